Source: an optimization exercise on an open RTL-to-GDS flow (aim: small area, a short achievable clock period and few clock cycles). Production flows keep margins and buffers that such runs may drop.
At most, simulation tests tie the RTL to the original design; equivalence was not proved.
The runs stand in the order in which they began. Some may have run side by side, so a run need not build on the results above it, and the first need not be the original design.
The series may have gaps, and a smaller design here may also do less where the tests do not look.
Only the layout flow was run in runs 4 to 6 and 9; the RTL was not checked for function there.
No activity file was given, so power comes from the tool's default toggle rates.

==> flow/design.v <==
module projectCPU2022(
  clk,
  rst,
  wrEn,
  data_fromRAM,
  addr_toRAM,
  data_toRAM,
  PC,
  W
);
input clk, rst;
input wire [15:0] data_fromRAM;
output reg [15:0] data_toRAM;
output reg wrEn;
output reg [12:0] addr_toRAM;
output reg [12:0] PC;  
output reg [15:0] W;  
reg [12:0] PCNext;
reg [2:0] opcode, opcodeNext;
reg [12:0] operand, operandNext;
reg [15:0] num, numNext;
reg [2:0] state, stateNext;
reg [15:0] WNext;
always @(posedge clk)begin
	state    <= stateNext;
	PC       <= PCNext;
	opcode   <= opcodeNext;
	operand  <= operandNext;
	W        <= WNext;
	num      <= numNext;
end
always @*begin
	stateNext    = state;
	PCNext       = PC;
	opcodeNext   = opcode;
	operandNext  = operand;
	numNext      = num;
	WNext        = W;
	addr_toRAM   = 0;
	wrEn         = 0;
	data_toRAM   = 0;
if(rst)
	begin
	stateNext    = 0;
	PCNext       = 0;
	opcodeNext   = 0;
	operandNext  = 0;
	WNext        = 0;
	numNext      = 0;
	addr_toRAM   = 0;
	wrEn         = 0;
	data_toRAM   = 0;
	end
else 
	case(state)
		0: begin
			PCNext      = PC;
			opcodeNext  = opcode;
			operandNext = 0;
			addr_toRAM  = PC;
			numNext     = 0;
			WNext       = W;
			wrEn        = 0;
			data_toRAM  = 0;
			stateNext   = 1;
		end
		1: begin
			PCNext      = PC;
			opcodeNext  = data_fromRAM[15:13];
			operandNext = data_fromRAM[12:0];
			numNext     = num;
			WNext       = W;
			wrEn        = 0;
			addr_toRAM  = data_fromRAM[12:0];
			stateNext   = 3;
			if(operandNext == 0) begin
				addr_toRAM  = 4;
				stateNext   = 2;
			end
		end
		2: begin
			PCNext      = PC;
			opcodeNext  = opcode;
			operandNext = data_fromRAM;
			WNext       = W;
			addr_toRAM  = data_fromRAM;
			numNext     = 0;
			wrEn        = 0;
			data_toRAM  = 0;
			stateNext   = 3;
		end 
		3: begin
			PCNext      = PC;
			opcodeNext  = opcode;
			operandNext = operand;
			addr_toRAM  = operand;
			numNext     = 0;
			WNext       = W;
			wrEn        = 0;
			data_toRAM  = 0;
			if(opcodeNext == 3'b000) begin
				stateNext = 4;
			end
			if(opcodeNext == 3'b001) begin
				stateNext = 4;
			end
			if(opcodeNext == 3'b010) begin
				stateNext = 4;
			end
			if(opcodeNext == 3'b011) begin
				stateNext = 4;
			end
			if(opcodeNext == 3'b100) begin
				stateNext = 4;
			end
			if(opcodeNext == 3'b101) begin
				stateNext = 4;
			end
			if(opcodeNext == 3'b110) begin
				stateNext = 4;
			end
			if(opcodeNext == 3'b111) begin
				stateNext = 4;
			end	
		end
		4: begin
			PCNext       = PC + 1;
			opcodeNext   = opcode;
			operandNext  = operand;
			addr_toRAM   = operand;
			numNext      = data_fromRAM;
			wrEn         = 1;
			WNext        = W;
			if(opcode == 3'b000) begin
				wrEn      = 0;
				WNext     = W + data_fromRAM;
				stateNext = 0;
			end
			if(opcode == 3'b001) begin
				wrEn      = 0;
				WNext     = ~(W | data_fromRAM);
				stateNext = 0;
			end
			if(opcode == 3'b010) begin
				wrEn      = 0;
				stateNext = 0;
				if(data_fromRAM < 16) begin
					WNext = W >> data_fromRAM;
				end
				else begin
					WNext = W << data_fromRAM[3:0];
				end
			end 
			if(opcode == 3'b011) begin
				wrEn        = 0;
				stateNext   = 0;
				if(data_fromRAM < 16) begin
					WNext = (W >> data_fromRAM) | (W << (16-data_fromRAM));
				end
				else begin
					WNext = (W << data_fromRAM[3:0]) | (W >> (16-data_fromRAM[3:0]));
				end
			end
			if(opcode == 3'b100) begin
				wrEn      = 0;
				stateNext = 0;
				if(W < data_fromRAM) begin
					WNext  = 16'hFFFF; 
				end
				else if (W == data_fromRAM) begin
					WNext  = 16'h0000;
				end
				else begin
					WNext  = 16'h0001;
				end
			end
			if(opcode == 3'b101) begin
				stateNext = 0;
				if(data_fromRAM == 0) begin
					wrEn   = 0;
					PCNext = W;
				end
				else begin
					wrEn   = 0;
					PCNext = PC + 1;
				end
			end
			if(opcode == 3'b110) begin
				wrEn      = 0;
				stateNext = 0;
				WNext     = data_fromRAM;
			end
			if(opcode == 3'b111) begin
				data_toRAM = W;
				stateNext  = 0;
			end
		end
		default: begin
			stateNext    = 0;
			PCNext       = 0;
			opcodeNext   = 0;
			operandNext  = 0;
			WNext        = 0;
			numNext      = 0;
			addr_toRAM   = 0;
			wrEn         = 0; 
			data_toRAM   = 0;
		end
	endcase
end
endmodule
==> flow/run.sh <==
#!/bin/bash
# synth_recipe.tcl (not shown) runs the flow's synth.tcl, then flattens the netlist and writes it again
# the make line also repeats each setting of config.mk as NAME=value (left out here)
make -C /OpenROAD-flow-scripts/flow DESIGN_CONFIG=/design/flow/config.mk WORK_HOME=/design/flow/orfs CLKGATE_MAP_FILE= SYNTH_SCRIPT=/design/flow/synth_recipe.tcl finish
==> flow/config.mk <==
export PLATFORM = sky130hd
export DESIGN_NAME = projectCPU2022
export DESIGN_NICKNAME = projectCPU2022
export VERILOG_FILES = /design/flow/design.v
export SDC_FILE = /design/flow/constraint.sdc
export NUM_CORES = 4
export LEC_CHECK = 0
export CAP_MARGIN = 20
export CORE_MARGIN = 2
export CORE_UTILIZATION = 40
export SLEW_MARGIN = 20
==> flow/constraint.sdc <==
create_clock -name core_clock -period 5.0 [get_ports {clk}]
set_input_delay 1.0000 -clock core_clock [delete_from_list [all_inputs] [get_ports {clk}]]
set_output_delay 1.0000 -clock core_clock [all_outputs]
set_load 0.01 [all_outputs]
==> flow_results.org, run 1 <==
** Run status
- The run finished with no timing, DRC or antenna violations.

** Clock network
- In this run the deepest clock path goes through 2 buffers.
- TritonCTS built the clock tree.
- Worst-skew pair later-pin latency :: 0.30 ns
- Clock tree synthesis found a total of 48 sinks.
- After clock tree synthesis, the clock-pin slew on the worst setup and hold paths is 0.07 ns.
- The H-tree generated during clock tree synthesis spans 2 levels.
- TritonCTS created 5 clock buffers.
- The root buffer cell chosen for the clock tree is sky130_fd_sc_hd__clkbuf_16.
- Once the clock tree was built, the setup fixing pass inserted 0 buffers.

** STA
- Share of the clock period used by the worst path :: a little over nine tenths
- Final Setup Violations :: 0
- Setup repair after global routing left no endpoint under its margin.
- Clock period minus worst slack :: ~4.7 ns
- Across the routed clock network, the largest skew measured is roughly 0.0053 ns.
- Final-report max-slew violation count :: 0
- Max frequency :: around 0.21 GHz
- Setup TNS :: 0 ns
- Transition time at the pin with the least slew margin :: between 0.8 and 0.9 ns
- Hold violation total from the final report :: 0
- Relative slew margins :: around two fifths

** Pwr
- Power per cell area :: 160 mW/mm^2
- Portion of total power attributed to sequential cells :: 30.4%
- Summed over all cells, the static leakage comes to 3.21 nW.
- Clk pwr share :: 30.7%
- Net switching is around 39% of the power.
- Internal power consumption :: around 0.84 mW
- Max IR drop VDD :: approximately 140 uV
- The completed layout was analyzed and its total power is 1.36 mW.
- For this design the total switching power over the nets is between 0.5 and 0.6 mW.
- Combinational fraction of design power :: between 30% and 40%

** Global route
- Wire length of the first global-routing pass :: 48,200 um
- The number of antenna violations at the first check in global routing came to 0.
- Met1 capacity usage during global routing :: ~42%
- Number of global-route vias before repair :: 7,817
- Met2 global-route usage :: roughly half
- Entering global routing, the biggest net connects 47 pins.
- Busiest metal layer after global routing :: met2
- Summed over all layers, the global routing overflow is 0.
- Met3 capacity usage during global routing :: 6.09%
- All-Layer GR Usage :: around a third

** Drt
- Vias per Instance :: ~6.4
- Final ANT Viol Nets :: 0
- Wires add up to roughly 32,000 um.
- The first routing iteration left 851 violations.
- Total number of vias :: 8,530
- In the routed design, unresolved DRC markers number 0.
- Average wire per standard cell :: approximately 24 um
- First-pass DRT Iterations :: 9

** Setup path
- The setup check on the worst reg-to-reg path leaves a slack of about 1.5 ns.
- Data on the critical path arrives at its endpoint at approximately 3.7 ns.
- Family of cells with the greatest summed delay on the critical path :: buffers and inverters
- Ordered cell list for the critical path :: clkdlybuf4s50_1 -> inv_2 -> ha_1 -> nand4_1 -> a21oi_1 -> nor2_1 -> a22oi_1 -> a21oi_1 -> nor2_1 -> nor2_1 -> clkdlybuf4s50_1
- Depth of the critical timing path with buffers and inverters included :: 11
- On the worst path, the slowest cell contributes a delay of 0.59 ns.
- Slowest CP cell :: sky130_fd_sc_hd__nor2_1
- Crit Reg-Reg Endpoint :: W[14]
- The critical path starts at data_fromRAM[1].
- Counting cells, the worst reg-to-reg path comes to 11.
- The critical path ends at addr_toRAM[6].
- The worst setup path is of the in -> out kind.
- For the worst setup path, the data required time is 4.00 ns.
- Most used cell, CP :: sky130_fd_sc_hd__nor2_1
- Crit end category :: output pin
- STA classifies the critical path startpoint as an input pin.
- Biggest fanout along the worst timing path :: 11
- Buf/Inv on CP :: 3
- Critical register-to-register path startpoint :: W[1]

** Die
- The die covers around 0.020 mm^2.
- Number of rows in the core area :: 49
- Boundary Pins :: between 70 and 80
- Area of the placeable core :: roughly 0.018 mm^2
- The die is 140 um tall.
- For this configuration, the core starts out at a cell density of about two fifths.
- The die is ~140 um wide.

** Yosys
- By area the synthesized netlist is led by sky130_fd_sc_hd__dfxtp_1, sky130_fd_sc_hd__ha_1, sky130_fd_sc_hd__nor2_1.
- Counting every net in the synthesized netlist gives 1,127.
- The mapped netlist covers around 0.0074 mm^2.
- Number of storage elements in the synthesis netlist :: between 40 and 50
- Yosys top cell area share :: 13.0%
- For this run, asynchronously set or reset flops after synthesis account for 0%.
- In this run the mean area of a mapped cell was approximately 7 um^2.
- Counting distinct cell types in the post-synthesis netlist gives 76.
- Number of synthesized flops with an enable pin :: 0
- sky130_fd_sc_hd__dfxtp_1 takes more of the synthesized area than any other cell.
- Register area share after synthesis :: between 10 and 15%
- Counting every instance in the synthesized netlist gives around 1.1k.
- Most common flop cell mapped by yosys :: sky130_fd_sc_hd__dfxtp_1
- Number of warnings issued by yosys :: 1

** Layout
- Final design area excluding fillers :: ~0.0085 mm^2
- The filler cells instantiated in the layout total between 1.5k and 2k.
- Share of layout cells above drive strength 1 :: 10.1%
- 0 antenna diodes ended up in the layout.
- The area growth from synthesis to layout is 15.3%.
- In the layout the commonest cells are sky130_fd_sc_hd__nor2_1, sky130_fd_sc_hd__nand2_1, sky130_fd_sc_hd__a21oi_1, sky130_fd_sc_hd__clkdlybuf4s50_1, sky130_fd_sc_hd__ha_1.
- The finished layout holds between 1k and 1.5k standard cells, fillers aside.
- For this run, the post-layout net count is between 1k and 1.5k.
- Most common cell after layout, fill and taps aside :: sky130_fd_sc_hd__nor2_1
- Cells fill between 40% and 50% of the core in the end.

** Flow run
- Max-cap violations in this run came to 0.

** Placement
- The number of placed instances, taps included, is approximately 1.3k.
- Final weighted congestion of routability-driven global placement :: 1.01
- After legalization and detailed placement, the total HPWL measured between 20,000 and 25,000 um.
- Input and output buffers added on the ports amount to 76.
- Summing all placed instances gives a cell area of about 0.0083 mm^2.

** Worst hold path
- Worst min-delay path class :: reg -> reg
-- sequential cells by signal (all words and copies together), names as in the netlist --
register  cells
opcode        3
PC           13
W            16
operand      13
state         3
-- worst min-delay path by stage --
stage	endpoint	slack [ns]	cells past startpoint	start
after floorplan	operand[12]	0.48	2	operand[12]
after global placement	operand[12]	0.50	2	operand[12]
after detailed placement	operand[0]	0.51	2	operand[0]
after CTS	operand[2]	0.53	2	operand[2]
after global routing	operand[11]	0.56	2	operand[11]
final	operand[2]	0.52	2	operand[2]
-- power groups by stage --
stage	Clock, mW	Combinational (mW)	Sequential (mW)
global placement	0	0.517	0.423
floorplan	0	0.353	0.411
detailed placement	0	0.515	0.423
CTS	0.422	0.518	0.414
finish	0.418	0.529	0.414
global route	0.437	0.572	0.415
-- cells in the mapped netlist, types with 8 or more instances --
master / n
sky130_fd_sc_hd__o21ai_1: 19
sky130_fd_sc_hd__clkbuf_1: 50
sky130_fd_sc_hd__o31ai_1: 9
sky130_fd_sc_hd__nor2_1: 142
sky130_fd_sc_hd__dfxtp_1: 48
sky130_fd_sc_hd__a31oi_1: 15
sky130_fd_sc_hd__a211oi_1: 14
sky130_fd_sc_hd__buf_1: 11
sky130_fd_sc_hd__a21oi_1: 90
sky130_fd_sc_hd__nand3_1: 26
sky130_fd_sc_hd__mux2i_1: 41
sky130_fd_sc_hd__mux4_2: 18
sky130_fd_sc_hd__nand2_1: 115
sky130_fd_sc_hd__nand2b_1: 8
sky130_fd_sc_hd__and2_1: 26
sky130_fd_sc_hd__o211ai_1: 19
sky130_fd_sc_hd__ha_1: 50
sky130_fd_sc_hd__nor3_1: 26
sky130_fd_sc_hd__mux2_2: 21
sky130_fd_sc_hd__a22oi_1: 28
sky130_fd_sc_hd__nor4_1: 10
sky130_fd_sc_hd__o21ai_0: 48
sky130_fd_sc_hd__inv_1: 44
sky130_fd_sc_hd__xor2_1: 8
sky130_fd_sc_hd__buf_2: 18
-- final cells by class --
| class | count | area, um^2 | share of cell area [%] |
|---|---|---|---|
| Multi-Input combinational cell | 873 | 5880 | 68.9 |
| Clock buffer | 6 | 139 | 1.63 |
| Inverter | 50 | 188 | 2.20 |
| Timing Repair Buffer | 115 | 1040 | 12.2 |
| Clock inverter | 2 | 38.8 | 0.455 |
| Tap cell | 229 | 287 | 3.36 |
| Sequential cell | 48 | 961 | 11.3 |
-- timing repair --
action,CTS,global route
resized for setup,0,1
endpoints found under the hold margin,0,0
hold buffers,0,0
setup endpoints to repair,0,4
-- logic make-up after synthesis --
logic type               Yosys count  synth area share, %
adder cells (fa/ha/maj)           51                 8.73
AO/OA/AOI/OAI                    327                 28.8
AND/OR/NAND/NOR                  396                 24.5
XOR/XNOR                          14                 2.01
flip-flops                        48                 13.0
buffers and inverters            137                 7.81
multiplexers                      85                 15.1
-- tightest hold or removal path, delay by kind of cell (launching register included) --
family / cells / cell delay [ns]
AOI/OAI and AO/OA: 1 / 0.08
DFF: 1 / 0.33
and+or+nand+nor: 1 / 0.08
-- stage by stage --
stage	hold slack (ns)	setup slack, ns
after floorplan	0.478	0.736
after global placement	0.497	0.232
after detailed placement	0.513	0.212
after CTS	0.525	0.197
after global routing	0.556	0.0997
final	0.519	0.275
-- metal layers --
metal,part of all wire (%),vias to the layer above,routed length [um]
met5,0,-,0
met1,42,4108,13300
li1,-,3925,-
met4,3.8,0,1200
met2,46,413,14500
met3,8.5,84,2700
Testbench counts, summed over its fixed seeds: cycles 95,127.
==> run 2: changes to the inputs <==
==> flow/design.v (replaced) <==
module projectCPU2022(
  clk,
  rst,
  wrEn,
  data_fromRAM,
  addr_toRAM,
  data_toRAM,
  PC,
  W
);
input clk, rst;
input wire [15:0] data_fromRAM;
output reg [15:0] data_toRAM;
output reg wrEn;
output reg [12:0] addr_toRAM;
output reg [12:0] PC;
output reg [15:0] W;
localparam [1:0] S_FETCH = 2'd0,   
                 S_DEC   = 2'd1,   
                 S_IND   = 2'd2,   
                 S_EXE   = 2'd3;   
reg [1:0]  state, stateNext;
reg [2:0]  opcode, opcodeNext;
reg [12:0] PCNext;
reg [15:0] WNext;
wire [15:0] D      = data_fromRAM;
wire [12:0] PCinc  = PC + 13'd1;
wire        opd0   = (D[12:0] == 13'd0);
wire        isST   = (opcode == 3'd7);
wire        left   = |D[15:4];
wire [3:0]  k      = D[3:0];
wire [3:0]  r      = left ? (4'd0 - k) : k;
wire [31:0] WW     = {W, W};
wire [15:0] rot    = WW >> r;
wire [15:0] mask   = left ? (16'hFFFF << k) : (16'hFFFF >> k);
reg [15:0] alu;
always @* begin
  case (opcode)
    3'd0: alu = W + D;
    3'd1: alu = ~(W | D);
    3'd2: alu = rot & mask;
    3'd3: alu = rot;
    3'd4: alu = (W < D) ? 16'hFFFF : ((W == D) ? 16'h0000 : 16'h0001);
    3'd6: alu = D;
    default: alu = W;
  endcase
end
always @(posedge clk) begin
  state  <= stateNext;
  opcode <= opcodeNext;
  PC     <= PCNext;
  W      <= WNext;
end
always @* begin
  stateNext  = state;
  opcodeNext = opcode;
  PCNext     = PC;
  WNext      = W;
  addr_toRAM = PC;
  wrEn       = 1'b0;
  data_toRAM = W;
  if (rst) begin
    stateNext  = S_FETCH;
    opcodeNext = 3'd0;
    PCNext     = 13'd0;
    WNext      = 16'd0;
  end else begin
    case (state)
      S_FETCH: begin
        addr_toRAM = PC;
        stateNext  = S_DEC;
      end
      S_DEC: begin
        opcodeNext = D[15:13];
        if (opd0) begin
          addr_toRAM = 13'd4;
          stateNext  = S_IND;
        end else begin
          addr_toRAM = D[12:0];
          if (D[15:13] == 3'd7) begin
            wrEn      = 1'b1;
            PCNext    = PCinc;
            stateNext = S_FETCH;
          end else begin
            stateNext = S_EXE;
          end
        end
      end
      S_IND: begin
        addr_toRAM = D[12:0];
        if (isST) begin
          wrEn      = 1'b1;
          PCNext    = PCinc;
          stateNext = S_FETCH;
        end else begin
          stateNext = S_EXE;
        end
      end
      S_EXE: begin
        WNext = alu;
        if (opcode == 3'd5 && D == 16'd0)
          PCNext = W[12:0];
        else
          PCNext = PCinc;
        addr_toRAM = PCNext;
        stateNext  = S_DEC;
      end
    endcase
  end
end
endmodule
==> flow_results.org, run 2 <==
** Run status
- The run finished with no timing, DRC or antenna violations.

** Setup path
- Crit Reg-Reg Endpoint :: W[0]
- Crit end category :: output pin
- The number of cells on the worst reg-to-reg path was 11 (unchanged).
- STA classifies the critical path startpoint as an input pin.
- Worst setup path class :: in -> out
- The required time reported for the critical path endpoint came to 4.00 ns (about the same).
- The data arrival time of the worst path was 3.85 ns (+0.13 ns).
- Worst setup path startpoint :: data_fromRAM[6]
- Capture point of the critical path :: addr_toRAM[0]
- Biggest fanout along the worst timing path :: 6 (-5)
- The reg2reg setup slack was 1.66 ns (+0.16 ns).
- Critical register-to-register path startpoint :: W[3]

** Die
- Die extent in x :: 120 um (-14%)
- Starting Density :: 40.9% (about the same)
- Number of rows in the core area :: 42 (-14%)
- Boundary Pins :: 77 (unchanged)
- Area of the placeable core :: 0.0132 mm^2 (-27%)
- The height of the die was 120 um (-14%).
- Die Area :: 0.0144 mm^2 (-26%)

** Layout
- The fill cell instance count of the final layout came to 1,333 (-28%).
- The post-route core utilization was 48.8% (+1.6 points).
- Largest Register :: W
- The top cell types in the final layout, fill and taps aside, are sky130_fd_sc_hd__nor2_1, sky130_fd_sc_hd__clkdlybuf4s50_1, sky130_fd_sc_hd__a21oi_1, sky130_fd_sc_hd__nand2_1, sky130_fd_sc_hd__ha_1.
- Post-route non-filler standard cell count :: 983 (-26%)
- Leaving out fill and tap cells, the most frequent cell in the layout is sky130_fd_sc_hd__nor2_1.
- Largest regs :: W x16, PC x13, opcode x3
- Flip-flop count of the largest register, all copies and words added :: 16 (unchanged)
- From synthesis to final layout, the design area changed by 19.3%.
- Final design area excluding fillers :: 0.00644 mm^2 (-25%)
- The number of diodes came to 0 (unchanged).
- The final layout net count came to 884 (-24%).
- Share of layout cells above drive strength 1 :: 7.68% (-2.5 points)

** Yosys
- Most frequent cells after synthesis :: sky130_fd_sc_hd__nor2_1, sky130_fd_sc_hd__a21oi_1, sky130_fd_sc_hd__nand2_1
- The number of register bits inferred by synthesis came to 34 (-29%).
- The share of synthesized registers carrying an async set or reset is 0% (unchanged).
- sky130_fd_sc_hd__nor2_1 is the most common cell in the netlist.
- The number of instances in the synthesized netlist was 757 (-28%).
- Most common flop cell mapped by yosys :: sky130_fd_sc_hd__dfxtp_1
- Ranking of synthesized cells by area :: sky130_fd_sc_hd__ha_1, sky130_fd_sc_hd__dfxtp_1, sky130_fd_sc_hd__mux2i_1
- Register area share after synthesis :: 12.6% (-0.37 points)
- The number of synthesized flops with an enable pin is 0 (unchanged).
- The synthesized net count was 834 (-26%).
- The synthesized area divided by synthesized cell count came to 7.13 um^2 (+1.9%).
- The cell area after synthesis is 0.00539 mm^2 (-27%).
- Cell accounting for the most synthesized area :: sky130_fd_sc_hd__ha_1
- Distinct cell type count of the synthesized netlist :: 67 (-12%)
- The Yosys warning count came to 1 (unchanged).
- The portion of synthesized cell area occupied by the leading cell type is 13.5% (+0.47 points).

** STA
- Max frequency :: 0.206 GHz (-2.5%)
- Final-report max-slew violation count :: 0 (unchanged)
- Hold violation total from the final report :: 0 (unchanged)
- Setup repair after global routing left no endpoint under its margin.
- The worst slew slack as a fraction of its limit was 38.3% (-3.4 points).
- Clock period minus worst slack :: 4.85 ns (+0.121 ns)
- The count of endpoints failing setup in the final report came to 0 (unchanged).
- The setup TNS was 0 ns (unchanged).
- Transition time at the pin with the least slew margin :: 0.925 ns (+0.0522 ns)
- The post-route fraction of the period consumed by the critical path is 96.9% (+2.4 points).
- The clock skew came to 0.00611 ns (+0.000826 ns).

** Pwr
- The power density over the cells was 250 mW/mm^2 (+57%).
- Total Power Consumption :: 1.61 mW (+18%)
- The worst supply voltage drop on vdd came to 114 uV (-19%).
- Static Leak :: 2.53 nW (-21%)

** Placement
- The weighted congestion reported at the end of routability-driven placement came to 0.943 (-6.7%).
- Count of port buffers added during placement :: 76 (unchanged)
- Placed wire-length estimate after detailed placement :: 15,000 um (-35%)
- The number of instances in the placed design came to 976 (-26%).
- The post-place instance area was 0.00630 mm^2 (-24%).

** Clock network
- Cts bufs inserted :: 5 (unchanged)
- TritonCTS built the clock tree.
- The maximum clock insertion buffer count is 2 (unchanged).
- Sink count of the clock tree :: 34 (-29%)
- Clock transition time at the flip-flop clock pins of the worst setup and hold paths :: 0.06 ns (about the same)
- Setup Buffers After CTS :: 0 (unchanged)
- The tree is rooted in a sky130_fd_sc_hd__clkbuf_16.
- Number of hold buffers added after cts :: 0 (unchanged)
- The number of H-tree branching levels came to 2 (unchanged).
- The clock insertion delay at the later pin of the skew report was 0.30 ns (about the same).

** Drt
- The number of iterations in the first detailed-routing pass is 6 (-3).
- Final ANT Viol Nets :: 0 (unchanged)
- Total number of vias :: 5,974 (-30%)
- The number of vias per cell was 6.08 (-5.7%).
- The detailed-route wire length came to 20,400 um (-36%).
- Average wire per standard cell :: 20.7 um (-13%)
- The first-iteration detailed-routing DRC count was 496 (-42%).
- The DRC violation count after routing was 0 (unchanged).

** Worst hold path
- Worst min-delay path class :: reg -> reg

** Global route
- The overall fraction of global-route tracks in use was 28.0% (-3.5 points).
- Largest net degree at the start of global routing :: 37 (-21%)
- The number of antenna violations at the first check in global routing was 0 (unchanged).
- The number of global-route vias before repair was 5,763 (-26%).
- The remaining global-route overflow was 0 (unchanged).
- The wire length of the first global-routing pass was 31,500 um (-35%).

** Flow run
- The max-cap violation count was 0 (unchanged).
## run 2: cell count changes in the layout (fill, tap and decap cells not counted), moves of 10 or more
cell,change
sky130_fd_sc_hd__a21oi_1,-20
sky130_fd_sc_hd__a221oi_1,+10
sky130_fd_sc_hd__a22oi_1,-19
sky130_fd_sc_hd__and2_1,-21
sky130_fd_sc_hd__dfxtp_1,-14
sky130_fd_sc_hd__mux2_2,-18
sky130_fd_sc_hd__mux4_2,-14
sky130_fd_sc_hd__nand2_1,-56
sky130_fd_sc_hd__nor2_1,-54
sky130_fd_sc_hd__o211ai_1,-12
sky130_fd_sc_hd__o21ai_1,-18
sky130_fd_sc_hd__xnor2_1,+11
## run 2: cells by family after synthesis
group	count (synthesis)	share of synthesized area, %
AO/OA/AOI/OAI	237	28.8
XOR/XNOR	18	2.92
adder cells (fa/ha/maj)	59	13.8
buffers and inverters	119	10.2
flip-flops	34	12.6
multiplexers	52	10.9
AND/OR/NAND/NOR	238	20.8
## run 2: metal layers
metal  up-vias  share of wire, %  global-route usage (%)
met5         -                 0                       0
met4         0               3.1                    10.6
met3        44               7.0                    5.04
met2       269                48                    48.0
met1      2843                42                    34.9
li1       2818                 -                       -
## run 2: area by class of cell
class	instances	area, um^2	share of cell area (%)
Timing Repair Buffer	113	1050	16.3
Inverter	49	184	2.86
Sequential cell	34	681	10.6
Multi-Input combinational cell	604	4170	64.8
Tap cell	176	220	3.42
Clock buffer	7	133	2.06
## run 2: repair_timing
| item | in CTS | in global routing |
|---|---|---|
| resized for setup | 0 | 1 |
| hold endpoints to repair | 0 | 0 |
| setup endpoints to repair | 0 | 1 |
## run 2: where the power goes
group          leakage, nW  switching (mW)  internal [mW]
clock               0.0640           0.133          0.183
sequential           0.276          0.0819          0.300
combinational         2.19           0.514          0.398
total                 2.53           0.730          0.881
## run 2: metrics by stage
stage,worst slack [ns],hold WS [ns]
finish,0.154,0.574
global route,0.0360,0.603
CTS,0.101,0.573
detailed placement,0.129,0.563
global placement,0.230,0.549
floorplan,1.05,0.559
## run 2: worst max-delay path, stage by stage
cell and delay (ns):
sky130_fd_sc_hd__clkdlybuf4s50_1 0.46, sky130_fd_sc_hd__nor4_4 0.38, sky130_fd_sc_hd__nand4_1 0.17, sky130_fd_sc_hd__or4_1 0.61, sky130_fd_sc_hd__buf_4 0.20, sky130_fd_sc_hd__nor2_4 0.09
sky130_fd_sc_hd__nand2_1 0.08, sky130_fd_sc_hd__nand2_1 0.10, sky130_fd_sc_hd__nand2_1 0.05, sky130_fd_sc_hd__o31ai_1 0.10, sky130_fd_sc_hd__clkdlybuf4s50_1 0.60
## run 2: worst min-delay path by stage
| stage | start | end | cells after the start |
|---|---|---|---|
| detailed placement | PC[1] | PC[1] | 2 |
| floorplan | PC[11] | PC[11] | 2 |
| CTS | PC[1] | PC[1] | 2 |
| global route | PC[11] | PC[11] | 2 |
| global placement | PC[11] | PC[11] | 2 |
| finish | PC[11] | PC[11] | 2 |
Testbench counts for the RTL of run 2, summed over its fixed seeds: cycles 48,579.
==> run 3: changes to the inputs <==
--- a/flow/config.mk
+++ b/flow/config.mk
@@ -8,4 +8,5 @@
 export CAP_MARGIN = 20
 export CORE_MARGIN = 2
 export CORE_UTILIZATION = 40
+export SETUP_SLACK_MARGIN = 2.3
 export SLEW_MARGIN = 20
==> flow_results.org, run 3 <==
** Run status
- Result of the run :: timing/DRC/antenna clean

** Pwr
- Static Leak :: 3.07 nW (+21%)
- The power density over the cells was 245 mW/mm^2 (-1.9%).
- The total design power came to 1.93 mW (+20%).
- The worst supply voltage drop on vdd is 122 uV (+7.8%).

** Layout
- The post-route core utilization is 59.6% (+11 points).
- In the final layout, the registers with the most flip-flops are W x16, PC x13, opcode x3.
- The number of diodes came to 0 (unchanged).
- The top cell types in the final layout, fill and taps aside, are sky130_fd_sc_hd__nor2_1, sky130_fd_sc_hd__buf_4, sky130_fd_sc_hd__nand2_1, sky130_fd_sc_hd__ha_1, sky130_fd_sc_hd__a21oi_1.
- Share of layout cells above drive strength 1 :: 30.6% (+23 points)
- Flip-flop count of the largest register, all copies and words added :: 16 (unchanged)
- From synthesis to final layout, the design area changed by 45.8%.
- Number of nets in the finished design :: 940 (+6.3%)
- Ranked by flip-flop count, first place goes to W.
- The library cell used most frequently in the layout, excluding fill and tap cells, is sky130_fd_sc_hd__nor2_1.

** Yosys
- Cell with the most instances after synthesis :: sky130_fd_sc_hd__nor2_1
- The synthesized net count came to 834 (unchanged).
- Ranking of synthesized cells by area :: sky130_fd_sc_hd__ha_1, sky130_fd_sc_hd__dfxtp_1, sky130_fd_sc_hd__mux2i_1
- Register area share after synthesis :: 12.6% (unchanged)
- After synthesis, the most frequently instantiated cells are sky130_fd_sc_hd__nor2_1, sky130_fd_sc_hd__a21oi_1, sky130_fd_sc_hd__nand2_1.
- The portion of synthesized cell area occupied by the leading cell type was 13.5% (unchanged).
- The synthesized design spends more area on one cell type than any other, namely sky130_fd_sc_hd__ha_1.
- The number of instances in the synthesized netlist is 757 (unchanged).
- The number of distinct library cells after synthesis was 67 (unchanged).
- The number of synthesized flops with an enable pin is 0 (unchanged).
- Number of storage elements in the synthesis netlist :: 34 (unchanged)
- The synthesized area divided by synthesized cell count is 7.13 um^2 (unchanged).
- The share of synthesized registers carrying an async set or reset was 0% (unchanged).
- Number of warnings issued by yosys :: 1 (unchanged)
- Post-synthesis instance area :: 0.00539 mm^2 (unchanged)
- For this run, the leading register cell type out of synthesis is sky130_fd_sc_hd__dfxtp_1.

** Drt
- Total Routed Length :: 22,600 um (+11%)
- First-pass DRT Iterations :: 5 (-1)
- The number of vias per cell was 6.14 (+1.0%).
- DRT iter0 DRCs :: 623 (+26%)
- The count of vias placed by the detailed router was 6,385 (+6.9%).
- Average wire per standard cell :: 21.7 um (+4.8%)
- Final ANT Viol Nets :: 0 (unchanged)
- DRC viols :: 0 (unchanged)

** STA
- The pin slew with the least headroom to its limit came to 1.15 ns (+0.225 ns).
- Setup repair after global routing could not meet its margin everywhere.
- Setup TNS :: 0 ns (unchanged)
- The final number of hold-violating endpoints is 0 (unchanged).
- Relative slew margins :: 22.5% (-16 points)
- The post-route fraction of the period consumed by the critical path was 79.7% (-17 points).
- The number of max-slew violations in the final report was 0 (unchanged).
- The clock period minus final worst setup slack came to 3.98 ns (-0.862 ns).
- Final Setup Violations :: 0 (unchanged)
- The maximum clock frequency is 0.251 GHz (+22%).
- Post-route setup slack :: 1.02 ns (+0.862 ns)
- The clock skew is 0.00343 ns (-0.00268 ns).

** Placement
- Final weighted congestion of routability-driven global placement :: 0.948 (+0.49%)
- The half-perimeter wire length after detailed placement was 15,100 um (+0.66%).
- The quantity of I/O buffers inserted on ports is 76 (unchanged).
- The setup slack at placement was 0.175 ns (+0.0458 ns).

** Clock network
- The number of H-tree branching levels was 2 (unchanged).
- The clock insertion delay at the later pin of the skew report was 0.30 ns (about the same).
- Clock tree from TritonCTS :: done
- The number of buffers inserted during clock tree synthesis is 5 (unchanged).
- The clock sink total was 34 (unchanged).
- Number of hold buffers added after cts :: 0 (unchanged)
- The maximum clock insertion buffer count was 2 (unchanged).
- Clock transition time at the flip-flop clock pins of the worst setup and hold paths :: 0.06 ns (about the same)
- Buffer type at the clock tree root :: sky130_fd_sc_hd__clkbuf_16

** Die
- The width of the die came to 120 um (unchanged).
- The number of I/O pins is 77 (unchanged).
- The area of the die came to 0.0144 mm^2 (unchanged).
- The total core area was 0.0132 mm^2 (unchanged).
- Die Height :: 120 um (unchanged)
- The initial cell density of the core came to 40.9% (unchanged).
- Number of rows in the core area :: 42 (unchanged)

** Global route
- The number of global-route vias before repair is 5,898 (+2.3%).
- The met1 demand-to-capacity share in global routing came to 44.2% (+9.4 points).
- Largest net degree at the start of global routing :: 37 (unchanged)
- The routing usage on met3 is 4.13% (-0.90 points).
- The wire length of the first global-routing pass was 34,500 um (+9.7%).
- The number of antenna violations at the first check in global routing came to 0 (unchanged).
- The global routing met2 resource utilization is 47.5% (-0.46 points).
- The remaining global-route overflow came to 0 (unchanged).
- All-Layer GR Usage :: 30.7% (+2.7 points)
- Busiest metal layer after global routing :: met2

** Setup path
- The required time reported for the critical path endpoint was 4.00 ns (about the same).
- Ordered cell list for the critical path :: buf_8 -> nor4_4 -> nand4_1 -> or4_4 -> buf_4 -> buf_16 -> nand3_2 -> o211ai_1 -> a31oi_1 -> buf_2
- The peak fanout along the critical path was 7 (+1).
- Worst setup path class :: in -> out
- The slowest stage of the critical path is the sky130_fd_sc_hd__or4_4 cell.
- Largest stage delay, worst path :: 0.52 ns (-0.09 ns)
- CP startpoint kind :: input pin
- The worst setup path is captured at an output pin.
- The data arrival time of the worst path came to 2.98 ns (-0.87 ns).

** Flow run
- The max-cap violation count came to 0 (unchanged).

** Worst hold path
- The tightest min-delay check is of the reg -> reg type.
[run 3: cell types whose count changed in the layout (fill, tap and decap cells not counted), sizes merged]
cell	previous run	this run
clkbuf	7	8
inv	49	48
clkdlybuf4s15	0	4
bufbuf	0	2
clkdlybuf4s50	76	46
clkinvlp	0	1
dlygate4sd2	0	3
buf	37	112
bufinv	0	2
[run 3: power breakdown]
part / internal [mW] / switching, mW / total [mW]
logic: 0.479 / 0.620 / 1.10
clock network: 0.300 / 0.148 / 0.448
registers: 0.300 / 0.0819 / 0.382
[run 3: layout make-up]
cell class	instances	area, um^2
flip-flops and latches	34	682
inverters	49	208
clock buffers	6	139
well taps	176	220
repair buffers	169	1670
fillers	1179	5330
multi-input cells	604	4880
clock inverters	2	60.1
[run 3: metrics by stage]
step,std cells,hold slack [ns],instance area (um^2)
2_1_floorplan,757,0.559,5710
3_3_place_gp,971,0.550,6460
6_report,1040,0.574,7860
5_1_grt,1040,0.617,7860
4_1_cts,1027,0.573,7480
3_5_place_dp,971,0.564,6460
[run 3: cells by family after synthesis]
family | after synthesis | share of synthesized area [%]
adder cells (fa/ha/maj) | 59 | 13.8
XOR/XNOR | 18 | 2.92
AND/OR/NAND/NOR | 238 | 20.8
AO/OA/AOI/OAI | 237 | 28.8
flip-flops | 34 | 12.6
buffers and inverters | 119 | 10.2
multiplexers | 52 | 10.9
[run 3: worst max-delay path: cells and delay by family]
family,cells,cell delay (ns)
AO/OA/AOI/OAI,2,0.32
buffers and inverters,4,0.60
AND/OR/NAND/NOR,4,1.07
[run 3: metal layers]
metal,wire [um],part of all wire [%]
met1,9940,44
met5,0,0
met2,10400,46
met3,1730,7.6
met4,541,2.4
[run 3: final timing paths]
check,startpoint,depth (start not counted),endpoint,slack (ns)
worst max-delay path,data_fromRAM[6],10,addr_toRAM[2],1.02
worst min-delay path,PC[11],2,PC[11],0.57
worst max register to register,W[9],11,W[12],1.94
worst min register to register,PC[11],2,PC[11],0.57
[run 3: what timing repair did]
action,4_1_cts,5_1_grt
setup endpoints to repair,43,45
gates cloned,7,1
pin swaps,29,27
resized for setup,193,68
buffers inserted,41,12
==> run 4: changes to the inputs <==
==> flow/design.v (replaced) <==
module projectCPU2022(
  clk,
  rst,
  wrEn,
  data_fromRAM,
  addr_toRAM,
  data_toRAM,
  PC,
  W
);
input clk, rst;
input wire [15:0] data_fromRAM;
output reg [15:0] data_toRAM;
output reg wrEn;
output reg [12:0] addr_toRAM;
output reg [12:0] PC;
output reg [15:0] W;
localparam [2:0] S_FET = 3'd0,   
                 S_DEC = 3'd1,   
                 S_PTR = 3'd2,   
                 S_IND = 3'd3,   
                 S_EXE = 3'd4,   
                 S_WR  = 3'd5;   
reg [2:0]  state;
reg [2:0]  opcode;
reg [15:0] M;         
reg        exe;       
wire [15:0] D     = data_fromRAM;
wire [12:0] PCinc = PC + 13'd1;
wire        opd0  = (D[12:0] == 13'd0);
wire        left  = |M[15:4];
wire [3:0]  k     = M[3:0];
wire [3:0]  r     = left ? (4'd0 - k) : k;
wire [31:0] WW    = {W, W};
wire [15:0] rot   = WW >> r;
wire [15:0] mask  = left ? (16'hFFFF << k) : (16'hFFFF >> k);
reg [15:0] alu;
always @* begin
  case (opcode)
    3'd0: alu = W + M;
    3'd1: alu = ~(W | M);
    3'd2: alu = rot & mask;
    3'd3: alu = rot;
    3'd4: alu = (W < M) ? 16'hFFFF : ((W == M) ? 16'h0000 : 16'h0001);
    default: alu = M;
  endcase
end
always @* begin
  case (state)
    S_DEC, S_IND: addr_toRAM = D[12:0];
    S_PTR:        addr_toRAM = 13'd4;
    S_EXE:        addr_toRAM = PCinc;
    S_WR:         addr_toRAM = M[12:0];
    default:      addr_toRAM = PC;
  endcase
  wrEn       = (state == S_WR);
  data_toRAM = W;
end
always @(posedge clk)
  M <= D;
always @(posedge clk) begin
  if (rst) begin
    state <= S_FET;
    PC    <= 13'd0;
    W     <= 16'd0;
    exe   <= 1'b0;
  end else begin
    exe <= 1'b0;
    if (exe)
      W <= alu;
    case (state)
      S_FET: state <= S_DEC;
      S_DEC: begin
        opcode <= D[15:13];
        if (opd0)
          state <= S_PTR;
        else if (D[15:13] == 3'd7)
          state <= S_WR;
        else
          state <= S_EXE;
      end
      S_PTR: state <= S_IND;
      S_IND: begin
        if (opcode == 3'd7)
          state <= S_WR;
        else
          state <= S_EXE;
      end
      S_EXE: begin
        exe <= (opcode != 3'd5);
        if (opcode == 3'd5 && D == 16'd0) begin
          PC    <= W[12:0];
          state <= S_FET;
        end else begin
          PC    <= PCinc;
          state <= S_DEC;
        end
      end
      S_WR: begin
        PC    <= PCinc;
        state <= S_FET;
      end
      default: state <= S_FET;
    endcase
  end
end
endmodule
--- a/flow/config.mk
+++ b/flow/config.mk
@@ -8,5 +8,4 @@
 export CAP_MARGIN = 20
 export CORE_MARGIN = 2
 export CORE_UTILIZATION = 40
-export SETUP_SLACK_MARGIN = 2.3
 export SLEW_MARGIN = 20
==> flow_results.org, run 4 <==
** Clock network
- The clock edge transition at the registers on the reported setup and hold paths came to 0.07 ns (about the same).
- Setup Buffers After CTS :: 0 (-100%)
- The number of H-tree branching levels is 2 (unchanged).
- The number of buffers inserted during clock tree synthesis is 5 (unchanged).
- The clock sink total came to 52 (+53%).
- Clock tree from TritonCTS :: done
- The post-cts sizing count was 0 (-100%).
- Worst-skew pair later-pin latency :: 0.32 ns (+0.02 ns)
- Buffer depth of the longest clock path :: 2 (unchanged)
- Number of hold buffers added after cts :: 0 (unchanged)
- Buffer type at the clock tree root :: sky130_fd_sc_hd__clkbuf_16

** Die
- Number of rows in the core area :: 44 (+4.8%)
- The total core area came to 0.0144 mm^2 (+8.9%).
- Die Area :: 0.0155 mm^2 (+7.5%)
- Boundary Pins :: 77 (unchanged)
- The width of the die came to 125 um (+3.7%).
- Die Height :: 125 um (+3.7%)
- The initial cell density of the core is 40.5% (-0.44 points).

** Yosys
- The synthesized net count was 862 (+3.4%).
- The most common cell in the synthesized netlist is sky130_fd_sc_hd__nor2_1.
- The cell area after synthesis was 0.00581 mm^2 (+7.8%).
- Most common flop cell mapped by yosys :: sky130_fd_sc_hd__dfxtp_1
- The synthesized area divided by synthesized cell count was 7.35 um^2 (+3.1%).
- The commonest cells after synthesis are sky130_fd_sc_hd__nor2_1, sky130_fd_sc_hd__nand2_1, sky130_fd_sc_hd__a21oi_1.
- The number of instances in the synthesized netlist was 791 (+4.5%).
- The sequential-to-total area share from yosys stat is 18.4% (+5.8 points).
- The share of synthesized registers carrying an async set or reset was 0% (unchanged).
- The Yosys warning count was 1 (unchanged).
- The number of synthesized flops with an enable pin came to 3 (+3).
- Yosys attributes the largest share of cell area to sky130_fd_sc_hd__dfxtp_1, sky130_fd_sc_hd__ha_1, sky130_fd_sc_hd__mux2i_1.
- Number of storage elements in the synthesis netlist :: 52 (+53%)
- Cell accounting for the most synthesized area :: sky130_fd_sc_hd__dfxtp_1
- The number of distinct library cells after synthesis is 61 (-9.0%).
- Yosys top cell area share :: 16.9% (+3.4 points)

** STA
- Relative slew margins :: 30.3% (+7.7 points)
- Tightest hold margin :: 0.525 ns (-0.0487 ns)
- Clock skew :: 0.0123 ns (+0.00884 ns)
- Final Setup Violations :: 0 (unchanged)
- The setup TNS is 0 ns (unchanged).
- The post-route fraction of the period consumed by the critical path is 80.8% (+1.1 points).
- Final-report max-slew violation count :: 0 (unchanged)
- Post-route setup slack :: 0.962 ns (-0.0540 ns)
- The maximum clock frequency was 0.248 GHz (-1.3%).
- Unrepaired setup endpoints after global routing :: no
- The pin slew with the least headroom to its limit came to 1.04 ns (-0.109 ns).
- The final number of hold-violating endpoints was 0 (unchanged).
- The clock period minus final worst setup slack was 4.04 ns (+0.0540 ns).

** Global route
- The largest net degree at the start of global routing is 38 (+2.7%).
- The number of global-route vias before repair came to 5,848 (-0.85%).
- The remaining global-route overflow was 0 (unchanged).
- The overall fraction of global-route tracks in use was 25.9% (-4.8 points).
- The wire length of the first global-routing pass came to 32,300 um (-6.4%).
- Initial antenna violation count :: 0 (unchanged)

** Setup path
- Worst EP required :: 4.00 ns (about the same)
- Crit end category :: output pin
- The data arrival time of the worst path is 3.04 ns (+0.06 ns).
- Biggest fanout along the worst timing path :: 9 (+2)
- The critical path is of the reg -> out type.
- The worst setup path is launched from a flop.

** Layout
- Largest regs :: M x16, W x16, PC x13
- Synthesis-to-layout area growth :: 16.5%
- The library cells used most frequently in the layout, excluding fill and tap cells, are sky130_fd_sc_hd__nor2_1, sky130_fd_sc_hd__clkdlybuf4s50_1, sky130_fd_sc_hd__nand2_1, sky130_fd_sc_hd__a21oi_1, sky130_fd_sc_hd__o21ai_0.
- Filler cells :: 1,435 (+22%)
- Post-route non-filler standard cell count :: 1,007 (-3.2%)
- The share of layout cells above drive strength 1 was 5.71% (-25 points).
- Leaving out fill and tap cells, the most frequent cell in the layout is sky130_fd_sc_hd__nor2_1.
- Multi-input combinational cell area :: 0.00425 mm^2 (-13%)
- Final antenna diode count :: 0 (unchanged)
- Sequential cell area :: 0.00107 mm^2 (+57%)
- The final layout net count was 893 (-5.0%).

** Placement
- Count of port buffers added during placement :: 76 (unchanged)
- Placed instance count :: 999 (+2.9%)
- Final weighted congestion of routability-driven global placement :: 0.957 (+1.0%)
- The half-perimeter wire length after detailed placement is 15,700 um (+3.9%).
- The setup slack at placement was 1.20 ns (+1.03 ns).

** Drt
- The first-iteration detailed-routing DRC count was 482 (-23%).
- The number of vias per cell came to 6.04 (-1.6%).
- The detailed-route wire length came to 20,600 um (-9.1%).
- The count of vias placed by the detailed router is 6,084 (-4.7%).
- The number of iterations in the first detailed-routing pass is 7 (+2).
- DRC viols :: 0 (unchanged)
- The remaining antenna violation count after routing came to 0 (unchanged).
- Average wire per standard cell :: 20.4 um (-6.1%)

** Flow run
- The max-cap violation count came to 0 (unchanged).

** Pwr
- The worst supply voltage drop on vdd came to 191 uV (+56%).
- Static Leak :: 2.62 nW (-15%)
- The power density over the cells is 187 mW/mm^2 (-24%).

** Run status
- Result of the run :: timing/DRC/antenna clean

** Worst hold path
- The tightest min-delay check is of the reg -> reg type.
## run 4: cell types whose count changed in the layout (fill, tap and decap cells not counted), sizes merged, moves of 8 or more
cell / change
mux2: +9
nand2b: -10
o22ai: +8
dfxtp: +15
o21ai: +15
a211oi: +9
nand2: +12
clkdlybuf4s50: +30
buf: -97
## run 4: power breakdown
group	total, mW	internal, mW	switching (mW)
Sequential	0.469	0.433	0.0357
Clock	0.416	0.236	0.180
Combinational	0.380	0.165	0.215
## run 4: through the flow
stage	cell area [um^2]	total power [mW]	util (%)
after floorplan	5810	0.712	-
after global placement	6610	0.853	46.0
after detailed placement	6610	0.852	46.0
after CTS	6770	1.27	47.1
after global routing	6770	1.32	47.1
final	6770	1.26	47.1
## run 4: kinds of logic (layout without fill, tap and decap cells)
group	Yosys count	in the layout	share of synthesized area, %
simple gates	227	227	17.7
mux	66	66	12.8
compound gates	262	262	28.4
fa+ha+maj	53	53	11.5
xor+xnor	16	16	2.54
buf+inv	115	147	8.57
flops	52	52	18.4
## run 4: cell type report
cell class / count / area share, %
multi-input cells: 624 / 62.8
inverters: 48 / 2.66
repair buffers: 91 / 12.9
clock inverters: 3 / 0.628
well taps: 184 / 3.40
flip-flops and latches: 52 / 15.8
clock buffers: 5 / 1.85
## run 4: worst paths after layout
path	start	to	slack, ns	cells past startpoint
max	PC[0]	addr_toRAM[10]	0.96	9
max reg2reg	M[3]	W[14]	1.38	9
min	PC[12]	PC[12]	0.53	2
min reg2reg	PC[12]	PC[12]	0.53	2
## run 4: per-layer routing
| layer | wire length [um] | part of all wire [%] | GRT usage, % |
|---|---|---|---|
| met1 | 8830 | 43 | 33.3 |
| met2 | 9510 | 46 | 42.7 |
| met3 | 1500 | 7.3 | 4.85 |
| met4 | 719 | 3.5 | 10.4 |
| met5 | 0 | 0 | 0 |
## run 4: critical path, stage by stage (launching register included)
cell	delay (ns)
sky130_fd_sc_hd__dfxtp_1	0.48
sky130_fd_sc_hd__ha_1	0.29
sky130_fd_sc_hd__and3_1	0.22
sky130_fd_sc_hd__nand3_1	0.25
sky130_fd_sc_hd__nor2_1	0.34
sky130_fd_sc_hd__nand3_1	0.17
sky130_fd_sc_hd__mux2i_1	0.20
sky130_fd_sc_hd__a21oi_1	0.08
sky130_fd_sc_hd__nor2_1	0.15
sky130_fd_sc_hd__clkdlybuf4s50_1	0.54
==> run 5: changes to the inputs <==
--- a/flow/design.v
+++ b/flow/design.v
@@ -28,28 +28,55 @@
 wire [15:0] D     = data_fromRAM;
 wire [12:0] PCinc = PC + 13'd1;
 wire        opd0  = (D[12:0] == 13'd0);
+wire        sub   = (opcode == 3'd4);
+wire        isADD = (opcode == 3'd0);
+wire        isNOR = (opcode == 3'd1);
+wire        isSRL = (opcode == 3'd2);
+wire        isRRL = (opcode == 3'd3);
+wire        isLD  = (opcode == 3'd6);
+wire [15:0] p = W ^ M;
+wire [15:0] g = W & M;
+reg  [15:0] G, P;
+integer j, s;
+always @* begin
+  G = g; P = p;
+  G[0] = g[0] | (p[0] & sub);
+  for (s = 1; s < 16; s = s * 2)
+    for (j = 2 * s - 1; j < 16; j = j + 2 * s) begin
+      G[j] = G[j] | (P[j] & G[j - s]);
+      P[j] = P[j] & P[j - s];
+    end
+  for (s = 4; s >= 1; s = s / 2)
+    for (j = 3 * s - 1; j < 16; j = j + 2 * s) begin
+      G[j] = G[j] | (P[j] & G[j - s]);
+      P[j] = P[j] & P[j - s];
+    end
+end
+wire [15:0] sum = p ^ {G[14:0], sub};
+wire        lt  = ~G[15];        
+wire        eq  = &p;            
 wire        left  = |M[15:4];
 wire [3:0]  k     = M[3:0];
-wire [3:0]  r     = left ? (4'd0 - k) : k;
-wire [31:0] WW    = {W, W};
-wire [15:0] rot   = WW >> r;
-wire [15:0] mask  = left ? (16'hFFFF << k) : (16'hFFFF >> k);
-reg [15:0] alu;
-always @* begin
-  case (opcode)
-    3'd0: alu = W + M;
-    3'd1: alu = ~(W | M);
-    3'd2: alu = rot & mask;
-    3'd3: alu = rot;
-    3'd4: alu = (W < M) ? 16'hFFFF : ((W == M) ? 16'h0000 : 16'h0001);
-    default: alu = M;
-  endcase
-end
+wire        fill  = isRRL;
+reg  [15:0] Wrev, frev;
+integer q;
+always @* for (q = 0; q < 16; q = q + 1) Wrev[q] = W[15 - q];
+wire [15:0] x0 = left ? Wrev : W;
+wire [15:0] x1 = k[0] ? {x0[0]   & fill,       x0[15:1]} : x0;
+wire [15:0] x2 = k[1] ? {x1[1:0] & {2{fill}},  x1[15:2]} : x1;
+wire [15:0] x3 = k[2] ? {x2[3:0] & {4{fill}},  x2[15:4]} : x2;
+wire [15:0] x4 = k[3] ? {x3[7:0] & {8{fill}},  x3[15:8]} : x3;
+always @* for (q = 0; q < 16; q = q + 1) frev[q] = x4[15 - q];
+wire [15:0] shres = left ? frev : x4;
+wire        isSH  = isSRL | isRRL;
+wire [15:0] cmpres = {{15{lt}}, ~eq};
+wire [15:0] alu = ({16{isADD}} & sum) | ({16{sub}} & cmpres) | ({16{isNOR}} & ~(W | M)) |
+                  ({16{isSH}} & shres) | ({16{isLD}} & M);
 always @* begin
   case (state)
     S_DEC, S_IND: addr_toRAM = D[12:0];
+    S_EXE, S_FET: addr_toRAM = PC;
     S_PTR:        addr_toRAM = 13'd4;
-    S_EXE:        addr_toRAM = PCinc;
     S_WR:         addr_toRAM = M[12:0];
     default:      addr_toRAM = PC;
   endcase
@@ -57,7 +84,7 @@
   data_toRAM = W;
 end
 always @(posedge clk)
-  M <= D;
+  M <= D ^ {16{state == S_EXE && opcode == 3'd4}};
 always @(posedge clk) begin
   if (rst) begin
     state <= S_FET;
@@ -72,6 +99,8 @@
       S_FET: state <= S_DEC;
       S_DEC: begin
         opcode <= D[15:13];
+        if (D[15:13] != 3'd7)
+          PC <= PCinc;
         if (opd0)
           state <= S_PTR;
         else if (D[15:13] == 3'd7)
@@ -80,19 +109,13 @@
           state <= S_EXE;
       end
       S_PTR: state <= S_IND;
-      S_IND: begin
-        if (opcode == 3'd7)
-          state <= S_WR;
-        else
-          state <= S_EXE;
-      end
+      S_IND: state <= (opcode == 3'd7) ? S_WR : S_EXE;
       S_EXE: begin
         exe <= (opcode != 3'd5);
         if (opcode == 3'd5 && D == 16'd0) begin
           PC    <= W[12:0];
           state <= S_FET;
         end else begin
-          PC    <= PCinc;
           state <= S_DEC;
         end
       end
--- a/flow/config.mk
+++ b/flow/config.mk
@@ -5,7 +5,9 @@
 export SDC_FILE = /design/flow/constraint.sdc
 export NUM_CORES = 4
 export LEC_CHECK = 0
+export ABC_AREA = 1
 export CAP_MARGIN = 20
 export CORE_MARGIN = 2
 export CORE_UTILIZATION = 40
+export SETUP_SLACK_MARGIN = 2.0
 export SLEW_MARGIN = 20
==> flow_results.org, run 5 <==
** Yosys
- Number of warnings issued by yosys :: 1 (unchanged)
- The most common cell in the synthesized netlist is sky130_fd_sc_hd__nand3_1.
- By count the netlist is led by sky130_fd_sc_hd__nand3_1, sky130_fd_sc_hd__nand2_1, sky130_fd_sc_hd__inv_1.
- Summed over all instances, the cell type with the most area after synthesis is sky130_fd_sc_hd__nand3_1.
- The number of register bits inferred by synthesis came to 52 (unchanged).
- Number of synthesized flops with an enable pin :: 3 (unchanged)
- Distinct cell type count of the synthesized netlist :: 44 (-28%)
- Average instance area after synthesis :: 6.51 um^2 (-11%)
- Post-synthesis instance area :: 0.00508 mm^2 (-13%)
- The sequential-to-total area share from yosys stat is 21.1% (+2.7 points).
- The share of synthesized registers carrying an async set or reset was 0% (unchanged).
- Most common flop cell mapped by yosys :: sky130_fd_sc_hd__dfxtp_1
- Ranked by total cell area, the synthesized netlist is headed by sky130_fd_sc_hd__nand3_1, sky130_fd_sc_hd__dfxtp_1, sky130_fd_sc_hd__nand2_1.
- Yosys top cell area share :: 21.2% (+4.3 points)
- Cells after Synth :: 781 (-1.3%)
- The synthesized net count came to 839 (-2.7%).

** Die
- The placement row count came to 41 (-6.8%).
- Starting Density :: 40.6% (+0.14 points)
- Die extent in x :: 117 um (-6.3%)
- Die Height :: 117 um (-6.3%)
- Die Area :: 0.0136 mm^2 (-12%)
- Boundary Pins :: 77 (unchanged)
- Area of the placeable core :: 0.0125 mm^2 (-13%)

** Layout
- The fill cell instance count of the final layout was 1,351 (-5.9%).
- Post-route non-filler standard cell count :: 1,002 (-0.50%)
- The number of diodes is 0 (unchanged).
- Compared with the post-synthesis result, the final layout area differs by 21.4%.
- The area taken by flip-flops and latches came to 0.00108 mm^2 (+0.58%).
- Largest regs :: M x16, W x16, PC x13
- Multi-input combinational cell area :: 0.00362 mm^2 (-15%)
- Leaving out fill and tap cells, the most frequent cell in the layout is sky130_fd_sc_hd__nand3_1.
- Highest-count cells in the layout ignoring fill and taps :: sky130_fd_sc_hd__nand3_1, sky130_fd_sc_hd__nand2_1, sky130_fd_sc_hd__inv_1, sky130_fd_sc_hd__clkdlybuf4s50_1, sky130_fd_sc_hd__dfxtp_1
- Share of layout cells above drive strength 1 :: 9.16% (+3.4 points)
- Number of nets in the finished design :: 887 (-0.67%)

** Worst hold path
- The number of cells on the worst hold path came to 2 (unchanged).
- The worst hold path belongs to the class reg -> reg.

** STA
- The count of endpoints failing setup in the final report came to 0 (unchanged).
- The setup TNS was 0 ns (unchanged).
- Clock skew :: 0.0103 ns (-0.00198 ns)
- The pin slew with the least headroom to its limit is 0.915 ns (-0.126 ns).
- Final-report max-slew violation count :: 0 (unchanged)
- The worst slack on hold paths came to 0.516 ns (-0.00953 ns).
- Setup repair after global routing could not meet its margin everywhere.
- The final number of hold-violating endpoints came to 0 (unchanged).
- The maximum clock frequency is 0.330 GHz (+33%).
- Clock period minus worst slack :: 3.03 ns (-1.01 ns)
- Share of the clock period used by the worst path :: 60.6% (-20 points)
- Relative slew margins :: 38.7% (+8.4 points)

** Drt
- Total Routed Length :: 20,300 um (-1.3%)
- The detail-routed net length per standard cell is 20.2 um (-0.81%).
- First-pass DRT Iterations :: 5 (-2)
- The remaining antenna violation count after routing is 0 (unchanged).
- The first-iteration detailed-routing DRC count is 594 (+23%).
- The number of vias per cell is 5.89 (-2.6%).
- The count of vias placed by the detailed router was 5,897 (-3.1%).
- The DRC violation count after routing was 0 (unchanged).

** Global route
- Number of global-route vias before repair :: 5,412 (-7.5%)
- Largest net degree at the start of global routing :: 39 (+2.6%)
- The wire length of the first global-routing pass was 30,900 um (-4.4%).
- The number of antenna violations at the first check in global routing was 0 (unchanged).
- All-Layer GR Usage :: 30.0% (+4.1 points)
- Global-route congestion overflow total :: 0 (unchanged)

** Setup path
- Biggest fanout along the worst timing path :: 3 (-6)
- The cell family contributing the most delay on the critical path is adder cells.
- The highest cell delay on the worst timing path is 0.49 ns (-0.05 ns).
- Number of cell instances on the worst register-to-register path :: 14 (+5)
- Worst setup path class :: reg -> reg
- CP startpoint kind :: flop
- The slowest stage of the critical path belongs to the cell sky130_fd_sc_hd__fa_1.
- The number of buffer and inverter instances along the worst setup path came to 1 (unchanged).
- Depth of the critical timing path with buffers and inverters included :: 14 (+5)
- Worst EP required :: 5.20 ns (+1.20 ns)
- STA classifies the critical path endpoint as a flop.
- Traced cell by cell, the critical path runs through nor3_4 -> fa_2 -> inv_2 -> fa_2 -> nand3b_1 -> nand2_1 -> nand2_1 -> o211ai_1 -> a31oi_1 -> fa_1 -> nor4_1 -> a221o_1 -> nor2_1 -> a21oi_1.
- The data arrival time of the worst path came to 3.23 ns (+0.19 ns).

** Pwr
- Power per cell area :: 202 mW/mm^2 (+8.3%)
- Static Leak :: 2.66 nW (+1.7%)
- The worst supply voltage drop on vdd was 144 uV (-25%).

** Placement
- Count of port buffers added during placement :: 76 (unchanged)
- The half-perimeter wire length after detailed placement is 15,100 um (-3.9%).
- The number of instances in the placed design is 983 (-1.6%).
- Final weighted congestion of routability-driven global placement :: 0.961 (+0.36%)

** Clock network
- Buffer depth of the longest clock path :: 2 (unchanged)
- The clock edge transition at the registers on the reported setup and hold paths came to 0.08 ns (about the same).
- The number of buffers inserted during clock tree synthesis was 5 (unchanged).
- The clock sink total was 52 (unchanged).
- Count of H-tree levels built during CTS :: 2 (unchanged)
- In this run the clock root is driven by a sky130_fd_sc_hd__clkbuf_16.
- Worst-skew pair later-pin latency :: 0.32 ns (about the same)
- Clock tree from TritonCTS :: done

** Flow run
- Max cap viols :: 0 (unchanged)

** Run status
- Result of the run :: timing/DRC/antenna clean
==> run 5: cell count changes after synthesis, moves of 16 or more <==
cell                       change
sky130_fd_sc_hd__a21oi_1      -30
sky130_fd_sc_hd__clkbuf_1     -28
sky130_fd_sc_hd__nand3_1     +202
sky130_fd_sc_hd__nand2_1      +64
sky130_fd_sc_hd__nor2_1       -37
sky130_fd_sc_hd__xor2_1       +18
sky130_fd_sc_hd__a211oi_1     -17
sky130_fd_sc_hd__ha_1         -21
sky130_fd_sc_hd__o21ai_0      -30
sky130_fd_sc_hd__inv_1        +16
sky130_fd_sc_hd__mux2i_1      -49
==> run 5: timing repair <==
item,CTS,global route
setup endpoints to repair,42,27
hold buffers,0,0
gates resized for setup,54,19
pin swaps,3,2
setup buffers,6,2
cloned,0,3
==> run 5: metal layers <==
layer	vias up	GRT usage (%)	routed length, um
met5	-	0	0
met1	2790	40.8	8880
li1	2770	-	-
met4	0	11.0	818
met3	58	4.36	1330
met2	279	48.4	9260
==> run 5: final timing paths <==
kind                 to  slack (ns)  startpoint
setup reg to reg  W[10]        1.97   opcode[1]
hold reg to reg   PC[1]        0.52       PC[1]
setup / recovery  W[10]        1.97   opcode[1]
hold / removal    PC[1]        0.52       PC[1]
==> run 5: area by class of cell <==
type / count / area share [%]
multi-input cells: 607 / 58.7
flip-flops and latches: 52 / 17.5
repair buffers: 94 / 13.8
inverters: 69 / 4.24
well taps: 172 / 3.49
clock buffers: 5 / 2.03
clock inverters: 3 / 0.284
==> run 5: cells by family after synthesis <==
group           after synthesis  synth area share (%)
simple gates                426                  38.6
buf+inv                     125                  11.4
compound gates              113                  13.4
flops                        52                  21.1
fa+ha+maj                    40                  11.2
xor+xnor                     25                  4.31
==> run 5: per-stage QoR <==
step / area (um^2) / setup slack (ns) / power [mW] / util [%]
3_5_place_dp: 5820 / 1.30 / 0.868 / 46.5
5_1_grt: 6170 / 1.75 / 1.30 / 49.3
6_report: 6170 / 1.97 / 1.25 / 49.3
2_1_floorplan: 5080 / 2.05 / 0.710 / -
4_1_cts: 6090 / 1.89 / 1.23 / 48.7
3_3_place_gp: 5820 / 1.35 / 0.866 / 46.5
==> run 5: where the power goes <==
group / total (mW) / internal [mW] / leakage [nW] / switching, mW
Clock: 0.369 / 0.186 / 0.0716 / 0.183
Sequential: 0.479 / 0.441 / 0.433 / 0.0380
Combinational: 0.399 / 0.153 / 2.16 / 0.247
Total: 1.25 / 0.780 / 2.66 / 0.467
==> run 5: worst reg2reg max path, cell delays in order, from the launching register on <==
cell,delay [ns]
sky130_fd_sc_hd__edfxtp_1,0.44
sky130_fd_sc_hd__nor3_4,0.24
sky130_fd_sc_hd__fa_2,0.22
sky130_fd_sc_hd__inv_2,0.04
sky130_fd_sc_hd__fa_2,0.32
sky130_fd_sc_hd__nand3b_1,0.16
sky130_fd_sc_hd__nand2_1,0.09
sky130_fd_sc_hd__nand2_1,0.05
sky130_fd_sc_hd__o211ai_1,0.20
sky130_fd_sc_hd__a31oi_1,0.17
sky130_fd_sc_hd__fa_1,0.49
sky130_fd_sc_hd__nor4_1,0.04
sky130_fd_sc_hd__a221o_1,0.27
sky130_fd_sc_hd__nor2_1,0.11
sky130_fd_sc_hd__a21oi_1,0.08
==> run 6: changes to the inputs <==
--- a/flow/config.mk
+++ b/flow/config.mk
@@ -9,5 +9,5 @@
 export CAP_MARGIN = 20
 export CORE_MARGIN = 2
 export CORE_UTILIZATION = 40
-export SETUP_SLACK_MARGIN = 2.0
+export SETUP_SLACK_MARGIN = 2.4
 export SLEW_MARGIN = 20
==> flow_results.org, run 6 <==
** Die
- Starting Density :: 40.6% (unchanged)
- The total core area was 0.0125 mm^2 (unchanged).
- Die extent in x :: 117 um (unchanged)
- Number of rows in the core area :: 41 (unchanged)
- Boundary Pins :: 77 (unchanged)
- The height of the die was 117 um (unchanged).
- The area of the die came to 0.0136 mm^2 (unchanged).

** STA
- The pin slew with the least headroom to its limit came to 0.936 ns (+0.0214 ns).
- Hold violation total from the final report :: 0 (unchanged)
- The post-route fraction of the period consumed by the critical path is 60.1% (-0.56 points).
- Setup TNS :: 0 ns (unchanged)
- Final Setup Violations :: 0 (unchanged)
- Unrepaired setup endpoints after global routing :: yes
- The clock period minus final worst setup slack came to 3.00 ns (-0.0279 ns).
- The maximum clock frequency is 0.333 GHz (+0.93%).
- Clock skew :: 0.0118 ns (+0.00156 ns)
- Relative slew margins :: 37.1% (-1.6 points)
- Final-report max-slew violation count :: 0 (unchanged)

** Setup path
- The worst setup path is captured at a flop.
- Worst EP required :: 5.19 ns (about the same)
- CP startpoint kind :: flop
- The peak fanout along the critical path came to 2 (-1).
- Crit path DAT :: 3.19 ns (-0.04 ns)
- The setup path with the least slack is of type reg -> reg.

** Pwr
- Static Leak :: 2.77 nW (+4.1%)
- The switching fraction of total power came to 37.0% (-0.47 points).
- The fraction of power consumed by sequential logic is 38.5% (about the same).
- The clock network power share was 27.9% (-1.7 points).
- Combinational fraction of design power :: 33.7% (+1.7 points)
- Power per cell area :: 192 mW/mm^2 (-4.9%)
- The internal portion of total power was 0.792 mW (+1.5%).
- The worst supply voltage drop on vdd came to 130 uV (-9.4%).
- The switching component of the power is 0.465 mW (-0.51%).

** Placement
- Final weighted congestion of routability-driven global placement :: 0.921 (-4.1%)
- The half-perimeter wire length after detailed placement is 14,400 um (-4.7%).
- The quantity of I/O buffers inserted on ports was 76 (unchanged).

** Worst hold path
- The worst hold path belongs to the class reg -> reg.

** Yosys
- Average instance area after synthesis :: 6.51 um^2 (unchanged)
- The number of synthesized flops with an enable pin was 3 (unchanged).
- Number of storage elements in the synthesis netlist :: 52 (unchanged)
- Cells after Synth :: 781 (unchanged)
- Distinct cell type count of the synthesized netlist :: 44 (unchanged)
- By count the netlist is led by sky130_fd_sc_hd__nand3_1, sky130_fd_sc_hd__nand2_1, sky130_fd_sc_hd__inv_1.
- The Yosys warning count is 1 (unchanged).
- Ranking of synthesized cells by area :: sky130_fd_sc_hd__nand3_1, sky130_fd_sc_hd__dfxtp_1, sky130_fd_sc_hd__nand2_1
- Cell with the most instances after synthesis :: sky130_fd_sc_hd__nand3_1
- The biggest area contributor in the post-synthesis netlist is sky130_fd_sc_hd__nand3_1.
- Most common flop cell mapped by yosys :: sky130_fd_sc_hd__dfxtp_1
- Fraction of registers with async set or reset after synthesis :: 0% (unchanged)
- Net count of the mapped netlist :: 839 (unchanged)
- The sequential-to-total area share from yosys stat came to 21.1% (unchanged).
- The portion of synthesized cell area occupied by the leading cell type was 21.2% (unchanged).
- The cell area after synthesis is 0.00508 mm^2 (unchanged).

** Layout
- The library cells used most frequently in the layout, excluding fill and tap cells, are sky130_fd_sc_hd__nand3_1, sky130_fd_sc_hd__nand2_1, sky130_fd_sc_hd__inv_1, sky130_fd_sc_hd__clkdlybuf4s50_1, sky130_fd_sc_hd__dfxtp_1.
- Filler cells :: 1,291 (-4.4%)
- Final design utilization :: 52.2% (+2.9 points)
- Leaving out fill and tap cells, the most frequent cell in the layout is sky130_fd_sc_hd__nand3_1.
- The number of diodes is 0 (unchanged).
- Largest regs :: M x16, W x16, PC x13
- The area of combinational cells with multiple inputs was 0.00385 mm^2 (+6.4%).
- Number of nets in the finished design :: 910 (+2.6%)
- From synthesis to final layout, the design area changed by 28.6%.
- The share of layout cells above drive strength 1 was 18.8% (+9.6 points).
- The area taken by flip-flops and latches was 0.00109 mm^2 (+0.93%).

** Drt
- DRT iter0 DRCs :: 538 (-9.4%)
- Average wire per standard cell :: 19.9 um (-1.5%)
- The detailed-route wire length is 20,400 um (+0.80%).
- Vias per Instance :: 5.91 (+0.41%)
- DRC viols :: 0 (unchanged)
- Final ANT Viol Nets :: 0 (unchanged)
- The count of vias placed by the detailed router is 6,057 (+2.7%).
- The number of iterations in the first detailed-routing pass was 5 (unchanged).

** Global route
- The number of global-route vias before repair was 5,630 (+4.0%).
- Met2 global-route usage :: 50.5% (+2.1 points)
- Met1 capacity usage during global routing :: 39.5% (-1.3 points)
- Wire length of the first global-routing pass :: 31,300 um (+1.4%)
- Initial antenna violation count :: 0 (unchanged)
- All-Layer GR Usage :: 30.2% (+0.24 points)
- The routing usage on met3 is 3.22% (-1.1 points).
- Global-route congestion overflow total :: 0 (unchanged)
- Largest net degree at the start of global routing :: 39 (unchanged)
- The global routing stage identified its most utilized layer as met2.

** Run status
- The flow ran to the end and the layout has no timing, DRC or antenna violations.

** Clock network
- Count of H-tree levels built during CTS :: 2 (unchanged)
- The maximum clock insertion buffer count is 2 (unchanged).
- The clock insertion delay at the later pin of the skew report was 0.30 ns (-0.02 ns).
- Sink count of the clock tree :: 52 (unchanged)
- The total of hold buffers inserted after clock tree synthesis is 0 (unchanged).
- Buffer type at the clock tree root :: sky130_fd_sc_hd__clkbuf_16
- TritonCTS built the clock tree.
- The number of buffers inserted during clock tree synthesis came to 5 (unchanged).
- Clock transition time at the flip-flop clock pins of the worst setup and hold paths :: 0.07 ns (about the same)

** Flow run
- Max cap viols :: 0 (unchanged)
-- run 6: cell counts after synthesis --
Identical to the previous run, type by type.
-- run 6: worst paths after layout --
check / from / to / slack (ns) / cells past startpoint
min: PC[10] / PC[10] / 0.55 / 2
max reg2reg: opcode[1] / W[14] / 2.00 / 18
max: opcode[1] / W[14] / 2.00 / 18
min reg2reg: PC[10] / PC[10] / 0.55 / 2
-- run 6: power groups by stage --
| stage | sequential [mW] | clock (mW) | combinational [mW] |
|---|---|---|---|
| global route | 0.488 | 0.373 | 0.462 |
| CTS | 0.481 | 0.359 | 0.391 |
| detailed placement | 0.495 | 0 | 0.368 |
| global placement | 0.494 | 0 | 0.368 |
| floorplan | 0.480 | 0 | 0.232 |
| finish | 0.483 | 0.350 | 0.423 |
-- run 6: worst max-delay path, cell delays in order, from the launching register on --
cell	delay [ns]
sky130_fd_sc_hd__edfxtp_1	0.44
sky130_fd_sc_hd__nor3_4	0.25
sky130_fd_sc_hd__fa_2	0.23
sky130_fd_sc_hd__inv_2	0.04
sky130_fd_sc_hd__fa_2	0.33
sky130_fd_sc_hd__nand3b_1	0.16
sky130_fd_sc_hd__nand2_1	0.09
sky130_fd_sc_hd__nand2_1	0.06
sky130_fd_sc_hd__o211ai_1	0.11
sky130_fd_sc_hd__buf_4	0.17
sky130_fd_sc_hd__nand2_2	0.05
sky130_fd_sc_hd__nand2_2	0.09
sky130_fd_sc_hd__nand3_2	0.08
sky130_fd_sc_hd__nand2_2	0.07
sky130_fd_sc_hd__fa_2	0.42
sky130_fd_sc_hd__nand2_1	0.08
sky130_fd_sc_hd__nand3_1	0.07
sky130_fd_sc_hd__nor2_1	0.08
sky130_fd_sc_hd__a21oi_1	0.07
-- run 6: through the flow --
| step | power [mW] | worst slack [ns] | hold WS [ns] | instance area, um^2 | std cells |
|---|---|---|---|---|---|
| 6_report | 1.26 | 2.00 | 0.551 | 6540 | 1025 |
| 2_1_floorplan | 0.712 | 2.15 | 0.496 | 5110 | 781 |
| 4_1_cts | 1.23 | 2.00 | 0.525 | 6200 | 1007 |
| 5_1_grt | 1.32 | 1.79 | 0.581 | 6540 | 1025 |
| 3_3_place_gp | 0.862 | 1.31 | 0.537 | 5830 | 981 |
| 3_5_place_dp | 0.862 | 1.26 | 0.543 | 5830 | 981 |
-- run 6: layout make-up --
class,instances,area share (%)
well taps,172,3.29
clock inverters,1,0.134
clock buffers,7,2.03
inverters,69,4.40
multi-input cells,611,59.0
flip-flops and latches,52,16.6
repair inverters,1,0.115
repair buffers,112,14.4
-- run 6: timing repair --
action	CTS	global route
endpoints found under the setup margin	43	44
pin swaps	27	29
buffers inserted	13	15
cloned	5	3
gates resized for setup	147	72
-- run 6: layer usage --
| layer | routed length (um) | share of wire, % |
|---|---|---|
| met1 | 8450 | 41 |
| met2 | 9900 | 48 |
| met3 | 1110 | 5.4 |
| met4 | 983 | 4.8 |
| met5 | 0 | 0 |
-- run 6: cell families (layout without fill, tap and decap cells) --
| group | after synthesis | count (layout) | share of synthesized area [%] |
|---|---|---|---|
| XOR/XNOR | 25 | 25 | 4.31 |
| AND/OR/NAND/NOR | 426 | 432 | 38.6 |
| AO/OA/AOI/OAI | 113 | 114 | 13.4 |
| adder cells (fa/ha/maj) | 40 | 40 | 11.2 |
| flip-flops | 52 | 52 | 21.1 |
| buffers and inverters | 125 | 190 | 11.4 |
==> run 7: changes to the inputs <==
--- a/flow/design.v
+++ b/flow/design.v
@@ -24,17 +24,19 @@
 reg [2:0]  state;
 reg [2:0]  opcode;
 reg [15:0] M;         
+reg [15:0] Px;        
 reg        exe;       
+reg        sub;       
 wire [15:0] D     = data_fromRAM;
 wire [12:0] PCinc = PC + 13'd1;
 wire        opd0  = (D[12:0] == 13'd0);
-wire        sub   = (opcode == 3'd4);
 wire        isADD = (opcode == 3'd0);
+wire        isCMP = (opcode == 3'd4);
 wire        isNOR = (opcode == 3'd1);
 wire        isSRL = (opcode == 3'd2);
 wire        isRRL = (opcode == 3'd3);
 wire        isLD  = (opcode == 3'd6);
-wire [15:0] p = W ^ M;
+wire [15:0] p = Px;
 wire [15:0] g = W & M;
 reg  [15:0] G, P;
 integer j, s;
@@ -42,15 +44,11 @@
   G = g; P = p;
   G[0] = g[0] | (p[0] & sub);
   for (s = 1; s < 16; s = s * 2)
-    for (j = 2 * s - 1; j < 16; j = j + 2 * s) begin
-      G[j] = G[j] | (P[j] & G[j - s]);
-      P[j] = P[j] & P[j - s];
-    end
-  for (s = 4; s >= 1; s = s / 2)
-    for (j = 3 * s - 1; j < 16; j = j + 2 * s) begin
-      G[j] = G[j] | (P[j] & G[j - s]);
-      P[j] = P[j] & P[j - s];
-    end
+    for (j = 0; j < 16; j = j + 1)
+      if (j & s) begin
+        G[j] = G[j] | (P[j] & G[(j & ~(s - 1)) - 1]);
+        P[j] = P[j] & P[(j & ~(s - 1)) - 1];
+      end
 end
 wire [15:0] sum = p ^ {G[14:0], sub};
 wire        lt  = ~G[15];        
@@ -70,7 +68,7 @@
 wire [15:0] shres = left ? frev : x4;
 wire        isSH  = isSRL | isRRL;
 wire [15:0] cmpres = {{15{lt}}, ~eq};
-wire [15:0] alu = ({16{isADD}} & sum) | ({16{sub}} & cmpres) | ({16{isNOR}} & ~(W | M)) |
+wire [15:0] alu = ({16{isADD}} & sum) | ({16{isCMP}} & cmpres) | ({16{isNOR}} & ~(W | M)) |
                   ({16{isSH}} & shres) | ({16{isLD}} & M);
 always @* begin
   case (state)
@@ -83,8 +81,12 @@
   wrEn       = (state == S_WR);
   data_toRAM = W;
 end
-always @(posedge clk)
-  M <= D ^ {16{state == S_EXE && opcode == 3'd4}};
+wire        cmpx  = (state == S_EXE) && (opcode == 3'd4);
+always @(posedge clk) begin
+  M   <= D ^ {16{cmpx}};
+  Px  <= D ^ {16{cmpx}} ^ W;
+  sub <= cmpx;
+end
 always @(posedge clk) begin
   if (rst) begin
     state <= S_FET;
--- a/flow/config.mk
+++ b/flow/config.mk
@@ -9,5 +9,5 @@
 export CAP_MARGIN = 20
 export CORE_MARGIN = 2
 export CORE_UTILIZATION = 40
-export SETUP_SLACK_MARGIN = 2.4
+export SETUP_SLACK_MARGIN = 2.5
 export SLEW_MARGIN = 20
==> flow_results.org, run 7 <==
** Die
- The height of the die was 120 um (+3.1%).
- Die Area :: 0.0145 mm^2 (+6.3%)
- The number of I/O pins came to 77 (unchanged).
- The total core area was 0.0132 mm^2 (+5.8%).
- Die extent in x :: 120 um (+3.1%)
- The placement row count was 42 (+2.4%).
- The initial cell density of the core came to 40.9% (+0.26 points).

** Clock network
- The maximum clock insertion buffer count came to 2 (unchanged).
- Clock tree from TritonCTS :: done
- Cts bufs inserted :: 9 (+4)
- Worst-skew pair later-pin latency :: 0.34 ns (+0.04 ns)
- Buffer type at the clock tree root :: sky130_fd_sc_hd__clkbuf_16
- The total of hold buffers inserted after clock tree synthesis was 0 (unchanged).
- Clock transition time at the flip-flop clock pins of the worst setup and hold paths :: 0.06 ns (about the same)
- The number of H-tree branching levels came to 3 (+1).
- The clock sink total is 69 (+33%).

** Layout
- Most common cell after layout, fill and taps aside :: sky130_fd_sc_hd__nand3_1
- Synthesis-to-layout area growth :: 27.7%
- Final design area excluding fillers :: 0.00691 mm^2 (+5.7%)
- The final instance count without filler cells was 1,093 (+6.6%).
- The number of diodes came to 0 (unchanged).
- In the layout the commonest cells are sky130_fd_sc_hd__nand3_1, sky130_fd_sc_hd__nand2_1, sky130_fd_sc_hd__inv_1, sky130_fd_sc_hd__clkdlybuf4s50_1.
- The post-route core utilization is 52.2% (about the same).
- The largest registers in the layout are M x16, Px x16, W x16.
- Number of nets in the finished design :: 936 (+2.9%)
- The share of layout cells above drive strength 1 came to 18.8% (about the same).

** Setup path
- On the critical path, the stage with the largest delay is an instance of sky130_fd_sc_hd__dfxtp_4.
- CP startpoint kind :: flop
- Crit path DAT :: 1.70 ns (-1.49 ns)
- By instance count, the cell type seen most on the critical path is sky130_fd_sc_hd__buf_6.
- The signal on the critical path passes through inv_2 -> nand2_2 -> nor2_2 -> buf_6 -> clkinvlp_4 -> buf_6 -> o221ai_2 -> buf_2.
- The highest cell delay on the worst timing path came to 0.35 ns (-0.09 ns).
- The required time reported for the critical path endpoint is 4.00 ns (-1.19 ns).
- Worst setup path class :: reg -> out
- Biggest fanout along the worst timing path :: 7 (+5)
- STA classifies the critical path endpoint as an output pin.

** STA
- The final number of hold-violating endpoints came to 0 (unchanged).
- The clock period minus final worst setup slack came to 2.70 ns (-0.307 ns).
- The setup TNS was 0 ns (unchanged).
- Share of the clock period used by the worst path :: 53.9% (-6.1 points)
- Setup repair after global routing could not meet its margin everywhere.
- The worst slew slack as a fraction of its limit was 38.5% (+1.4 points).
- Max frequency :: 0.371 GHz (+11%)
- Final-report max-slew violation count :: 0 (unchanged)
- Clock skew :: 0.00510 ns (-0.00674 ns)
- Final Setup Violations :: 0 (unchanged)
- Transition time at the pin with the least slew margin :: 0.921 ns (-0.0154 ns)
- The final worst setup slack came to 2.30 ns (+0.307 ns).

** Yosys
- The cell area after synthesis came to 0.00541 mm^2 (+6.5%).
- The number of synthesized flops with an enable pin was 3 (unchanged).
- The number of register bits inferred by synthesis came to 69 (+33%).
- The number of instances in the synthesized netlist was 843 (+7.9%).
- Number of warnings issued by yosys :: 1 (unchanged)
- After synthesis, the cell types taking the most area are sky130_fd_sc_hd__dfxtp_1, sky130_fd_sc_hd__nand3_1, sky130_fd_sc_hd__nand2_1.
- Distinct cell type count of the synthesized netlist :: 47 (+6.8%)
- Sorting the synthesized cells by how often they occur yields sky130_fd_sc_hd__nand3_1, sky130_fd_sc_hd__nand2_1, sky130_fd_sc_hd__inv_1.
- Most common flop cell mapped by yosys :: sky130_fd_sc_hd__dfxtp_1
- Yosys top cell area share :: 24.4% (+3.2 points)
- Register area share after synthesis :: 26.1% (+5.0 points)
- By instance count, the leading cell after synthesis is sky130_fd_sc_hd__nand3_1.
- Fraction of registers with async set or reset after synthesis :: 0% (unchanged)
- The synthesized area divided by synthesized cell count is 6.42 um^2 (-1.4%).
- The synthesized design spends more area on one cell type than any other, namely sky130_fd_sc_hd__dfxtp_1.
- Net count of the mapped netlist :: 867 (+3.3%)

** Placement
- The half-perimeter wire length after detailed placement came to 14,500 um (+0.42%).
- Placed instance count :: 1,036 (+5.6%)
- Count of port buffers added during placement :: 76 (unchanged)
- The post-place instance area was 0.00602 mm^2 (+3.4%).
- The weighted congestion reported at the end of routability-driven placement was 0.937 (+1.7%).
- Worst slack at placement :: 1.37 ns (+0.117 ns)

** Flow run
- The max-cap violation count was 0 (unchanged).

** Worst hold path
- Worst min-delay path class :: reg -> reg

** Drt
- Final ANT Viol Nets :: 0 (unchanged)
- The number of vias per cell came to 5.92 (+0.20%).
- Total number of vias :: 6,472 (+6.9%)
- Total Routed Length :: 21,200 um (+3.5%)
- The detail-routed net length per standard cell is 19.4 um (-3.0%).
- DRT iter0 DRCs :: 724 (+35%)
- First-pass DRT Iterations :: 5 (unchanged)
- The DRC violation count after routing is 0 (unchanged).

** Pwr
- The power density over the cells is 266 mW/mm^2 (+38%).
- The worst supply voltage drop on vdd is 131 uV (+0.32%).
- The static leakage was 2.99 nW (+7.8%).

** Global route
- The remaining global-route overflow came to 0 (unchanged).
- The number of global-route vias before repair was 5,935 (+5.4%).
- The largest net degree at the start of global routing came to 38 (-2.6%).
- Initial antenna violation count :: 0 (unchanged)
- The overall fraction of global-route tracks in use was 28.3% (-1.9 points).
- Wire length of the first global-routing pass :: 31,900 um (+1.8%)

** Run status
- The run finished with no timing, DRC or antenna violations.
-- run 7: cell count changes after synthesis, moves of 6 or more --
cell / previous run / this run
sky130_fd_sc_hd__fa_1: 9 / 0
sky130_fd_sc_hd__a21oi_1: 39 / 50
sky130_fd_sc_hd__xor2_1: 22 / 35
sky130_fd_sc_hd__nor3_1: 7 / 25
sky130_fd_sc_hd__ha_1: 31 / 6
sky130_fd_sc_hd__nand2_1: 136 / 151
sky130_fd_sc_hd__dfxtp_1: 49 / 66
sky130_fd_sc_hd__a221oi_1: 10 / 4
sky130_fd_sc_hd__inv_1: 64 / 74
-- run 7: cells by family after synthesis --
| kind of cell | after synthesis | share of synthesized area [%] |
|---|---|---|
| AOI/OAI and AO/OA | 130 | 14.2 |
| DFF | 69 | 26.1 |
| adders and majority gates | 6 | 1.39 |
| and+or+nand+nor | 465 | 40.2 |
| buffers and inverters | 138 | 12.5 |
| xor gates and xnor gates | 35 | 5.67 |
-- run 7: cell type report --
cell class	instances	area [um^2]
clock buffers	11	243
clock inverters	5	50.0
fillers	1354	6330
inverters	78	335
multi-input cells	639	3590
flip-flops and latches	69	1450
well taps	176	220
repair buffers	111	992
repair inverters	4	26.3
-- run 7: per-layer routing --
| metal | share of wire, % | wire [um] | vias to the layer above | global-route usage [%] |
|---|---|---|---|---|
| met2 | 46 | 9820 | 370 | 44.9 |
| met1 | 40 | 8560 | 3019 | 37.1 |
| li1 | - | - | 3016 | - |
| met3 | 8.7 | 1840 | 67 | 4.86 |
| met5 | 0 | 0 | - | 0 |
| met4 | 4.5 | 943 | 0 | 14.1 |
-- run 7: power by group --
part           switching [mW]  internal, mW  total [mW]
registers              0.0803         0.602       0.682
clock network           0.238         0.396       0.634
logic                   0.305         0.218       0.523
-- run 7: critical path: cells and delay by family, from the launching register on --
kind	cells	cell delay, ns
flip-flops	1	0.35
buffers and inverters	5	0.73
AND/OR/NAND/NOR	2	0.14
AO/OA/AOI/OAI	1	0.13
-- run 7: path summary, 6_finish.rpt --
| check | start | to | slack, ns | cells after the start |
|---|---|---|---|---|
| worst max-delay path | state[1] | addr_toRAM[8] | 2.30 | 8 |
| worst min-delay path | PC[1] | PC[1] | 0.52 | 2 |
| worst max register to register | Px[0] | W[9] | 2.58 | 15 |
| worst min register to register | PC[1] | PC[1] | 0.52 | 2 |
-- run 7: timing repair --
item                                    in CTS  in global routing
resized for setup                          147                 47
pin swaps                                   10                 12
cloned                                       4                  3
endpoints found under the hold margin        0                  0
endpoints found under the setup margin      66                 42
buffers inserted                            21                 13
-- run 7: stage by stage --
step,hold WS (ns),total power [mW]
2_1_floorplan,0.498,0.945
3_3_place_gp,0.495,1.12
6_report,0.515,1.84
4_1_cts,0.524,1.79
3_5_place_dp,0.514,1.13
5_1_grt,0.539,1.93
Testbench counts for the RTL of run 7, summed over its fixed seeds: cycles 57,384.
==> run 8: changes to the inputs <==
--- a/flow/config.mk
+++ b/flow/config.mk
@@ -9,5 +9,5 @@
 export CAP_MARGIN = 20
 export CORE_MARGIN = 2
 export CORE_UTILIZATION = 40
-export SETUP_SLACK_MARGIN = 2.5
+export SETUP_SLACK_MARGIN = 2.4
 export SLEW_MARGIN = 20
==> flow_results.org, run 8 <==
** STA
- The worst slack on hold paths came to 0.520 ns (+0.00477 ns).
- The number of max-slew violations in the final report came to 0 (unchanged).
- Max frequency :: 0.371 GHz (about the same)
- Setup repair after global routing could not meet its margin everywhere.
- Clock skew :: 0.00478 ns (-0.000320 ns)
- Final Setup Violations :: 0 (unchanged)
- The final number of hold-violating endpoints was 0 (unchanged).
- Setup TNS :: 0 ns (unchanged)
- The clock period minus final worst setup slack was 2.70 ns (-0.0000100 ns).
- Share of the clock period used by the worst path :: 53.9% (about the same)
- Transition time at the pin with the least slew margin :: 0.872 ns (-0.0492 ns)
- Relative slew margins :: 41.8% (+3.3 points)

** Global route
- Number of global-route vias before repair :: 5,933 (-0.034%)
- Initial antenna violation count :: 0 (unchanged)
- The wire length of the first global-routing pass was 31,800 um (-0.22%).
- The routing usage on met3 came to 4.76% (-0.094 points).
- Met1 capacity usage during global routing :: 37.2% (+0.058 points)
- Largest net degree at the start of global routing :: 38 (unchanged)
- The remaining global-route overflow was 0 (unchanged).
- Met2 global-route usage :: 44.4% (-0.50 points)
- Busiest metal layer after global routing :: met2
- The overall fraction of global-route tracks in use was 28.2% (-0.090 points).

** Setup path
- STA classifies the critical path endpoint as an output pin.
- The reg2reg setup slack came to 2.56 ns (-0.02 ns).
- Biggest fanout along the worst timing path :: 7 (unchanged)
- By startpoint and endpoint, the worst setup path is classified as reg -> out.
- CP startpoint kind :: flop
- The required time reported for the critical path endpoint was 4.00 ns (about the same).
- Number of cell instances on the worst register-to-register path :: 15 (unchanged)
- Crit path DAT :: 1.70 ns (about the same)
- The startpoint identified for the worst register-to-register timing path is Px[0].
- The endpoint identified for the worst register-to-register timing path is W[9].

** Worst hold path
- The number of cells on the worst hold path came to 2 (unchanged).
- Worst min-delay path class :: reg -> reg
- The worst hold path terminates at PC[1].
- Start point of the worst hold path :: PC[1]

** Die
- Die extent in x :: 120 um (unchanged)
- Die Height :: 120 um (unchanged)
- The total core area was 0.0132 mm^2 (unchanged).
- The initial cell density of the core is 40.9% (unchanged).
- Die Area :: 0.0145 mm^2 (unchanged)
- The placement row count is 42 (unchanged).
- Boundary Pins :: 77 (unchanged)

** Placement
- The quantity of I/O buffers inserted on ports is 76 (unchanged).
- The half-perimeter wire length after detailed placement came to 14,500 um (unchanged).
- The weighted congestion reported at the end of routability-driven placement is 0.937 (unchanged).
- The number of instances in the placed design came to 1,036 (unchanged).

** Layout
- The final layout net count is 928 (-0.85%).
- Leaving out fill and tap cells, the most frequent cell in the layout is sky130_fd_sc_hd__nand3_1.
- Synthesis-to-layout area growth :: 23.4%
- The number of diodes is 0 (unchanged).
- The largest registers in the layout are M x16, Px x16, W x16.
- Sequential cell area :: 0.00145 mm^2 (about the same)
- Share of layout cells above drive strength 1 :: 16.0% (-2.8 points)
- The fill cell instance count of the final layout was 1,390 (+2.7%).
- Multi-input combinational cell area :: 0.00347 mm^2 (-3.4%)
- The top cell types in the final layout, fill and taps aside, are sky130_fd_sc_hd__nand3_1, sky130_fd_sc_hd__nand2_1, sky130_fd_sc_hd__inv_1, sky130_fd_sc_hd__clkdlybuf4s50_1.
- The final instance count without filler cells is 1,085 (-0.73%).

** Drt
- Vias per Instance :: 5.92 (about the same)
- The remaining antenna violation count after routing came to 0 (unchanged).
- The detailed-route wire length came to 20,500 um (-3.2%).
- The detail-routed net length per standard cell was 18.9 um (-2.5%).
- DRT iter0 DRCs :: 808 (+12%)
- First-pass DRT Iterations :: 6 (+1)
- DRC viols :: 0 (unchanged)
- Total number of vias :: 6,428 (-0.68%)

** Yosys
- The number of distinct library cells after synthesis was 47 (unchanged).
- The area fraction in compound gates after synthesis came to 14.2% (unchanged).
- Cell accounting for the most synthesized area :: sky130_fd_sc_hd__dfxtp_1
- The synthesized-area fraction occupied by adder cells is 1.39% (unchanged).
- Number of storage elements in the synthesis netlist :: 69 (unchanged)
- Cell with the most instances after synthesis :: sky130_fd_sc_hd__nand3_1
- Most frequent cells after synthesis :: sky130_fd_sc_hd__nand3_1, sky130_fd_sc_hd__nand2_1, sky130_fd_sc_hd__inv_1
- The share of synthesized registers carrying an async set or reset was 0% (unchanged).
- The number of synthesized flops with an enable pin is 3 (unchanged).
- Register area share after synthesis :: 26.1% (unchanged)
- Number of warnings issued by yosys :: 1 (unchanged)
- By area, the combinational part of the netlist is dominated by simple AND/OR/NAND/NOR gates.
- Among all flip-flop cells after synthesis, the most frequent one is sky130_fd_sc_hd__dfxtp_1.
- Net count of the mapped netlist :: 867 (unchanged)
- Yosys attributes the largest share of cell area to sky130_fd_sc_hd__dfxtp_1, sky130_fd_sc_hd__nand3_1, sky130_fd_sc_hd__nand2_1.
- The mux cell area share after synthesis was 0% (unchanged).
- The parity-gate share of the synthesized area counting xor and xnor cells is 5.67% (unchanged).
- Post-synthesis instance area :: 0.00541 mm^2 (unchanged)
- Cells after Synth :: 843 (unchanged)
- Average instance area after synthesis :: 6.42 um^2 (unchanged)
- Yosys top cell area share :: 24.4% (unchanged)
- Simple-gate share of the synthesized area :: 40.2% (unchanged)

** Clock network
- TritonCTS built the clock tree.
- Cts bufs inserted :: 9 (unchanged)
- Number of hold buffers added after cts :: 0 (unchanged)
- The clock edge transition at the registers on the reported setup and hold paths came to 0.06 ns (about the same).
- Worst-skew pair later-pin latency :: 0.34 ns (about the same)
- The clock sink total is 69 (unchanged).
- Buffer depth of the longest clock path :: 2 (unchanged)
- Count of H-tree levels built during CTS :: 3 (unchanged)
- The tree is rooted in a sky130_fd_sc_hd__clkbuf_16.

** Pwr
- The worst supply voltage drop on vdd came to 135 uV (+3.0%).
- Total Power Consumption :: 1.81 mW (-1.3%)
- Static Leak :: 2.90 nW (-2.8%)
- Power per cell area :: 272 mW/mm^2 (+2.1%)

** Run status
- The flow ran to the end and the layout has no timing, DRC or antenna violations.

** Flow run
- Max cap viols :: 0 (unchanged)
## run 8: cell counts after synthesis
No cell type changed its count.
## run 8: metrics by stage
step,worst slack (ns),area (um^2),util (%)
2_1_floorplan,2.64,5410,-
3_3_place_gp,1.48,6020,45.5
3_5_place_dp,1.37,6020,45.5
4_1_cts,2.28,6530,49.3
5_1_grt,2.23,6680,50.4
6_report,2.30,6680,50.4
## run 8: how the worst max path moves through the flow
stage | start | endpoint
after floorplan | data_fromRAM[0] | addr_toRAM[0]
after global placement | data_fromRAM[7] | PC[7]
after detailed placement | data_fromRAM[7] | PC[7]
after CTS | state[1] | addr_toRAM[8]
after global routing | state[1] | addr_toRAM[8]
final | state[1] | addr_toRAM[8]
## run 8: cell type report
| class | count | share of cell area [%] |
|---|---|---|
| flip-flops and latches | 69 | 21.7 |
| clock inverters | 5 | 0.750 |
| clock buffers | 11 | 3.64 |
| well taps | 176 | 3.30 |
| multi-input cells | 638 | 52.0 |
| repair inverters | 3 | 0.244 |
| repair buffers | 105 | 13.5 |
| inverters | 78 | 4.95 |
## run 8: worst max-delay path, cell delays in order, from the launching register on
cell	delay, ns
sky130_fd_sc_hd__dfxtp_4	0.35
sky130_fd_sc_hd__inv_2	0.06
sky130_fd_sc_hd__nand2_2	0.05
sky130_fd_sc_hd__nor2_2	0.09
sky130_fd_sc_hd__buf_6	0.14
sky130_fd_sc_hd__clkinvlp_4	0.19
sky130_fd_sc_hd__buf_6	0.18
sky130_fd_sc_hd__o221ai_2	0.13
sky130_fd_sc_hd__buf_2	0.16
## run 8: power breakdown
part / leakage (nW) / switching [mW] / internal, mW
sequential: 0.583 / 0.0783 / 0.601
clock: 0.149 / 0.242 / 0.396
combinational: 2.17 / 0.294 / 0.202
total: 2.90 / 0.614 / 1.20
## run 8: what timing repair did
item                                    4_1_cts  5_1_grt
pin swaps                                     9        5
gates resized for setup                     132       29
cloned                                        4        1
buffers inserted                             17       11
endpoints found under the setup margin       51       50
endpoints found under the hold margin         0        0
## run 8: cells by family (layout without fill, tap and decap cells)
kind of cell / count (synthesis) / after routing
simple gates: 465 / 467
buf+inv: 138 / 202
xor+xnor: 35 / 35
fa+ha+maj: 6 / 6
flops: 69 / 69
compound gates: 130 / 130
## run 8: per-layer routing
metal / part of all wire (%) / wire length (um) / vias up
met1: 41 / 8470 / 3009
met2: 46 / 9440 / 363
met4: 4.3 / 876 / 0
met5: 0 / 0 / -
met3: 8.2 / 1680 / 57
li1: - / - / 2999
==> run 9: changes to the inputs <==
--- a/flow/design.v
+++ b/flow/design.v
@@ -15,13 +15,7 @@
 output reg [12:0] addr_toRAM;
 output reg [12:0] PC;
 output reg [15:0] W;
-localparam [2:0] S_FET = 3'd0,   
-                 S_DEC = 3'd1,   
-                 S_PTR = 3'd2,   
-                 S_IND = 3'd3,   
-                 S_EXE = 3'd4,   
-                 S_WR  = 3'd5;   
-reg [2:0]  state;
+reg        stPC, stBus, stPtr, stWr, st2;
 reg [2:0]  opcode;
 reg [15:0] M;         
 reg [15:0] Px;        
@@ -70,18 +64,17 @@
 wire [15:0] cmpres = {{15{lt}}, ~eq};
 wire [15:0] alu = ({16{isADD}} & sum) | ({16{isCMP}} & cmpres) | ({16{isNOR}} & ~(W | M)) |
                   ({16{isSH}} & shres) | ({16{isLD}} & M);
+wire sFET = stPC & ~st2;
+wire sDEC = stBus & ~st2;
+wire sIND = stBus & st2;
+wire sEXE = stPC & st2;
 always @* begin
-  case (state)
-    S_DEC, S_IND: addr_toRAM = D[12:0];
-    S_EXE, S_FET: addr_toRAM = PC;
-    S_PTR:        addr_toRAM = 13'd4;
-    S_WR:         addr_toRAM = M[12:0];
-    default:      addr_toRAM = PC;
-  endcase
-  wrEn       = (state == S_WR);
+  addr_toRAM = ({13{stBus}} & D[12:0]) | ({13{stPC}} & PC) | ({13{stWr}} & M[12:0]) |
+               {10'd0, stPtr, 2'd0};
+  wrEn       = stWr;
   data_toRAM = W;
 end
-wire        cmpx  = (state == S_EXE) && (opcode == 3'd4);
+wire        cmpx  = sEXE && (opcode == 3'd4);
 always @(posedge clk) begin
   M   <= D ^ {16{cmpx}};
   Px  <= D ^ {16{cmpx}} ^ W;
@@ -89,7 +82,11 @@
 end
 always @(posedge clk) begin
   if (rst) begin
-    state <= S_FET;
+    stPC  <= 1'b1;
+    stBus <= 1'b0;
+    stPtr <= 1'b0;
+    stWr  <= 1'b0;
+    st2   <= 1'b0;
     PC    <= 13'd0;
     W     <= 16'd0;
     exe   <= 1'b0;
@@ -97,36 +94,50 @@
     exe <= 1'b0;
     if (exe)
       W <= alu;
-    case (state)
-      S_FET: state <= S_DEC;
-      S_DEC: begin
-        opcode <= D[15:13];
-        if (D[15:13] != 3'd7)
-          PC <= PCinc;
-        if (opd0)
-          state <= S_PTR;
-        else if (D[15:13] == 3'd7)
-          state <= S_WR;
-        else
-          state <= S_EXE;
+    stPC  <= 1'b0;
+    stBus <= 1'b0;
+    stPtr <= 1'b0;
+    stWr  <= 1'b0;
+    st2   <= 1'b0;
+    if (sFET)
+      stBus <= 1'b1;                     
+    if (sDEC) begin
+      opcode <= D[15:13];
+      if (D[15:13] != 3'd7)
+        PC <= PCinc;
+      if (opd0)
+        stPtr <= 1'b1;                   
+      else if (D[15:13] == 3'd7)
+        stWr <= 1'b1;                    
+      else begin
+        stPC <= 1'b1;                    
+        st2  <= 1'b1;
       end
-      S_PTR: state <= S_IND;
-      S_IND: state <= (opcode == 3'd7) ? S_WR : S_EXE;
-      S_EXE: begin
-        exe <= (opcode != 3'd5);
-        if (opcode == 3'd5 && D == 16'd0) begin
-          PC    <= W[12:0];
-          state <= S_FET;
-        end else begin
-          state <= S_DEC;
-        end
+    end
+    if (stPtr) begin
+      stBus <= 1'b1;                     
+      st2   <= 1'b1;
+    end
+    if (sIND) begin
+      if (opcode == 3'd7)
+        stWr <= 1'b1;                    
+      else begin
+        stPC <= 1'b1;                    
+        st2  <= 1'b1;
       end
-      S_WR: begin
-        PC    <= PCinc;
-        state <= S_FET;
-      end
-      default: state <= S_FET;
-    endcase
+    end
+    if (sEXE) begin
+      exe <= (opcode != 3'd5);
+      if (opcode == 3'd5 && D == 16'd0) begin
+        PC   <= W[12:0];
+        stPC <= 1'b1;                    
+      end else
+        stBus <= 1'b1;                   
+    end
+    if (stWr) begin
+      PC   <= PCinc;
+      stPC <= 1'b1;                      
+    end
   end
 end
 endmodule
--- a/flow/config.mk
+++ b/flow/config.mk
@@ -9,5 +9,5 @@
 export CAP_MARGIN = 20
 export CORE_MARGIN = 2
 export CORE_UTILIZATION = 40
-export SETUP_SLACK_MARGIN = 2.4
+export SETUP_SLACK_MARGIN = 2.5
 export SLEW_MARGIN = 20
==> flow_results.org, run 9 <==
** Yosys
- In the synthesized netlist the dominant register cell turns out to be sky130_fd_sc_hd__dfxtp_1.
- By instance count, the leading cell after synthesis is sky130_fd_sc_hd__nand3_1.
- The share of synthesized registers carrying an async set or reset came to 0% (unchanged).
- The cell area after synthesis is 0.00550 mm^2 (+1.6%).
- In the post-synthesis netlist, the biggest area contributors are sky130_fd_sc_hd__dfxtp_1, sky130_fd_sc_hd__nand3_1, sky130_fd_sc_hd__nand2_1.
- Distinct cell type count of the synthesized netlist :: 41 (-13%)
- Net count of the mapped netlist :: 885 (+2.1%)
- Number of synthesized flops with an enable pin :: 3 (unchanged)
- Register area share after synthesis :: 26.4% (+0.32 points)
- The number of instances in the synthesized netlist came to 861 (+2.1%).
- Yosys top cell area share :: 24.8% (+0.34 points)
- The biggest area contributor in the post-synthesis netlist is sky130_fd_sc_hd__dfxtp_1.
- Most frequent cells after synthesis :: sky130_fd_sc_hd__nand3_1, sky130_fd_sc_hd__nand2_1, sky130_fd_sc_hd__inv_1
- The Yosys warning count came to 1 (unchanged).
- The synthesized area divided by synthesized cell count came to 6.38 um^2 (-0.53%).
- The number of register bits inferred by synthesis came to 71 (+2.9%).

** Layout
- The final instance count without filler cells came to 1,086 (+0.092%).
- The fill cell instance count of the final layout came to 1,391 (+0.072%).
- Highest-count cells in the layout ignoring fill and taps :: sky130_fd_sc_hd__nand3_1, sky130_fd_sc_hd__nand2_1, sky130_fd_sc_hd__inv_1, sky130_fd_sc_hd__dfxtp_1, sky130_fd_sc_hd__clkdlybuf4s50_1
- Number of nets in the finished design :: 931 (+0.32%)
- Final antenna diode count :: 0 (unchanged)
- The area growth from synthesis to layout is 22.5%.
- Share of layout cells above drive strength 1 :: 15.6% (-0.35 points)
- Largest regs :: M x16, Px x16, W x16
- Leaving out fill and tap cells, the most frequent cell in the layout is sky130_fd_sc_hd__nand3_1.

** STA
- Share of the clock period used by the worst path :: 49.9% (-4.0 points)
- Clock skew :: 0.00702 ns (+0.00224 ns)
- Setup TNS :: 0 ns (unchanged)
- The count of endpoints failing setup in the final report is 0 (unchanged).
- Hold violation total from the final report :: 0 (unchanged)
- The pin slew with the least headroom to its limit is 1.09 ns (+0.216 ns).
- The worst slew slack as a fraction of its limit came to 27.4% (-14 points).
- The number of max-slew violations in the final report came to 0 (unchanged).
- The maximum clock frequency was 0.401 GHz (+8.1%).
- Clock period minus worst slack :: 2.49 ns (-0.202 ns)
- Unrepaired setup endpoints after global routing :: yes

** Setup path
- Walking the worst path, the cells encountered are buf_2 -> nand2_1 -> o211ai_1 -> buf_2.
- Crit path DAT :: 1.49 ns (-0.21 ns)
- Largest stage delay, worst path :: 0.17 ns (-0.18 ns)
- STA classifies the critical path startpoint as an input pin.
- The required time reported for the critical path endpoint came to 4.00 ns (about the same).
- Slowest CP cell :: sky130_fd_sc_hd__buf_2
- The worst setup path is of the in -> out kind.
- On the critical path the largest part of the delay comes from buffers and inverters.
- Crit end category :: output pin
- Biggest fanout along the worst timing path :: 3 (-4)
- The number of buffer and inverter instances along the worst setup path was 2 (-3).
- Most used cell, CP :: sky130_fd_sc_hd__buf_2

** Placement
- Placed instance count :: 1,051 (+1.4%)
- Final weighted congestion of routability-driven global placement :: 0.971 (+3.7%)
- Count of port buffers added during placement :: 76 (unchanged)
- The half-perimeter wire length after detailed placement was 15,100 um (+4.7%).

** Flow run
- The max-cap violation count came to 0 (unchanged).

** Global route
- The number of global-route vias before repair is 5,928 (-0.084%).
- The largest net degree at the start of global routing was 39 (+2.6%).
- All-Layer GR Usage :: 28.4% (+0.19 points)
- The remaining global-route overflow was 0 (unchanged).
- Wire length of the first global-routing pass :: 32,200 um (+1.1%)
- The number of antenna violations at the first check in global routing is 0 (unchanged).

** Pwr
- The combinational share of power was 21.1% (-6.3 points).
- The internal portion of total power is 1.09 mW (-9.4%).
- Power per cell area :: 237 mW/mm^2 (-13%)
- Portion of total power attributed to sequential cells :: 41.4% (+3.9 points)
- The clock network power share is 37.5% (+2.3 points).
- Max IR drop VDD :: 166 uV (+23%)
- Power spent charging and discharging nets :: 0.510 mW (-17%)
- The static leakage was 2.91 nW (+0.39%).
- The switching fraction of total power came to 31.9% (-1.9 points).

** Drt
- DRT iter0 DRCs :: 649 (-20%)
- The count of vias placed by the detailed router is 6,445 (+0.26%).
- Vias per Instance :: 5.93 (+0.17%)
- Average wire per standard cell :: 19.4 um (+2.9%)
- First-pass DRT Iterations :: 5 (-1)
- The DRC violation count after routing was 0 (unchanged).
- Total Routed Length :: 21,100 um (+3.0%)
- Final ANT Viol Nets :: 0 (unchanged)

** Clock network
- Clock transition time at the flip-flop clock pins of the worst setup and hold paths :: 0.05 ns (about the same)
- Buffer depth of the longest clock path :: 2 (unchanged)
- Sink count of the clock tree :: 71 (+2.9%)
- Count of H-tree levels built during CTS :: 3 (unchanged)
- Clock tree from TritonCTS :: done
- Buffer type at the clock tree root :: sky130_fd_sc_hd__clkbuf_16
- Worst-skew pair later-pin latency :: 0.34 ns (about the same)
- The number of buffers inserted during clock tree synthesis was 9 (unchanged).

** Die
- Die Height :: 121 um (+0.77%)
- Area of the placeable core :: 0.0133 mm^2 (+0.79%)
- Number of rows in the core area :: 42 (unchanged)
- The width of the die came to 121 um (+0.77%).
- The area of the die is 0.0147 mm^2 (+1.5%).
- Boundary Pins :: 77 (unchanged)
- The initial cell density of the core was 41.2% (+0.33 points).

** Worst hold path
- The worst hold path belongs to the class reg -> reg.

** Run status
- Result of the run :: timing/DRC/antenna clean
-- run 9: repair_timing --
action / CTS / global route
gates cloned: 4 / 1
hold buffers: 0 / 0
buffers inserted: 9 / 7
endpoints found under the setup margin: 70 / 37
pin swaps: 9 / 6
gates resized for setup: 164 / 30
-- run 9: power groups by stage --
| stage | clock [mW] | sequential (mW) | combinational, mW |
|---|---|---|---|
| 2_1_floorplan | 0 | 0.645 | 0.212 |
| 3_3_place_gp | 0 | 0.674 | 0.301 |
| 3_5_place_dp | 0 | 0.674 | 0.304 |
| 4_1_cts | 0.604 | 0.662 | 0.318 |
| 5_1_grt | 0.631 | 0.666 | 0.366 |
| 6_report | 0.598 | 0.661 | 0.337 |
-- run 9: area by class of cell --
cell class / instances / area (um^2) / share of cell area, %
inverter: 84 / 339 / 5.03
timing repair inverter: 2 / 10.0 / 0.149
tap: 176 / 220 / 3.27
clock inverter: 1 / 5.00 / 0.0743
multi-input combinational: 646 / 3610 / 53.7
clock buffer: 13 / 260 / 3.86
sequential: 71 / 1490 / 22.2
timing repair buffer: 93 / 795 / 11.8
-- run 9: per-layer routing --
| layer | track usage (%) | vias up | wire length, um |
|---|---|---|---|
| met1 | 37.1 | 3042 | 8930 |
| met5 | 0 | - | 0 |
| li1 | - | 3019 | - |
| met2 | 45.8 | 327 | 9760 |
| met4 | 13.1 | 0 | 813 |
| met3 | 4.70 | 57 | 1590 |
-- run 9: worst paths after layout --
| check | from | end | slack, ns | depth (start not counted) |
|---|---|---|---|---|
| worst max-delay path | data_fromRAM[10] | addr_toRAM[10] | 2.51 | 4 |
| worst min-delay path | W[0] | Px[0] | 0.52 | 1 |
| worst max register to register | Px[0] | W[9] | 2.64 | 15 |
| worst min register to register | W[0] | Px[0] | 0.52 | 1 |
-- run 9: logic make-up (layout without fill, tap and decap cells) --
family                     Yosys count  after routing  synth area share (%)
xor gates and xnor gates            40             40                  6.37
DFF                                 71             71                  26.4
adders and majority gates            6              6                  1.37
and+or+nand+nor                    484            487                  40.9
buffers and inverters              147            193                  12.2
AOI/OAI and AO/OA                  113            113                  12.7
-- run 9: through the flow --
stage               utilization [%]  setup slack [ns]  hold slack, ns  total power, mW  area [um^2]
floorplan                         -              2.64           0.451            0.857         5500
global placement               45.9              1.57           0.492            0.976         6130
detailed placement             45.9              1.49           0.491            0.978         6130
CTS                            49.1              2.35           0.500             1.58         6550
global route                   50.5              2.48           0.532             1.66         6740
finish                         50.5              2.51           0.524             1.60         6740
==> run 10: changes to the inputs <==
--- a/flow/design.v
+++ b/flow/design.v
@@ -17,8 +17,7 @@
 output reg [15:0] W;
 reg        stPC, stBus, stPtr, stWr, st2;
 reg [2:0]  opcode;
-reg [15:0] M;         
-reg [15:0] Px;        
+reg [15:0] M;
 reg        exe;       
 reg        sub;       
 wire [15:0] D     = data_fromRAM;
@@ -30,8 +29,8 @@
 wire        isSRL = (opcode == 3'd2);
 wire        isRRL = (opcode == 3'd3);
 wire        isLD  = (opcode == 3'd6);
-wire [15:0] p = Px;
-wire [15:0] g = W & M;
+wire [15:0] p = M;
+wire [15:0] g = W & ~M;
 reg  [15:0] G, P;
 integer j, s;
 always @* begin
@@ -75,9 +74,9 @@
   data_toRAM = W;
 end
 wire        cmpx  = sEXE && (opcode == 3'd4);
+wire        addx  = sEXE && ((opcode == 3'd0) || (opcode == 3'd4));
 always @(posedge clk) begin
-  M   <= D ^ {16{cmpx}};
-  Px  <= D ^ {16{cmpx}} ^ W;
+  M   <= D ^ ({16{addx}} & W) ^ {16{cmpx}};
   sub <= cmpx;
 end
 always @(posedge clk) begin
==> flow/flow/run.sh (new file) <==
#!/bin/bash
# The standard layout, with every port buffered by buf_4 rather than the flow's default
# buffer choice (a delay cell). The ORFS logs stay under orfs/logs; make's output goes to
# standard.log.
set -euo pipefail
export BUFFER_PORTS_ARGS="-buffer_cell sky130_fd_sc_hd__buf_4"
bash standard.sh > standard.log 2>&1
==> flow/standard.sh (new file) <==
#!/bin/bash
# synth_recipe.tcl (not shown) runs the flow's synth.tcl, then flattens the netlist and writes it again
# the make line also repeats each setting of config.mk as NAME=value (left out here)
make -C /OpenROAD-flow-scripts/flow DESIGN_CONFIG=/design/flow/config.mk WORK_HOME=/design/flow/orfs CLKGATE_MAP_FILE= SYNTH_SCRIPT=/design/flow/synth_recipe.tcl "${@:-finish}"
removed: flow/run.sh
==> flow_results.org, run 10 <==
** Global route
- Global-route congestion overflow total :: 0 (unchanged)
- The overall fraction of global-route tracks in use is 28.6% (+0.18 points).
- The largest net degree at the start of global routing was 34 (-13%).
- The wire length of the first global-routing pass came to 30,000 um (-6.9%).
- The number of global-route vias before repair is 5,479 (-7.6%).
- The number of antenna violations at the first check in global routing came to 1 (+1).

** Placement
- The quantity of I/O buffers inserted on ports was 76 (unchanged).
- Placed wire-length estimate after detailed placement :: 14,100 um (-6.8%)
- The weighted congestion reported at the end of routability-driven placement is 0.905 (-6.9%).

** Yosys
- The number of distinct library cells after synthesis came to 42 (+2.4%).
- Fraction of registers with async set or reset after synthesis :: 0% (unchanged)
- The cell area after synthesis was 0.00511 mm^2 (-6.9%).
- The portion of synthesized cell area occupied by the leading cell type was 21.1% (-3.6 points).
- Average instance area after synthesis :: 6.04 um^2 (-5.4%)
- Cells after Synth :: 847 (-1.6%)
- Number of warnings issued by yosys :: 1 (unchanged)
- The number of synthesized flops with an enable pin was 3 (unchanged).
- The number of register bits inferred by synthesis is 55 (-23%).
- Most frequent cells after synthesis :: sky130_fd_sc_hd__nand3_1, sky130_fd_sc_hd__nand2_1, sky130_fd_sc_hd__inv_1
- Sorting the synthesized cells by area gives the leading types as sky130_fd_sc_hd__nand3_1, sky130_fd_sc_hd__dfxtp_1, sky130_fd_sc_hd__nand2_1.
- Net count of the mapped netlist :: 866 (-2.1%)
- sky130_fd_sc_hd__nand3_1 takes more of the synthesized area than any other cell.
- Yosys instantiated no cell more often than sky130_fd_sc_hd__nand3_1.
- Register area share after synthesis :: 22.1% (-4.3 points)
- Most common flop cell mapped by yosys :: sky130_fd_sc_hd__dfxtp_1

** STA
- Transition time at the pin with the least slew margin :: 0.872 ns (-0.215 ns)
- Clock skew :: 0.00830 ns (+0.00127 ns)
- Hold violation total from the final report :: 0 (unchanged)
- The maximum clock frequency was 0.401 GHz (+0.12%).
- Setup TNS :: 0 ns (unchanged)
- The clock period minus final worst setup slack was 2.49 ns (-0.00310 ns).
- The number of max-slew violations in the final report was 0 (unchanged).
- Setup repair after global routing could not meet its margin everywhere.
- The post-route fraction of the period consumed by the critical path came to 49.8% (-0.062 points).
- Relative slew margins :: 41.8% (+14 points)
- The count of endpoints failing setup in the final report was 0 (unchanged).
- The worst slack on hold paths is 0.522 ns (-0.00281 ns).

** Clock network
- Clock transition time at the flip-flop clock pins of the worst setup and hold paths :: 0.08 ns (+0.03 ns)
- The root buffer cell chosen for the clock tree is sky130_fd_sc_hd__clkbuf_16.
- The total of hold buffers inserted after clock tree synthesis is 0 (unchanged).
- The clock insertion delay at the later pin of the skew report is 0.31 ns (-0.03 ns).
- TritonCTS built the clock tree.
- The number of H-tree branching levels was 2 (-1).
- Sink count of the clock tree :: 55 (-23%)
- The number of buffers inserted during clock tree synthesis came to 5 (-4).
- The maximum clock insertion buffer count is 2 (unchanged).

** Setup path
- STA classifies the critical path startpoint as an input pin.
- Traced cell by cell, the critical path runs through buf_6 -> a21oi_2 -> o221ai_1 -> buf_4.
- Worst setup path startpoint :: data_fromRAM[2]
- The startpoint identified for the worst register-to-register timing path is W[8].
- The data arrival time of the worst path is 1.49 ns (about the same).
- Biggest fanout along the worst timing path :: 3 (unchanged)
- Worst setup path class :: in -> out
- Grouping stages by cell kind, the critical path spends the most delay in buffers and inverters.
- On the critical path, the stage with the largest delay is an instance of sky130_fd_sc_hd__buf_4.
- Buf/Inv on CP :: 2 (unchanged)
- STA classifies the critical path endpoint as an output pin.
- Worst EP required :: 4.00 ns (about the same)
- Largest stage delay, worst path :: 0.16 ns (about the same)

** Pwr
- The power density over the cells was 207 mW/mm^2 (-13%).
- The worst supply voltage drop on vdd was 143 uV (-14%).
- The total design power is 1.26 mW (-21%).
- The static leakage came to 2.61 nW (-11%).

** Worst hold path
- Start point of the worst hold path :: stPtr
- The path class of the tightest hold or removal check is reg -> reg.

** Drt
- Vias per Instance :: 5.76 (-3.0%)
- The first-iteration detailed-routing DRC count was 618 (-4.8%).
- Total Routed Length :: 19,300 um (-8.4%)
- The remaining antenna violation count after routing was 0 (unchanged).
- The detail-routed net length per standard cell came to 18.1 um (-6.9%).
- The number of iterations in the first detailed-routing pass was 5 (unchanged).
- The count of vias placed by the detailed router was 6,155 (-4.5%).
- The DRC violation count after routing came to 0 (unchanged).

** Die
- Die Height :: 117 um (-3.4%)
- The area of the die came to 0.0137 mm^2 (-6.7%).
- Boundary Pins :: 77 (unchanged)
- The total core area is 0.0126 mm^2 (-5.8%).
- Die extent in x :: 117 um (-3.4%)
- The placement row count came to 41 (-2.4%).
- The initial cell density of the core came to 40.7% (-0.48 points).

** Layout
- The area of combinational cells with multiple inputs is 0.00343 mm^2 (-5.2%).
- Leaving out fill and tap cells, the most frequent cells in the layout are sky130_fd_sc_hd__nand3_1, sky130_fd_sc_hd__nand2_1, sky130_fd_sc_hd__buf_4, sky130_fd_sc_hd__inv_1, sky130_fd_sc_hd__nor2_1.
- Leaving out fill and tap cells, the most frequent cell in the layout is sky130_fd_sc_hd__nand3_1.
- Sequential cell area :: 0.00116 mm^2 (-22%)
- The fill cell instance count of the final layout is 1,376 (-1.1%).
- Largest regs :: M x16, W x16, PC x13
- Number of nets in the finished design :: 914 (-1.8%)
- The area growth from synthesis to layout is 18.7%.
- The share of layout cells above drive strength 1 was 20.9% (+5.3 points).

** Flow run
- The max-cap violation count was 0 (unchanged).

** Run status
- Result of the run :: timing/DRC/antenna clean
-- run 10: per-stage QoR --
stage	instance area (um^2)	utilization, %	instances	worst slack [ns]
final	6070	48.3	1069	2.51
after global routing	6070	48.3	1068	2.49
after CTS	5890	46.9	1059	2.49
after detailed placement	5570	44.3	1038	1.70
after global placement	5570	44.3	1038	1.81
after floorplan	5110	-	847	2.63
-- run 10: layer usage --
layer	part of all wire [%]	global-route usage [%]	wire length, um	vias up
li1	-	-	-	2978
met1	44	39.9	8440	2796
met2	43	44.5	8370	332
met3	8.9	4.58	1730	49
met4	4.1	10.8	786	0
met5	0	0	0	-
-- run 10: power by group --
part	internal, mW	switching [mW]
Sequential	0.464	0.0588
Clock	0.195	0.194
Combinational	0.131	0.216
-- run 10: cell families after synthesis --
| kind of cell | after synthesis | share of synthesized area (%) |
|---|---|---|
| and+or+nand+nor | 499 | 46.2 |
| buffers and inverters | 144 | 12.9 |
| AOI/OAI and AO/OA | 128 | 15.1 |
| DFF | 55 | 22.1 |
| xor gates and xnor gates | 20 | 3.42 |
| adders and majority gates | 1 | 0.245 |
-- run 10: layout make-up --
type / count / share of cell area (%)
diodes: 1 / 0.0412
clock buffers: 5 / 2.06
clock inverters: 3 / 0.556
inverters: 87 / 5.81
multi-input cells: 648 / 56.4
flip-flops and latches: 55 / 19.1
well taps: 172 / 3.54
repair buffers: 93 / 12.0
repair inverters: 5 / 0.453
-- run 10: worst register-to-register path, stage by stage (launching register included) --
cell	delay, ns
sky130_fd_sc_hd__dfxtp_1	0.53
sky130_fd_sc_hd__nand2_1	0.13
sky130_fd_sc_hd__nand2_1	0.07
sky130_fd_sc_hd__o21ai_0	0.16
sky130_fd_sc_hd__o21ai_1	0.38
sky130_fd_sc_hd__a31oi_1	0.20
sky130_fd_sc_hd__nand3_2	0.20
sky130_fd_sc_hd__nand2_2	0.19
sky130_fd_sc_hd__nor2_1	0.17
sky130_fd_sc_hd__nand3_1	0.11
sky130_fd_sc_hd__nand2_1	0.07
sky130_fd_sc_hd__inv_1	0.03
-- run 10: repair_timing --
item,4_1_cts,5_1_grt
setup buffers,9,7
gates resized for setup,21,27
cloned,4,1
setup endpoints to repair,42,39
pin swaps,3,3
-- run 10: path summary, 6_finish.rpt --
| kind | endpoint | slack, ns | cells past startpoint |
|---|---|---|---|
| min | stBus | 0.52 | 2 |
| min reg2reg | stBus | 0.52 | 2 |
| max | addr_toRAM[2] | 2.51 | 4 |
| max reg2reg | W[15] | 2.67 | 11 |
Testbench counts for the RTL of run 10, summed over its fixed seeds: cycles 57,384.
==> run 11: changes to the inputs <==
==> flow/run.sh (new file) <==
#!/bin/bash
# synth_recipe.tcl (not shown) runs the flow's synth.tcl, then flattens the netlist and writes it again
# the make line also repeats each setting of config.mk as NAME=value (left out here)
make -C /OpenROAD-flow-scripts/flow DESIGN_CONFIG=/design/flow/config.mk WORK_HOME=/design/flow/orfs CLKGATE_MAP_FILE= SYNTH_SCRIPT=/design/flow/synth_recipe.tcl finish
removed: flow/flow/run.sh
removed: flow/standard.sh
==> flow_results.org, run 11 <==
** Clock network
- Buffer depth of the longest clock path :: 2 (unchanged)
- Buffer type at the clock tree root :: sky130_fd_sc_hd__clkbuf_16
- The clock sink total was 55 (unchanged).
- The clock edge transition at the registers on the reported setup and hold paths came to 0.08 ns (about the same).
- The number of buffers inserted during clock tree synthesis is 5 (unchanged).
- The clock insertion delay at the later pin of the skew report is 0.31 ns (about the same).
- TritonCTS built the clock tree.
- The number of H-tree branching levels was 2 (unchanged).

** Layout
- Highest-count cells in the layout ignoring fill and taps :: sky130_fd_sc_hd__nand3_1, sky130_fd_sc_hd__nand2_1, sky130_fd_sc_hd__inv_1, sky130_fd_sc_hd__nor2_1, sky130_fd_sc_hd__clkdlybuf4s50_1
- Filler cells :: 1,306 (-5.1%)
- The area of all placed cells without fillers was 0.00622 mm^2 (+2.4%).
- Compared with the post-synthesis result, the final layout area differs by 21.6%.
- Number of nets in the finished design :: 921 (+0.77%)
- The post-route core utilization is 49.5% (+1.2 points).
- Share of layout cells above drive strength 1 :: 17.7% (-3.2 points)
- Largest regs :: M x16, W x16, PC x13
- Final antenna diode count :: 0 (-1)
- Leaving out fill and tap cells, the most frequent cell in the layout is sky130_fd_sc_hd__nand3_1.
- Post-route non-filler standard cell count :: 1,075 (+0.56%)

** Global route
- Initial antenna violation count :: 0 (-1)
- Number of global-route vias before repair :: 5,739 (+4.7%)
- Global-route congestion overflow total :: 0 (unchanged)
- Wire length of the first global-routing pass :: 31,500 um (+5.3%)
- The largest net degree at the start of global routing came to 34 (unchanged).
- All-Layer GR Usage :: 30.1% (+1.5 points)

** Yosys
- The Yosys warning count came to 1 (unchanged).
- Register area share after synthesis :: 22.1% (unchanged)
- The synthesized area divided by synthesized cell count is 6.04 um^2 (unchanged).
- The share of synthesized registers carrying an async set or reset came to 0% (unchanged).
- Number of storage elements in the synthesis netlist :: 55 (unchanged)
- The portion of synthesized cell area occupied by the leading cell type is 21.1% (unchanged).
- Distinct cell type count of the synthesized netlist :: 42 (unchanged)
- Summed over all instances, the cell type with the most area after synthesis is sky130_fd_sc_hd__nand3_1.
- The number of synthesized flops with an enable pin is 3 (unchanged).
- Most frequent cells after synthesis :: sky130_fd_sc_hd__nand3_1, sky130_fd_sc_hd__nand2_1, sky130_fd_sc_hd__inv_1
- The number of instances in the synthesized netlist is 847 (unchanged).
- Most common flop cell mapped by yosys :: sky130_fd_sc_hd__dfxtp_1
- Post-synthesis instance area :: 0.00511 mm^2 (unchanged)
- In the post-synthesis netlist, the cell with the most instances is sky130_fd_sc_hd__nand3_1.
- The synthesized net count is 866 (unchanged).
- By area the synthesized netlist is led by sky130_fd_sc_hd__nand3_1, sky130_fd_sc_hd__dfxtp_1, sky130_fd_sc_hd__nand2_1.

** Setup path
- Worst setup path class :: in -> out
- Biggest fanout along the worst timing path :: 3 (unchanged)
- The data arrival time of the worst path came to 1.48 ns (about the same).
- Worst EP required :: 4.00 ns (about the same)
- CP startpoint kind :: input pin
- The number of cells on the worst reg-to-reg path was 17 (+6).
- In this run the worst setup path begins at data_fromRAM[11].
- The startpoint identified for the worst register-to-register timing path is M[5].
- The reg2reg setup slack came to 2.67 ns (about the same).
- Following the worst setup path forward leads to its endpoint at addr_toRAM[11].
- The worst setup path is captured at an output pin.
- Crit Reg-Reg Endpoint :: W[14]

** STA
- Share of the clock period used by the worst path :: 49.5% (-0.28 points)
- The count of endpoints failing setup in the final report came to 0 (unchanged).
- Hold violation total from the final report :: 0 (unchanged)
- The worst slew slack as a fraction of its limit came to 39.7% (-2.1 points).
- The setup TNS was 0 ns (unchanged).
- The maximum clock frequency is 0.404 GHz (+0.57%).
- The worst slack on hold paths was 0.515 ns (-0.00641 ns).
- Final-report max-slew violation count :: 0 (unchanged)
- The clock skew was 0.0114 ns (+0.00306 ns).
- Setup repair after global routing could not meet its margin everywhere.
- Clock period minus worst slack :: 2.48 ns (-0.0142 ns)
- Post-route setup slack :: 2.52 ns (+0.0142 ns)
- The pin slew with the least headroom to its limit was 0.904 ns (+0.0317 ns).

** Run status
- The flow ran to the end and the layout has no timing, DRC or antenna violations.

** Die
- The height of the die came to 117 um (unchanged).
- Die Area :: 0.0137 mm^2 (unchanged)
- Starting Density :: 40.7% (unchanged)
- Area of the placeable core :: 0.0126 mm^2 (unchanged)
- Number of rows in the core area :: 41 (unchanged)
- Boundary Pins :: 77 (unchanged)
- Die extent in x :: 117 um (unchanged)

** Placement
- The weighted congestion reported at the end of routability-driven placement came to 0.957 (+5.8%).
- Worst slack at placement :: 1.30 ns (-0.400 ns)
- Count of port buffers added during placement :: 76 (unchanged)
- Placed instance count :: 1,038 (unchanged)
- Placed cell area :: 0.00576 mm^2 (+3.5%)
- The half-perimeter wire length after detailed placement was 14,800 um (+4.6%).

** Pwr
- Total Power Consumption :: 1.27 mW (+0.54%)
- The fraction of power consumed by sequential logic is 41.3% (-0.3 points).
- The combinational share of power came to 28.4% (+0.8 points).
- Internal power consumption :: 0.793 mW (+0.39%)
- The static leakage is 2.55 nW (-2.1%).
- Power per cell area :: 203 mW/mm^2 (-1.8%)
- The switching component of the power was 0.473 mW (+0.80%).
- Max IR drop VDD :: 136 uV (-4.8%)
- The switching fraction of total power came to 37.3% (+0.094 points).
- The clock network power share came to 30.3% (-0.6 points).

** Worst hold path
- In this run the most critical hold path is launched from stPtr.
- Worst min-delay path class :: reg -> reg

** Drt
- DRC viols :: 0 (unchanged)
- First-pass DRT Iterations :: 5 (unchanged)
- The number of vias per cell was 5.99 (+4.0%).
- The detailed-route wire length was 20,800 um (+7.7%).
- Final ANT Viol Nets :: 0 (unchanged)
- DRT iter0 DRCs :: 616 (-0.32%)
- The count of vias placed by the detailed router is 6,437 (+4.6%).
- Average wire per standard cell :: 19.4 um (+7.1%)

** Flow run
- Max cap viols :: 0 (unchanged)
run 11: layout make-up:
class / count / area, um^2 / share of cell area [%]
inverter: 87 / 357 / 5.73
tap: 172 / 215 / 3.46
sequential: 55 / 1170 / 18.7
clock buffer: 5 / 125 / 2.01
timing repair buffer: 99 / 828 / 13.3
timing repair inverter: 6 / 32.5 / 0.523
clock inverter: 3 / 33.8 / 0.543
multi-input combinational: 648 / 3460 / 55.7
run 11: how the worst min path moves through the flow:
| stage | slack [ns] | endpoint | cells after the start |
|---|---|---|---|
| finish | 0.52 | stBus | 2 |
| global route | 0.54 | stBus | 2 |
| CTS | 0.52 | stBus | 2 |
| detailed placement | 0.51 | stBus | 2 |
| global placement | 0.52 | stBus | 2 |
| floorplan | 0.45 | stBus | 2 |
run 11: worst max-delay path, stage by stage:
cell,delay [ns]
sky130_fd_sc_hd__buf_2,0.16
sky130_fd_sc_hd__nand2_1,0.07
sky130_fd_sc_hd__o211ai_1,0.09
sky130_fd_sc_hd__buf_2,0.16
run 11: logic make-up (layout without fill, tap and decap cells):
logic type / count (synthesis) / in the layout / share of synthesized area [%]
buffers and inverters: 144 / 200 / 12.9
AND/OR/NAND/NOR: 499 / 499 / 46.2
flip-flops: 55 / 55 / 22.1
XOR/XNOR: 20 / 20 / 3.42
AO/OA/AOI/OAI: 128 / 128 / 15.1
adder cells (fa/ha/maj): 1 / 1 / 0.245
run 11: power groups by stage:
| stage | clock network [mW] | logic (mW) | registers [mW] |
|---|---|---|---|
| after floorplan | 0 | 0.232 | 0.504 |
| after global placement | 0 | 0.331 | 0.530 |
| after detailed placement | 0 | 0.334 | 0.530 |
| after CTS | 0.388 | 0.343 | 0.521 |
| after global routing | 0.405 | 0.393 | 0.528 |
| final | 0.383 | 0.360 | 0.522 |
run 11: metal layers:
metal	part of all wire (%)	track usage, %	wire, um	up-vias
met1	42	40.8	8770	2963
met4	4.2	13.4	872	0
met3	8.9	4.58	1850	65
li1	-	-	-	2987
met2	45	47.6	9320	422
met5	0	0	0	-
run 11: repair_timing:
item / 4_1_cts / 5_1_grt
pin swaps: 6 / 7
setup endpoints to repair: 56 / 49
resized for setup: 145 / 32
setup buffers: 16 / 7
hold buffers: 0 / 0
gates cloned: 6 / 0
==> run 12: changes to the inputs <==
==> flow/flow/run.sh (new file) <==
#!/bin/bash
# The standard layout, with every port buffered by buf_4 rather than the flow's default
# buffer choice (a delay cell). The ORFS logs stay under orfs/logs; make's output goes to
# standard.log.
set -euo pipefail
export BUFFER_PORTS_ARGS="-buffer_cell sky130_fd_sc_hd__buf_4"
bash standard.sh > standard.log 2>&1
==> flow/standard.sh (new file) <==
#!/bin/bash
# synth_recipe.tcl (not shown) runs the flow's synth.tcl, then flattens the netlist and writes it again
# the make line also repeats each setting of config.mk as NAME=value (left out here)
make -C /OpenROAD-flow-scripts/flow DESIGN_CONFIG=/design/flow/config.mk WORK_HOME=/design/flow/orfs CLKGATE_MAP_FILE= SYNTH_SCRIPT=/design/flow/synth_recipe.tcl "${@:-finish}"
--- a/flow/config.mk
+++ b/flow/config.mk
@@ -9,5 +9,5 @@
 export CAP_MARGIN = 20
 export CORE_MARGIN = 2
 export CORE_UTILIZATION = 40
-export SETUP_SLACK_MARGIN = 2.5
+export SETUP_SLACK_MARGIN = 2.7
 export SLEW_MARGIN = 20
removed: flow/run.sh
==> flow_results.org, run 12 <==
** Clock network
- Buffer type at the clock tree root :: sky130_fd_sc_hd__clkbuf_16
- Number of hold buffers added after cts :: 0 (unchanged)
- The number of buffers inserted during clock tree synthesis came to 5 (unchanged).
- Sink count of the clock tree :: 55 (unchanged)
- Worst-skew pair later-pin latency :: 0.31 ns (about the same)
- The number of H-tree branching levels is 2 (unchanged).
- TritonCTS built the clock tree.
- The maximum clock insertion buffer count came to 2 (unchanged).
- Clock transition time at the flip-flop clock pins of the worst setup and hold paths :: 0.08 ns (about the same)

** STA
- The pin slew with the least headroom to its limit is 0.914 ns (+0.0102 ns).
- Max frequency :: 0.404 GHz (about the same)
- The count of endpoints failing setup in the final report was 0 (unchanged).
- Clock skew :: 0.00720 ns (-0.00416 ns)
- The final number of hold-violating endpoints is 0 (unchanged).
- Setup TNS :: 0 ns (unchanged)
- Relative slew margins :: 39.0% (-0.68 points)
- Unrepaired setup endpoints after global routing :: yes
- Final-report max-slew violation count :: 0 (unchanged)
- Post-route setup slack :: 2.53 ns (+0.00164 ns)
- Clock period minus worst slack :: 2.47 ns (-0.00164 ns)
- The post-route fraction of the period consumed by the critical path is 49.5% (about the same).

** Yosys
- The number of synthesized flops with an enable pin came to 3 (unchanged).
- The synthesized area divided by synthesized cell count came to 6.04 um^2 (unchanged).
- Cells after Synth :: 847 (unchanged)
- The Yosys warning count was 1 (unchanged).
- Post-synthesis instance area :: 0.00511 mm^2 (unchanged)
- Distinct cell type count of the synthesized netlist :: 42 (unchanged)
- Cell accounting for the most synthesized area :: sky130_fd_sc_hd__nand3_1
- Most common flop cell mapped by yosys :: sky130_fd_sc_hd__dfxtp_1
- The synthesized net count is 866 (unchanged).
- The share of synthesized registers carrying an async set or reset was 0% (unchanged).
- The sequential-to-total area share from yosys stat came to 22.1% (unchanged).
- By area the synthesized netlist is led by sky130_fd_sc_hd__nand3_1, sky130_fd_sc_hd__dfxtp_1, sky130_fd_sc_hd__nand2_1.
- Yosys top cell area share :: 21.1% (unchanged)
- Most frequent cells after synthesis :: sky130_fd_sc_hd__nand3_1, sky130_fd_sc_hd__nand2_1, sky130_fd_sc_hd__inv_1
- The number of register bits inferred by synthesis came to 55 (unchanged).
- Yosys instantiated no cell more often than sky130_fd_sc_hd__nand3_1.

** Layout
- Final antenna diode count :: 0 (unchanged)
- Post-route non-filler standard cell count :: 1,094 (+1.8%)
- Final design utilization :: 52.2% (+2.7 points)
- Number of nets in the finished design :: 940 (+2.1%)
- In the layout the commonest cells are sky130_fd_sc_hd__nand3_1, sky130_fd_sc_hd__nand2_1, sky130_fd_sc_hd__buf_4, sky130_fd_sc_hd__inv_1, sky130_fd_sc_hd__nor2_1.
- Share of layout cells above drive strength 1 :: 27.7% (+9.9 points)
- Filler cells :: 1,316 (+0.77%)
- Multi-input combinational cell area :: 0.00365 mm^2 (+5.4%)
- Largest regs :: M x16, W x16, PC x13
- Final design area excluding fillers :: 0.00656 mm^2 (+5.5%)
- Compared with the post-synthesis result, the final layout area differs by 28.3%.
- Leaving out fill and tap cells, the most frequent cell in the layout is sky130_fd_sc_hd__nand3_1.
- Sequential cell area :: 0.00117 mm^2 (+0.75%)

** Drt
- The count of vias placed by the detailed router came to 6,260 (-2.7%).
- The number of iterations in the first detailed-routing pass came to 5 (unchanged).
- The DRC violation count after routing was 0 (unchanged).
- DRT iter0 DRCs :: 622 (+0.97%)
- The detailed-route wire length was 20,000 um (-3.9%).
- Vias per Instance :: 5.72 (-4.4%)
- The remaining antenna violation count after routing was 0 (unchanged).
- Average wire per standard cell :: 18.3 um (-5.6%)

** Global route
- Largest net degree at the start of global routing :: 34 (unchanged)
- Initial antenna violation count :: 1 (+1)
- All-Layer GR Usage :: 29.0% (-1.1 points)
- Number of global-route vias before repair :: 5,477 (-4.6%)
- Global-route congestion overflow total :: 0 (unchanged)
- The wire length of the first global-routing pass came to 30,400 um (-3.8%).

** Die
- The number of I/O pins is 77 (unchanged).
- Die extent in x :: 117 um (unchanged)
- Area of the placeable core :: 0.0126 mm^2 (unchanged)
- The height of the die came to 117 um (unchanged).
- Die Area :: 0.0137 mm^2 (unchanged)
- The placement row count came to 41 (unchanged).
- The initial cell density of the core is 40.7% (unchanged).

** Flow run
- Max cap viols :: 0 (unchanged)

** Setup path
- The critical path in this run is classified as in -> out.
- STA classifies the critical path endpoint as an output pin.
- The data arrival time of the worst path came to 1.47 ns (about the same).
- The peak fanout along the critical path was 3 (unchanged).
- Worst EP required :: 4.00 ns (about the same)
- CP startpoint kind :: input pin

** Placement
- The half-perimeter wire length after detailed placement is 14,100 um (-4.3%).
- Worst slack at placement :: 1.84 ns (+0.534 ns)
- Count of port buffers added during placement :: 76 (unchanged)
- Placed cell area :: 0.00557 mm^2 (-3.3%)
- Placed instance count :: 1,038 (unchanged)
- Final weighted congestion of routability-driven global placement :: 0.893 (-6.6%)

** Pwr
- The static leakage is 2.81 nW (+10%).
- The power density over the cells came to 196 mW/mm^2 (-3.5%).
- The worst supply voltage drop on vdd is 134 uV (-1.6%).

** Run status
- The flow ran to the end and the layout has no timing, DRC or antenna violations.

** Worst hold path
- The worst hold path belongs to the class reg -> reg.
-- run 12: cell types whose count changed in the layout (fill, tap and decap cells not counted), moves of 6 or more --
cell / previous run / this run
sky130_fd_sc_hd__buf_6: 1 / 8
sky130_fd_sc_hd__buf_4: 24 / 100
sky130_fd_sc_hd__clkdlybuf4s50_1: 46 / 0
sky130_fd_sc_hd__buf_2: 22 / 0
sky130_fd_sc_hd__o22ai_1: 10 / 4
-- run 12: final timing paths --
kind	end	start	slack, ns	cells after the start
worst max-delay path	addr_toRAM[10]	data_fromRAM[10]	2.53	4
worst min-delay path	stBus	stPtr	0.54	2
worst max register to register	PC[12]	PC[1]	2.77	13
worst min register to register	stBus	stPtr	0.54	2
-- run 12: worst max-delay path, stage by stage --
cell                       delay (ns)
sky130_fd_sc_hd__buf_4           0.14
sky130_fd_sc_hd__nand2_1         0.08
sky130_fd_sc_hd__o221ai_2        0.10
sky130_fd_sc_hd__buf_4           0.16
-- run 12: final cells by class --
class	instances	share of cell area [%]
Timing Repair Buffer	116	14.9
Multi-Input combinational cell	650	55.6
Timing Repair inverter	6	0.496
Clock buffer	5	1.91
Inverter	87	5.55
Clock inverter	3	0.419
Sequential cell	55	17.9
Tap cell	172	3.28
-- run 12: report_power, final --
part | internal, mW | switching, mW
sequential | 0.465 | 0.0607
combinational | 0.151 | 0.230
clock | 0.192 | 0.190
-- run 12: cell families after synthesis --
kind of cell | count (synthesis) | synth area share (%)
XOR/XNOR | 20 | 3.42
buffers and inverters | 144 | 12.9
flip-flops | 55 | 22.1
AO/OA/AOI/OAI | 128 | 15.1
AND/OR/NAND/NOR | 499 | 46.2
adder cells (fa/ha/maj) | 1 | 0.245
-- run 12: layer usage --
layer,GRT usage (%),part of all wire [%]
met5,0,0
met4,12.2,4.5
met3,3.71,7.7
met2,45.2,45
met1,40.5,43
-- run 12: per-stage QoR --
stage / hold slack (ns) / total power, mW
global placement: 0.514 / 0.850
floorplan: 0.451 / 0.736
global route: 0.582 / 1.35
CTS: 0.523 / 1.26
finish: 0.540 / 1.29
detailed placement: 0.508 / 0.847
-- run 12: timing repair --
action / 4_1_cts / 5_1_grt
gates resized for setup: 63 / 65
setup buffers: 23 / 16
gates cloned: 6 / 2
pin swaps: 10 / 15
endpoints found under the setup margin: 42 / 50
==> run 13: changes to the inputs <==
==> flow/flow/run.sh (replaced) <==
#!/bin/bash
# The standard layout, with every port buffered by buf_2 rather than the flow's default
# buffer choice (a delay cell). The ORFS logs stay under orfs/logs; make's output goes to
# standard.log.
set -euo pipefail
export BUFFER_PORTS_ARGS="-buffer_cell sky130_fd_sc_hd__buf_2"
bash standard.sh > standard.log 2>&1
--- a/flow/config.mk
+++ b/flow/config.mk
@@ -9,5 +9,5 @@
 export CAP_MARGIN = 20
 export CORE_MARGIN = 2
 export CORE_UTILIZATION = 40
-export SETUP_SLACK_MARGIN = 2.7
+export SETUP_SLACK_MARGIN = 2.5
 export SLEW_MARGIN = 20
==> flow_results.org, run 13 <==
** STA
- The clock period minus final worst setup slack was 2.52 ns (+0.0497 ns).
- Final Setup Violations :: 0 (unchanged)
- The clock skew is 0.0147 ns (+0.00749 ns).
- Transition time at the pin with the least slew margin :: 1.08 ns (+0.165 ns)
- Hold violation total from the final report :: 0 (unchanged)
- Share of the clock period used by the worst path :: 50.5% (+0.99 points)
- Unrepaired setup endpoints after global routing :: yes
- Relative slew margins :: 27.8% (-11 points)
- The maximum clock frequency is 0.396 GHz (-2.0%).
- Setup TNS :: 0 ns (unchanged)
- Final-report max-slew violation count :: 0 (unchanged)

** Yosys
- The Yosys warning count is 1 (unchanged).
- Sorting the synthesized cells by area gives the leading types as sky130_fd_sc_hd__nand3_1, sky130_fd_sc_hd__dfxtp_1, sky130_fd_sc_hd__nand2_1.
- The number of synthesized flops with an enable pin was 3 (unchanged).
- The largest total area in the synthesized netlist belongs to sky130_fd_sc_hd__nand3_1.
- The share of synthesized registers carrying an async set or reset came to 0% (unchanged).
- The most common cell in the synthesized netlist is sky130_fd_sc_hd__nand3_1.
- Yosys top cell area share :: 21.1% (unchanged)
- The synthesized net count is 866 (unchanged).
- The cell area after synthesis is 0.00511 mm^2 (unchanged).
- The post-synthesis simple-gate area fraction came to 46.2% (unchanged).
- The area fraction in compound gates after synthesis came to 15.1% (unchanged).
- The synthesized area divided by synthesized cell count was 6.04 um^2 (unchanged).
- Most frequent cells after synthesis :: sky130_fd_sc_hd__nand3_1, sky130_fd_sc_hd__nand2_1, sky130_fd_sc_hd__inv_1
- The number of register bits inferred by synthesis was 55 (unchanged).
- Most common flop cell mapped by yosys :: sky130_fd_sc_hd__dfxtp_1
- Area share of fa/ha/maj cells after synthesis :: 0.245% (unchanged)
- After synthesis, the largest family of logic cells by area is simple AND/OR/NAND/NOR gates.
- Synthesized-area fraction occupied by xor and xnor cells :: 3.42% (unchanged)
- The mux cell area share after synthesis came to 0% (unchanged).
- The number of instances in the synthesized netlist is 847 (unchanged).
- Distinct cell type count of the synthesized netlist :: 42 (unchanged)
- Register area share after synthesis :: 22.1% (unchanged)

** Placement
- Placed instance count :: 1,038 (unchanged)
- The weighted congestion reported at the end of routability-driven placement is 0.931 (+4.3%).
- Count of port buffers added during placement :: 76 (unchanged)
- The post-place instance area was 0.00538 mm^2 (-3.5%).
- Placed wire-length estimate after detailed placement :: 14,000 um (-1.2%)

** Drt
- First-pass DRT Iterations :: 7 (+2)
- The DRC violation count after routing was 0 (unchanged).
- Total number of vias :: 6,123 (-2.2%)
- Vias per Instance :: 5.68 (-0.74%)
- Average wire per standard cell :: 18.0 um (-1.8%)
- The first-iteration detailed-routing DRC count came to 661 (+6.3%).
- Final ANT Viol Nets :: 0 (unchanged)
- The detailed-route wire length came to 19,400 um (-3.2%).

** Setup path
- The critical path starts at stPC.
- The reg2reg setup slack was 2.70 ns (-0.07 ns).
- Worst setup path class :: reg -> out
- The peak fanout along the critical path is 7 (+4).
- Critical register-to-register path startpoint :: W[0]
- CP startpoint kind :: flop
- Crit path DAT :: 1.52 ns (+0.05 ns)
- Number of cell instances on the worst register-to-register path :: 15 (+2)
- Crit Reg-Reg Endpoint :: W[15]
- The required time reported for the critical path endpoint came to 4.00 ns (about the same).
- The highest cell delay on the worst timing path came to 0.45 ns (+0.29 ns).
- The worst setup path is captured at an output pin.
- Ordered cell list for the critical path :: clkinvlp_2 -> o221ai_1 -> buf_2
- Slowest CP cell :: sky130_fd_sc_hd__dfxtp_2

** Clock network
- Buffer depth of the longest clock path :: 2 (unchanged)
- Worst-skew pair later-pin latency :: 0.32 ns (about the same)
- Buffer type at the clock tree root :: sky130_fd_sc_hd__clkbuf_16
- The clock edge transition at the registers on the reported setup and hold paths was 0.08 ns (about the same).
- The clock sink total came to 55 (unchanged).
- The number of buffers inserted during clock tree synthesis was 5 (unchanged).
- TritonCTS built the clock tree.
- Count of H-tree levels built during CTS :: 2 (unchanged)

** Die
- The total core area is 0.0126 mm^2 (unchanged).
- The initial cell density of the core came to 40.7% (unchanged).
- The placement row count is 41 (unchanged).
- Die Area :: 0.0137 mm^2 (unchanged)
- Die Height :: 117 um (unchanged)
- The width of the die is 117 um (unchanged).
- Boundary Pins :: 77 (unchanged)

** Layout
- The final instance count without filler cells was 1,078 (-1.5%).
- In the layout the commonest cells are sky130_fd_sc_hd__nand3_1, sky130_fd_sc_hd__nand2_1, sky130_fd_sc_hd__inv_1, sky130_fd_sc_hd__buf_2, sky130_fd_sc_hd__nor2_1.
- Synthesis-to-layout area growth :: 15.6%
- Largest regs :: M x16, W x16, PC x13
- Most common cell after layout, fill and taps aside :: sky130_fd_sc_hd__nand3_1
- The final layout net count came to 924 (-1.7%).
- Share of layout cells above drive strength 1 :: 20.5% (-7.1 points)
- The number of diodes came to 0 (unchanged).
- Final design area excluding fillers :: 0.00591 mm^2 (-9.9%)

** Global route
- Wire length of the first global-routing pass :: 30,200 um (-0.43%)
- The number of global-route vias before repair is 5,574 (+1.8%).
- The overall fraction of global-route tracks in use is 28.7% (-0.35 points).
- The met1 demand-to-capacity share in global routing is 40.1% (-0.47 points).
- The largest net degree at the start of global routing is 34 (unchanged).
- The global routing met2 resource utilization came to 44.2% (-0.96 points).
- Global-route congestion overflow total :: 0 (unchanged)
- Met3 capacity usage during global routing :: 3.04% (-0.67 points)
- After global routing, the most crowded layer is met2.
- The number of antenna violations at the first check in global routing was 0 (-1).

** Pwr
- The worst supply voltage drop on vdd was 131 uV (-2.0%).
- Power per cell area :: 210 mW/mm^2 (+7.0%)
- The static leakage came to 2.64 nW (-6.1%).

** Worst hold path
- Start point of the worst hold path :: stPtr
- Cell depth of the worst min-delay path :: 2 (unchanged)
- Worst min-delay path class :: reg -> reg
- The worst hold path terminates at stBus.

** Run status
- Result of the run :: timing/DRC/antenna clean

** Flow run
- The max-cap violation count was 0 (unchanged).
run 13: cell counts after synthesis:
Identical to the previous run, type by type.
run 13: worst max path at each step:
stage | to | slack [ns] | depth (start not counted)
after floorplan | PC[11] | 2.63 | 10
after global placement | PC[8] | 1.76 | 8
after detailed placement | PC[8] | 1.72 | 8
after CTS | addr_toRAM[5] | 2.50 | 4
after global routing | addr_toRAM[9] | 2.45 | 4
final | addr_toRAM[3] | 2.48 | 3
run 13: through the flow:
| step | worst slack [ns] | power (mW) | hold WS (ns) | utilization (%) |
|---|---|---|---|---|
| 6_report | 2.48 | 1.24 | 0.534 | 47.0 |
| 5_1_grt | 2.45 | 1.30 | 0.554 | 47.0 |
| 2_1_floorplan | 2.63 | 0.736 | 0.451 | - |
| 3_3_place_gp | 1.76 | 0.830 | 0.513 | 42.8 |
| 3_5_place_dp | 1.72 | 0.828 | 0.516 | 42.8 |
| 4_1_cts | 2.50 | 1.23 | 0.533 | 45.7 |
run 13: logic make-up after synthesis:
logic type	Yosys count
buf+inv	144
compound gates	128
flops	55
simple gates	499
xor+xnor	20
fa+ha+maj	1
run 13: per-layer routing:
layer / share of wire, % / vias up
li1: - / 2994
met4: 4.8 / 0
met5: 0 / -
met2: 43 / 319
met3: 7.5 / 58
met1: 44 / 2752
run 13: worst max-delay path: cells and delay by family, from the launching register on:
family          cells  cell delay [ns]
compound gates      1             0.28
flops               1             0.45
buf+inv             2             0.49
run 13: power by group:
| part | internal [mW] | switching [mW] | leakage, nW | total (mW) |
|---|---|---|---|---|
| logic | 0.114 | 0.212 | 2.11 | 0.326 |
| registers | 0.465 | 0.0574 | 0.458 | 0.522 |
| clock network | 0.194 | 0.199 | 0.0772 | 0.393 |
run 13: cell type report:
type	instances	area [um^2]
fillers	1338	6660
multi-input cells	649	3400
flip-flops and latches	55	1150
repair buffers	101	606
inverters	87	353
well taps	172	215
clock buffers	5	125
clock inverters	3	33.8
repair inverters	6	30.0
run 13: repair_timing:
item,CTS,global route
cloned,5,2
resized for setup,22,14
pin swaps,3,3
hold buffers,0,0
setup endpoints to repair,42,39
setup buffers,12,12
==> run 14: changes to the inputs <==
--- a/flow/design.v
+++ b/flow/design.v
@@ -37,11 +37,15 @@
   G = g; P = p;
   G[0] = g[0] | (p[0] & sub);
   for (s = 1; s < 16; s = s * 2)
-    for (j = 0; j < 16; j = j + 1)
-      if (j & s) begin
-        G[j] = G[j] | (P[j] & G[(j & ~(s - 1)) - 1]);
-        P[j] = P[j] & P[(j & ~(s - 1)) - 1];
-      end
+    for (j = 2 * s - 1; j < 16; j = j + 2 * s) begin
+      G[j] = G[j] | (P[j] & G[j - s]);
+      P[j] = P[j] & P[j - s];
+    end
+  for (s = 4; s >= 1; s = s / 2)
+    for (j = 3 * s - 1; j < 16; j = j + 2 * s) begin
+      G[j] = G[j] | (P[j] & G[j - s]);
+      P[j] = P[j] & P[j - s];
+    end
 end
 wire [15:0] sum = p ^ {G[14:0], sub};
 wire        lt  = ~G[15];        
--- a/flow/config.mk
+++ b/flow/config.mk
@@ -9,5 +9,5 @@
 export CAP_MARGIN = 20
 export CORE_MARGIN = 2
 export CORE_UTILIZATION = 40
-export SETUP_SLACK_MARGIN = 2.5
+export SETUP_SLACK_MARGIN = 2.4
 export SLEW_MARGIN = 20
==> flow_results.org, run 14 <==
** Drt
- The DRC violation count after routing was 0 (unchanged).
- The routed length on met3 was 1520 um (+4.5%).
- The detail-routed net length per standard cell is 17.6 um (-2.2%).
- The met1 layer wirelength in the final routing is 8270 um (-3.7%).
- The count of vias placed by the detailed router came to 6,122 (-0.016%).
- The number of vias per cell came to 5.70 (+0.36%).
- DRT iter0 DRCs :: 587 (-11%)
- Final ANT Viol Nets :: 0 (unchanged)
- The detailed router used layers up to and including met4.
- The detailed-route wire length was 18,900 um (-2.6%).
- First-pass DRT Iterations :: 5 (-2)
- The wire length on met2 is 8760 um (+4.4%).

** Setup path
- The required time reported for the critical path endpoint came to 4.00 ns (about the same).
- Worst setup path class :: reg -> out
- STA classifies the critical path startpoint as a flop.
- Biggest fanout along the worst timing path :: 15 (+8)
- Worst R2R Setup Slack :: 2.53 ns (-0.17 ns)
- On the critical path, the stage with the largest delay is an instance of sky130_fd_sc_hd__dfxtp_1.
- In this run the critical register-to-register path is captured at W[6].
- Crit end category :: output pin
- Buf/Inv on CP :: 3 (+1)
- The data arrival time of the worst path was 1.58 ns (+0.06 ns).
- The highest cell delay on the worst timing path was 0.31 ns (-0.14 ns).
- Critical register-to-register path startpoint :: W[2]
- Number of cell instances on the worst register-to-register path :: 11 (-4)
- Family of cells with the greatest summed delay on the critical path :: buffers and inverters
- Ordered cell list for the critical path :: buf_4 -> clkinvlp_2 -> o221ai_1 -> buf_2

** Clock network
- Sink count of the clock tree :: 55 (unchanged)
- Buffer type at the clock tree root :: sky130_fd_sc_hd__clkbuf_16
- Number of hold buffers added after cts :: 0 (unchanged)
- The clock insertion delay at the later pin of the skew report came to 0.30 ns (-0.02 ns).
- The number of buffers inserted during clock tree synthesis came to 5 (unchanged).
- TritonCTS built the clock tree.
- The number of H-tree branching levels came to 2 (unchanged).
- The maximum clock insertion buffer count is 2 (unchanged).
- The clock edge transition at the registers on the reported setup and hold paths is 0.08 ns (about the same).

** STA
- Tightest hold margin :: 0.534 ns (+0.000364 ns)
- Share of the clock period used by the worst path :: 51.7% (+1.2 points)
- The clock period minus final worst setup slack was 2.58 ns (+0.0596 ns).
- Transition time at the pin with the least slew margin :: 1.09 ns (+0.0156 ns)
- The clock skew came to 0.00598 ns (-0.00871 ns).
- The worst slew slack as a fraction of its limit was 26.7% (-1.0 points).
- Final Setup Violations :: 0 (unchanged)
- The maximum clock frequency is 0.387 GHz (-2.3%).
- The final number of hold-violating endpoints was 0 (unchanged).
- Setup TNS :: 0 ns (unchanged)
- The final worst setup slack is 2.42 ns (-0.0596 ns).
- Unrepaired setup endpoints after global routing :: yes
- The number of max-slew violations in the final report came to 0 (unchanged).

** Worst hold path
- The path with the worst hold slack has its endpoint at stBus.
- The number of cells on the worst hold path was 2 (unchanged).
- Start point of the worst hold path :: stPtr
- Worst min-delay path class :: reg -> reg

** Pwr
- Clk pwr share :: 33.7% (+2.0 points)
- Internal power consumption :: 0.813 mW (+5.2%)
- The power density over the cells was 215 mW/mm^2 (+2.5%).
- Max IR drop VDD :: 126 uV (-4.0%)
- Combinational fraction of design power :: 25.3% (-0.9 points)
- The total design power was 1.25 mW (+0.95%).
- The switching component of the power is 0.440 mW (-6.1%).
- The static leakage was 2.56 nW (-3.2%).
- The switching fraction of total power came to 35.1% (-2.6 points).
- The fraction of power consumed by sequential logic is 41.0% (-1.1 points).

** Global route
- The number of global-route vias before repair is 5,409 (-3.0%).
- The overall fraction of global-route tracks in use came to 27.7% (-0.98 points).
- The wire length of the first global-routing pass was 29,200 um (-3.4%).
- The remaining global-route overflow is 0 (unchanged).
- Initial antenna violation count :: 0 (unchanged)
- The largest net degree at the start of global routing was 34 (unchanged).

** Layout
- Highest-count cells in the layout ignoring fill and taps :: sky130_fd_sc_hd__nand3_1, sky130_fd_sc_hd__nand2_1, sky130_fd_sc_hd__inv_1, sky130_fd_sc_hd__buf_2, sky130_fd_sc_hd__o21ai_0
- Most common cell after layout, fill and taps aside :: sky130_fd_sc_hd__nand3_1
- In the final layout, the registers with the most flip-flops are M x16, W x16, PC x13.
- The number of diodes is 0 (unchanged).
- From synthesis to final layout, the design area changed by 15.0%.
- Final design utilization :: 46.7% (-0.35 points)
- Share of layout cells above drive strength 1 :: 17.5% (-3.0 points)
- The final instance count without filler cells is 1,074 (-0.37%).
- Final design area excluding fillers :: 0.00582 mm^2 (-1.5%)
- Number of nets in the finished design :: 920 (-0.43%)

** Placement
- Placed instance count :: 1,043 (+0.48%)
- Placed cell area :: 0.00536 mm^2 (-0.35%)
- The half-perimeter wire length after detailed placement was 14,000 um (+0.11%).
- The setup slack at placement came to 1.62 ns (-0.105 ns).
- Count of port buffers added during placement :: 76 (unchanged)
- Final weighted congestion of routability-driven global placement :: 0.906 (-2.7%)

** Die
- Die Area :: 0.0136 mm^2 (-0.99%)
- Die Height :: 117 um (-0.50%)
- Die extent in x :: 117 um (-0.50%)
- The initial cell density of the core came to 40.6% (-0.087 points).
- Number of rows in the core area :: 41 (unchanged)
- The total core area is 0.0125 mm^2 (-0.82%).
- Boundary Pins :: 77 (unchanged)

** Yosys
- Number of synthesized flops with an enable pin :: 3 (unchanged)
- The portion of synthesized cell area occupied by the leading cell type came to 20.6% (-0.57 points).
- Summed over all instances, the cell type with the most area after synthesis is sky130_fd_sc_hd__dfxtp_1.
- Number of warnings issued by yosys :: 1 (unchanged)
- The synthesized area divided by synthesized cell count was 5.98 um^2 (-1.0%).
- The number of register bits inferred by synthesis is 55 (unchanged).
- After synthesis, the cell types taking the most area are sky130_fd_sc_hd__dfxtp_1, sky130_fd_sc_hd__nand3_1, sky130_fd_sc_hd__nand2_1.
- Fraction of registers with async set or reset after synthesis :: 0% (unchanged)
- The sequential-to-total area share from yosys stat came to 22.3% (+0.23 points).
- The cell area after synthesis is 0.00506 mm^2 (-1.0%).
- The most common cell in the synthesized netlist is sky130_fd_sc_hd__nand3_1.
- The number of distinct library cells after synthesis is 41 (-2.4%).
- The number of instances in the synthesized netlist was 847 (unchanged).
- Most common flop cell mapped by yosys :: sky130_fd_sc_hd__dfxtp_1
- Most frequent cells after synthesis :: sky130_fd_sc_hd__nand3_1, sky130_fd_sc_hd__nand2_1, sky130_fd_sc_hd__inv_1
- Net count of the mapped netlist :: 866 (unchanged)

** Run status
- Result of the run :: timing/DRC/antenna clean

** Flow run
- Max cap viols :: 0 (unchanged)
-- run 14: cell types whose count changed in the layout (fill, tap and decap cells not counted), moves of 9 or more --
cell,before,now
sky130_fd_sc_hd__nand2_2,14,4
sky130_fd_sc_hd__nand3_1,216,207
sky130_fd_sc_hd__o21ai_0,42,58
sky130_fd_sc_hd__nor2_1,57,46
sky130_fd_sc_hd__nor3_1,9,19
sky130_fd_sc_hd__nand3_2,13,4
-- run 14: final cells by class --
cell class / count / area [um^2]
Fill cell: 1358 / 6650
Multi-Input combinational cell: 646 / 3340
Sequential cell: 55 / 1140
Timing Repair Buffer: 96 / 543
Inverter: 91 / 375
Tap cell: 172 / 215
Clock buffer: 5 / 125
Clock inverter: 3 / 47.5
Timing Repair inverter: 6 / 30.0
-- run 14: logic make-up after synthesis --
family	count (synthesis)	synth area share, %
compound gates	141	16.5
xor+xnor	27	4.67
fa+ha+maj	1	0.247
buf+inv	146	13.1
flops	55	22.3
simple gates	477	43.2
-- run 14: worst max path at each step --
stage,end,cells past startpoint,startpoint,slack [ns]
floorplan,PC[9],12,data_fromRAM[8],2.61
global placement,PC[9],11,data_fromRAM[5],1.61
detailed placement,PC[9],11,data_fromRAM[5],1.62
CTS,PC[9],11,data_fromRAM[5],2.40
global route,addr_toRAM[12],4,stWr,2.35
finish,addr_toRAM[12],4,stWr,2.42
-- run 14: repair_timing --
| item | CTS | global route |
|---|---|---|
| gates resized for setup | 14 | 19 |
| setup buffers | 5 | 11 |
| setup endpoints to repair | 37 | 32 |
| gates cloned | 4 | 2 |
| pin swaps | 1 | 2 |
-- run 14: layer usage --
metal,vias to the layer above,global-route usage (%)
met3,25,3.32
met2,302,45.1
met1,2801,38.7
met5,-,0
met4,0,7.46
li1,2994,-
-- run 14: worst reg2reg max path: cells and delay by family (launching register included) --
kind                   cells  cell delay, ns
AO/OA/AOI/OAI              5            0.86
flip-flops                 1            0.61
AND/OR/NAND/NOR            4            0.58
buffers and inverters      2            0.32
-- run 14: power groups by stage --
stage / Sequential (mW) / Clock [mW] / Combinational [mW]
after floorplan: 0.501 / 0 / 0.220
after global placement: 0.520 / 0 / 0.293
after detailed placement: 0.519 / 0 / 0.292
after CTS: 0.511 / 0.432 / 0.299
after global routing: 0.518 / 0.445 / 0.352
final: 0.513 / 0.423 / 0.317
Testbench counts for the RTL of run 14, summed over its fixed seeds: cycles 57,384.
==> run 15: changes to the inputs <==
--- a/flow/config.mk
+++ b/flow/config.mk
@@ -9,5 +9,6 @@
 export CAP_MARGIN = 20
 export CORE_MARGIN = 2
 export CORE_UTILIZATION = 40
-export SETUP_SLACK_MARGIN = 2.4
+export CTS_BUF_LIST = sky130_fd_sc_hd__clkbuf_8
+export SETUP_SLACK_MARGIN = 2.5
 export SLEW_MARGIN = 20
==> flow_results.org, run 15 <==
** STA
- Final Setup Violations :: 0 (unchanged)
- The worst slack on hold paths is 0.557 ns (+0.0231 ns).
- Share of the clock period used by the worst path :: 50.5% (-1.2 points)
- The maximum clock frequency was 0.396 GHz (+2.3%).
- Unrepaired setup endpoints after global routing :: yes
- Setup TNS :: 0 ns (unchanged)
- Clock period minus worst slack :: 2.53 ns (-0.0580 ns)
- Hold violation total from the final report :: 0 (unchanged)
- The clock skew came to 0.0113 ns (+0.00529 ns).
- The number of max-slew violations in the final report is 0 (unchanged).
- Relative slew margins :: 28.4% (+1.6 points)
- The pin slew with the least headroom to its limit is 1.07 ns (-0.0244 ns).

** Setup path
- Buf/Inv on CP :: 4 (+1)
- For this design, the slowest cell found on the critical path is sky130_fd_sc_hd__nor3_4.
- The peak fanout along the critical path came to 10 (-5).
- Worst setup path class :: in -> reg
- Capture point of the critical path :: PC[9]
- Critical register-to-register path startpoint :: W[12]
- Crit end category :: flop
- Ordered cell list for the critical path :: buf_2 -> inv_1 -> nand2_1 -> nor4_2 -> nand3_2 -> nor3_4 -> nand2_4 -> inv_4 -> nand2_2 -> o21ai_1 -> a21oi_1 -> or2_1 -> inv_1
- Depth of the critical timing path with buffers and inverters included :: 13 (+9)
- The highest cell delay on the worst timing path was 0.28 ns (-0.03 ns).
- Worst EP required :: 5.29 ns (+1.29 ns)
- Tracing the worst setup path back leads to its startpoint at data_fromRAM[8].
- Crit Reg-Reg Endpoint :: W[6]
- STA classifies the critical path startpoint as an input pin.
- Family of cells with the greatest summed delay on the critical path :: simple AND/OR/NAND/NOR gates
- Counting stages on the worst path, the most repeated cell is sky130_fd_sc_hd__inv_1.
- The number of cells on the worst reg-to-reg path came to 9 (-2).
- The data arrival time of the worst path is 2.81 ns (+1.23 ns).
- The reg2reg setup slack was 2.67 ns (+0.14 ns).

** Placement
- The number of instances in the placed design was 1,043 (unchanged).
- Placed cell area :: 0.00536 mm^2 (unchanged)
- The quantity of I/O buffers inserted on ports is 76 (unchanged).
- Final weighted congestion of routability-driven global placement :: 0.906 (unchanged)
- Placed wire-length estimate after detailed placement :: 14,000 um (unchanged)

** Worst hold path
- The number of cells on the worst hold path came to 2 (unchanged).
- Worst min-delay path class :: reg -> reg

** Clock network
- Buffer depth of the longest clock path :: 2 (unchanged)
- Clock transition time at the flip-flop clock pins of the worst setup and hold paths :: 0.12 ns (+0.04 ns)
- Worst-skew pair later-pin latency :: 0.33 ns (+0.03 ns)
- Cts bufs inserted :: 5 (unchanged)
- Clock tree synthesis selected as its root buffer the cell sky130_fd_sc_hd__clkbuf_8.
- The number of H-tree branching levels came to 2 (unchanged).
- Number of hold buffers added after cts :: 0 (unchanged)
- The clock sink total was 55 (unchanged).
- TritonCTS built the clock tree.

** Layout
- The share of layout cells above drive strength 1 was 20.2% (+2.7 points).
- Post-route non-filler standard cell count :: 1,086 (+1.1%)
- Sequential cell area :: 0.00115 mm^2 (+0.44%)
- The library cell used most frequently in the layout, excluding fill and tap cells, is sky130_fd_sc_hd__nand3_1.
- Largest regs :: M x16, W x16, PC x13
- Final antenna diode count :: 0 (unchanged)
- Filler cells :: 1,339 (-1.4%)
- Final design area excluding fillers :: 0.00596 mm^2 (+2.4%)
- The final layout net count was 932 (+1.3%).
- Highest-count cells in the layout ignoring fill and taps :: sky130_fd_sc_hd__nand3_1, sky130_fd_sc_hd__nand2_1, sky130_fd_sc_hd__inv_1, sky130_fd_sc_hd__buf_2, sky130_fd_sc_hd__o21ai_0
- The post-route core utilization came to 47.8% (+1.1 points).
- Synthesis-to-layout area growth :: 17.7%
- The area of combinational cells with multiple inputs came to 0.00341 mm^2 (+2.0%).

** Yosys
- The number of synthesized flops with an enable pin came to 3 (unchanged).
- The sequential-to-total area share from yosys stat is 22.3% (unchanged).
- Distinct cell type count of the synthesized netlist :: 41 (unchanged)
- Net count of the mapped netlist :: 866 (unchanged)
- Number of storage elements in the synthesis netlist :: 55 (unchanged)
- Number of warnings issued by yosys :: 1 (unchanged)
- By area the synthesized netlist is led by sky130_fd_sc_hd__dfxtp_1, sky130_fd_sc_hd__nand3_1, sky130_fd_sc_hd__nand2_1.
- Cell accounting for the most synthesized area :: sky130_fd_sc_hd__dfxtp_1
- Most frequent cells after synthesis :: sky130_fd_sc_hd__nand3_1, sky130_fd_sc_hd__nand2_1, sky130_fd_sc_hd__inv_1
- Yosys top cell area share :: 20.6% (unchanged)
- The synthesized area divided by synthesized cell count is 5.98 um^2 (unchanged).
- The most common cell in the synthesized netlist is sky130_fd_sc_hd__nand3_1.
- Post-synthesis instance area :: 0.00506 mm^2 (unchanged)
- The share of synthesized registers carrying an async set or reset was 0% (unchanged).
- Cells after Synth :: 847 (unchanged)
- For this run, the leading register cell type out of synthesis is sky130_fd_sc_hd__dfxtp_1.

** Global route
- The number of global-route vias before repair is 5,434 (+0.46%).
- The remaining global-route overflow is 0 (unchanged).
- Largest net degree at the start of global routing :: 34 (unchanged)
- All-Layer GR Usage :: 28.1% (+0.43 points)
- Wire length of the first global-routing pass :: 29,600 um (+1.4%)
- The number of antenna violations at the first check in global routing is 0 (unchanged).

** Pwr
- The power density over the cells was 197 mW/mm^2 (-8.4%).
- Max IR drop VDD :: 120 uV (-5.0%)
- Static Leak :: 2.60 nW (+1.7%)

** Drt
- The number of iterations in the first detailed-routing pass came to 6 (+1).
- DRC viols :: 0 (unchanged)
- The first-iteration detailed-routing DRC count came to 632 (+7.7%).
- Total number of vias :: 6,272 (+2.5%)
- The remaining antenna violation count after routing came to 0 (unchanged).
- The detailed-route wire length is 19,300 um (+2.3%).
- Average wire per standard cell :: 17.8 um (+1.2%)
- Vias per Instance :: 5.78 (+1.3%)

** Flow run
- Max cap viols :: 0 (unchanged)

** Die
- Die Area :: 0.0136 mm^2 (unchanged)
- Number of rows in the core area :: 41 (unchanged)
- The number of I/O pins came to 77 (unchanged).
- Area of the placeable core :: 0.0125 mm^2 (unchanged)
- The width of the die came to 117 um (unchanged).
- The initial cell density of the core was 40.6% (unchanged).
- The height of the die is 117 um (unchanged).

** Run status
- Result of the run :: timing/DRC/antenna clean
-- run 15: cell counts after synthesis --
No cell type changed its count.
-- run 15: logic make-up (layout without fill, tap and decap cells) --
kind of cell | Yosys count | count (layout) | synth area share (%)
fa+ha+maj | 1 | 1 | 0.247
compound gates | 141 | 141 | 16.5
xor+xnor | 27 | 27 | 4.67
buf+inv | 146 | 213 | 13.1
simple gates | 477 | 477 | 43.2
flops | 55 | 55 | 22.3
-- run 15: how the worst min path moves through the flow --
stage	start	endpoint	slack [ns]
global route	stPC	exe	0.57
floorplan	stPtr	stBus	0.45
CTS	stPtr	stBus	0.54
global placement	stPtr	stBus	0.49
detailed placement	stPC	exe	0.50
finish	stPC	exe	0.56
-- run 15: metal layers --
layer / track usage, % / wire [um]
met5: 0 / 0
met4: 7.54 / 378
met3: 3.37 / 1660
met2: 46.4 / 9020
met1: 38.9 / 8240
-- run 15: final cells by class --
type,count,share of cell area (%)
clock inverters,3,0.798
multi-input cells,646,57.2
flip-flops and latches,55,19.3
repair buffers,108,11.0
clock buffers,5,1.15
well taps,172,3.61
repair inverters,6,0.546
inverters,91,6.45
-- run 15: worst register-to-register path, delay by kind of cell (launching register included) --
family                 cells  cell delay (ns)
AOI/OAI and AO/OA          5             0.87
buffers and inverters      2             0.30
DFF                        1             0.68
and+or+nand+nor            2             0.39
-- run 15: through the flow --
step / power, mW / setup WS, ns
6_report: 1.18 / 2.47
5_1_grt: 1.23 / 2.35
4_1_cts: 1.16 / 2.49
3_5_place_dp: 0.811 / 1.62
3_3_place_gp: 0.813 / 1.61
2_1_floorplan: 0.721 / 2.61
-- run 15: report_power, final --
part / switching, mW / internal (mW) / total (mW)
registers: 0.0497 / 0.464 / 0.514
clock network: 0.176 / 0.152 / 0.328
logic: 0.216 / 0.117 / 0.333
-- run 15: repair_timing --
action                     in CTS  in global routing
pin swaps                       7                 10
gates resized for setup        34                 29
gates cloned                    5                  1
setup buffers                  14                 14
setup endpoints to repair      38                 35
==> run 16: changes to the inputs <==
--- a/flow/config.mk
+++ b/flow/config.mk
@@ -6,9 +6,8 @@
 export NUM_CORES = 4
 export LEC_CHECK = 0
 export ABC_AREA = 1
-export CAP_MARGIN = 20
+export CAP_MARGIN = 5
 export CORE_MARGIN = 2
 export CORE_UTILIZATION = 40
-export CTS_BUF_LIST = sky130_fd_sc_hd__clkbuf_8
 export SETUP_SLACK_MARGIN = 2.5
-export SLEW_MARGIN = 20
+export SLEW_MARGIN = 5
==> flow_results.org, run 16 <==
** Run status
- Result of the run :: timing/DRC/antenna clean

** Yosys
- Ranking of synthesized cells by area :: sky130_fd_sc_hd__dfxtp_1, sky130_fd_sc_hd__nand3_1, sky130_fd_sc_hd__nand2_1
- Area share of fa/ha/maj cells after synthesis :: 0.247% (unchanged)
- Average instance area after synthesis :: 5.98 um^2 (unchanged)
- The number of synthesized flops with an enable pin was 3 (unchanged).
- The most used flip-flop cell after synthesis is sky130_fd_sc_hd__dfxtp_1.
- The portion of synthesized cell area occupied by the leading cell type came to 20.6% (unchanged).
- The mux cell area share after synthesis is 0% (unchanged).
- Fraction of registers with async set or reset after synthesis :: 0% (unchanged)
- The post-synthesis simple-gate area fraction came to 43.2% (unchanged).
- The commonest cells after synthesis are sky130_fd_sc_hd__nand3_1, sky130_fd_sc_hd__nand2_1, sky130_fd_sc_hd__inv_1.
- Post-synthesis instance area :: 0.00506 mm^2 (unchanged)
- The synthesized net count was 866 (unchanged).
- By instance count, the leading cell after synthesis is sky130_fd_sc_hd__nand3_1.
- The number of instances in the synthesized netlist is 847 (unchanged).
- Dominant combinational cell family by area after synthesis :: simple AND/OR/NAND/NOR gates
- Number of storage elements in the synthesis netlist :: 55 (unchanged)
- Register area share after synthesis :: 22.3% (unchanged)
- The Yosys warning count came to 1 (unchanged).
- The area fraction in compound gates after synthesis was 16.5% (unchanged).
- Cell accounting for the most synthesized area :: sky130_fd_sc_hd__dfxtp_1
- Distinct cell type count of the synthesized netlist :: 41 (unchanged)
- Synthesized-area fraction occupied by xor and xnor cells :: 4.67% (unchanged)

** Layout
- Highest-count cells in the layout ignoring fill and taps :: sky130_fd_sc_hd__nand3_1, sky130_fd_sc_hd__nand2_1, sky130_fd_sc_hd__inv_1, sky130_fd_sc_hd__buf_2, sky130_fd_sc_hd__o21ai_0
- The area taken by flip-flops and latches was 0.00115 mm^2 (-0.33%).
- The post-route core utilization came to 47.9% (+0.050 points).
- The fill cell instance count of the final layout came to 1,335 (-0.30%).
- Most common cell after layout, fill and taps aside :: sky130_fd_sc_hd__nand3_1
- Largest regs :: M x16, W x16, PC x13
- The number of diodes was 0 (unchanged).
- The share of layout cells above drive strength 1 is 19.6% (-0.62 points).
- Multi-input combinational cell area :: 0.00342 mm^2 (+0.44%)
- The final layout net count was 925 (-0.75%).
- Compared with the post-synthesis result, the final layout area differs by 17.8%.
- The final instance count without filler cells came to 1,079 (-0.64%).

** STA
- Setup TNS :: 0 ns (unchanged)
- Final Setup Violations :: 0 (unchanged)
- The worst slew slack as a fraction of its limit was 23.3% (-5.0 points).
- Final-report max-slew violation count :: 0 (unchanged)
- The pin slew with the least headroom to its limit was 1.15 ns (+0.0754 ns).
- Tightest hold margin :: 0.552 ns (-0.00565 ns)
- Max frequency :: 0.402 GHz (+1.6%)
- The final number of hold-violating endpoints came to 0 (unchanged).
- The post-route fraction of the period consumed by the critical path was 49.7% (-0.82 points).
- Clock period minus worst slack :: 2.49 ns (-0.0409 ns)
- The clock skew is 0.00924 ns (-0.00202 ns).
- Setup repair after global routing could not meet its margin everywhere.

** Clock network
- The number of H-tree branching levels came to 2 (unchanged).
- Worst-skew pair later-pin latency :: 0.31 ns (-0.02 ns)
- Clock tree from TritonCTS :: done
- Clock transition time at the flip-flop clock pins of the worst setup and hold paths :: 0.08 ns (-0.04 ns)
- Buffer type at the clock tree root :: sky130_fd_sc_hd__clkbuf_16
- The maximum clock insertion buffer count came to 2 (unchanged).
- Sink count of the clock tree :: 55 (unchanged)
- Cts bufs inserted :: 5 (unchanged)

** Pwr
- The fraction of power consumed by sequential logic is 40.3% (-3.4 points).
- Max IR drop VDD :: 132 uV (+11%)
- Power spent charging and discharging nets :: 0.453 mW (+2.7%)
- Switching part of the total power :: 35.6% (-1.9 points)
- The clock network power share is 33.7% (+5.8 points).
- Combinational fraction of design power :: 25.9% (-2.5 points)
- The static leakage is 2.60 nW (about the same).
- Power per cell area :: 213 mW/mm^2 (+8.2%)
- Internal power consumption :: 0.819 mW (+12%)
- The total design power is 1.27 mW (+8.3%).

** Setup path
- Worst R2R Setup Slack :: 2.71 ns (+0.04 ns)
- The worst register-to-register path begins at M[5].
- The required time reported for the critical path endpoint is 4.00 ns (-1.29 ns).
- Worst setup path class :: in -> out
- Crit Reg-Reg Endpoint :: W[15]
- Number of cell instances on the worst register-to-register path :: 14 (+5)
- STA classifies the critical path startpoint as an input pin.
- In this run the worst setup path terminates at addr_toRAM[0].
- The peak fanout along the critical path came to 3 (-7).
- The worst setup path is captured at an output pin.
- The data arrival time of the worst path is 1.49 ns (-1.32 ns).
- In this run the worst setup path begins at data_fromRAM[0].

** Global route
- The number of antenna violations at the first check in global routing is 0 (unchanged).
- Number of global-route vias before repair :: 5,439 (+0.092%)
- The wire length of the first global-routing pass came to 29,500 um (-0.32%).
- All-Layer GR Usage :: 28.0% (-0.084 points)
- Largest net degree at the start of global routing :: 34 (unchanged)
- The remaining global-route overflow came to 0 (unchanged).

** Drt
- The DRC violation count after routing came to 0 (unchanged).
- Total Routed Length :: 19,000 um (-1.4%)
- DRT iter0 DRCs :: 588 (-7.0%)
- First-pass DRT Iterations :: 5 (-1)
- Vias per Instance :: 5.70 (-1.4%)
- The detail-routed net length per standard cell was 17.6 um (-0.73%).
- The remaining antenna violation count after routing came to 0 (unchanged).
- The count of vias placed by the detailed router came to 6,147 (-2.0%).

** Die
- Number of rows in the core area :: 41 (unchanged)
- The initial cell density of the core is 40.6% (unchanged).
- The area of the die was 0.0136 mm^2 (unchanged).
- Area of the placeable core :: 0.0125 mm^2 (unchanged)
- The height of the die came to 117 um (unchanged).
- The number of I/O pins came to 77 (unchanged).
- Die extent in x :: 117 um (unchanged)

** Placement
- The quantity of I/O buffers inserted on ports is 76 (unchanged).
- The number of instances in the placed design was 1,043 (unchanged).
- The half-perimeter wire length after detailed placement is 14,000 um (unchanged).
- Final weighted congestion of routability-driven global placement :: 0.906 (unchanged)

** Worst hold path
- The min-delay analysis places its worst path in the category reg -> reg.
- The number of cells on the worst hold path came to 2 (unchanged).

** Flow run
- Max cap viols :: 0 (unchanged)
run 16: cell count changes in the layout (fill, tap and decap cells not counted), sizes merged:
cell | previous run | this run
buf | 108 | 101
clkinvlp | 14 | 13
inv | 84 | 85
run 16: what timing repair did:
| action | in CTS | in global routing |
|---|---|---|
| setup endpoints to repair | 38 | 34 |
| hold buffers | 0 | 0 |
| pin swaps | 5 | 10 |
| resized for setup | 30 | 32 |
| buffers inserted | 14 | 8 |
| gates cloned | 5 | 1 |
run 16: worst max-delay path, stage by stage:
cell and delay [ns]:
sky130_fd_sc_hd__buf_2 0.15, sky130_fd_sc_hd__nand2_1 0.08, sky130_fd_sc_hd__o221ai_2 0.08, sky130_fd_sc_hd__buf_2 0.17
run 16: routing by layer:
metal	global-route usage [%]	wire (um)	share of wire, %	vias up
met5	0	0	0	-
met4	7.78	354	1.9	0
met3	3.43	1480	7.8	27
met2	46.1	8890	47	278
met1	38.8	8310	44	2837
li1	-	-	-	3005
run 16: power groups by stage:
| stage | clock [mW] | combinational, mW | sequential (mW) |
|---|---|---|---|
| global route | 0.445 | 0.365 | 0.518 |
| CTS | 0.432 | 0.311 | 0.511 |
| global placement | 0 | 0.293 | 0.520 |
| floorplan | 0 | 0.220 | 0.501 |
| finish | 0.429 | 0.330 | 0.513 |
| detailed placement | 0 | 0.292 | 0.519 |
run 16: layout make-up:
cell class                      count  area share, %
Timing Repair Buffer              101           9.96
Multi-Input combinational cell    646           57.4
Clock inverter                      3          0.797
Timing Repair inverter              6          0.545
Clock buffer                        5           2.10
Tap cell                          172           3.61
Inverter                           91           6.42
Sequential cell                    55           19.2
run 16: cells by family (layout without fill, tap and decap cells):
| family | Yosys count | count (layout) |
|---|---|---|
| buffers and inverters | 146 | 206 |
| adder cells (fa/ha/maj) | 1 | 1 |
| flip-flops | 55 | 55 |
| AO/OA/AOI/OAI | 141 | 141 |
| AND/OR/NAND/NOR | 477 | 477 |
| XOR/XNOR | 27 | 27 |
run 16: worst min-delay path by stage:
| stage | startpoint | end |
|---|---|---|
| final | stPC | exe |
| after global routing | stPC | exe |
| after floorplan | stPtr | stBus |
| after detailed placement | stPC | exe |
| after CTS | stPtr | stBus |
| after global placement | stPtr | stBus |
run 16: metrics by stage:
step	setup slack [ns]	cell area, um^2
2_1_floorplan	2.61	5060
3_3_place_gp	1.61	5360
5_1_grt	2.49	5970
6_report	2.51	5970
3_5_place_dp	1.62	5360
4_1_cts	2.46	5770
==> run 17: changes to the inputs <==
--- a/flow/config.mk
+++ b/flow/config.mk
@@ -6,8 +6,8 @@
 export NUM_CORES = 4
 export LEC_CHECK = 0
 export ABC_AREA = 1
-export CAP_MARGIN = 5
+export CAP_MARGIN = 20
 export CORE_MARGIN = 2
 export CORE_UTILIZATION = 40
 export SETUP_SLACK_MARGIN = 2.5
-export SLEW_MARGIN = 5
+export SLEW_MARGIN = 20
==> flow_results.org, run 17 <==
** Global route
- All-Layer GR Usage :: 28.0% (unchanged)
- The remaining global-route overflow is 0 (unchanged).
- Number of global-route vias before repair :: 5,439 (unchanged)
- Initial antenna violation count :: 0 (unchanged)
- Largest net degree at the start of global routing :: 34 (unchanged)
- Wire length of the first global-routing pass :: 29,500 um (unchanged)

** Layout
- The largest registers in the layout are M x16, W x16, PC x13.
- Share of layout cells above drive strength 1 :: 19.8% (+0.20 points)
- Post-route non-filler standard cell count :: 1,080 (+0.093%)
- Most common cell after layout, fill and taps aside :: sky130_fd_sc_hd__nand3_1
- Highest-count cells in the layout ignoring fill and taps :: sky130_fd_sc_hd__nand3_1, sky130_fd_sc_hd__nand2_1, sky130_fd_sc_hd__inv_1, sky130_fd_sc_hd__buf_2, sky130_fd_sc_hd__o21ai_0
- Final antenna diode count :: 0 (unchanged)
- Filler cells :: 1,334 (-0.075%)
- Final design utilization :: 47.9% (+0.080 points)
- Synthesis-to-layout area growth :: 18.0%
- The final layout net count was 926 (+0.11%).

** Setup path
- Crit end category :: output pin
- Crit path DAT :: 1.48 ns (about the same)
- STA classifies the critical path startpoint as an input pin.
- The setup path with the least slack is of type in -> out.
- The peak fanout along the critical path was 3 (unchanged).
- The reg2reg setup slack is 2.69 ns (-0.02 ns).
- Worst EP required :: 4.00 ns (about the same)

** Die
- Starting Density :: 40.6% (unchanged)
- The total core area is 0.0125 mm^2 (unchanged).
- The width of the die is 117 um (unchanged).
- Die Area :: 0.0136 mm^2 (unchanged)
- Number of rows in the core area :: 41 (unchanged)
- The height of the die was 117 um (unchanged).
- Boundary Pins :: 77 (unchanged)

** Drt
- Top routing layer in use :: met4
- Final ANT Viol Nets :: 0 (unchanged)
- The detail-routed net length per standard cell was 17.6 um (about the same).
- First-pass DRT Iterations :: 5 (unchanged)
- DRC viols :: 0 (unchanged)
- The first-iteration detailed-routing DRC count was 579 (-1.5%).
- The count of vias placed by the detailed router was 6,183 (+0.59%).
- The routed length on met3 came to 1420 um (-3.9%).
- Vias per Instance :: 5.73 (+0.49%)
- The met1 layer wirelength in the final routing is 8330 um (+0.30%).
- Total Routed Length :: 19,000 um (about the same)
- The wire length on met2 is 8900 um (+0.11%).

** Yosys
- Most frequent cells after synthesis :: sky130_fd_sc_hd__nand3_1, sky130_fd_sc_hd__nand2_1, sky130_fd_sc_hd__inv_1
- Ranked by total cell area, the synthesized netlist is headed by sky130_fd_sc_hd__dfxtp_1, sky130_fd_sc_hd__nand3_1, sky130_fd_sc_hd__nand2_1.
- Number of storage elements in the synthesis netlist :: 55 (unchanged)
- Cell with the most instances after synthesis :: sky130_fd_sc_hd__nand3_1
- The number of distinct library cells after synthesis is 41 (unchanged).
- Among all flip-flop cells after synthesis, the most frequent one is sky130_fd_sc_hd__dfxtp_1.
- Number of warnings issued by yosys :: 1 (unchanged)
- Average instance area after synthesis :: 5.98 um^2 (unchanged)
- Cell accounting for the most synthesized area :: sky130_fd_sc_hd__dfxtp_1
- Post-synthesis instance area :: 0.00506 mm^2 (unchanged)
- Fraction of registers with async set or reset after synthesis :: 0% (unchanged)
- The number of synthesized flops with an enable pin was 3 (unchanged).
- The number of instances in the synthesized netlist was 847 (unchanged).
- Register area share after synthesis :: 22.3% (unchanged)
- Yosys top cell area share :: 20.6% (unchanged)
- Net count of the mapped netlist :: 866 (unchanged)

** Clock network
- Cts bufs inserted :: 5 (unchanged)
- The clock sink total is 55 (unchanged).
- Clock tree synthesis selected as its root buffer the cell sky130_fd_sc_hd__clkbuf_16.
- The clock insertion delay at the later pin of the skew report is 0.31 ns (about the same).
- Number of hold buffers added after cts :: 0 (unchanged)
- The maximum clock insertion buffer count came to 2 (unchanged).
- Clock tree from TritonCTS :: done
- The number of H-tree branching levels is 2 (unchanged).
- The clock edge transition at the registers on the reported setup and hold paths is 0.08 ns (about the same).

** STA
- Setup TNS :: 0 ns (unchanged)
- The number of max-slew violations in the final report was 0 (unchanged).
- The worst slew slack as a fraction of its limit came to 27.7% (+4.3 points).
- Unrepaired setup endpoints after global routing :: yes
- The worst slack on hold paths was 0.555 ns (+0.00336 ns).
- The count of endpoints failing setup in the final report came to 0 (unchanged).
- Clock period minus worst slack :: 2.48 ns (-0.00394 ns)
- The maximum clock frequency is 0.403 GHz (+0.16%).
- Hold violation total from the final report :: 0 (unchanged)
- The pin slew with the least headroom to its limit is 1.08 ns (-0.0649 ns).
- Share of the clock period used by the worst path :: 49.6% (-0.079 points)
- Clock skew :: 0.00915 ns (-0.0000976 ns)

** Placement
- The number of instances in the placed design came to 1,043 (unchanged).
- The half-perimeter wire length after detailed placement came to 14,000 um (unchanged).
- The quantity of I/O buffers inserted on ports came to 76 (unchanged).
- Final weighted congestion of routability-driven global placement :: 0.906 (unchanged)

** Pwr
- Total Power Consumption :: 1.27 mW (about the same)
- The static leakage is 2.61 nW (+0.20%).
- Max IR drop VDD :: 131 uV (-1.1%)
- Power per cell area :: 213 mW/mm^2 (-0.16%)

** Run status
- Result of the run :: timing/DRC/antenna clean

** Flow run
- The max-cap violation count is 0 (unchanged).

** Worst hold path
- Worst min-delay path class :: reg -> reg
[run 17: cell counts after synthesis]
Identical to the previous run, type by type.
[run 17: kinds of logic (layout without fill, tap and decap cells)]
family                   after synthesis  after routing  share of synthesized area, %
AO/OA/AOI/OAI                        141            141                          16.5
AND/OR/NAND/NOR                      477            477                          43.2
XOR/XNOR                              27             27                          4.67
buffers and inverters                146            207                          13.1
flip-flops                            55             55                          22.3
adder cells (fa/ha/maj)                1              1                         0.247
[run 17: final cells by class]
cell class | count | area, um^2 | share of cell area (%)
Timing Repair inverter | 6 | 32.5 | 0.544
Clock inverter | 3 | 47.5 | 0.796
Timing Repair Buffer | 102 | 602 | 10.1
Inverter | 91 | 383 | 6.41
Multi-Input combinational cell | 646 | 3420 | 57.3
Tap cell | 172 | 215 | 3.60
Sequential cell | 55 | 1150 | 19.2
Clock buffer | 5 | 125 | 2.09
[run 17: report_power, final]
part | total (mW) | internal (mW) | leakage [nW] | switching, mW
Combinational | 0.330 | 0.116 | 2.07 | 0.214
Sequential | 0.513 | 0.464 | 0.457 | 0.0493
Clock | 0.429 | 0.240 | 0.0844 | 0.189
[run 17: timing repair]
action | CTS | global route
cloned | 5 | 1
endpoints found under the hold margin | 0 | 0
setup buffers | 14 | 8
gates resized for setup | 30 | 32
setup endpoints to repair | 38 | 34
pin swaps | 5 | 10
[run 17: worst max-delay path, stage by stage]
cell and delay, ns:
sky130_fd_sc_hd__buf_2 0.15, sky130_fd_sc_hd__nand2_1 0.08, sky130_fd_sc_hd__o221ai_2 0.08, sky130_fd_sc_hd__buf_2 0.17
[run 17: worst paths after layout]
path	to	start	depth (start not counted)
max reg2reg	W[15]	M[5]	14
min	exe	stPC	2
max	addr_toRAM[0]	data_fromRAM[0]	4
min reg2reg	exe	stPC	2
[run 17: metal layers]
layer / vias up / track usage (%)
li1: 3006 / -
met1: 2843 / 38.8
met2: 303 / 46.1
met3: 31 / 3.43
met4: 0 / 7.78
met5: - / 0
[run 17: stage by stage]
stage          setup WS, ns  instance area, um^2
3_5_place_dp           1.62                 5360
3_3_place_gp           1.61                 5360
4_1_cts                2.46                 5770
6_report               2.52                 5980
5_1_grt                2.49                 5980
2_1_floorplan          2.61                 5060
==> run 18: changes to the inputs <==
==> flow/flow/run.sh (replaced) <==
#!/bin/bash
# The standard layout with two changes:
#  - every port is buffered by buf_2 rather than the flow's default buffer choice (a delay cell);
#  - synthesis is synth_recipe.tcl unchanged except that ABC maps the combinational logic with
#    flow/abc.script (area-oriented mapping); flip-flops are mapped before ABC runs, so the
#    registers, their names and cell types are those of the standard synthesis.
# Logs: standard.log (make) and the ORFS step logs under orfs/logs.
set -euo pipefail
here=$(pwd)
{
  echo 'proc abc {args} {'
  echo '  set i [lsearch -exact $args -script]'
  echo "  if {\$i >= 0} { lset args [expr {\$i + 1}] $here/flow/abc.script }"
  echo '  yosys abc {*}$args'
  echo '}'
  cat synth_recipe.tcl
} > synth_own.tcl
export BUFFER_PORTS_ARGS="-buffer_cell sky130_fd_sc_hd__buf_2"
bash standard.sh SYNTH_SCRIPT=$here/synth_own.tcl finish > standard.log 2>&1
==> flow/flow/abc.script (new file) <==
strash
dch -f
amap
topo
stime -c
==> flow_results.org, run 18 <==
** Layout
- Sequential cell area :: 0.00119 mm^2 (+4.1%)
- The fill cell instance count of the final layout is 885 (-34%).
- The area of combinational cells with multiple inputs came to 0.00350 mm^2 (+2.2%).
- Most common cell after layout, fill and taps aside :: sky130_fd_sc_hd__buf_4
- The final instance count without filler cells was 896 (-17%).
- Highest-count cells in the layout ignoring fill and taps :: sky130_fd_sc_hd__buf_4, sky130_fd_sc_hd__nor2_1, sky130_fd_sc_hd__buf_2, sky130_fd_sc_hd__o22a_1, sky130_fd_sc_hd__nand2_1
- Number of nets in the finished design :: 778 (-16%)
- Share of layout cells above drive strength 1 :: 43.0% (+23 points)
- Relative to the synthesized area, the layout overhead comes to 53.8%.
- Final design area excluding fillers :: 0.00656 mm^2 (+9.8%)
- The number of diodes is 0 (unchanged).
- The largest registers in the layout are M x16, W x16, PC x13.

** Placement
- Count of port buffers added during placement :: 76 (unchanged)
- The number of instances in the placed design came to 797 (-24%).
- The post-place instance area was 0.00483 mm^2 (-9.8%).
- The half-perimeter wire length after detailed placement was 12,300 um (-12%).
- The weighted congestion reported at the end of routability-driven placement is 0.912 (+0.70%).

** Yosys
- The number of instances in the synthesized netlist is 594 (-30%).
- The sequential-to-total area share from yosys stat came to 26.5% (+4.2 points).
- The cell area after synthesis was 0.00427 mm^2 (-16%).
- The Yosys warning count came to 1 (unchanged).
- Net count of the mapped netlist :: 613 (-29%)
- Among all cell types in the netlist, the one instantiated most often is sky130_fd_sc_hd__nor2_1.
- By count the netlist is led by sky130_fd_sc_hd__nor2_1, sky130_fd_sc_hd__clkinv_1, sky130_fd_sc_hd__dfxtp_1.
- The number of register bits inferred by synthesis is 55 (unchanged).
- Fraction of registers with async set or reset after synthesis :: 0% (unchanged)
- By area the synthesized netlist is led by sky130_fd_sc_hd__dfxtp_1, sky130_fd_sc_hd__o22a_1, sky130_fd_sc_hd__nor2_1.
- Average instance area after synthesis :: 7.18 um^2 (+20%)
- Cell accounting for the most synthesized area :: sky130_fd_sc_hd__dfxtp_1
- The number of synthesized flops with an enable pin came to 3 (unchanged).
- Most common flop cell mapped by yosys :: sky130_fd_sc_hd__dfxtp_1
- Distinct cell type count of the synthesized netlist :: 33 (-20%)
- Yosys top cell area share :: 24.4% (+3.8 points)

** Setup path
- The peak fanout along the critical path is 4 (+1).
- STA classifies the critical path endpoint as a flop.
- The cell depth of the worst setup path was 15 (+11).
- Worst EP required :: 5.24 ns (+1.24 ns)
- Slowest CP cell :: sky130_fd_sc_hd__dfxtp_2
- In this design, the largest share of critical-path delay is due to compound AO/OA/AOI/OAI gates.
- Traced cell by cell, the critical path runs through clkinv_4 -> nand4_1 -> buf_4 -> nor3_4 -> buf_4 -> o22ai_2 -> o22a_1 -> o22a_1 -> buf_4 -> o22a_1 -> o22ai_1 -> nor2_1 -> nor2_1 -> o21ai_0 -> a221oi_1.
- The worst setup path is launched from a flop.
- The number of buffer and inverter instances along the worst setup path came to 4 (+2).
- Crit path DAT :: 3.18 ns (+1.70 ns)
- Largest stage delay, worst path :: 0.35 ns (+0.18 ns)
- Number of cell instances on the worst register-to-register path :: 15 (+1)
- The critical path in this run is classified as reg -> reg.

** Die
- Starting Density :: 41.3% (+0.72 points)
- Area of the placeable core :: 0.0103 mm^2 (-17%)
- The width of the die came to 107 um (-7.9%).
- The placement row count was 37 (-9.8%).
- The height of the die is 107 um (-7.9%).
- The area of the die came to 0.0115 mm^2 (-15%).
- Boundary Pins :: 77 (unchanged)

** Drt
- The number of iterations in the first detailed-routing pass was 6 (+1).
- The number of vias per cell is 6.64 (+16%).
- The count of vias placed by the detailed router came to 5,951 (-3.8%).
- Average wire per standard cell :: 22.0 um (+25%)
- DRC viols :: 0 (unchanged)
- The detailed-route wire length is 19,700 um (+3.6%).
- DRT iter0 DRCs :: 647 (+12%)
- The remaining antenna violation count after routing is 0 (unchanged).

** Global route
- Largest net degree at the start of global routing :: 33 (-2.9%)
- Wire length of the first global-routing pass :: 28,300 um (-4.2%)
- The number of antenna violations at the first check in global routing was 0 (unchanged).
- All-Layer GR Usage :: 31.7% (+3.7 points)
- The number of global-route vias before repair is 5,283 (-2.9%).
- Global-route congestion overflow total :: 0 (unchanged)

** Clock network
- The clock edge transition at the registers on the reported setup and hold paths was 0.11 ns (+0.03 ns).
- Count of H-tree levels built during CTS :: 2 (unchanged)
- Cts bufs inserted :: 5 (unchanged)
- The clock insertion delay at the later pin of the skew report came to 0.33 ns (+0.02 ns).
- The total of hold buffers inserted after clock tree synthesis was 0 (unchanged).
- The tree is rooted in a sky130_fd_sc_hd__clkbuf_8.
- Sink count of the clock tree :: 55 (unchanged)
- TritonCTS built the clock tree.
- Buffer depth of the longest clock path :: 2 (unchanged)

** STA
- Clock skew :: 0.0140 ns (+0.00482 ns)
- Max frequency :: 0.341 GHz (-15%)
- Final-report max-slew violation count :: 0 (unchanged)
- Setup repair after global routing could not meet its margin everywhere.
- The clock period minus final worst setup slack was 2.94 ns (+0.454 ns).
- The worst slack on hold paths was 0.532 ns (-0.0231 ns).
- Relative slew margins :: 36.8% (+9.1 points)
- The pin slew with the least headroom to its limit is 0.946 ns (-0.135 ns).
- The post-route fraction of the period consumed by the critical path came to 58.7% (+9.1 points).
- The final number of hold-violating endpoints came to 0 (unchanged).
- Final Setup Violations :: 0 (unchanged)
- The setup TNS came to 0 ns (unchanged).

** Run status
- The flow ran to the end and the layout has no timing, DRC or antenna violations.

** Pwr
- The worst supply voltage drop on vdd came to 150 uV (+14%).
- The power density over the cells came to 179 mW/mm^2 (-16%).
- The static leakage is 2.40 nW (-8.2%).
- The total design power was 1.17 mW (-7.9%).

** Worst hold path
- Worst min-delay path class :: reg -> reg
- Cell depth of the worst min-delay path :: 1 (-1)

** Flow run
- Max cap viols :: 0 (unchanged)
==> run 18: kinds of logic after synthesis <==
kind of cell / after synthesis / synth area share (%)
XOR/XNOR: 6 / 1.23
adder cells (fa/ha/maj): 1 / 0.293
AO/OA/AOI/OAI: 261 / 44.0
buffers and inverters: 77 / 8.18
AND/OR/NAND/NOR: 194 / 19.8
flip-flops: 55 / 26.5
==> run 18: worst reg2reg max path, stage by stage (launching register included) <==
cell and delay (ns):
sky130_fd_sc_hd__dfxtp_2 0.35, sky130_fd_sc_hd__clkinv_4 0.05, sky130_fd_sc_hd__nand4_1 0.20, sky130_fd_sc_hd__buf_4 0.22
sky130_fd_sc_hd__nor3_4 0.23, sky130_fd_sc_hd__buf_4 0.15, sky130_fd_sc_hd__o22ai_2 0.09, sky130_fd_sc_hd__o22a_1 0.25
sky130_fd_sc_hd__o22a_1 0.22, sky130_fd_sc_hd__buf_4 0.14, sky130_fd_sc_hd__o22a_1 0.19, sky130_fd_sc_hd__o22ai_1 0.19
sky130_fd_sc_hd__nor2_1 0.06, sky130_fd_sc_hd__nor2_1 0.07, sky130_fd_sc_hd__o21ai_0 0.16, sky130_fd_sc_hd__a221oi_1 0.26
==> run 18: final timing paths <==
check             startpoint     to  slack [ns]
hold reg to reg        PC[0]  PC[0]        0.53
hold / removal         PC[0]  PC[0]        0.53
setup reg to reg       M[12]  W[11]        2.06
setup / recovery       M[12]  W[11]        2.06
==> run 18: cell type report <==
type / instances / area share (%)
Clock inverter: 2 / 0.210
Sequential cell: 55 / 18.2
Inverter: 61 / 5.11
Clock buffer: 6 / 1.11
Tap cell: 136 / 2.59
Timing Repair inverter: 2 / 0.381
Multi-Input combinational cell: 463 / 53.3
Timing Repair Buffer: 171 / 19.1
==> run 18: metrics by stage <==
step,worst slack (ns),util [%]
6_report,2.06,63.6
4_1_cts,2.07,55.2
3_3_place_gp,1.08,46.8
3_5_place_dp,1.03,46.8
5_1_grt,1.91,63.6
2_1_floorplan,1.89,-
==> run 18: power breakdown <==
| group | total [mW] | switching [mW] | internal [mW] |
|---|---|---|---|
| clock | 0.264 | 0.164 | 0.0997 |
| sequential | 0.524 | 0.0591 | 0.465 |
| combinational | 0.384 | 0.212 | 0.172 |
==> run 18: per-layer routing <==
metal / wire length, um / part of all wire [%] / up-vias / track usage [%]
met4: 666 / 3.4 / 0 / 12.2
met5: 0 / 0 / - / 0
li1: - / - / 2674 / -
met3: 1790 / 9.0 / 78 / 5.45
met2: 9160 / 46 / 376 / 50.9
met1: 8120 / 41 / 2823 / 42.4
==> run 18: timing repair <==
action / CTS / global route
setup endpoints to repair: 45 / 42
gates resized for setup: 122 / 113
setup buffers: 44 / 44
pin swaps: 51 / 74
gates cloned: 2 / 1
==> run 19: changes to the inputs <==
==> flow/flow/abc.script (replaced) <==
strash
dch -f
amap
topo
buffer -c
upsize -c
dnsize -c
==> flow_results.org, run 19 <==
** Run status
- The run finished with no timing, DRC or antenna violations.

** Global route
- The remaining global-route overflow is 0 (unchanged).
- Largest net degree at the start of global routing :: 33 (unchanged)
- Number of global-route vias before repair :: 4,992 (-5.5%)
- The wire length of the first global-routing pass is 27,000 um (-4.5%).
- Initial antenna violation count :: 0 (unchanged)
- The overall fraction of global-route tracks in use was 27.0% (-4.7 points).

** Layout
- Synthesis-to-layout area growth :: 33.1%
- The fill cell instance count of the final layout is 1,016 (+15%).
- The number of diodes came to 0 (unchanged).
- Share of layout cells above drive strength 1 :: 36.4% (-6.6 points)
- The largest registers in the layout are M x16, W x16, PC x13.
- Highest-count cells in the layout ignoring fill and taps :: sky130_fd_sc_hd__nor2_1, sky130_fd_sc_hd__buf_2, sky130_fd_sc_hd__buf_4, sky130_fd_sc_hd__o22a_1, sky130_fd_sc_hd__nand2_1
- Most common cell after layout, fill and taps aside :: sky130_fd_sc_hd__nor2_1
- The final instance count without filler cells was 868 (-3.1%).
- The area of combinational cells with multiple inputs came to 0.00325 mm^2 (-7.3%).
- Number of nets in the finished design :: 746 (-4.1%)
- Sequential cell area :: 0.00117 mm^2 (-2.1%)

** Setup path
- Family of cells with the greatest summed delay on the critical path :: compound AO/OA/AOI/OAI gates
- The data arrival time of the worst path is 3.22 ns (+0.04 ns).
- Most used cell, CP :: sky130_fd_sc_hd__o22a_1
- The largest individual stage delay along the critical path comes from the cell sky130_fd_sc_hd__dfxtp_4.
- Buf/Inv on CP :: 4 (unchanged)
- Walking the worst path, the cells encountered are inv_4 -> nand4_1 -> nor3_4 -> buf_6 -> buf_4 -> o22ai_2 -> o22a_1 -> o22a_1 -> buf_4 -> o22a_1 -> o22ai_2 -> nand2_1 -> a21oi_2 -> nor4_1 -> o21ai_1 -> a22oi_1 -> nor2_1.
- Tracing the worst setup path back leads to its startpoint at M[10].
- The peak fanout along the critical path was 6 (+2).
- Critical register-to-register path startpoint :: M[10]
- The highest cell delay on the worst timing path is 0.36 ns (about the same).
- The required time reported for the critical path endpoint came to 5.24 ns (about the same).
- Worst setup path class :: reg -> reg
- STA classifies the critical path endpoint as a flop.
- STA classifies the critical path startpoint as a flop.

** Yosys
- The number of register bits inferred by synthesis was 55 (unchanged).
- Cell with the most instances after synthesis :: sky130_fd_sc_hd__nor2_1
- The number of instances in the synthesized netlist is 638 (+7.4%).
- The number of synthesized flops with an enable pin is 3 (unchanged).
- The biggest area contributor in the post-synthesis netlist is sky130_fd_sc_hd__dfxtp_1.
- The share of synthesized registers carrying an async set or reset was 0% (unchanged).
- The number of distinct library cells after synthesis came to 47 (+42%).
- The synthesized net count came to 657 (+7.2%).
- The sequential-to-total area share from yosys stat was 24.9% (-1.6 points).
- Most common flop cell mapped by yosys :: sky130_fd_sc_hd__dfxtp_1
- Ranking of synthesized cells by area :: sky130_fd_sc_hd__dfxtp_1, sky130_fd_sc_hd__o22a_1, sky130_fd_sc_hd__nor2_1
- Number of warnings issued by yosys :: 1 (unchanged)
- The portion of synthesized cell area occupied by the leading cell type was 22.9% (-1.5 points).
- Post-synthesis instance area :: 0.00455 mm^2 (+6.6%)
- Most frequent cells after synthesis :: sky130_fd_sc_hd__nor2_1, sky130_fd_sc_hd__dfxtp_1, sky130_fd_sc_hd__inv_1, sky130_fd_sc_hd__o22a_1, sky130_fd_sc_hd__nand2_1
- The synthesized area divided by synthesized cell count is 7.13 um^2 (-0.78%).

** Pwr
- Power per cell area :: 208 mW/mm^2 (+17%)
- Switching part of the total power :: 33.0% (-4.1 points)
- Combinational fraction of design power :: 26.1% (-6.7 points)
- The clock network power share was 32.7% (+10 points).
- Portion of total power attributed to sequential cells :: 41.2% (-3.5 points)
- The worst supply voltage drop on vdd was 190 uV (+27%).
- The static leakage is 2.19 nW (-8.8%).
- The switching component of the power was 0.417 mW (-4.3%).
- Internal power consumption :: 0.845 mW (+15%)

** Placement
- Placed instance count :: 800 (+0.38%)
- The quantity of I/O buffers inserted on ports was 76 (unchanged).
- Placed wire-length estimate after detailed placement :: 12,200 um (-0.92%)
- The weighted congestion reported at the end of routability-driven placement is 0.942 (+3.2%).

** Drt
- The number of iterations in the first detailed-routing pass came to 6 (unchanged).
- The first-iteration detailed-routing DRC count came to 537 (-17%).
- The number of vias per cell came to 6.45 (-2.9%).
- Final ANT Viol Nets :: 0 (unchanged)
- The count of vias placed by the detailed router came to 5,596 (-6.0%).
- Average wire per standard cell :: 20.8 um (-5.4%)
- Total Routed Length :: 18,100 um (-8.4%)
- DRC viols :: 0 (unchanged)

** STA
- The number of max-slew violations in the final report was 0 (unchanged).
- The pin slew with the least headroom to its limit came to 0.802 ns (-0.144 ns).
- The post-route fraction of the period consumed by the critical path was 59.7% (+0.95 points).
- Max frequency :: 0.335 GHz (-1.6%)
- Hold violation total from the final report :: 0 (unchanged)
- Setup TNS :: 0 ns (unchanged)
- Relative slew margins :: 46.6% (+9.8 points)
- Unrepaired setup endpoints after global routing :: yes
- The count of endpoints failing setup in the final report was 0 (unchanged).
- The clock skew was 0.00601 ns (-0.00795 ns).
- The clock period minus final worst setup slack is 2.98 ns (+0.0475 ns).

** Clock network
- Worst-skew pair later-pin latency :: 0.30 ns (-0.03 ns)
- The total of hold buffers inserted after clock tree synthesis is 0 (unchanged).
- Buffer depth of the longest clock path :: 2 (unchanged)
- The number of buffers inserted during clock tree synthesis was 5 (unchanged).
- CTS placed an instance of sky130_fd_sc_hd__clkbuf_16 at the clock tree root.
- Sink count of the clock tree :: 55 (unchanged)
- Count of H-tree levels built during CTS :: 2 (unchanged)
- The clock edge transition at the registers on the reported setup and hold paths came to 0.08 ns (-0.03 ns).
- TritonCTS built the clock tree.

** Flow run
- The max-cap violation count was 0 (unchanged).

** Worst hold path
- Start point of the worst hold path :: PC[0]
- The path class of the tightest hold or removal check is reg -> reg.

** Die
- The width of the die came to 111 um (+3.1%).
- The placement row count was 38 (+2.7%).
- The initial cell density of the core was 41.4% (+0.071 points).
- Die Height :: 111 um (+3.1%)
- The total core area came to 0.0110 mm^2 (+6.4%).
- The number of I/O pins is 77 (unchanged).
- Die Area :: 0.0122 mm^2 (+6.3%)
==> run 19: cell types whose count changed in the layout (fill, tap and decap cells not counted), sizes merged <==
cell      before  now
bufinv         0    1
clkinvlp       0    9
buf          171  138
nor3          37   36
clkbuf         6    5
inv            9   54
clkinv        56    4
==> run 19: power groups by stage <==
stage | logic (mW) | registers, mW | clock network [mW]
2_1_floorplan | 0.193 | 0.504 | 0
3_3_place_gp | 0.249 | 0.528 | 0
3_5_place_dp | 0.252 | 0.529 | 0
4_1_cts | 0.289 | 0.517 | 0.411
5_1_grt | 0.356 | 0.525 | 0.428
6_report | 0.329 | 0.520 | 0.412
==> run 19: worst paths after layout <==
kind	to	slack, ns	cells after the start
setup reg to reg	W[12]	2.02	17
hold reg to reg	PC[0]	0.54	1
hold / removal	PC[0]	0.54	1
setup / recovery	W[12]	2.02	17
==> run 19: per-stage QoR <==
| stage | setup WS [ns] | area (um^2) | hold WS, ns | power [mW] | utilization [%] |
|---|---|---|---|---|---|
| final | 2.02 | 6050 | 0.535 | 1.26 | 55.1 |
| after CTS | 2.11 | 5540 | 0.541 | 1.22 | 50.4 |
| after global routing | 1.89 | 6050 | 0.572 | 1.31 | 55.1 |
| after global placement | 1.59 | 4860 | 0.562 | 0.777 | 44.2 |
| after floorplan | 2.50 | 4560 | 0.461 | 0.696 | - |
| after detailed placement | 1.40 | 4860 | 0.569 | 0.780 | 44.2 |
==> run 19: cell type report <==
cell class              count  area share (%)
clock buffers               5            2.07
clock inverters             3           0.703
inverters                  61            4.32
multi-input cells         462            53.6
flip-flops and latches     55            19.3
well taps                 140            2.89
repair buffers            138            16.7
repair inverters            4           0.413
==> run 19: kinds of logic (layout without fill, tap and decap cells) <==
family                   after synthesis  after routing  share of synthesized area [%]
AO/OA/AOI/OAI                        261            261                           42.9
AND/OR/NAND/NOR                      194            194                           19.0
buffers and inverters                121            211                           11.8
flip-flops                            55             55                           24.9
XOR/XNOR                               6              6                           1.16
adder cells (fa/ha/maj)                1              1                          0.275
==> run 19: per-layer routing <==
layer	GRT usage (%)	part of all wire (%)	vias to the layer above
met5	0	0	-
met4	6.83	2.1	0
met3	8.23	9.0	40
met2	42.8	45	290
met1	35.7	44	2674
li1	-	-	2592
==> run 19: what timing repair did <==
action,in CTS,in global routing
gates resized for setup,84,74
buffers inserted,34,22
gates cloned,3,1
pin swaps,33,30
endpoints found under the setup margin,48,43
==> run 20: changes to the inputs <==
==> flow/flow/abc.script (replaced) <==
strash
dc2
dch -f
map -a
topo
buffer -c
upsize -c
dnsize -c
==> flow_results.org, run 20 <==
** Run status
- The run finished with no timing, DRC or antenna violations.

** Flow run
- The max-cap violation count is 0 (unchanged).

** Setup path
- Worst EP required :: 5.23 ns (about the same)
- Crit path DAT :: 3.22 ns (about the same)
- Largest stage delay, worst path :: 0.33 ns (-0.03 ns)
- The number of buffer and inverter instances along the worst setup path is 7 (+3).
- Biggest fanout along the worst timing path :: 3 (-3)
- Slowest CP cell :: sky130_fd_sc_hd__dfxtp_2
- STA classifies the critical path startpoint as a flop.
- Family of cells with the greatest summed delay on the critical path :: compound AO/OA/AOI/OAI gates
- Counting stages on the worst path, the most repeated cell is sky130_fd_sc_hd__a21oi_2.
- STA classifies the critical path endpoint as a flop.
- Worst setup path class :: reg -> reg

** Yosys
- Number of storage elements in the synthesis netlist :: 55 (unchanged)
- By area, the combinational part of the netlist is dominated by compound AO/OA/AOI/OAI gates.
- Yosys top cell area share :: 22.3% (-0.61 points)
- Most frequent cells after synthesis :: sky130_fd_sc_hd__nand2_1, sky130_fd_sc_hd__o21ai_0, sky130_fd_sc_hd__nor2_1
- sky130_fd_sc_hd__nand2_1 is the most common cell in the netlist.
- Most common flop cell mapped by yosys :: sky130_fd_sc_hd__dfxtp_1
- Mux contribution to synthesized area :: 0.857% (+0.86 points)
- The number of instances in the synthesized netlist came to 758 (+19%).
- The synthesized area divided by synthesized cell count came to 6.16 um^2 (-14%).
- Simple-gate share of the synthesized area :: 26.4% (+7.4 points)
- Synthesized-area fraction occupied by xor and xnor cells :: 5.06% (+3.9 points)
- The number of distinct library cells after synthesis was 44 (-6.4%).
- Area share of fa/ha/maj cells after synthesis :: 0.268% (-0.0074 points)
- Complex-gate fraction of the synthesized area :: 30.2% (-13 points)
- Number of warnings issued by yosys :: 1 (unchanged)
- The cell area after synthesis is 0.00467 mm^2 (+2.8%).
- The biggest area contributor in the post-synthesis netlist is sky130_fd_sc_hd__dfxtp_1.
- Fraction of registers with async set or reset after synthesis :: 0% (unchanged)
- The synthesized net count was 777 (+18%).
- The sequential-to-total area share from yosys stat is 24.2% (-0.67 points).
- Ranking of synthesized cells by area :: sky130_fd_sc_hd__dfxtp_1, sky130_fd_sc_hd__o21ai_0, sky130_fd_sc_hd__nand2_1
- The number of synthesized flops with an enable pin was 3 (unchanged).

** Clock network
- Clock tree from TritonCTS :: done
- The clock sink total was 55 (unchanged).
- The number of H-tree branching levels was 2 (unchanged).
- The maximum clock insertion buffer count came to 2 (unchanged).
- The tree is rooted in a sky130_fd_sc_hd__clkbuf_16.
- The clock edge transition at the registers on the reported setup and hold paths is 0.08 ns (about the same).
- Number of hold buffers added after cts :: 0 (unchanged)
- The clock insertion delay at the later pin of the skew report was 0.31 ns (about the same).
- Cts bufs inserted :: 5 (unchanged)

** STA
- Final Setup Violations :: 0 (unchanged)
- Relative slew margins :: 46.7% (+0.14 points)
- The pin slew with the least headroom to its limit came to 0.797 ns (-0.00498 ns).
- Max frequency :: 0.335 GHz (-0.15%)
- Final-report max-slew violation count :: 0 (unchanged)
- Unrepaired setup endpoints after global routing :: yes
- The setup TNS is 0 ns (unchanged).
- The clock period minus final worst setup slack was 2.99 ns (+0.00437 ns).
- The post-route fraction of the period consumed by the critical path was 59.7% (+0.087 points).
- The final number of hold-violating endpoints was 0 (unchanged).
- The final worst setup slack is 2.01 ns (-0.00437 ns).
- Clock skew :: 0.00733 ns (+0.00132 ns)

** Drt
- The number of iterations in the first detailed-routing pass came to 6 (unchanged).
- Total number of vias :: 6,040 (+7.9%)
- Vias per Instance :: 6.00 (-7.0%)
- DRT iter0 DRCs :: 772 (+44%)
- The detailed-route wire length is 19,800 um (+9.5%).
- The DRC violation count after routing was 0 (unchanged).
- Final ANT Viol Nets :: 0 (unchanged)
- Average wire per standard cell :: 19.7 um (-5.6%)

** Layout
- Final design area excluding fillers :: 0.00645 mm^2 (+6.5%)
- The fill cell instance count of the final layout is 1,104 (+8.7%).
- The share of layout cells above drive strength 1 was 31.8% (-4.6 points).
- The post-route core utilization came to 56.5% (+1.3 points).
- In the layout the commonest cells are sky130_fd_sc_hd__nand2_1, sky130_fd_sc_hd__nor2_1, sky130_fd_sc_hd__inv_1, sky130_fd_sc_hd__buf_2, sky130_fd_sc_hd__o21ai_0.
- Number of nets in the finished design :: 882 (+18%)
- The area taken by flip-flops and latches was 0.00116 mm^2 (-0.54%).
- Most common cell after layout, fill and taps aside :: sky130_fd_sc_hd__nand2_1
- Final antenna diode count :: 0 (unchanged)
- The area of combinational cells with multiple inputs was 0.00341 mm^2 (+5.2%).
- Largest regs :: M x16, W x16, PC x13
- Compared with the post-synthesis result, the final layout area differs by 38.0%.

** Pwr
- Max IR drop VDD :: 211 uV (+11%)
- Static Leak :: 2.66 nW (+22%)
- The total design power was 1.28 mW (+1.4%).
- Power per cell area :: 198 mW/mm^2 (-4.8%)

** Die
- Starting Density :: 40.9% (-0.48 points)
- Number of rows in the core area :: 39 (+2.6%)
- Boundary Pins :: 77 (unchanged)
- Area of the placeable core :: 0.0114 mm^2 (+4.0%)
- The area of the die came to 0.0126 mm^2 (+2.7%).
- The width of the die was 112 um (+1.3%).
- Die Height :: 112 um (+1.3%)

** Placement
- The setup slack at placement is 1.10 ns (-0.301 ns).
- The quantity of I/O buffers inserted on ports was 76 (unchanged).
- The post-place instance area came to 0.00501 mm^2 (+3.1%).
- Placed wire-length estimate after detailed placement :: 13,200 um (+8.3%)
- The weighted congestion reported at the end of routability-driven placement is 1.02 (+8.0%).

** Global route
- Number of global-route vias before repair :: 5,587 (+12%)
- Global-route congestion overflow total :: 0 (unchanged)
- The number of antenna violations at the first check in global routing is 0 (unchanged).
- Wire length of the first global-routing pass :: 30,100 um (+11%)
- All-Layer GR Usage :: 29.8% (+2.9 points)
- Largest net degree at the start of global routing :: 25 (-24%)

** Worst hold path
- Worst min-delay path class :: reg -> reg
-- run 20: cell types whose count changed in the layout (fill, tap and decap cells not counted), moves of 17 or more --
cell	delta
sky130_fd_sc_hd__nand3_1	+21
sky130_fd_sc_hd__a21oi_1	+21
sky130_fd_sc_hd__o21ai_0	+44
sky130_fd_sc_hd__nand2_1	+83
sky130_fd_sc_hd__o22ai_2	-17
sky130_fd_sc_hd__o22a_1	-47
sky130_fd_sc_hd__o221ai_1	-17
sky130_fd_sc_hd__inv_1	+38
-- run 20: area by class of cell --
type | instances | area share, %
Clock buffer | 5 | 1.94
Clock inverter | 3 | 0.408
Inverter | 86 | 5.82
Multi-Input combinational cell | 563 | 52.9
Sequential cell | 55 | 18.0
Tap cell | 143 | 2.78
Timing Repair Buffer | 147 | 17.4
Timing Repair inverter | 5 | 0.660
-- run 20: cells by family (layout without fill, tap and decap cells) --
| kind of cell | after synthesis | count (layout) |
|---|---|---|
| AOI/OAI and AO/OA | 238 | 238 |
| adders and majority gates | 1 | 1 |
| xor gates and xnor gates | 27 | 27 |
| DFF | 55 | 55 |
| and+or+nand+nor | 292 | 293 |
| muxes | 4 | 4 |
| buffers and inverters | 141 | 246 |
-- run 20: worst min-delay path, stage by stage, from the launching register on --
cell and delay [ns]:
sky130_fd_sc_hd__dfxtp_1 0.33, sky130_fd_sc_hd__nand3_1 0.08, sky130_fd_sc_hd__a21oi_1 0.06
-- run 20: timing repair --
action	4_1_cts	5_1_grt
pin swaps	37	28
setup endpoints to repair	43	40
resized for setup	138	76
cloned	6	1
hold endpoints to repair	0	0
buffers inserted	41	22
-- run 20: stage by stage --
stage / cells / hold WS [ns]
after floorplan: 758 / 0.455
after global placement: 929 / 0.496
final: 1007 / 0.505
after CTS: 984 / 0.505
after global routing: 1007 / 0.525
after detailed placement: 929 / 0.501
-- run 20: layer usage --
metal,up-vias,share of wire (%),GRT usage [%]
li1,2797,-,-
met1,2777,40,40.8
met2,414,47,49.0
met3,52,10,4.32
met4,0,2.6,9.43
met5,-,0,0
-- run 20: power breakdown --
group | internal (mW) | switching (mW) | leakage (nW) | total, mW
clock | 0.191 | 0.188 | 0.0748 | 0.379
sequential | 0.464 | 0.0471 | 0.459 | 0.511
combinational | 0.158 | 0.230 | 2.12 | 0.389
-- run 20: final timing paths --
kind                            from  cells past startpoint  slack, ns  endpoint
worst max-delay path            M[0]                     25       2.01     W[11]
worst min-delay path             st2                      2       0.51      stWr
worst max register to register  M[0]                     25       2.01     W[11]
worst min register to register   st2                      2       0.51      stWr
==> run 21: changes to the inputs <==
==> flow/flow/run.sh (replaced) <==
#!/bin/bash
# The standard layout, with every port buffered by buf_2 rather than the flow's default
# buffer choice (a delay cell). The ORFS logs stay under orfs/logs; make's output goes to
# standard.log.
set -euo pipefail
export BUFFER_PORTS_ARGS="-buffer_cell sky130_fd_sc_hd__buf_2"
bash standard.sh > standard.log 2>&1
--- a/flow/config.mk
+++ b/flow/config.mk
@@ -11,3 +11,4 @@
 export CORE_UTILIZATION = 40
 export SETUP_SLACK_MARGIN = 2.5
 export SLEW_MARGIN = 20
+export TNS_END_PERCENT = 0
removed: flow/flow/abc.script
==> flow_results.org, run 21 <==
** Run status
- Result of the run :: timing/DRC/antenna clean

** Pwr
- The switching component of the power is 0.451 mW (-3.1%).
- The power density over the cells was 214 mW/mm^2 (+7.8%).
- The switching fraction of total power is 35.5% (-0.87 points).
- The clock network power share was 33.8% (+4.2 points).
- Static Leak :: 2.60 nW (-2.3%)
- The worst supply voltage drop on vdd is 130 uV (-38%).
- Combinational fraction of design power :: 25.7% (-4.7 points)
- The fraction of power consumed by sequential logic is 40.4% (+0.4 points).
- The internal portion of total power is 0.818 mW (+0.60%).

** Setup path
- Crit path DAT :: 1.53 ns (-1.69 ns)
- The peak fanout along the critical path was 14 (+11).
- Critical register-to-register path startpoint :: W[8]
- Number of cell instances on the worst register-to-register path :: 9 (-64%)
- Worst setup path class :: reg -> out
- Crit end category :: output pin
- Crit Reg-Reg Endpoint :: W[6]
- CP startpoint kind :: flop
- The critical path starts at stPC.
- Worst EP required :: 4.00 ns (-1.23 ns)
- The reg2reg setup slack was 2.68 ns (+0.67 ns).
- Capture point of the critical path :: addr_toRAM[5]

** Global route
- The largest net degree at the start of global routing is 34 (+36%).
- The number of antenna violations at the first check in global routing came to 0 (unchanged).
- The remaining global-route overflow was 0 (unchanged).
- Number of global-route vias before repair :: 5,414 (-3.1%)
- All-Layer GR Usage :: 27.8% (-2.1 points)
- Wire length of the first global-routing pass :: 29,300 um (-2.6%)

** Clock network
- The total of hold buffers inserted after clock tree synthesis was 0 (unchanged).
- The number of H-tree branching levels came to 2 (unchanged).
- The maximum clock insertion buffer count is 2 (unchanged).
- Cts bufs inserted :: 5 (unchanged)
- Clock tree from TritonCTS :: done
- Clock tree synthesis selected as its root buffer the cell sky130_fd_sc_hd__clkbuf_16.
- The clock edge transition at the registers on the reported setup and hold paths was 0.08 ns (about the same).
- Worst-skew pair later-pin latency :: 0.31 ns (about the same)
- Sink count of the clock tree :: 55 (unchanged)

** Yosys
- In the post-synthesis netlist, the cell with the most instances is sky130_fd_sc_hd__nand3_1.
- The Yosys warning count is 1 (unchanged).
- Cell accounting for the most synthesized area :: sky130_fd_sc_hd__dfxtp_1
- The cell area after synthesis came to 0.00506 mm^2 (+8.4%).
- After synthesis, the most frequently instantiated cells are sky130_fd_sc_hd__nand3_1, sky130_fd_sc_hd__nand2_1, sky130_fd_sc_hd__inv_1.
- For this run, the leading register cell type out of synthesis is sky130_fd_sc_hd__dfxtp_1.
- Average instance area after synthesis :: 5.98 um^2 (-3.0%)
- The sequential-to-total area share from yosys stat is 22.3% (-1.9 points).
- Yosys top cell area share :: 20.6% (-1.7 points)
- Number of synthesized flops with an enable pin :: 3 (unchanged)
- The number of register bits inferred by synthesis is 55 (unchanged).
- Cells after Synth :: 847 (+12%)
- The share of synthesized registers carrying an async set or reset is 0% (unchanged).
- Net count of the mapped netlist :: 866 (+11%)
- By area the synthesized netlist is led by sky130_fd_sc_hd__dfxtp_1, sky130_fd_sc_hd__nand3_1, sky130_fd_sc_hd__nand2_1.
- Distinct cell type count of the synthesized netlist :: 41 (-6.8%)

** STA
- Share of the clock period used by the worst path :: 50.6% (-9.1 points)
- Final-report max-slew violation count :: 0 (unchanged)
- Setup TNS :: 0 ns (unchanged)
- Final Setup Violations :: 0 (unchanged)
- The clock period minus final worst setup slack came to 2.53 ns (-0.456 ns).
- The final number of hold-violating endpoints came to 0 (unchanged).
- Relative slew margins :: 25.7% (-21 points)
- Transition time at the pin with the least slew margin :: 1.11 ns (+0.314 ns)
- Max frequency :: 0.395 GHz (+18%)
- The clock skew was 0.00788 ns (+0.000549 ns).
- Unrepaired setup endpoints after global routing :: yes

** Drt
- First-pass DRT Iterations :: 6 (unchanged)
- DRT iter0 DRCs :: 516 (-33%)
- The count of vias placed by the detailed router came to 6,165 (+2.1%).
- The remaining antenna violation count after routing was 0 (unchanged).
- DRC viols :: 0 (unchanged)
- The detailed-route wire length was 18,900 um (-4.4%).
- Vias per Instance :: 5.71 (-4.8%)
- The detail-routed net length per standard cell was 17.5 um (-11%).

** Layout
- The number of diodes came to 0 (unchanged).
- The area of all placed cells without fillers was 0.00594 mm^2 (-7.9%).
- Largest regs :: M x16, W x16, PC x13
- Share of layout cells above drive strength 1 :: 18.9% (-13 points)
- Most common cell after layout, fill and taps aside :: sky130_fd_sc_hd__nand3_1
- Filler cells :: 1,349 (+22%)
- Synthesis-to-layout area growth :: 17.3%
- The top cell types in the final layout, fill and taps aside, are sky130_fd_sc_hd__nand3_1, sky130_fd_sc_hd__nand2_1, sky130_fd_sc_hd__inv_1, sky130_fd_sc_hd__buf_2, sky130_fd_sc_hd__o21ai_0.
- Number of nets in the finished design :: 926 (+5.0%)

** Placement
- Count of port buffers added during placement :: 76 (unchanged)
- The weighted congestion reported at the end of routability-driven placement came to 0.906 (-11%).
- Placed cell area :: 0.00536 mm^2 (+6.9%)
- Placed wire-length estimate after detailed placement :: 14,000 um (+6.1%)

** Die
- The initial cell density of the core came to 40.6% (-0.31 points).
- The total core area is 0.0125 mm^2 (+9.2%).
- The number of I/O pins came to 77 (unchanged).
- Die extent in x :: 117 um (+3.9%)
- Number of rows in the core area :: 41 (+5.1%)
- The area of the die was 0.0136 mm^2 (+8.1%).
- Die Height :: 117 um (+3.9%)

** Worst hold path
- Start point of the worst hold path :: stPtr
- The tightest min-delay check is of the reg -> reg type.

** Flow run
- The max-cap violation count is 0 (unchanged).
## run 21: layer usage
metal	part of all wire [%]	track usage, %	vias to the layer above
met1	44	38.8	2833
met5	0	0	-
met2	47	45.8	290
li1	-	-	3014
met3	7.4	3.17	28
met4	1.3	6.98	0
## run 21: worst min-delay path by stage
stage	to	slack, ns	depth (start not counted)
6_report	stBus	0.54	2
5_1_grt	stBus	0.56	2
4_1_cts	stBus	0.52	2
3_5_place_dp	exe	0.50	2
3_3_place_gp	stBus	0.49	2
2_1_floorplan	stBus	0.45	2
## run 21: power by group through the flow
stage	sequential, mW	clock [mW]	combinational, mW
after detailed placement	0.519	0	0.292
after global routing	0.518	0.444	0.361
final	0.513	0.429	0.327
after global placement	0.520	0	0.293
after floorplan	0.501	0	0.220
after CTS	0.511	0.432	0.301
## run 21: critical path, cell delays in order (launching register included)
cell and delay, ns:
sky130_fd_sc_hd__dfxtp_1 0.46, sky130_fd_sc_hd__clkinvlp_4 0.17, sky130_fd_sc_hd__buf_12 0.17, sky130_fd_sc_hd__o221ai_2 0.23, sky130_fd_sc_hd__buf_2 0.18
## run 21: per-stage QoR
| step | power [mW] | std cells | setup slack, ns | hold WS (ns) | utilization [%] |
|---|---|---|---|---|---|
| after floorplan | 0.721 | 847 | 2.61 | 0.451 | - |
| after global placement | 0.813 | 1043 | 1.61 | 0.494 | 43.0 |
| after detailed placement | 0.811 | 1043 | 1.62 | 0.504 | 43.0 |
| after CTS | 1.24 | 1063 | 2.43 | 0.522 | 45.5 |
| after global routing | 1.32 | 1080 | 2.44 | 0.560 | 47.6 |
| final | 1.27 | 1080 | 2.47 | 0.536 | 47.6 |
## run 21: kinds of logic (layout without fill, tap and decap cells)
family,after synthesis,after routing,synth area share (%)
AO/OA/AOI/OAI,141,141,16.5
XOR/XNOR,27,27,4.67
adder cells (fa/ha/maj),1,1,0.247
buffers and inverters,146,207,13.1
flip-flops,55,55,22.3
AND/OR/NAND/NOR,477,477,43.2
## run 21: timing repair
| action | in CTS | in global routing |
|---|---|---|
| pin swaps | 3 | 6 |
| buffers inserted | 7 | 16 |
| resized for setup | 18 | 29 |
| cloned | 5 | 1 |
| setup endpoints to repair | 38 | 39 |
## run 21: cell type report
type                       count  area [um^2]  share of cell area (%)
multi-input combinational    646         3380                    56.9
timing repair inverter         6         32.5                   0.548
timing repair buffer         102          614                    10.3
tap                          172          215                    3.62
clock inverter                 3         47.5                   0.801
sequential                    55         1140                    19.3
inverter                      91          378                    6.36
clock buffer                   5          125                    2.11
==> run 22: changes to the inputs <==
--- a/flow/config.mk
+++ b/flow/config.mk
@@ -11,4 +11,4 @@
 export CORE_UTILIZATION = 40
 export SETUP_SLACK_MARGIN = 2.5
 export SLEW_MARGIN = 20
-export TNS_END_PERCENT = 0
+export TNS_END_PERCENT = 20
==> flow_results.org, run 22 <==
** Run status
- The run finished with no timing, DRC or antenna violations.

** Setup path
- STA classifies the critical path endpoint as an output pin.
- Largest stage delay, worst path :: 0.46 ns (about the same)
- STA classifies the critical path startpoint as a flop.
- The data arrival time of the worst path came to 1.52 ns (about the same).
- Ordered cell list for the critical path :: clkinvlp_4 -> buf_12 -> o221ai_2 -> buf_2
- The peak fanout along the critical path is 14 (unchanged).
- Worst setup path class :: reg -> out
- On the critical path, the stage with the largest delay is an instance of sky130_fd_sc_hd__dfxtp_1.
- Worst EP required :: 4.00 ns (about the same)
- The reg2reg setup slack came to 2.69 ns (about the same).

** STA
- Unrepaired setup endpoints after global routing :: yes
- The pin slew with the least headroom to its limit was 1.09 ns (-0.0254 ns).
- The maximum clock frequency is 0.397 GHz (+0.43%).
- Share of the clock period used by the worst path :: 50.4% (-0.22 points)
- The clock period minus final worst setup slack came to 2.52 ns (-0.0108 ns).
- Relative slew margins :: 27.4% (+1.7 points)
- Clock skew :: 0.00756 ns (-0.000322 ns)
- Setup TNS :: 0 ns (unchanged)
- The number of max-slew violations in the final report was 0 (unchanged).
- Tightest hold margin :: 0.538 ns (+0.00247 ns)
- The final number of hold-violating endpoints is 0 (unchanged).
- Final Setup Violations :: 0 (unchanged)

** Yosys
- Number of synthesized flops with an enable pin :: 3 (unchanged)
- Ranking of synthesized cells by area :: sky130_fd_sc_hd__dfxtp_1, sky130_fd_sc_hd__nand3_1, sky130_fd_sc_hd__nand2_1
- The Yosys warning count came to 1 (unchanged).
- Post-synthesis instance area :: 0.00506 mm^2 (unchanged)
- Average instance area after synthesis :: 5.98 um^2 (unchanged)
- The most common cell in the synthesized netlist is sky130_fd_sc_hd__nand3_1.
- The number of distinct library cells after synthesis is 41 (unchanged).
- Cell accounting for the most synthesized area :: sky130_fd_sc_hd__dfxtp_1
- Net count of the mapped netlist :: 866 (unchanged)
- Number of storage elements in the synthesis netlist :: 55 (unchanged)
- The commonest cells after synthesis are sky130_fd_sc_hd__nand3_1, sky130_fd_sc_hd__nand2_1, sky130_fd_sc_hd__inv_1.
- Yosys top cell area share :: 20.6% (unchanged)
- In the synthesized netlist the dominant register cell turns out to be sky130_fd_sc_hd__dfxtp_1.
- The sequential-to-total area share from yosys stat was 22.3% (unchanged).
- The number of instances in the synthesized netlist is 847 (unchanged).
- Fraction of registers with async set or reset after synthesis :: 0% (unchanged)

** Drt
- The first-iteration detailed-routing DRC count was 597 (+16%).
- Total Routed Length :: 19,100 um (+0.95%)
- The detail-routed net length per standard cell is 17.7 um (+1.1%).
- The DRC violation count after routing came to 0 (unchanged).
- First-pass DRT Iterations :: 7 (+1)
- Vias per Instance :: 5.75 (+0.67%)
- The count of vias placed by the detailed router is 6,195 (+0.49%).
- The remaining antenna violation count after routing was 0 (unchanged).

** Die
- Die Height :: 117 um (unchanged)
- Area of the placeable core :: 0.0125 mm^2 (unchanged)
- The initial cell density of the core is 40.6% (unchanged).
- The number of I/O pins is 77 (unchanged).
- The width of the die came to 117 um (unchanged).
- Number of rows in the core area :: 41 (unchanged)
- Die Area :: 0.0136 mm^2 (unchanged)

** Layout
- Most common cell after layout, fill and taps aside :: sky130_fd_sc_hd__nand3_1
- Leaving out fill and tap cells, the most frequent cells in the layout are sky130_fd_sc_hd__nand3_1, sky130_fd_sc_hd__nand2_1, sky130_fd_sc_hd__inv_1, sky130_fd_sc_hd__buf_2, sky130_fd_sc_hd__o21ai_0.
- The number of diodes was 0 (unchanged).
- Number of nets in the finished design :: 924 (-0.22%)
- Synthesis-to-layout area growth :: 17.1%
- The share of layout cells above drive strength 1 is 19.0% (+0.042 points).
- The largest registers in the layout are M x16, W x16, PC x13.

** Flow run
- The max-cap violation count was 0 (unchanged).

** Clock network
- Clock transition time at the flip-flop clock pins of the worst setup and hold paths :: 0.08 ns (about the same)
- The number of buffers inserted during clock tree synthesis is 5 (unchanged).
- Buffer type at the clock tree root :: sky130_fd_sc_hd__clkbuf_16
- TritonCTS built the clock tree.
- Buffer depth of the longest clock path :: 2 (unchanged)
- The clock sink total was 55 (unchanged).
- Worst-skew pair later-pin latency :: 0.31 ns (about the same)
- Count of H-tree levels built during CTS :: 2 (unchanged)

** Placement
- Count of port buffers added during placement :: 76 (unchanged)
- The weighted congestion reported at the end of routability-driven placement was 0.906 (unchanged).
- The half-perimeter wire length after detailed placement was 14,000 um (unchanged).

** Global route
- The wire length of the first global-routing pass came to 29,500 um (+0.64%).
- The overall fraction of global-route tracks in use came to 28.0% (+0.22 points).
- Largest net degree at the start of global routing :: 34 (unchanged)
- The remaining global-route overflow is 0 (unchanged).
- The number of global-route vias before repair was 5,427 (+0.24%).
- The number of antenna violations at the first check in global routing is 0 (unchanged).

** Pwr
- Total Power Consumption :: 1.27 mW (-0.28%)
- Static Leak :: 2.59 nW (-0.15%)
- The power density over the cells was 214 mW/mm^2 (about the same).
- The worst supply voltage drop on vdd was 131 uV (+0.40%).

** Worst hold path
- The path class of the tightest hold or removal check is reg -> reg.
-- run 22: cell counts after synthesis --
No cell type changed its count.
-- run 22: routing by layer --
metal / track usage (%) / share of wire [%] / vias up
met1: 39.2 / 44 / 2865
met2: 46.0 / 47 / 293
met4: 7.38 / 1.8 / 0
met3: 3.06 / 7.7 / 33
met5: 0 / 0 / -
li1: - / - / 3004
-- run 22: path summary, 6_finish.rpt --
path                   end  startpoint  depth (start not counted)
min                  stBus       stPtr                          2
max          addr_toRAM[5]        stPC                          4
max reg2reg          W[15]        M[5]                         14
min reg2reg          stBus       stPtr                          2
-- run 22: cell families after synthesis --
group | synth area share (%)
xor+xnor | 4.67
compound gates | 16.5
flops | 22.3
simple gates | 43.2
buf+inv | 13.1
fa+ha+maj | 0.247
-- run 22: worst max-delay path: cells and delay by family (launching register included) --
| kind | cells | cell delay [ns] |
|---|---|---|
| buffers and inverters | 3 | 0.52 |
| AO/OA/AOI/OAI | 1 | 0.23 |
| flip-flops | 1 | 0.46 |
-- run 22: through the flow --
| step | utilization [%] | setup slack (ns) | cell area [um^2] | std cells |
|---|---|---|---|---|
| after detailed placement | 43.0 | 1.62 | 5360 | 1043 |
| final | 47.5 | 2.48 | 5930 | 1078 |
| after global routing | 47.5 | 2.44 | 5930 | 1078 |
| after CTS | 45.7 | 2.43 | 5700 | 1065 |
| after floorplan | - | 2.61 | 5060 | 847 |
| after global placement | 43.0 | 1.61 | 5360 | 1043 |
-- run 22: final cells by class --
class	count	area, um^2
fill	1342	6540
multi-input combinational	646	3400
sequential	55	1140
timing repair buffer	100	587
inverter	91	378
tap	172	215
clock buffer	5	125
clock inverter	3	47.5
timing repair inverter	6	32.5
-- run 22: power breakdown --
part	internal [mW]	switching, mW	total [mW]
Clock	0.240	0.186	0.426
Combinational	0.113	0.213	0.326
Sequential	0.464	0.0497	0.513
Total	0.817	0.449	1.27
-- run 22: timing repair --
action / 4_1_cts / 5_1_grt
pin swaps: 4 / 7
resized for setup: 20 / 30
endpoints found under the setup margin: 38 / 35
buffers inserted: 9 / 11
hold buffers: 0 / 0
gates cloned: 5 / 1
==> run 23: changes to the inputs <==
--- a/flow/config.mk
+++ b/flow/config.mk
@@ -8,7 +8,6 @@
 export ABC_AREA = 1
 export CAP_MARGIN = 20
 export CORE_MARGIN = 2
-export CORE_UTILIZATION = 40
+export CORE_UTILIZATION = 48
 export SETUP_SLACK_MARGIN = 2.5
 export SLEW_MARGIN = 20
-export TNS_END_PERCENT = 20
==> flow_results.org, run 23 <==
** Run status
- Result of the run :: timing/DRC/antenna clean

** Pwr
- The static leakage was 2.64 nW (+1.9%).
- The switching component of the power is 0.438 mW (-2.3%).
- Power per cell area :: 189 mW/mm^2 (-11%)
- Total Power Consumption :: 1.12 mW (-12%)
- The clock network power share is 23.4% (-10 points).
- The internal portion of total power came to 0.681 mW (-17%).
- The switching fraction of total power was 39.1% (+3.7 points).
- The fraction of power consumed by sequential logic is 46.0% (+5.4 points).
- Combinational fraction of design power :: 30.7% (+4.9 points)
- The worst supply voltage drop on vdd was 124 uV (-5.2%).

** Setup path
- Largest stage delay, worst path :: 0.16 ns (-0.30 ns)
- Most used cell, CP :: sky130_fd_sc_hd__buf_2
- Crit path DAT :: 1.48 ns (-0.04 ns)
- STA classifies the critical path endpoint as an output pin.
- The peak fanout along the critical path was 2 (-12).
- The largest individual stage delay along the critical path comes from the cell sky130_fd_sc_hd__o221ai_2.
- Family of cells with the greatest summed delay on the critical path :: buffers and inverters
- Critical register-to-register path startpoint :: M[11]
- Buf/Inv on CP :: 3 (unchanged)
- Ordered cell list for the critical path :: buf_2 -> inv_2 -> o221ai_2 -> buf_2
- The critical path is of the in -> out type.
- CP startpoint kind :: input pin
- The number of cells on the worst reg-to-reg path is 14 (unchanged).
- The reg2reg setup slack came to 2.64 ns (-0.05 ns).
- The required time reported for the critical path endpoint was 4.00 ns (about the same).
- The endpoint identified for the worst register-to-register timing path is W[15].
- Depth of the critical timing path with buffers and inverters included :: 4 (unchanged)
- The most critical setup path has its startpoint at data_fromRAM[4].
- In this run the worst setup path terminates at addr_toRAM[4].

** Yosys
- Cell with the most instances after synthesis :: sky130_fd_sc_hd__nand3_1
- The share of synthesized registers carrying an async set or reset was 0% (unchanged).
- Sorting the synthesized cells by area gives the leading types as sky130_fd_sc_hd__dfxtp_1, sky130_fd_sc_hd__nand3_1, sky130_fd_sc_hd__nand2_1.
- The synthesized area divided by synthesized cell count is 5.98 um^2 (unchanged).
- Yosys top cell area share :: 20.6% (unchanged)
- Number of warnings issued by yosys :: 1 (unchanged)
- The number of register bits inferred by synthesis was 55 (unchanged).
- The number of synthesized flops with an enable pin was 3 (unchanged).
- Sorting the synthesized cells by how often they occur yields sky130_fd_sc_hd__nand3_1, sky130_fd_sc_hd__nand2_1, sky130_fd_sc_hd__inv_1.
- Post-synthesis instance area :: 0.00506 mm^2 (unchanged)
- Of all cell types, the one taking the most synthesized area is sky130_fd_sc_hd__dfxtp_1.
- The number of distinct library cells after synthesis was 41 (unchanged).
- The number of instances in the synthesized netlist is 847 (unchanged).
- Net count of the mapped netlist :: 866 (unchanged)
- The sequential-to-total area share from yosys stat was 22.3% (unchanged).
- Most common flop cell mapped by yosys :: sky130_fd_sc_hd__dfxtp_1

** Worst hold path
- Start point of the worst hold path :: stPtr
- Worst min-delay path class :: reg -> reg

** Flow run
- Max cap viols :: 0 (unchanged)

** Die
- The number of I/O pins is 77 (unchanged).
- Die extent in x :: 107 um (-8.4%)
- Die Area :: 0.0114 mm^2 (-16%)
- Area of the placeable core :: 0.0103 mm^2 (-18%)
- The height of the die came to 107 um (-8.4%).
- The initial cell density of the core was 49.3% (+8.6 points).
- The placement row count came to 37 (-9.8%).

** Global route
- Initial antenna violation count :: 0 (unchanged)
- The routing usage on met3 was 5.11% (+2.0 points).
- The met1 demand-to-capacity share in global routing came to 45.9% (+6.8 points).
- Largest net degree at the start of global routing :: 34 (unchanged)
- met2 is the most crowded layer.
- The remaining global-route overflow came to 0 (unchanged).
- Number of global-route vias before repair :: 5,871 (+8.2%)
- All-Layer GR Usage :: 34.6% (+6.7 points)
- The wire length of the first global-routing pass is 31,100 um (+5.7%).
- Met2 global-route usage :: 56.6% (+11 points)

** Drt
- Total Routed Length :: 20,300 um (+6.1%)
- Vias per Instance :: 6.18 (+7.6%)
- The count of vias placed by the detailed router was 6,525 (+5.3%).
- First-pass DRT Iterations :: 6 (-1)
- DRC viols :: 0 (unchanged)
- Final ANT Viol Nets :: 0 (unchanged)
- Average wire per standard cell :: 19.2 um (+8.4%)
- DRT iter0 DRCs :: 685 (+15%)

** Layout
- The fill cell instance count of the final layout was 1,051 (-22%).
- Highest-count cells in the layout ignoring fill and taps :: sky130_fd_sc_hd__nand3_1, sky130_fd_sc_hd__nand2_1, sky130_fd_sc_hd__inv_1, sky130_fd_sc_hd__buf_2, sky130_fd_sc_hd__o21ai_0
- The area growth from synthesis to layout was 17.0% (about the same).
- In the final layout, the registers with the most flip-flops are M x16, W x16, PC x13.
- The share of layout cells above drive strength 1 came to 20.7% (+1.7 points).
- The post-route core utilization is 57.6% (+10 points).
- Number of nets in the finished design :: 937 (+1.4%)
- Most common cell after layout, fill and taps aside :: sky130_fd_sc_hd__nand3_1
- Final antenna diode count :: 0 (unchanged)
- The final instance count without filler cells was 1,055 (-2.1%).

** STA
- The clock period minus final worst setup slack came to 2.48 ns (-0.0385 ns).
- The clock skew was 0.00720 ns (-0.000357 ns).
- The maximum clock frequency was 0.403 GHz (+1.6%).
- The count of endpoints failing setup in the final report came to 0 (unchanged).
- The worst slew slack as a fraction of its limit was 47.2% (+20 points).
- The number of max-slew violations in the final report came to 0 (unchanged).
- The worst slack on hold paths was 0.524 ns (-0.0141 ns).
- Setup repair after global routing could not meet its margin everywhere.
- The final number of hold-violating endpoints came to 0 (unchanged).
- Transition time at the pin with the least slew margin :: 0.791 ns (-0.294 ns)
- Setup TNS :: 0 ns (unchanged)
- The post-route fraction of the period consumed by the critical path is 49.6% (-0.77 points).

** Placement
- The half-perimeter wire length after detailed placement is 14,300 um (+2.1%).
- The number of instances in the placed design was 1,004 (-3.7%).
- The quantity of I/O buffers inserted on ports was 76 (unchanged).
- Final weighted congestion of routability-driven global placement :: 0.959 (+5.9%)

** Clock network
- The clock edge transition at the registers on the reported setup and hold paths came to 0.10 ns (+0.02 ns).
- Worst-skew pair later-pin latency :: 0.33 ns (+0.02 ns)
- Count of H-tree levels built during CTS :: 2 (unchanged)
- Buffer type at the clock tree root :: sky130_fd_sc_hd__clkbuf_8
- Clock tree from TritonCTS :: done
- Buffer depth of the longest clock path :: 2 (unchanged)
- The clock sink total was 55 (unchanged).
- Cts bufs inserted :: 5 (unchanged)
## run 23: changes by cell type in the layout (fill, tap and decap cells not counted), sizes merged
cell / delta
buf: +13
inv: -1
clkinvlp: -2
clkbuf: +1
bufinv: -1
clkinv: +2
nand2: +1
## run 23: metrics by stage
stage          worst slack (ns)  instance area [um^2]
2_1_floorplan              2.61                  5060
3_3_place_gp               1.71                  5290
3_5_place_dp               1.62                  5290
4_1_cts                    2.43                  5560
5_1_grt                    2.44                  5920
6_report                   2.52                  5920
## run 23: worst min-delay path, stage by stage, from the launching register on
cell                      delay [ns]
sky130_fd_sc_hd__dfxtp_1        0.36
sky130_fd_sc_hd__inv_1          0.08
sky130_fd_sc_hd__a21oi_1        0.06
## run 23: per-layer routing
layer	up-vias	wire length, um
li1	3024	-
met4	0	705
met1	3041	8130
met3	51	2020
met5	-	0
met2	409	9420
## run 23: cell type report
| cell class | instances | area [um^2] | share of cell area [%] |
|---|---|---|---|
| inverter | 91 | 380 | 6.42 |
| timing repair inverter | 4 | 20.0 | 0.338 |
| clock buffer | 5 | 68.8 | 1.16 |
| clock inverter | 3 | 15.0 | 0.253 |
| tap | 136 | 170 | 2.87 |
| timing repair buffer | 114 | 711 | 12.0 |
| sequential | 55 | 1160 | 19.6 |
| multi-input combinational | 647 | 3400 | 57.4 |
## run 23: what timing repair did
| action | CTS | global route |
|---|---|---|
| gates resized for setup | 26 | 36 |
| hold buffers | 0 | 0 |
| setup buffers | 11 | 27 |
| cloned | 4 | 1 |
| pin swaps | 4 | 9 |
| endpoints found under the setup margin | 41 | 40 |
## run 23: power groups by stage
stage          clock network [mW]  logic, mW  registers, mW
3_5_place_dp                    0      0.288          0.525
4_1_cts                     0.265      0.302          0.515
3_3_place_gp                    0      0.284          0.524
5_1_grt                     0.278      0.376          0.518
6_report                    0.262      0.344          0.515
2_1_floorplan                   0      0.220          0.501
## run 23: how the worst min path moves through the flow
stage                     slack (ns)  cells after the start    end
after floorplan                 0.45                      2  stBus
after global placement          0.49                      2    exe
after detailed placement        0.49                      2    exe
after CTS                       0.51                      2  stBus
after global routing            0.55                      2  stBus
final                           0.52                      2  stBus
## run 23: cell families (layout without fill, tap and decap cells)
logic type               Yosys count  count (layout)  synth area share, %
AO/OA/AOI/OAI                    141             141                 16.5
XOR/XNOR                          27              27                 4.67
adder cells (fa/ha/maj)            1               1                0.247
buffers and inverters            146             217                 13.1
flip-flops                        55              55                 22.3
AND/OR/NAND/NOR                  477             478                 43.2
==> run 24: changes to the inputs <==
--- a/flow/config.mk
+++ b/flow/config.mk
@@ -8,6 +8,8 @@
 export ABC_AREA = 1
 export CAP_MARGIN = 20
 export CORE_MARGIN = 2
-export CORE_UTILIZATION = 48
+export CORE_UTILIZATION = 40
+export CTS_CLUSTER_DIAMETER = 150
+export CTS_CLUSTER_SIZE = 40
 export SETUP_SLACK_MARGIN = 2.5
 export SLEW_MARGIN = 20
==> flow_results.org, run 24 <==
** Pwr
- Clk pwr share :: 33.7% (+10 points)
- The fraction of power consumed by sequential logic came to 40.3% (-5.7 points).
- The switching fraction of total power is 35.6% (-3.6 points).
- Combinational fraction of design power :: 25.9% (-4.8 points)
- Power per cell area :: 213 mW/mm^2 (+13%)
- Power spent charging and discharging nets :: 0.453 mW (+3.3%)
- Max IR drop VDD :: 131 uV (+5.5%)
- Static Leak :: 2.61 nW (-1.2%)
- Internal power consumption :: 0.820 mW (+20%)

** Yosys
- In the synthesized netlist the dominant register cell turns out to be sky130_fd_sc_hd__dfxtp_1.
- Net count of the mapped netlist :: 866 (unchanged)
- The portion of synthesized cell area occupied by the leading cell type came to 20.6% (unchanged).
- Post-synthesis instance area :: 0.00506 mm^2 (unchanged)
- The mux cell area share after synthesis came to 0% (unchanged).
- The number of instances in the synthesized netlist was 847 (unchanged).
- Cell accounting for the most synthesized area :: sky130_fd_sc_hd__dfxtp_1
- Average instance area after synthesis :: 5.98 um^2 (unchanged)
- The most common cell in the synthesized netlist is sky130_fd_sc_hd__nand3_1.
- Most frequent cells after synthesis :: sky130_fd_sc_hd__nand3_1, sky130_fd_sc_hd__nand2_1, sky130_fd_sc_hd__inv_1
- Dominant combinational cell family by area after synthesis :: simple AND/OR/NAND/NOR gates
- Distinct cell type count of the synthesized netlist :: 41 (unchanged)
- Synthesized-area fraction occupied by xor and xnor cells :: 4.67% (unchanged)
- The number of register bits inferred by synthesis came to 55 (unchanged).
- The share of synthesized registers carrying an async set or reset was 0% (unchanged).
- The Yosys warning count was 1 (unchanged).
- The area fraction in compound gates after synthesis was 16.5% (unchanged).
- Number of synthesized flops with an enable pin :: 3 (unchanged)
- The sequential-to-total area share from yosys stat came to 22.3% (unchanged).
- Yosys attributes the largest share of cell area to sky130_fd_sc_hd__dfxtp_1, sky130_fd_sc_hd__nand3_1, sky130_fd_sc_hd__nand2_1.
- Area share of fa/ha/maj cells after synthesis :: 0.247% (unchanged)
- The post-synthesis simple-gate area fraction was 43.2% (unchanged).

** Worst hold path
- Endpoint of the worst hold-timing path :: exe
- Start point of the worst hold path :: stPC
- The path class of the tightest hold or removal check is reg -> reg.
- Cell depth of the worst min-delay path :: 2 (unchanged)

** Clock network
- Buffer depth of the longest clock path :: 2 (unchanged)
- The number of buffers inserted during clock tree synthesis was 5 (unchanged).
- TritonCTS built the clock tree.
- The clock insertion delay at the later pin of the skew report came to 0.31 ns (-0.02 ns).
- The total of hold buffers inserted after clock tree synthesis came to 0 (unchanged).
- Sink count of the clock tree :: 55 (unchanged)
- The clock edge transition at the registers on the reported setup and hold paths came to 0.08 ns (-0.02 ns).
- Count of H-tree levels built during CTS :: 2 (unchanged)
- In this run the clock root is driven by a sky130_fd_sc_hd__clkbuf_16.

** STA
- The pin slew with the least headroom to its limit came to 1.08 ns (+0.290 ns).
- The worst slack on hold paths was 0.555 ns (+0.0307 ns).
- Share of the clock period used by the worst path :: 49.6% (about the same)
- The count of endpoints failing setup in the final report was 0 (unchanged).
- The clock period minus final worst setup slack is 2.48 ns (-0.000460 ns).
- Final-report max-slew violation count :: 0 (unchanged)
- Unrepaired setup endpoints after global routing :: yes
- The final number of hold-violating endpoints is 0 (unchanged).
- Setup TNS :: 0 ns (unchanged)
- Relative slew margins :: 27.7% (-20 points)
- Clock skew :: 0.00915 ns (+0.00194 ns)
- The maximum clock frequency came to 0.403 GHz (about the same).

** Setup path
- Traced cell by cell, the critical path runs through buf_2 -> nand2_1 -> o221ai_2 -> buf_2.
- Crit path DAT :: 1.48 ns (about the same)
- Crit end category :: output pin
- The number of buffer and inverter instances along the worst setup path was 2 (-1).
- Biggest fanout along the worst timing path :: 3 (+1)
- The number of cells on the worst reg-to-reg path was 14 (unchanged).
- The worst register-to-register path begins at M[5].
- In this run the critical register-to-register path is captured at W[15].
- Largest stage delay, worst path :: 0.17 ns (about the same)
- STA classifies the critical path startpoint as an input pin.
- The cell depth of the worst setup path came to 4 (unchanged).
- Worst R2R Setup Slack :: 2.69 ns (+0.05 ns)
- Slowest CP cell :: sky130_fd_sc_hd__buf_2
- Family of cells with the greatest summed delay on the critical path :: buffers and inverters
- The required time reported for the critical path endpoint was 4.00 ns (about the same).
- Worst setup path class :: in -> out
- Most used cell, CP :: sky130_fd_sc_hd__buf_2

** Global route
- The number of antenna violations at the first check in global routing came to 0 (unchanged).
- The largest net degree at the start of global routing was 34 (unchanged).
- Wire length of the first global-routing pass :: 29,500 um (-5.2%)
- The overall fraction of global-route tracks in use was 28.0% (-6.6 points).
- The number of global-route vias before repair came to 5,439 (-7.4%).
- The remaining global-route overflow is 0 (unchanged).

** Die
- The height of the die is 117 um (+9.2%).
- The placement row count was 41 (+11%).
- Die Area :: 0.0136 mm^2 (+19%)
- The total core area was 0.0125 mm^2 (+21%).
- The initial cell density of the core was 40.6% (-8.6 points).
- The number of I/O pins is 77 (unchanged).
- The width of the die was 117 um (+9.2%).

** Layout
- Number of nets in the finished design :: 926 (-1.2%)
- Most common cell after layout, fill and taps aside :: sky130_fd_sc_hd__nand3_1
- The number of diodes is 0 (unchanged).
- Relative to the synthesized area, the layout overhead comes to 18.0%.
- Highest-count cells in the layout ignoring fill and taps :: sky130_fd_sc_hd__nand3_1, sky130_fd_sc_hd__nand2_1, sky130_fd_sc_hd__inv_1, sky130_fd_sc_hd__buf_2, sky130_fd_sc_hd__o21ai_0
- Filler cells :: 1,334 (+27%)
- The largest registers in the layout are M x16, W x16, PC x13.
- Share of layout cells above drive strength 1 :: 19.8% (-0.85 points)

** Flow run
- The max-cap violation count was 0 (unchanged).

** Placement
- The half-perimeter wire length after detailed placement is 14,000 um (-2.1%).
- Count of port buffers added during placement :: 76 (unchanged)
- Final weighted congestion of routability-driven global placement :: 0.906 (-5.6%)

** Drt
- Total number of vias :: 6,183 (-5.2%)
- The detail-routed net length per standard cell is 17.6 um (-8.2%).
- DRT iter0 DRCs :: 579 (-15%)
- The number of iterations in the first detailed-routing pass is 5 (-1).
- Vias per Instance :: 5.73 (-7.4%)
- The DRC violation count after routing is 0 (unchanged).
- The remaining antenna violation count after routing was 0 (unchanged).
- The detailed-route wire length is 19,000 um (-6.1%).

** Run status
- Result of the run :: timing/DRC/antenna clean
[run 24: cell counts after synthesis]
No cell type changed its count.
[run 24: logic make-up after synthesis]
group | after synthesis
XOR/XNOR | 27
buffers and inverters | 146
flip-flops | 55
adder cells (fa/ha/maj) | 1
AND/OR/NAND/NOR | 477
AO/OA/AOI/OAI | 141
[run 24: worst max-delay path by stage]
stage / start / endpoint
after global placement: data_fromRAM[5] / PC[9]
final: data_fromRAM[0] / addr_toRAM[0]
after CTS: data_fromRAM[5] / PC[9]
after global routing: stWr / addr_toRAM[1]
after detailed placement: data_fromRAM[5] / PC[9]
after floorplan: data_fromRAM[8] / PC[9]
[run 24: per-layer routing]
metal	vias up	global-route usage, %	wire [um]
met5	-	0	0
met4	0	7.78	388
met3	31	3.43	1420
met2	303	46.1	8900
met1	2843	38.8	8330
li1	3006	-	-
[run 24: area by class of cell]
class | instances | area (um^2) | area share (%)
clock buffers | 5 | 125 | 2.09
clock inverters | 3 | 47.5 | 0.796
multi-input cells | 646 | 3420 | 57.3
inverters | 91 | 383 | 6.41
well taps | 172 | 215 | 3.60
flip-flops and latches | 55 | 1150 | 19.2
repair buffers | 102 | 602 | 10.1
repair inverters | 6 | 32.5 | 0.544
[run 24: stage by stage]
stage / total power [mW] / std cells / cell area [um^2] / worst slack [ns] / utilization, %
5_1_grt: 1.33 / 1080 / 5980 / 2.49 / 47.9
6_report: 1.27 / 1080 / 5980 / 2.52 / 47.9
4_1_cts: 1.25 / 1070 / 5770 / 2.46 / 46.3
2_1_floorplan: 0.721 / 847 / 5060 / 2.61 / -
3_3_place_gp: 0.813 / 1043 / 5360 / 1.61 / 43.0
3_5_place_dp: 0.811 / 1043 / 5360 / 1.62 / 43.0
[run 24: power by group through the flow]
stage          combinational, mW  sequential (mW)  clock [mW]
2_1_floorplan              0.220            0.501           0
3_3_place_gp               0.293            0.520           0
3_5_place_dp               0.292            0.519           0
4_1_cts                    0.311            0.511       0.432
5_1_grt                    0.365            0.518       0.445
6_report                   0.330            0.513       0.429
[run 24: repair_timing]
item                       4_1_cts  5_1_grt
buffers inserted                14        8
resized for setup               30       32
hold endpoints to repair         0        0
pin swaps                        5       10
gates cloned                     5        1
setup endpoints to repair       38       34
[run 24: worst register-to-register path: stages (launching register included)]
cell and delay, ns:
sky130_fd_sc_hd__dfxtp_1 0.34, sky130_fd_sc_hd__inv_1 0.17, sky130_fd_sc_hd__nand2_1 0.12, sky130_fd_sc_hd__nor2_4 0.25
sky130_fd_sc_hd__buf_4 0.24, sky130_fd_sc_hd__nand3_1 0.16, sky130_fd_sc_hd__nand3_1 0.15, sky130_fd_sc_hd__nand3_1 0.10
sky130_fd_sc_hd__nand3_1 0.13, sky130_fd_sc_hd__nand3_1 0.14, sky130_fd_sc_hd__nand3_1 0.13, sky130_fd_sc_hd__nand3_1 0.10
sky130_fd_sc_hd__nand3_1 0.11, sky130_fd_sc_hd__nand2_1 0.05, sky130_fd_sc_hd__inv_1 0.05

==> port drivers added, routing unchanged <==
How much do the figures lean on ideal ports? The routed layouts below were timed once more, with nothing changed but the port constraints. Step 1 (the two cells are an assumption about what drives the block):
set clk [get_ports {clk}]
set_driving_cell -lib_cell sky130_fd_sc_hd__clkbuf_16 $clk
set_driving_cell -lib_cell sky130_fd_sc_hd__buf_2 [delete_from_list [all_inputs] $clk]
Step 2 adds t to the input delays and takes it off the output delays; t is the mean of the earliest and latest rising clock arrival at the registers after step 1. Input paths then give back, and output paths get back, about the clock's delay inside the block. Three values: ideal, step 1, step 2; two values: the first two.
run	shift t [ns]	setup WS [ns]	worst slew at a driven data input, ns
run 1	0.335	0.275 / 0.251 / 0.251	0.04
run 2	0.340	0.154 / 0.132 / 0.132	0.05
run 3	0.340	1.016 / 0.972 / 0.972	0.06
run 4	0.348	0.962 / 0.923 / 1.139	0.05
run 5	0.350	1.969 / 1.969 / 1.838	0.03
run 6	0.334	1.997 / 1.997 / 1.997	0.05
run 7	0.381	2.304 / 2.262 / 2.214	0.06
run 8	0.382	2.304 / 2.263 / 2.119	0.05
run 9	0.384	2.506 / 2.459 / 2.225	0.06
run 10	0.342	2.509 / 2.478 / 2.270	0.04
run 11	0.340	2.523 / 2.492 / 2.229	0.05
run 12	0.346	2.525 / 2.500 / 2.337	0.05
run 13	0.346	2.475 / 2.438 / 2.316	0.04
run 14	0.338	2.416 / 2.377 / 2.217	0.04
run 15	0.362	2.474 / 2.481 / 2.128	0.05
run 16	0.345	2.515 / 2.479 / 2.237	0.05
run 17	0.342	2.519 / 2.484 / 2.251	0.05
run 18	0.360	2.065 / 2.065 / 1.966	0.06
run 19	0.334	2.017 / 2.017 / 2.017	0.06
run 20	0.342	2.013 / 2.013 / 2.013	0.07
run 21	0.344	2.469 / 2.430 / 2.193	0.04
run 22	0.341	2.480 / 2.441 / 2.287	0.04
run 23	0.355	2.518 / 2.476 / 2.235	0.06
run 24	0.342	2.519 / 2.484 / 2.251	0.05
After both steps every run listed still meets setup and hold. For run 15, which loses most, drivers alone change the setup slack by +0.007 ns; drivers and shift together by -0.346 ns.
